What follows belongs to an exercise in optimizing a design on an open flow for small area; a production flow would make more cautious choices. RTL that was checked went through simulation tests only; none was proved equivalent to the original. The runs stand in the order in which they began. Some may have run side by side, so a run need not build on the results above it, and the first need not be the original design. Not every run is shown, and edits may drop behaviour that the tests do not exercise. No functional check of the RTL was part of runs 3 and 4. Power is estimated from default activity; no workload was simulated. No driver is modelled on the clock port, so clocking that relies on it looks cheaper here than on a real chip.

==> design.v <==
module Pc(
  input         clock,
  input         reset,
  input  [63:0] io_in,
  output [63:0] io_out,
  output [63:0] io_pc4
);
  reg [63:0] reg_;  
  assign io_out = reg_;  
  assign io_pc4 = $signed(reg_) + 64'sh4;  
  always @(posedge clock) begin
    if (reset) begin  
      reg_ <= 64'sh0;  
    end else begin
      reg_ <= io_in;  
    end
  end
endmodule
module RegFiles(
  input         clock,
  input         reset,
  input         io_reg_write,
  input  [4:0]  io_rs1,
  input  [4:0]  io_rs2,
  input  [4:0]  io_rd,
  input  [63:0] io_w_data,
  output [63:0] io_r_data1,
  output [63:0] io_r_data2
);
  reg [63:0] registers_0;  
  reg [63:0] registers_1;  
  reg [63:0] registers_2;  
  reg [63:0] registers_3;  
  reg [63:0] registers_4;  
  reg [63:0] registers_5;  
  reg [63:0] registers_6;  
  reg [63:0] registers_7;  
  reg [63:0] registers_8;  
  reg [63:0] registers_9;  
  reg [63:0] registers_10;  
  reg [63:0] registers_11;  
  reg [63:0] registers_12;  
  reg [63:0] registers_13;  
  reg [63:0] registers_14;  
  reg [63:0] registers_15;  
  reg [63:0] registers_16;  
  reg [63:0] registers_17;  
  reg [63:0] registers_18;  
  reg [63:0] registers_19;  
  reg [63:0] registers_20;  
  reg [63:0] registers_21;  
  reg [63:0] registers_22;  
  reg [63:0] registers_23;  
  reg [63:0] registers_24;  
  reg [63:0] registers_25;  
  reg [63:0] registers_26;  
  reg [63:0] registers_27;  
  reg [63:0] registers_28;  
  reg [63:0] registers_29;  
  reg [63:0] registers_30;  
  reg [63:0] registers_31;  
  wire [63:0] _GEN_1 = 5'h1 == io_rs1 ? $signed(registers_1) : $signed(registers_0);  
  wire [63:0] _GEN_2 = 5'h2 == io_rs1 ? $signed(registers_2) : $signed(_GEN_1);  
  wire [63:0] _GEN_3 = 5'h3 == io_rs1 ? $signed(registers_3) : $signed(_GEN_2);  
  wire [63:0] _GEN_4 = 5'h4 == io_rs1 ? $signed(registers_4) : $signed(_GEN_3);  
  wire [63:0] _GEN_5 = 5'h5 == io_rs1 ? $signed(registers_5) : $signed(_GEN_4);  
  wire [63:0] _GEN_6 = 5'h6 == io_rs1 ? $signed(registers_6) : $signed(_GEN_5);  
  wire [63:0] _GEN_7 = 5'h7 == io_rs1 ? $signed(registers_7) : $signed(_GEN_6);  
  wire [63:0] _GEN_8 = 5'h8 == io_rs1 ? $signed(registers_8) : $signed(_GEN_7);  
  wire [63:0] _GEN_9 = 5'h9 == io_rs1 ? $signed(registers_9) : $signed(_GEN_8);  
  wire [63:0] _GEN_10 = 5'ha == io_rs1 ? $signed(registers_10) : $signed(_GEN_9);  
  wire [63:0] _GEN_11 = 5'hb == io_rs1 ? $signed(registers_11) : $signed(_GEN_10);  
  wire [63:0] _GEN_12 = 5'hc == io_rs1 ? $signed(registers_12) : $signed(_GEN_11);  
  wire [63:0] _GEN_13 = 5'hd == io_rs1 ? $signed(registers_13) : $signed(_GEN_12);  
  wire [63:0] _GEN_14 = 5'he == io_rs1 ? $signed(registers_14) : $signed(_GEN_13);  
  wire [63:0] _GEN_15 = 5'hf == io_rs1 ? $signed(registers_15) : $signed(_GEN_14);  
  wire [63:0] _GEN_16 = 5'h10 == io_rs1 ? $signed(registers_16) : $signed(_GEN_15);  
  wire [63:0] _GEN_17 = 5'h11 == io_rs1 ? $signed(registers_17) : $signed(_GEN_16);  
  wire [63:0] _GEN_18 = 5'h12 == io_rs1 ? $signed(registers_18) : $signed(_GEN_17);  
  wire [63:0] _GEN_19 = 5'h13 == io_rs1 ? $signed(registers_19) : $signed(_GEN_18);  
  wire [63:0] _GEN_20 = 5'h14 == io_rs1 ? $signed(registers_20) : $signed(_GEN_19);  
  wire [63:0] _GEN_21 = 5'h15 == io_rs1 ? $signed(registers_21) : $signed(_GEN_20);  
  wire [63:0] _GEN_22 = 5'h16 == io_rs1 ? $signed(registers_22) : $signed(_GEN_21);  
  wire [63:0] _GEN_23 = 5'h17 == io_rs1 ? $signed(registers_23) : $signed(_GEN_22);  
  wire [63:0] _GEN_24 = 5'h18 == io_rs1 ? $signed(registers_24) : $signed(_GEN_23);  
  wire [63:0] _GEN_25 = 5'h19 == io_rs1 ? $signed(registers_25) : $signed(_GEN_24);  
  wire [63:0] _GEN_26 = 5'h1a == io_rs1 ? $signed(registers_26) : $signed(_GEN_25);  
  wire [63:0] _GEN_27 = 5'h1b == io_rs1 ? $signed(registers_27) : $signed(_GEN_26);  
  wire [63:0] _GEN_28 = 5'h1c == io_rs1 ? $signed(registers_28) : $signed(_GEN_27);  
  wire [63:0] _GEN_29 = 5'h1d == io_rs1 ? $signed(registers_29) : $signed(_GEN_28);  
  wire [63:0] _GEN_30 = 5'h1e == io_rs1 ? $signed(registers_30) : $signed(_GEN_29);  
  wire [63:0] _GEN_33 = 5'h1 == io_rs2 ? $signed(registers_1) : $signed(registers_0);  
  wire [63:0] _GEN_34 = 5'h2 == io_rs2 ? $signed(registers_2) : $signed(_GEN_33);  
  wire [63:0] _GEN_35 = 5'h3 == io_rs2 ? $signed(registers_3) : $signed(_GEN_34);  
  wire [63:0] _GEN_36 = 5'h4 == io_rs2 ? $signed(registers_4) : $signed(_GEN_35);  
  wire [63:0] _GEN_37 = 5'h5 == io_rs2 ? $signed(registers_5) : $signed(_GEN_36);  
  wire [63:0] _GEN_38 = 5'h6 == io_rs2 ? $signed(registers_6) : $signed(_GEN_37);  
  wire [63:0] _GEN_39 = 5'h7 == io_rs2 ? $signed(registers_7) : $signed(_GEN_38);  
  wire [63:0] _GEN_40 = 5'h8 == io_rs2 ? $signed(registers_8) : $signed(_GEN_39);  
  wire [63:0] _GEN_41 = 5'h9 == io_rs2 ? $signed(registers_9) : $signed(_GEN_40);  
  wire [63:0] _GEN_42 = 5'ha == io_rs2 ? $signed(registers_10) : $signed(_GEN_41);  
  wire [63:0] _GEN_43 = 5'hb == io_rs2 ? $signed(registers_11) : $signed(_GEN_42);  
  wire [63:0] _GEN_44 = 5'hc == io_rs2 ? $signed(registers_12) : $signed(_GEN_43);  
  wire [63:0] _GEN_45 = 5'hd == io_rs2 ? $signed(registers_13) : $signed(_GEN_44);  
  wire [63:0] _GEN_46 = 5'he == io_rs2 ? $signed(registers_14) : $signed(_GEN_45);  
  wire [63:0] _GEN_47 = 5'hf == io_rs2 ? $signed(registers_15) : $signed(_GEN_46);  
  wire [63:0] _GEN_48 = 5'h10 == io_rs2 ? $signed(registers_16) : $signed(_GEN_47);  
  wire [63:0] _GEN_49 = 5'h11 == io_rs2 ? $signed(registers_17) : $signed(_GEN_48);  
  wire [63:0] _GEN_50 = 5'h12 == io_rs2 ? $signed(registers_18) : $signed(_GEN_49);  
  wire [63:0] _GEN_51 = 5'h13 == io_rs2 ? $signed(registers_19) : $signed(_GEN_50);  
  wire [63:0] _GEN_52 = 5'h14 == io_rs2 ? $signed(registers_20) : $signed(_GEN_51);  
  wire [63:0] _GEN_53 = 5'h15 == io_rs2 ? $signed(registers_21) : $signed(_GEN_52);  
  wire [63:0] _GEN_54 = 5'h16 == io_rs2 ? $signed(registers_22) : $signed(_GEN_53);  
  wire [63:0] _GEN_55 = 5'h17 == io_rs2 ? $signed(registers_23) : $signed(_GEN_54);  
  wire [63:0] _GEN_56 = 5'h18 == io_rs2 ? $signed(registers_24) : $signed(_GEN_55);  
  wire [63:0] _GEN_57 = 5'h19 == io_rs2 ? $signed(registers_25) : $signed(_GEN_56);  
  wire [63:0] _GEN_58 = 5'h1a == io_rs2 ? $signed(registers_26) : $signed(_GEN_57);  
  wire [63:0] _GEN_59 = 5'h1b == io_rs2 ? $signed(registers_27) : $signed(_GEN_58);  
  wire [63:0] _GEN_60 = 5'h1c == io_rs2 ? $signed(registers_28) : $signed(_GEN_59);  
  wire [63:0] _GEN_61 = 5'h1d == io_rs2 ? $signed(registers_29) : $signed(_GEN_60);  
  wire [63:0] _GEN_62 = 5'h1e == io_rs2 ? $signed(registers_30) : $signed(_GEN_61);  
  assign io_r_data1 = 5'h1f == io_rs1 ? $signed(registers_31) : $signed(_GEN_30);  
  assign io_r_data2 = 5'h1f == io_rs2 ? $signed(registers_31) : $signed(_GEN_62);  
  always @(posedge clock) begin
    if (reset) begin  
      registers_0 <= 64'sh0;  
    end else if (io_reg_write) begin  
      if (io_rd != 5'h0) begin  
        if (5'h0 == io_rd) begin  
          registers_0 <= io_w_data;  
        end else begin
          registers_0 <= 64'sh0;  
        end
      end else begin
        registers_0 <= 64'sh0;  
      end
    end else begin
      registers_0 <= 64'sh0;  
    end
    if (reset) begin  
      registers_1 <= 64'sh0;  
    end else if (io_reg_write) begin  
      if (io_rd != 5'h0) begin  
        if (5'h1 == io_rd) begin  
          registers_1 <= io_w_data;  
        end
      end
    end
    if (reset) begin  
      registers_2 <= 64'sh0;  
    end else if (io_reg_write) begin  
      if (io_rd != 5'h0) begin  
        if (5'h2 == io_rd) begin  
          registers_2 <= io_w_data;  
        end
      end
    end
    if (reset) begin  
      registers_3 <= 64'sh0;  
    end else if (io_reg_write) begin  
      if (io_rd != 5'h0) begin  
        if (5'h3 == io_rd) begin  
          registers_3 <= io_w_data;  
        end
      end
    end
    if (reset) begin  
      registers_4 <= 64'sh0;  
    end else if (io_reg_write) begin  
      if (io_rd != 5'h0) begin  
        if (5'h4 == io_rd) begin  
          registers_4 <= io_w_data;  
        end
      end
    end
    if (reset) begin  
      registers_5 <= 64'sh0;  
    end else if (io_reg_write) begin  
      if (io_rd != 5'h0) begin  
        if (5'h5 == io_rd) begin  
          registers_5 <= io_w_data;  
        end
      end
    end
    if (reset) begin  
      registers_6 <= 64'sh0;  
    end else if (io_reg_write) begin  
      if (io_rd != 5'h0) begin  
        if (5'h6 == io_rd) begin  
          registers_6 <= io_w_data;  
        end
      end
    end
    if (reset) begin  
      registers_7 <= 64'sh0;  
    end else if (io_reg_write) begin  
      if (io_rd != 5'h0) begin  
        if (5'h7 == io_rd) begin  
          registers_7 <= io_w_data;  
        end
      end
    end
    if (reset) begin  
      registers_8 <= 64'sh0;  
    end else if (io_reg_write) begin  
      if (io_rd != 5'h0) begin  
        if (5'h8 == io_rd) begin  
          registers_8 <= io_w_data;  
        end
      end
    end
    if (reset) begin  
      registers_9 <= 64'sh0;  
    end else if (io_reg_write) begin  
      if (io_rd != 5'h0) begin  
        if (5'h9 == io_rd) begin  
          registers_9 <= io_w_data;  
        end
      end
    end
    if (reset) begin  
      registers_10 <= 64'sh0;  
    end else if (io_reg_write) begin  
      if (io_rd != 5'h0) begin  
        if (5'ha == io_rd) begin  
          registers_10 <= io_w_data;  
        end
      end
    end
    if (reset) begin  
      registers_11 <= 64'sh0;  
    end else if (io_reg_write) begin  
      if (io_rd != 5'h0) begin  
        if (5'hb == io_rd) begin  
          registers_11 <= io_w_data;  
        end
      end
    end
    if (reset) begin  
      registers_12 <= 64'sh0;  
    end else if (io_reg_write) begin  
      if (io_rd != 5'h0) begin  
        if (5'hc == io_rd) begin  
          registers_12 <= io_w_data;  
        end
      end
    end
    if (reset) begin  
      registers_13 <= 64'sh0;  
    end else if (io_reg_write) begin  
      if (io_rd != 5'h0) begin  
        if (5'hd == io_rd) begin  
          registers_13 <= io_w_data;  
        end
      end
    end
    if (reset) begin  
      registers_14 <= 64'sh0;  
    end else if (io_reg_write) begin  
      if (io_rd != 5'h0) begin  
        if (5'he == io_rd) begin  
          registers_14 <= io_w_data;  
        end
      end
    end
    if (reset) begin  
      registers_15 <= 64'sh0;  
    end else if (io_reg_write) begin  
      if (io_rd != 5'h0) begin  
        if (5'hf == io_rd) begin  
          registers_15 <= io_w_data;  
        end
      end
    end
    if (reset) begin  
      registers_16 <= 64'sh0;  
    end else if (io_reg_write) begin  
      if (io_rd != 5'h0) begin  
        if (5'h10 == io_rd) begin  
          registers_16 <= io_w_data;  
        end
      end
    end
    if (reset) begin  
      registers_17 <= 64'sh0;  
    end else if (io_reg_write) begin  
      if (io_rd != 5'h0) begin  
        if (5'h11 == io_rd) begin  
          registers_17 <= io_w_data;  
        end
      end
    end
    if (reset) begin  
      registers_18 <= 64'sh0;  
    end else if (io_reg_write) begin  
      if (io_rd != 5'h0) begin  
        if (5'h12 == io_rd) begin  
          registers_18 <= io_w_data;  
        end
      end
    end
    if (reset) begin  
      registers_19 <= 64'sh0;  
    end else if (io_reg_write) begin  
      if (io_rd != 5'h0) begin  
        if (5'h13 == io_rd) begin  
          registers_19 <= io_w_data;  
        end
      end
    end
    if (reset) begin  
      registers_20 <= 64'sh0;  
    end else if (io_reg_write) begin  
      if (io_rd != 5'h0) begin  
        if (5'h14 == io_rd) begin  
          registers_20 <= io_w_data;  
        end
      end
    end
    if (reset) begin  
      registers_21 <= 64'sh0;  
    end else if (io_reg_write) begin  
      if (io_rd != 5'h0) begin  
        if (5'h15 == io_rd) begin  
          registers_21 <= io_w_data;  
        end
      end
    end
    if (reset) begin  
      registers_22 <= 64'sh0;  
    end else if (io_reg_write) begin  
      if (io_rd != 5'h0) begin  
        if (5'h16 == io_rd) begin  
          registers_22 <= io_w_data;  
        end
      end
    end
    if (reset) begin  
      registers_23 <= 64'sh0;  
    end else if (io_reg_write) begin  
      if (io_rd != 5'h0) begin  
        if (5'h17 == io_rd) begin  
          registers_23 <= io_w_data;  
        end
      end
    end
    if (reset) begin  
      registers_24 <= 64'sh0;  
    end else if (io_reg_write) begin  
      if (io_rd != 5'h0) begin  
        if (5'h18 == io_rd) begin  
          registers_24 <= io_w_data;  
        end
      end
    end
    if (reset) begin  
      registers_25 <= 64'sh0;  
    end else if (io_reg_write) begin  
      if (io_rd != 5'h0) begin  
        if (5'h19 == io_rd) begin  
          registers_25 <= io_w_data;  
        end
      end
    end
    if (reset) begin  
      registers_26 <= 64'sh0;  
    end else if (io_reg_write) begin  
      if (io_rd != 5'h0) begin  
        if (5'h1a == io_rd) begin  
          registers_26 <= io_w_data;  
        end
      end
    end
    if (reset) begin  
      registers_27 <= 64'sh0;  
    end else if (io_reg_write) begin  
      if (io_rd != 5'h0) begin  
        if (5'h1b == io_rd) begin  
          registers_27 <= io_w_data;  
        end
      end
    end
    if (reset) begin  
      registers_28 <= 64'sh0;  
    end else if (io_reg_write) begin  
      if (io_rd != 5'h0) begin  
        if (5'h1c == io_rd) begin  
          registers_28 <= io_w_data;  
        end
      end
    end
    if (reset) begin  
      registers_29 <= 64'sh0;  
    end else if (io_reg_write) begin  
      if (io_rd != 5'h0) begin  
        if (5'h1d == io_rd) begin  
          registers_29 <= io_w_data;  
        end
      end
    end
    if (reset) begin  
      registers_30 <= 64'sh0;  
    end else if (io_reg_write) begin  
      if (io_rd != 5'h0) begin  
        if (5'h1e == io_rd) begin  
          registers_30 <= io_w_data;  
        end
      end
    end
    if (reset) begin  
      registers_31 <= 64'sh0;  
    end else if (io_reg_write) begin  
      if (io_rd != 5'h0) begin  
        if (5'h1f == io_rd) begin  
          registers_31 <= io_w_data;  
        end
      end
    end
  end
endmodule
module Alu(
  input  [63:0] io_oper_a,
  input  [63:0] io_oper_b,
  input  [4:0]  io_alu_ctrl,
  output [63:0] io_result,
  output        io_zero
);
  wire [63:0] _res_T_1 = $signed(io_oper_a) & $signed(io_oper_b);  
  wire [63:0] _res_T_3 = $signed(io_oper_a) | $signed(io_oper_b);  
  wire [63:0] _res_T_6 = $signed(io_oper_a) + $signed(io_oper_b);  
  wire [63:0] _res_T_9 = $signed(io_oper_a) - $signed(io_oper_b);  
  wire [63:0] _GEN_0 = 5'h6 == io_alu_ctrl ? $signed(_res_T_9) : $signed(64'sh0);  
  wire [63:0] _GEN_1 = 5'h2 == io_alu_ctrl ? $signed(_res_T_6) : $signed(_GEN_0);  
  wire [63:0] _GEN_2 = 5'h1 == io_alu_ctrl ? $signed(_res_T_3) : $signed(_GEN_1);  
  wire [63:0] res = 5'h0 == io_alu_ctrl ? $signed(_res_T_1) : $signed(_GEN_2);  
  assign io_result = 5'h0 == io_alu_ctrl ? $signed(_res_T_1) : $signed(_GEN_2);  
  assign io_zero = $signed(res) == 64'sh0;  
endmodule
module AluCtrl(
  input  [1:0] io_alu_op,
  input  [2:0] io_fun3,
  input        io_fun7,
  output [3:0] io_alu_ctrl
);
  wire [3:0] _io_alu_ctrl_T = {1'h0,io_fun7,2'h2};  
  wire [3:0] _GEN_0 = 3'h0 == io_fun3 ? _io_alu_ctrl_T : 4'h0;  
  wire [3:0] _GEN_1 = 3'h6 == io_fun3 ? 4'h1 : _GEN_0;  
  wire [3:0] _GEN_2 = 3'h7 == io_fun3 ? 4'h0 : _GEN_1;  
  wire [3:0] _GEN_3 = 2'h2 == io_alu_op ? _GEN_2 : 4'h0;  
  wire [3:0] _GEN_4 = 2'h1 == io_alu_op ? 4'h6 : _GEN_3;  
  assign io_alu_ctrl = 2'h0 == io_alu_op ? 4'h2 : _GEN_4;  
endmodule
module Ctrl(
  input  [31:0] io_inst,
  output        io_alu_src,
  output        io_mem_to_reg,
  output        io_reg_write,
  output        io_mem_read,
  output        io_mem_write,
  output        io_branch,
  output [1:0]  io_alu_op
);
  wire [6:0] opcode = io_inst[6:0];  
  wire  _io_alu_src_T_1 = ~io_inst[6];  
  wire  _io_mem_to_reg_T_4 = _io_alu_src_T_1 & ~io_inst[5];  
  wire  _io_mem_to_reg_T_6 = ~io_inst[4];  
  wire  _io_reg_write_T_5 = io_inst[5] & _io_mem_to_reg_T_6;  
  wire  alu_op0 = io_inst[6] & io_inst[5] & _io_mem_to_reg_T_6;  
  wire  alu_op1 = _io_alu_src_T_1 & io_inst[4];  
  assign io_alu_src = ~io_inst[6] & ~(io_inst[5] & io_inst[4]);  
  assign io_mem_to_reg = _io_alu_src_T_1 & ~io_inst[5] & ~io_inst[4];  
  assign io_reg_write = _io_alu_src_T_1 & ~(io_inst[5] & _io_mem_to_reg_T_6);  
  assign io_mem_read = _io_mem_to_reg_T_4 & _io_mem_to_reg_T_6;  
  assign io_mem_write = _io_alu_src_T_1 & _io_reg_write_T_5;  
  assign io_branch = opcode[6];  
  assign io_alu_op = {alu_op1,alu_op0};  
endmodule
module ImmGen(
  input  [31:0] io_instruction,
  output [63:0] io_i_imm,
  output [63:0] io_s_imm,
  output [63:0] io_b_imm,
  output [63:0] io_u_imm,
  output [63:0] io_j_imm
);
  wire [11:0] i_imm_12 = io_instruction[31:20];  
  wire [51:0] _i_imm_32_T_2 = i_imm_12[11] ? 52'hfffffffffffff : 52'h0;  
  wire [4:0] s_lower_half = io_instruction[11:7];  
  wire [6:0] s_upper_half = io_instruction[31:25];  
  wire [11:0] s_imm_12 = {s_upper_half,s_lower_half};  
  wire [51:0] _s_imm_64_T_2 = s_imm_12[11] ? 52'hfffffffffffff : 52'h0;  
  wire [3:0] sb_lower_half = io_instruction[11:8];  
  wire [5:0] sb_upper_half = io_instruction[30:25];  
  wire  sb_11thbit = io_instruction[7];  
  wire  sb_12thbit = io_instruction[31];  
  wire [12:0] sb_imm_13 = {sb_12thbit,sb_11thbit,sb_upper_half,sb_lower_half,1'h0};  
  wire [50:0] _sb_imm_64_T_2 = sb_imm_13[12] ? 51'h7ffffffffffff : 51'h0;  
  wire [19:0] u_imm_20 = io_instruction[31:12];  
  wire [43:0] _u_imm_64_T_2 = u_imm_20[19] ? 44'hfffffffffff : 44'h0;  
  wire [63:0] u_imm_64 = {_u_imm_64_T_2,u_imm_20};  
  wire [75:0] _GEN_0 = {u_imm_64, 12'h0};  
  wire [78:0] _io_u_imm_T = {{3'd0}, _GEN_0};  
  wire [9:0] uj_lower_half = io_instruction[30:21];  
  wire  uj_11thbit = io_instruction[20];  
  wire [7:0] uj_upper_half = io_instruction[19:12];  
  wire [20:0] uj_imm_21 = {sb_12thbit,uj_upper_half,uj_11thbit,uj_lower_half,1'h0};  
  wire [42:0] _uj_imm_64_T_2 = uj_imm_21[20] ? 43'h7ffffffffff : 43'h0;  
  assign io_i_imm = {_i_imm_32_T_2,i_imm_12};  
  assign io_s_imm = {_s_imm_64_T_2,s_upper_half,s_lower_half};  
  assign io_b_imm = {_sb_imm_64_T_2,sb_12thbit,sb_11thbit,sb_upper_half,sb_lower_half,1'h0};  
  assign io_u_imm = _io_u_imm_T[63:0];  
  assign io_j_imm = {_uj_imm_64_T_2,sb_12thbit,uj_upper_half,uj_11thbit,uj_lower_half,1'h0};  
endmodule
module Top(
  input         clock,
  input         reset,
  output [9:0]  imem_addr,
  input  [31:0] imem_inst,
  output [9:0]  dmem_addr,
  output [63:0] dmem_wdata,
  output        dmem_we,
  input  [63:0] dmem_rdata
);
  wire  pc_clock;  
  wire  pc_reset;  
  wire [63:0] pc_io_in;  
  wire [63:0] pc_io_out;  
  wire [63:0] pc_io_pc4;  
  wire [9:0] imem_io_address;  
  wire [31:0] imem_io_inst;  
  wire  reg_files_clock;  
  wire  reg_files_reset;  
  wire  reg_files_io_reg_write;  
  wire [4:0] reg_files_io_rs1;  
  wire [4:0] reg_files_io_rs2;  
  wire [4:0] reg_files_io_rd;  
  wire [63:0] reg_files_io_w_data;  
  wire [63:0] reg_files_io_r_data1;  
  wire [63:0] reg_files_io_r_data2;  
  wire [63:0] alu_io_oper_a;  
  wire [63:0] alu_io_oper_b;  
  wire [4:0] alu_io_alu_ctrl;  
  wire [63:0] alu_io_result;  
  wire  alu_io_zero;  
  wire [1:0] alu_ctrl_io_alu_op;  
  wire [2:0] alu_ctrl_io_fun3;  
  wire  alu_ctrl_io_fun7;  
  wire [3:0] alu_ctrl_io_alu_ctrl;  
  wire [31:0] ctrl_io_inst;  
  wire  ctrl_io_alu_src;  
  wire  ctrl_io_mem_to_reg;  
  wire  ctrl_io_reg_write;  
  wire  ctrl_io_mem_read;  
  wire  ctrl_io_mem_write;  
  wire  ctrl_io_branch;  
  wire [1:0] ctrl_io_alu_op;  
  wire [31:0] imm_gen_io_instruction;  
  wire [63:0] imm_gen_io_i_imm;  
  wire [63:0] imm_gen_io_s_imm;  
  wire [63:0] imm_gen_io_b_imm;  
  wire [63:0] imm_gen_io_u_imm;  
  wire [63:0] imm_gen_io_j_imm;  
  wire  dmem_io_mem_write;  
  wire  dmem_io_mem_read;  
  wire [9:0] dmem_io_address;  
  wire [63:0] dmem_io_write_data;  
  wire [63:0] dmem_io_read_data;  
  wire [63:0] _GEN_0 = imem_io_inst[6:0] == 7'h37 ? $signed(imm_gen_io_u_imm) : $signed(64'sh0);  
  wire [63:0] _GEN_1 = imem_io_inst[6:0] == 7'h17 ? $signed(imm_gen_io_u_imm) : $signed(_GEN_0);  
  wire [63:0] _GEN_2 = imem_io_inst[6:0] == 7'h6f ? $signed(imm_gen_io_j_imm) : $signed(_GEN_1);  
  wire [63:0] _GEN_3 = imem_io_inst[6:0] == 7'h63 ? $signed(imm_gen_io_b_imm) : $signed(_GEN_2);  
  wire [63:0] _GEN_4 = imem_io_inst[6:0] == 7'h23 ? $signed(imm_gen_io_s_imm) : $signed(_GEN_3);  
  wire [63:0] _GEN_5 = imem_io_inst[6:0] == 7'h13 ? $signed(imm_gen_io_i_imm) : $signed(_GEN_4);  
  wire [63:0] imm = imem_io_inst[6:0] == 7'h3 ? $signed(imm_gen_io_i_imm) : $signed(_GEN_5);  
  wire [63:0] _pc_io_in_T_2 = $signed(pc_io_out) + $signed(imm);  
  Pc pc (  
    .clock(pc_clock),
    .reset(pc_reset),
    .io_in(pc_io_in),
    .io_out(pc_io_out),
    .io_pc4(pc_io_pc4)
  );
  RegFiles reg_files (  
    .clock(reg_files_clock),
    .reset(reg_files_reset),
    .io_reg_write(reg_files_io_reg_write),
    .io_rs1(reg_files_io_rs1),
    .io_rs2(reg_files_io_rs2),
    .io_rd(reg_files_io_rd),
    .io_w_data(reg_files_io_w_data),
    .io_r_data1(reg_files_io_r_data1),
    .io_r_data2(reg_files_io_r_data2)
  );
  Alu alu (  
    .io_oper_a(alu_io_oper_a),
    .io_oper_b(alu_io_oper_b),
    .io_alu_ctrl(alu_io_alu_ctrl),
    .io_result(alu_io_result),
    .io_zero(alu_io_zero)
  );
  AluCtrl alu_ctrl (  
    .io_alu_op(alu_ctrl_io_alu_op),
    .io_fun3(alu_ctrl_io_fun3),
    .io_fun7(alu_ctrl_io_fun7),
    .io_alu_ctrl(alu_ctrl_io_alu_ctrl)
  );
  Ctrl ctrl (  
    .io_inst(ctrl_io_inst),
    .io_alu_src(ctrl_io_alu_src),
    .io_mem_to_reg(ctrl_io_mem_to_reg),
    .io_reg_write(ctrl_io_reg_write),
    .io_mem_read(ctrl_io_mem_read),
    .io_mem_write(ctrl_io_mem_write),
    .io_branch(ctrl_io_branch),
    .io_alu_op(ctrl_io_alu_op)
  );
  ImmGen imm_gen (  
    .io_instruction(imm_gen_io_instruction),
    .io_i_imm(imm_gen_io_i_imm),
    .io_s_imm(imm_gen_io_s_imm),
    .io_b_imm(imm_gen_io_b_imm),
    .io_u_imm(imm_gen_io_u_imm),
    .io_j_imm(imm_gen_io_j_imm)
  );
  assign imem_addr = imem_io_address;
  assign imem_io_inst = imem_inst;
  assign dmem_addr = dmem_io_address;
  assign dmem_wdata = dmem_io_write_data;
  assign dmem_we = dmem_io_mem_write & ~dmem_io_mem_read;  
  assign dmem_io_read_data = dmem_rdata;
  assign pc_clock = clock;
  assign pc_reset = reset;
  assign pc_io_in = alu_io_zero & ctrl_io_branch ? $signed(_pc_io_in_T_2) : $signed(pc_io_pc4);  
  assign imem_io_address = pc_io_out[11:2];  
  assign reg_files_clock = clock;
  assign reg_files_reset = reset;
  assign reg_files_io_reg_write = ctrl_io_reg_write;  
  assign reg_files_io_rs1 = imem_io_inst[19:15];  
  assign reg_files_io_rs2 = imem_io_inst[24:20];  
  assign reg_files_io_rd = imem_io_inst[11:7];  
  assign reg_files_io_w_data = ctrl_io_mem_to_reg ? $signed(dmem_io_read_data) : $signed(alu_io_result);  
  assign alu_io_oper_a = reg_files_io_r_data1;  
  assign alu_io_oper_b = ctrl_io_alu_src ? $signed(imm) : $signed(reg_files_io_r_data2);  
  assign alu_io_alu_ctrl = {{1'd0}, alu_ctrl_io_alu_ctrl};  
  assign alu_ctrl_io_alu_op = ctrl_io_alu_op;  
  assign alu_ctrl_io_fun3 = imem_io_inst[14:12];  
  assign alu_ctrl_io_fun7 = imem_io_inst[30];  
  assign ctrl_io_inst = imem_io_inst;  
  assign imm_gen_io_instruction = imem_io_inst;  
  assign dmem_io_mem_write = ctrl_io_mem_write;  
  assign dmem_io_mem_read = ctrl_io_mem_read;  
  assign dmem_io_address = alu_io_result[11:2];  
  assign dmem_io_write_data = reg_files_io_r_data2;  
endmodule
==> run.sh <==
#!/bin/bash
# synth_recipe.tcl (not shown) runs the flow's synth.tcl, then flattens the netlist and writes it again
# the make line also repeats each setting of config.mk as NAME=value (left out here)
make -C /OpenROAD-flow-scripts/flow DESIGN_CONFIG=/design/flow/config.mk WORK_HOME=/design/flow/orfs CLKGATE_MAP_FILE= SYNTH_SCRIPT=/design/flow/synth_recipe.tcl finish
==> config.mk <==
export PLATFORM = sky130hd
export DESIGN_NAME = Top
export DESIGN_NICKNAME = Top
export VERILOG_FILES = /design/flow/design.v
export SDC_FILE = /design/flow/constraint.sdc
export NUM_CORES = 8
export LEC_CHECK = 0
export CAP_MARGIN = 20
export CORE_MARGIN = 2
export CORE_UTILIZATION = 40
export SLEW_MARGIN = 20
==> constraint.sdc <==
create_clock -name core_clock -period 20.0 [get_ports {clock}]
set_input_delay 4.0000 -clock core_clock [delete_from_list [all_inputs] [get_ports {clock}]]
set_output_delay 4.0000 -clock core_clock [all_outputs]
set_load 0.01 [all_outputs]
==> results of run 1 <==
-- logic make-up (layout without fill, tap and decap cells) --
logic type | Yosys count | after routing | synth area share, %
AO/OA/AOI/OAI | 5435 | 5435 | 31.6
XOR/XNOR | 59 | 59 | 0.464
adder cells (fa/ha/maj) | 206 | 206 | 2.33
buffers and inverters | 1783 | 1099 | 6.05
flip-flops | 2060 | 2060 | 37.0
multiplexers | 353 | 353 | 3.29
other | 1 | 72 | 0.00337
AND/OR/NAND/NOR | 5310 | 5310 | 19.3
-- final cells by class --
cell class,instances,area share (%)
multi-input cells,11400,52.7
inverters,203,0.617
flip-flops and latches,2060,33.4
repair buffers,481,3.42
well taps,3705,3.76
diodes,8,0.0162
clock buffers,350,5.40
clock inverters,65,0.655
-- through the flow --
step | power, W | utilization (%) | hold slack (ns) | std cells
2_1_floorplan | 0.00578 | - | 0.444 | 15300
3_3_place_gp | 0.00697 | 41.8 | 0.453 | 17900
3_5_place_dp | 0.00696 | 41.8 | 0.460 | 17900
4_1_cts | 0.0112 | 44.5 | 0.468 | 18300
5_1_grt | 0.0115 | 44.6 | 0.483 | 18300
6_report | 0.0113 | 44.6 | 0.469 | 18300
-- worst max-delay path, cell delays in order --
cell	delay, ns
sky130_fd_sc_hd__clkbuf_8	0.35
sky130_fd_sc_hd__buf_4	0.77
sky130_fd_sc_hd__nand2b_1	0.68
sky130_fd_sc_hd__nor2_4	0.88
sky130_fd_sc_hd__buf_4	0.57
sky130_fd_sc_hd__nand2_1	0.10
sky130_fd_sc_hd__nand3_1	0.09
sky130_fd_sc_hd__a21oi_1	0.07
sky130_fd_sc_hd__o21ai_0	0.46
sky130_fd_sc_hd__a222oi_1	0.22
sky130_fd_sc_hd__o211ai_1	0.23
sky130_fd_sc_hd__o221ai_1	0.15
sky130_fd_sc_hd__a221oi_1	0.82
sky130_fd_sc_hd__o32a_1	0.35
sky130_fd_sc_hd__nand2_1	0.16
sky130_fd_sc_hd__a21boi_0	0.22
sky130_fd_sc_hd__ha_1	0.53
sky130_fd_sc_hd__nor4_1	0.92
sky130_fd_sc_hd__o41ai_1	0.22
sky130_fd_sc_hd__xnor2_1	0.17
sky130_fd_sc_hd__a221oi_1	0.70
sky130_fd_sc_hd__clkdlybuf4s50_1	0.67
-- final timing paths --
path / slack [ns] / depth (start not counted) / end / startpoint
min: 0.47 / 2 / reg_files.registers_28[60]$_SDFFE_PP0P_ / reg_files.registers_28[60]$_SDFFE_PP0P_
max: 2.56 / 22 / dmem_addr[8] / imem_inst[20]
max reg2reg: 9.51 / 30 / pc.reg_[11]$_SDFF_PP0_ / reg_files.registers_1[34]$_SDFFE_PP0P_
min reg2reg: 0.47 / 2 / reg_files.registers_28[60]$_SDFFE_PP0P_ / reg_files.registers_28[60]$_SDFFE_PP0P_
-- placed cells by master, fill, tap and decap left out, types with 177 or more instances in the layout --
cell	instances
sky130_fd_sc_hd__o22ai_1	455
sky130_fd_sc_hd__a22oi_1	333
sky130_fd_sc_hd__buf_4	289
sky130_fd_sc_hd__o21ai_0	485
sky130_fd_sc_hd__nand3_1	177
sky130_fd_sc_hd__nor2_1	1996
sky130_fd_sc_hd__clkbuf_16	225
sky130_fd_sc_hd__nand2_1	2441
sky130_fd_sc_hd__inv_1	202
sky130_fd_sc_hd__ha_1	203
sky130_fd_sc_hd__a211oi_1	1097
sky130_fd_sc_hd__mux2i_1	265
sky130_fd_sc_hd__a221oi_1	208
sky130_fd_sc_hd__dfxtp_1	2060
sky130_fd_sc_hd__nor3_1	197
sky130_fd_sc_hd__a22o_1	193
sky130_fd_sc_hd__a21oi_1	1924
-- where the power goes --
group / leakage [nW] / internal, W / switching [W] / total (W)
sequential: 16.6 / 0.00415 / 0.0000351 / 0.00418
clock: 3.69 / 0.00244 / 0.00183 / 0.00428
combinational: 23.5 / 0.000727 / 0.00206 / 0.00279
-- layer usage --
metal  GRT usage, %  share of wire, %
met1           43.7                40
met2           50.2                43
met3           6.84               9.9
met4           19.3               6.6
met5              0            0.0085
==> impl_metrics.env, run 1 <==
export IMPL_status="timing/DRC/antenna clean"
export IMPL_die_area_mm2=0.283
export IMPL_postSynth_topFlopCell="sky130_fd_sc_hd__dfxtp_1"
export IMPL_yosys_top_cells_area="sky130_fd_sc_hd__dfxtp_1 37%, sky130_fd_sc_hd__a21oi_1 8.8%, sky130_fd_sc_hd__nand2_1 8.4%"
export IMPL_post_route_drc_count=0
export IMPL_hold_viol_final=0
export IMPL_achievable_frequency_ghz=0.0573
export IMPL_synth_yosys_warnings=2
export IMPL_clock_sinks=2060
export IMPL_synthDistinctLibCells=92
export IMPL_chipHeight_um=532
export IMPL_grt_setup_unrepaired="false"
export IMPL_finalNetCount=14700
export IMPL_cts_inserted_buffers=223
export IMPL_setup_tns_ns=0
export IMPL_drt_first_pass_iters=8
export IMPL_min_path_type="register to register"
export IMPL_yosysMostFrequentCell="sky130_fd_sc_hd__nand2_1"
export IMPL_worstSetupEndpointType="output port"
export IMPL_gp_congestion=0.988
export IMPL_cts_max_path_buffers=3
export IMPL_post_dp_cell_area_mm2=0.116
export IMPL_number_of_violations_reported_at_the_end_of_detailed_routing_iteration_0=15700
export IMPL_worst_path_max_fanout=39
export IMPL_clk_latency_ns=0.90
export IMPL_ctsHtreeMaxLevel=4
export IMPL_fin_ws_ns=2.56
export IMPL_synth_seq_area_share_pct=37.0
export IMPL_timing_final_crit_period_ns=17.44
export IMPL_cp_data_required_time_ns=16.00
export IMPL_grt_start_max_net_pins=202
export IMPL_drv_max_cap_violation_count=0
export IMPL_dp_worst_setup_slack_ns=3.04
export IMPL_synth_seq_cells=2060
export IMPL_postRouteWirelength_um=496000
export IMPL_timing_final_max_slew_violations=0
export IMPL_max_slew_margin_rel_pct=18.5
export IMPL_globalRouteOverflowTotal=0
export IMPL_grt_first_pass_wirelength_um=723000
export IMPL_synthTopCellsByCount="2488 x sky130_fd_sc_hd__nand2_1, 2060 x sky130_fd_sc_hd__dfxtp_1, 2058 x sky130_fd_sc_hd__nor2_1, 1954 x sky130_fd_sc_hd__a21oi_1, 1410 x sky130_fd_sc_hd__clkbuf_1"
export IMPL_stdcell_area_mm2=0.123
export IMPL_synth_largest_area_cell="sky130_fd_sc_hd__dfxtp_1"
export IMPL_routed_via_count=116000
export IMPL_dp_hpwl_um=318000
export IMPL_synth_edff_count=0
export IMPL_grt_antenna_before_repair=16
export IMPL_share_of_cells_above_drive_strength_1_pct=6.67
export IMPL_clkSlewWorstSetupHoldPaths_ns=0.06
export IMPL_setup_viol=0
export IMPL_cts_setup_buffers=0
export IMPL_tritoncts="built"
export IMPL_synth_avg_cell_area_um2=7.32
export IMPL_drt_wirelength_per_cell_um=27.1
export IMPL_io_pin_count=183
export IMPL_pwr_density_cell_mw_per_mm2=91.2
export IMPL_power_leakage_nw=43.8
export IMPL_filler_cell_count=28100
export IMPL_start_util_pct=40.2
export IMPL_asyncSetResetFlopFracSynth_pct=0
export IMPL_timing_worst_setup_path_type="input port to output port"
export IMPL_multiInputGateArea_mm2=0.0651
export IMPL_core_mm2=0.277
export IMPL_cts_repair_resized=0
export IMPL_root_buffer="sky130_fd_sc_hd__clkbuf_16"
export IMPL_synth_cells=15200
export IMPL_synthToLayoutAreaGrowth_pct=10.8
export IMPL_final_min_period_over_clock_period_pct=87.2
export IMPL_post_synth_instance_area_mm2=0.111
export IMPL_buffer_ports_inserted=182
export IMPL_critPathLaunchType="input port"
export IMPL_viasPerCell=6.32
export IMPL_grt_use_total_pct=33.2
export IMPL_synth_top_area_share_pct=37.0
export IMPL_timing_clock_skew_ns=0.0560
export IMPL_holdBufCountCts=0
export IMPL_grt_pass1_vias=105000
export IMPL_cp_data_arrival_time_ns=13.44
export IMPL_placementRows=193
export IMPL_drt_antenna_violating_nets=0
export IMPL_area_sequential_mm2=0.0412
export IMPL_peakVddDrop_uv=87.6
export IMPL_tightestPinTransition_ns=1.22
export IMPL_fp_dieW_um=532
==> run 2, diff against run 1 <==
==> design.v (replaced) <==
module Top(
  input         clock,
  input         reset,
  output [9:0]  imem_addr,
  input  [31:0] imem_inst,
  output [9:0]  dmem_addr,
  output [63:0] dmem_wdata,
  output        dmem_we,
  input  [63:0] dmem_rdata
);
  reg  [2:0]  phase;
  reg         clr;        
  reg  [9:0]  pc;         
  reg         cy;         
  reg         eqf;        
  reg  [9:0]  addr_r;     
  reg  [55:0] sbuf;       
  wire [31:0] inst = imem_inst;
  wire [4:0]  rd  = inst[11:7];
  wire [4:0]  rs1 = inst[19:15];
  wire [4:0]  rs2 = inst[24:20];
  wire is_br  = inst[6];
  wire is_st  = ~inst[6] & inst[5] & ~inst[4];
  wire is_r   = inst[5] & inst[4];             
  wire wr_op  = ~inst[6] & ~(inst[5] & ~inst[4]);
  wire p0     = (phase == 3'd0);
  wire p7     = (phase == 3'd7);
  wire [255:0] tap0;      
  wire [127:0] tap1;      
  wire [7:0]   wd;
  genvar i;
  assign tap0[7:0] = 8'd0;
  assign tap1[3:0] = 4'd0;
  generate
    for (i = 1; i < 32; i = i + 1) begin : g_reg
      reg [63:0] r;
      wire we = clr | (wr_op & (rd == i));
      always @(posedge clock)
        r <= {we ? wd : r[7:0], r[63:8]};
      assign tap0[8*i+7:8*i] = r[7:0];
      assign tap1[4*i+3:4*i] = r[11:8];
    end
  endgenerate
  wire [7:0] a  = tap0[8*rs1 +: 8];
  wire [3:0] a1 = tap1[4*rs1 +: 4];
  wire [7:0] b  = tap0[8*rs2 +: 8];
  wire [11:0] imm  = is_st ? {inst[31:25], inst[11:7]} : inst[31:20];
  wire [7:0]  immb = p0 ? imm[7:0] :
                     (phase == 3'd1) ? {{4{imm[11]}}, imm[11:8]} : {8{imm[11]}};
  wire       use_b = is_r | is_br;
  wire [7:0] opb   = use_b ? b : immb;
  wire       inv   = (is_r & inst[30]) | is_br;
  wire       cin   = p0 ? inv : cy;
  wire [8:0] sum   = {1'b0, a} + {1'b0, opb ^ {8{inv}}} + {8'd0, cin};
  wire [7:0] lg    = inst[12] ? (a & opb) : (a | opb);
  wire [7:0] alu   = inst[13] ? lg : sum[7:0];
  wire [7:0] ldb   = dmem_rdata[8*phase +: 8];
  assign wd = clr ? 8'd0 : (inst[4] ? alu : ldb);
  wire       zb    = (sum[7:0] == 8'd0);
  wire [3:0] ahi   = a1 + imm[11:8] + {3'd0, sum[8]};
  wire [9:0] addr0 = {ahi, sum[7:2]};
  wire [9:0] boff  = {inst[7], inst[30:25], inst[11:9]};
  wire       taken = is_br & eqf & zb;
  always @(posedge clock) begin
    cy   <= sum[8];
    eqf  <= zb & (p0 | eqf);
    sbuf <= {b, sbuf[55:8]};
    if (p0) addr_r <= addr0;
    if (reset) begin
      phase <= 3'd0;
      clr   <= 1'b1;
      pc    <= 10'd0;
    end else begin
      phase <= phase + 3'd1;
      if (p7) begin
        clr <= 1'b0;
        if (!clr) pc <= pc + (taken ? boff : 10'd1);
      end
    end
  end
  assign imem_addr  = pc;
  assign dmem_addr  = p0 ? addr0 : addr_r;
  assign dmem_wdata = {b, sbuf};
  assign dmem_we    = is_st & p7 & ~clr;
endmodule
==> run 2 against run 1 <==
  * Sequential power decreased by 1%
  * Synthesized cell count decreased by 79%
  * First-iteration DRC count decreased by 88%
  * Critical path type unchanged
  * Largest power group is now sequential cells
  * Highest routed layer unchanged
==> impl_metrics.env, run 2 <==
export IMPL_cts_inserted_buffers=185
export IMPL_synth_adder_area_share_pct=0.862
export IMPL_grt_use_total_pct=17.7
export IMPL_grt_start_max_net_pins=68
export IMPL_tightestPinTransition_ns=1.20
export IMPL_met3_usage_pct=4.32
export IMPL_drt_first_pass_iters=5
export IMPL_dp_hpwl_um=78300
export IMPL_buffer_ports_inserted=177
export IMPL_routed_via_count=26200
export IMPL_ctsHtreeMaxLevel=4
export IMPL_setup_viol=0
export IMPL_post_synth_instance_area_mm2=0.0521
export IMPL_start_util_pct=40.3
export IMPL_final_core_utilization_pct=48.2
export IMPL_globalRouteOverflowTotal=0
export IMPL_post_dp_cell_area_mm2=0.0559
export IMPL_io_pin_count=183
export IMPL_clk_latency_ns=0.77
export IMPL_synth_edff_count=0
export IMPL_clkSlewWorstSetupHoldPaths_ns=0.06
export IMPL_peakVddDrop_uv=100
export IMPL_core_mm2=0.129
export IMPL_worst_path_max_fanout=32
export IMPL_synth_seq_cells=2066
export IMPL_grt_setup_unrepaired="false"
export IMPL_synth_avg_cell_area_um2=16.0
export IMPL_filler_cell_count=11000
export IMPL_gp_congestion=0.902
export IMPL_synth_yosys_warnings=1
export IMPL_cts_repair_resized=0
export IMPL_max_flop_register="g.r"
export IMPL_synthMuxAreaShare_pct=8.21
export IMPL_timing_clock_skew_ns=0.0265
export IMPL_timing_final_max_slew_violations=0
export IMPL_setup_tns_ns=0
export IMPL_global_route_layer_with_the_greatest_usage="met2"
export IMPL_final_common_cell="sky130_fd_sc_hd__dfxtp_1"
export IMPL_postRouteWirelength_um=119000
export IMPL_power_leakage_nw=24.3
export IMPL_timing_final_crit_period_ns=15.12
export IMPL_pwr_density_cell_mw_per_mm2=129
export IMPL_root_buffer="sky130_fd_sc_hd__clkbuf_16"
export IMPL_status="timing/DRC/antenna clean"
export IMPL_final_min_period_over_clock_period_pct=75.6
export IMPL_fp_dieW_um=365
export IMPL_layout_cells_excl_fill=5459
export IMPL_clock_sinks=2066
export IMPL_min_path_type="register to register"
export IMPL_r2r_worst_path_cells=26
export IMPL_critPathMaxStageDelay_ns=0.81
export IMPL_synth_cells=3260
export IMPL_timing_worst_setup_path_type="input port to output port"
export IMPL_synth_seq_area_share_pct=79.4
export IMPL_number_of_violations_reported_at_the_end_of_detailed_routing_iteration_0=1930
export IMPL_cts_max_path_buffers=3
export IMPL_achievable_frequency_ghz=0.0661
export IMPL_yosysMostFrequentCell="sky130_fd_sc_hd__dfxtp_1"
export IMPL_largest_register_ff_count=1984
export IMPL_synthToLayoutAreaGrowth_pct=19.6
export IMPL_cts_setup_buffers=0
export IMPL_synth_top_area_share_pct=79.4
export IMPL_global_route_usage_met2_pct=26.9
export IMPL_synth_largest_area_cell="sky130_fd_sc_hd__dfxtp_1"
export IMPL_numPlacedInstances=5118
export IMPL_hold_path_cell_count=0
export IMPL_finalNetCount=3688
export IMPL_grt_first_pass_wirelength_um=169000
export IMPL_post_route_drc_count=0
export IMPL_grt_antenna_before_repair=6
export IMPL_drt_antenna_violating_nets=0
export IMPL_final_cell_mix="2066 x sky130_fd_sc_hd__dfxtp_1, 225 x sky130_fd_sc_hd__a22o_1, 185 x sky130_fd_sc_hd__clkbuf_16"
export IMPL_synth_top_family_by_area="multiplexers"
export IMPL_synthDistinctLibCells=74
export IMPL_share_of_cells_above_drive_strength_1_pct=15.6
export IMPL_cp_slowest_cell="sky130_fd_sc_hd__o311ai_0"
export IMPL_grt_pass1_vias=25500
export IMPL_synthTopCellsByCount="2066 x sky130_fd_sc_hd__dfxtp_1, 225 x sky130_fd_sc_hd__a22o_1, 152 x sky130_fd_sc_hd__mux4_2, 86 x sky130_fd_sc_hd__nand2_1, 75 x sky130_fd_sc_hd__nor2_1"
export IMPL_cp_data_arrival_time_ns=11.12
export IMPL_largestRegisters="g.r: 1984 flops, sbuf: 56 flops"
export IMPL_max_slew_margin_rel_pct=20.1
export IMPL_postSynth_topFlopCell="sky130_fd_sc_hd__dfxtp_1"
export IMPL_worstSetupEndpointType="output port"
export IMPL_post_layout_total_power_w=0.00806
export IMPL_hold_viol_final=0
export IMPL_tritoncts="built"
export IMPL_die_area_mm2=0.133
export IMPL_asyncSetResetFlopFracSynth_pct=0
export IMPL_critPathLaunchType="input port"
export IMPL_drv_max_cap_violation_count=0
export IMPL_stdcell_area_mm2=0.0623
export IMPL_compound_cell_area_share_of_the_yosys_netlist_pct=7.04
export IMPL_synth_xor_area_share_pct=0.219
export IMPL_synthSimpleGateAreaFrac_pct=2.75
export IMPL_placementRows=132
export IMPL_use_met1_pct=24.3
export IMPL_chipHeight_um=365
export IMPL_cp_data_required_time_ns=16.00
export IMPL_drt_wirelength_per_cell_um=21.8
export IMPL_yosys_top_cells_area="sky130_fd_sc_hd__dfxtp_1 79%, sky130_fd_sc_hd__mux4_2 6.6%, sky130_fd_sc_hd__a22o_1 3.8%"
export IMPL_holdBufCountCts=0
export IMPL_viasPerCell=4.80
-- run 2: changes by cell type in the layout (fill, tap and decap cells not counted), moves of 158 or more --
cell,change
sky130_fd_sc_hd__a211oi_1,-1093
sky130_fd_sc_hd__buf_4,-237
sky130_fd_sc_hd__a22oi_1,-329
sky130_fd_sc_hd__o21ai_0,-459
sky130_fd_sc_hd__nor2_1,-1925
sky130_fd_sc_hd__inv_1,-169
sky130_fd_sc_hd__nor3_1,-158
sky130_fd_sc_hd__a221oi_1,-202
sky130_fd_sc_hd__mux2i_1,-215
sky130_fd_sc_hd__o22ai_1,-426
sky130_fd_sc_hd__ha_1,-181
sky130_fd_sc_hd__nand2_1,-2355
sky130_fd_sc_hd__nand3_1,-165
sky130_fd_sc_hd__a21oi_1,-1866
-- run 2: kinds of logic (layout without fill, tap and decap cells) --
| family | Yosys count | after routing |
|---|---|---|
| buffers and inverters | 148 | 604 |
| other | 0 | 1 |
| AOI/OAI and AO/OA | 469 | 469 |
| and+or+nand+nor | 298 | 298 |
| adders and majority gates | 34 | 34 |
| muxes | 232 | 232 |
| DFF | 2066 | 2066 |
| xor gates and xnor gates | 13 | 13 |
-- run 2: worst paths after layout --
| path | start | endpoint | slack [ns] |
|---|---|---|---|
| worst max-delay path | imem_inst[20] | dmem_addr[9] | 4.88 |
| worst min register to register | g_reg[30].r[21]$_DFF_P_ | g_reg[30].r[13]$_DFF_P_ | 0.31 |
| worst min-delay path | g_reg[30].r[21]$_DFF_P_ | g_reg[30].r[13]$_DFF_P_ | 0.31 |
| worst max register to register | phase[1]$_SDFF_PP0_ | pc[9]$_SDFFE_PP0P_ | 12.49 |
-- run 2: final cells by class --
class	instances	area, um2	area share (%)
Antenna cell	1	2.50	0.00402
Clock buffer	273	5450	8.75
Clock inverter	67	972	1.56
Inverter	36	135	0.217
Multi-Input combinational cell	1046	10100	16.1
Sequential cell	2066	41400	66.4
Tap cell	1742	2180	3.50
Timing Repair Buffer	228	2160	3.47
-- run 2: worst max-delay path, delay by kind of cell --
| family | cells | cell delay, ns |
|---|---|---|
| adders and majority gates | 3 | 0.89 |
| xor gates and xnor gates | 3 | 0.50 |
| AOI/OAI and AO/OA | 10 | 2.77 |
| buffers and inverters | 5 | 1.86 |
| muxes | 2 | 0.84 |
| and+or+nand+nor | 2 | 0.17 |
-- run 2: metrics by stage --
stage / hold slack [ns] / setup WS (ns)
2_1_floorplan: 0.310 / 7.56
3_5_place_dp: 0.312 / 4.88
3_3_place_gp: 0.309 / 4.88
6_report: 0.308 / 4.88
5_1_grt: 0.304 / 4.44
4_1_cts: 0.306 / 4.87
-- run 2: per-layer routing --
metal,vias up,wire [um]
li1,12000,-
met1,12900,54600
met2,1012,51800
met3,250,8870
met4,4,3860
met5,-,16
-- run 2: report_power, final --
group	switching (W)	total, W	leakage (nW)	internal [W]
clock network	0.00148	0.00361	3.14	0.00213
logic	0.000189	0.000300	4.49	0.000111
registers	0.00000937	0.00414	16.7	0.00413
total	0.00168	0.00806	24.3	0.00638
==> run 3, diff against run 2 <==
--- a/design.v
+++ b/design.v
@@ -1,2 +1,30 @@
+module ao222n(input a1, input a2, input b1, input b2, input c1, input c2, output y);
+  assign y = ~((a1 & a2) | (b1 & b2) | (c1 & c2));
+endmodule
+module ao22n(input a1, input a2, input b1, input b2, output y);
+  assign y = ~((a1 & a2) | (b1 & b2));
+endmodule
+module wmux(input s, input sn, input a, input b, output y);
+  assign y = (s & a) | (sn & b);
+endmodule
+module sel31(input [30:0] s, input [30:0] d, output y);
+  wire [10:0] n;
+  genvar k;
+  generate
+    for (k = 0; k < 10; k = k + 1) begin : g
+      ao222n u(.a1(s[3*k]), .a2(d[3*k]), .b1(s[3*k+1]), .b2(d[3*k+1]),
+               .c1(s[3*k+2]), .c2(d[3*k+2]), .y(n[k]));
+    end
+  endgenerate
+  assign n[10] = ~(s[30] & d[30]);
+  assign y = ~&n;
+endmodule
+module sel8(input [7:0] s, input [7:0] d, output y);
+  wire [2:0] n;
+  ao222n u0(.a1(s[0]), .a2(d[0]), .b1(s[1]), .b2(d[1]), .c1(s[2]), .c2(d[2]), .y(n[0]));
+  ao222n u1(.a1(s[3]), .a2(d[3]), .b1(s[4]), .b2(d[4]), .c1(s[5]), .c2(d[5]), .y(n[1]));
+  ao22n  u2(.a1(s[6]), .a2(d[6]), .b1(s[7]), .b2(d[7]), .y(n[2]));
+  assign y = ~&n;
+endmodule
 module Top(
   input         clock,
@@ -26,23 +54,49 @@
   wire p0     = (phase == 3'd0);
   wire p7     = (phase == 3'd7);
-  wire [255:0] tap0;      
-  wire [127:0] tap1;      
-  wire [7:0]   wd;
-  genvar i;
-  assign tap0[7:0] = 8'd0;
-  assign tap1[3:0] = 4'd0;
+  wire [30:0] sa, sb, sw, swn;
+  genvar i, j;
+  generate
+    for (i = 0; i < 31; i = i + 1) begin : g_sel
+      assign sa[i]  = (rs1 == i + 1);
+      assign sb[i]  = (rs2 == i + 1);
+      assign sw[i]  = clr | (wr_op & (rd == i + 1));
+      assign swn[i] = ~sw[i];
+    end
+  endgenerate
+  wire [7:0] tap0 [0:30];   
+  wire [3:0] tap1 [0:30];   
+  wire [7:0] wd;
   generate
     for (i = 1; i < 32; i = i + 1) begin : g_reg
-      reg [63:0] r;
-      wire we = clr | (wr_op & (rd == i));
+      reg  [63:0] r;
+      wire [7:0]  nb;
+      for (j = 0; j < 8; j = j + 1) begin : g_w
+        wmux u(.s(sw[i-1]), .sn(swn[i-1]), .a(wd[j]), .b(r[j]), .y(nb[j]));
+      end
       always @(posedge clock)
-        r <= {we ? wd : r[7:0], r[63:8]};
-      assign tap0[8*i+7:8*i] = r[7:0];
-      assign tap1[4*i+3:4*i] = r[11:8];
+        r <= {nb, r[63:8]};
+      assign tap0[i-1] = r[7:0];
+      assign tap1[i-1] = r[11:8];
     end
   endgenerate
-  wire [7:0] a  = tap0[8*rs1 +: 8];
-  wire [3:0] a1 = tap1[4*rs1 +: 4];
-  wire [7:0] b  = tap0[8*rs2 +: 8];
+  wire [7:0] a, b;
+  wire [3:0] a1;
+  generate
+    for (j = 0; j < 8; j = j + 1) begin : g_rd
+      wire [30:0] da, db;
+      for (i = 0; i < 31; i = i + 1) begin : g_c
+        assign da[i] = tap0[i][j];
+      end
+      sel31 ua(.s(sa), .d(da), .y(a[j]));
+      sel31 ub(.s(sb), .d(da), .y(b[j]));
+    end
+    for (j = 0; j < 4; j = j + 1) begin : g_rd1
+      wire [30:0] da;
+      for (i = 0; i < 31; i = i + 1) begin : g_c
+        assign da[i] = tap1[i][j];
+      end
+      sel31 ua(.s(sa), .d(da), .y(a1[j]));
+    end
+  endgenerate
   wire [11:0] imm  = is_st ? {inst[31:25], inst[11:7]} : inst[31:20];
   wire [7:0]  immb = p0 ? imm[7:0] :
@@ -55,6 +109,19 @@
   wire [7:0] lg    = inst[12] ? (a & opb) : (a | opb);
   wire [7:0] alu   = inst[13] ? lg : sum[7:0];
-  wire [7:0] ldb   = dmem_rdata[8*phase +: 8];
-  assign wd = clr ? 8'd0 : (inst[4] ? alu : ldb);
+  wire [7:0] sl;
+  wire [7:0] ldb;
+  generate
+    for (i = 0; i < 8; i = i + 1) begin : g_ph
+      assign sl[i] = (phase == i) & ~inst[4] & ~clr;
+    end
+    for (j = 0; j < 8; j = j + 1) begin : g_ld
+      wire [7:0] dd;
+      for (i = 0; i < 8; i = i + 1) begin : g_c
+        assign dd[i] = dmem_rdata[8*i+j];
+      end
+      sel8 u(.s(sl), .d(dd), .y(ldb[j]));
+    end
+  endgenerate
+  assign wd = ldb | (alu & {8{inst[4] & ~clr}});
   wire       zb    = (sum[7:0] == 8'd0);
   wire [3:0] ahi   = a1 + imm[11:8] + {3'd0, sum[8]};
--- a/config.mk
+++ b/config.mk
@@ -8,4 +8,8 @@
 export CAP_MARGIN = 20
 export CORE_MARGIN = 2
-export CORE_UTILIZATION = 40
+export CORE_UTILIZATION = 65
+export CTS_CLUSTER_DIAMETER = 60
+export CTS_CLUSTER_SIZE = 30
 export SLEW_MARGIN = 20
+export SYNTH_HIERARCHICAL = 1
+export SYNTH_MINIMUM_KEEP_SIZE = 0
==> run 3 against run 2 <==
  * Core utilization grew 26 points
  * Count of clock-buffer cells in the layout down 176
  * Synthesized area decreased by 5.4%
  * Sequential power about the same
  * Flip-flop and latch count is the same
  * Clock power down 38%
==> impl_metrics.env, run 3 <==
export IMPL_synth_top_area_share_pct=83.9
export IMPL_drt_wirelength_per_cell_um=25.7
export IMPL_synth_seq_cells=2066
export IMPL_grt_antenna_before_repair=3
export IMPL_placementRows=100
export IMPL_reg2reg_setup_slack_ns=12.85
export IMPL_synth_avg_cell_area_um2=15.9
export IMPL_finalNetCount=3500
export IMPL_fin_ws_ns=5.04
export IMPL_post_route_drc_count=0
export IMPL_clk_latency_ns=0.69
export IMPL_dp_worst_setup_slack_ns=5.25
export IMPL_cts_inserted_buffers=93
export IMPL_switchingPower_w=0.00139
export IMPL_io_pin_count=183
export IMPL_grt_use_total_pct=28.4
export IMPL_routed_via_count=25800
export IMPL_drt_first_pass_iters=10
export IMPL_largest_register_ff_count=1984
export IMPL_synth_largest_area_cell="sky130_fd_sc_hd__dfxtp_1"
export IMPL_yosys_top_cells_area="sky130_fd_sc_hd__dfxtp_1 84%, sky130_fd_sc_hd__a22o_1 4.4%, sky130_fd_sc_hd__a222oi_1 4.4%"
export IMPL_crit_reg2reg_launch="g_reg[25].r[0]$_DFF_P_"
export IMPL_synthDistinctLibCells=53
export IMPL_cts_max_path_buffers=3
export IMPL_r2r_end="pc[9]$_SDFFE_PP0P_"
export IMPL_holdBufCountCts=0
export IMPL_chipHeight_um=279
export IMPL_power_leakage_nw=21.9
export IMPL_hold_path_cell_count=0
export IMPL_hold_viol_final=0
export IMPL_final_hold_worst_slack_ns=0.316
export IMPL_postSynth_topFlopCell="sky130_fd_sc_hd__dfxtp_1"
export IMPL_asyncSetResetFlopFracSynth_pct=0
export IMPL_max_flop_register="g.r"
export IMPL_core_mm2=0.0748
export IMPL_start_util_pct=65.9
export IMPL_synth_cells=3105
export IMPL_final_min_period_over_clock_period_pct=74.8
export IMPL_power_report_internal_total_w=0.00511
export IMPL_peakVddDrop_uv=112
export IMPL_synth_edff_count=0
export IMPL_synthToLayoutAreaGrowth_pct=12.5
export IMPL_cts_repair_resized=0
export IMPL_power_share_clock_pct=34.3
export IMPL_cts_setup_buffers=0
export IMPL_timing_final_max_slew_violations=0
export IMPL_largestRegisters="g.r: 1984 flops, sbuf: 56 flops"
export IMPL_die_area_mm2=0.0781
export IMPL_gp_congestion=1.03
export IMPL_worstSetupEndpointType="output port"
export IMPL_globalRouteOverflowTotal=0
export IMPL_tritoncts="built"
export IMPL_clock_sinks=2066
export IMPL_timing_worst_setup_path_type="input port to output port"
export IMPL_clkSlewWorstSetupHoldPaths_ns=0.10
export IMPL_final_common_cell="sky130_fd_sc_hd__dfxtp_1"
export IMPL_synthTopCellsByCount="2066 x sky130_fd_sc_hd__dfxtp_1, 248 x sky130_fd_sc_hd__a22o_1, 216 x sky130_fd_sc_hd__a222oi_1, 88 x sky130_fd_sc_hd__nor2_1, 53 x sky130_fd_sc_hd__nand2_1"
export IMPL_share_of_cells_above_drive_strength_1_pct=5.81
export IMPL_cp_data_arrival_time_ns=10.96
export IMPL_worst_path_max_fanout=8
export IMPL_r2r_worst_path_cells=21
export IMPL_dp_hpwl_um=75500
export IMPL_ctsHtreeMaxLevel=3
export IMPL_fp_dieW_um=279
export IMPL_min_path_type="register to register"
export IMPL_synth_seq_area_share_pct=83.9
export IMPL_timing_final_crit_period_ns=14.96
export IMPL_min_from="g_reg[21].r[25]$_DFF_P_"
export IMPL_max_slew_margin_rel_pct=20.6
export IMPL_power_frac_comb_pct=1.9
export IMPL_setup_tns_ns=0
export IMPL_postRouteWirelength_um=113000
export IMPL_pwr_density_cell_mw_per_mm2=117
export IMPL_number_of_violations_reported_at_the_end_of_detailed_routing_iteration_0=3577
export IMPL_timing_hold_worst_endpoint="g_reg[21].r[17]$_DFF_P_"
export IMPL_buffer_ports_inserted=177
export IMPL_status="timing/DRC/antenna clean"
export IMPL_setup_viol=0
export IMPL_final_cell_mix="2066 x sky130_fd_sc_hd__dfxtp_1, 248 x sky130_fd_sc_hd__a22o_1, 216 x sky130_fd_sc_hd__a222oi_1"
export IMPL_achievable_frequency_ghz=0.0668
export IMPL_grt_first_pass_wirelength_um=162000
export IMPL_drt_antenna_violating_nets=0
export IMPL_part_of_the_total_power_dissipated_in_sequential_elements_pct=63.8
export IMPL_root_buffer="sky130_fd_sc_hd__clkbuf_16"
export IMPL_cp_data_required_time_ns=16.00
export IMPL_critPathLaunchType="input port"
export IMPL_post_synth_instance_area_mm2=0.0493
export IMPL_grt_setup_unrepaired="false"
export IMPL_yosysMostFrequentCell="sky130_fd_sc_hd__dfxtp_1"
export IMPL_drv_max_cap_violation_count=0
export IMPL_timing_clock_skew_ns=0.0382
export IMPL_grt_pass1_vias=25100
export IMPL_viasPerCell=5.86
export IMPL_grt_start_max_net_pins=37
export IMPL_tightestPinTransition_ns=1.19
export IMPL_synth_yosys_warnings=7
export IMPL_p_sw_share_pct=21.4
==> run 3: changes by cell type after synthesis, moves of 30 or more <==
cell | before | now
sky130_fd_sc_hd__a21o_1 | 8 | 39
sky130_fd_sc_hd__mux2i_1 | 50 | 11
sky130_fd_sc_hd__a222oi_1 | 0 | 216
sky130_fd_sc_hd__nand4_1 | 2 | 42
sky130_fd_sc_hd__a221o_1 | 32 | 2
sky130_fd_sc_hd__mux4_2 | 152 | 0
sky130_fd_sc_hd__a21oi_1 | 67 | 29
sky130_fd_sc_hd__nand2_1 | 86 | 53
==> run 3: layout make-up <==
cell class | count | area [um2]
antenna | 3 | 7.51
inverter | 45 | 169
multi-input combinational | 961 | 7700
fill | 4457 | 19300
timing repair buffer | 207 | 2000
tap | 969 | 1210
clock inverter | 50 | 666
sequential | 2066 | 41400
clock buffer | 97 | 2360
==> run 3: power by group through the flow <==
stage / Sequential, W / Clock, W / Combinational, W
after floorplan: 0.00424 / 0 / 0.0000573
after global placement: 0.00424 / 0 / 0.000119
after detailed placement: 0.00424 / 0 / 0.000121
after CTS: 0.00415 / 0.00226 / 0.000122
after global routing: 0.00415 / 0.00241 / 0.000131
final: 0.00415 / 0.00223 / 0.000123
==> run 3: per-module statistics from Yosys (local to each module, per instance) <==
module / cell area [um2] / cells inside / flops+latches
wmux: 8.76 / 1 / 0
ao22n: 12.5 / 1 / 0
Top: 44300 / 2545 / 2066
sel31: 27.5 / 4 / 0
ao222n: 10.0 / 1 / 0
sel8: 5.00 / 1 / 0
==> run 3: kinds of logic (layout without fill, tap and decap cells) <==
kind of cell               Yosys count  after routing  share of synthesized area, %
DFF                               2066           2066                          83.9
buffers and inverters               78            399                         0.594
and+or+nand+nor                    285            285                          2.86
muxes                               17             17                         0.360
adders and majority gates           36             36                         0.934
other                                0              3                             0
AOI/OAI and AO/OA                  604            604                          11.0
xor gates and xnor gates            19             19                         0.338
==> run 3: through the flow <==
step	cells	util [%]	total power, W	instance area, um2
6_report	4398	74.1	0.00650	55500
5_1_grt	4395	74.1	0.00669	55500
4_1_cts	4395	74.1	0.00653	55500
3_5_place_dp	4248	70.1	0.00436	52400
3_3_place_gp	4248	70.1	0.00436	52400
2_1_floorplan	3105	-	0.00430	49300
==> run 3: metal layers <==
layer  global-route usage (%)  wire length, um  up-vias
met5                        0               14        -
met4                     13.1             5520        2
met3                     5.31             8920      267
met2                     44.1            49600     1296
met1                     39.0            48800    12500
li1                         -                -    11700
==> run 3: critical path, stage by stage <==
cell,delay (ns)
sky130_fd_sc_hd__clkdlybuf4s50_1,0.66
sky130_fd_sc_hd__nand2b_1,0.49
sky130_fd_sc_hd__nor3_1,0.29
sky130_fd_sc_hd__a222oi_1,0.68
sky130_fd_sc_hd__nand4_1,0.42
sky130_fd_sc_hd__a2111o_1,0.59
sky130_fd_sc_hd__mux2_2,0.34
sky130_fd_sc_hd__xnor2_1,0.15
sky130_fd_sc_hd__fa_1,0.51
sky130_fd_sc_hd__a211oi_1,0.34
sky130_fd_sc_hd__o21ai_1,0.14
sky130_fd_sc_hd__a221oi_2,0.33
sky130_fd_sc_hd__o21bai_1,0.16
sky130_fd_sc_hd__fa_1,0.42
sky130_fd_sc_hd__fa_1,0.39
sky130_fd_sc_hd__xnor2_1,0.14
sky130_fd_sc_hd__o21ai_1,0.29
sky130_fd_sc_hd__clkdlybuf4s50_1,0.60
==> run 3: worst max-delay path by stage <==
stage             startpoint            to  slack (ns)  depth (start not counted)
6_report       imem_inst[22]  dmem_addr[8]        5.04                         18
5_1_grt        imem_inst[22]  dmem_addr[9]        4.91                         19
4_1_cts        imem_inst[22]  dmem_addr[8]        5.23                         18
2_1_floorplan  imem_inst[21]  dmem_addr[8]        7.72                         18
3_3_place_gp   imem_inst[22]  dmem_addr[8]        5.29                         18
3_5_place_dp   imem_inst[22]  dmem_addr[8]        5.25                         18
==> run 4, diff against run 3 <==
--- a/config.mk
+++ b/config.mk
@@ -8,5 +8,5 @@
 export CAP_MARGIN = 20
 export CORE_MARGIN = 2
-export CORE_UTILIZATION = 65
+export CORE_UTILIZATION = 40
 export CTS_CLUSTER_DIAMETER = 60
 export CTS_CLUSTER_SIZE = 30
==> run 4 against run 3 <==
  * Via count decreased by 2.1%
  * Count of clock-buffer cells in the layout increased by 15
  * Core utilization decreased by 27 points
  * Critical path type unchanged
  * Highest routed layer unchanged
==> impl_metrics.env, run 4 <==
export IMPL_status="timing/DRC/antenna clean"
export IMPL_timing_final_max_slew_violations=0
export IMPL_placementRows=128
export IMPL_grt_use_total_pct=16.6
export IMPL_synthSimpleGateAreaFrac_pct=2.86
export IMPL_asyncSetResetFlopFracSynth_pct=0
export IMPL_compound_cell_area_share_of_the_yosys_netlist_pct=11.0
export IMPL_final_common_cell="sky130_fd_sc_hd__dfxtp_1"
export IMPL_worst_path_max_fanout=8
export IMPL_largestRegisters="g.r: 1984 flops, sbuf: 56 flops"
export IMPL_path_buf_inv=2
export IMPL_synth_edff_count=0
export IMPL_synth_cells=3105
export IMPL_peakVddDrop_uv=71.1
export IMPL_grt_antenna_before_repair=7
export IMPL_core_mm2=0.122
export IMPL_buffer_ports_inserted=177
export IMPL_critPathTopFamily="compound AO/OA/AOI/OAI gates"
export IMPL_grt_setup_unrepaired="false"
export IMPL_dp_hpwl_um=75400
export IMPL_start_util_pct=40.4
export IMPL_chipHeight_um=355
export IMPL_clkSlewWorstSetupHoldPaths_ns=0.09
export IMPL_final_core_utilization_pct=46.8
export IMPL_part_of_the_total_power_dissipated_in_sequential_elements_pct=61.0
export IMPL_postRouteWirelength_um=107000
export IMPL_max_slew_margin_rel_pct=28.2
export IMPL_cts_max_path_buffers=3
export IMPL_synth_top_family_by_area="compound AO/OA/AOI/OAI gates"
export IMPL_clock_sinks=2066
export IMPL_synth_adder_area_share_pct=0.934
export IMPL_cp_slowest_cell="sky130_fd_sc_hd__clkdlybuf4s50_1"
export IMPL_ctsHtreeMaxLevel=3
export IMPL_drv_max_cap_violation_count=0
export IMPL_synthMuxAreaShare_pct=0.360
export IMPL_drt_antenna_violating_nets=0
export IMPL_power_report_internal_total_w=0.00529
export IMPL_globalRouteOverflowTotal=0
export IMPL_synthTopCellsByCount="2066 x sky130_fd_sc_hd__dfxtp_1, 248 x sky130_fd_sc_hd__a22o_1, 216 x sky130_fd_sc_hd__a222oi_1, 88 x sky130_fd_sc_hd__nor2_1, 53 x sky130_fd_sc_hd__nand2_1"
export IMPL_synth_xor_area_share_pct=0.338
export IMPL_setup_viol=0
export IMPL_power_frac_comb_pct=1.8
export IMPL_worstSetupEndpointType="output port"
export IMPL_postSynth_topFlopCell="sky130_fd_sc_hd__dfxtp_1"
export IMPL_critPathMaxStageDelay_ns=0.68
export IMPL_n_antenna_cell=0
export IMPL_r2r_worst_path_cells=21
export IMPL_synth_yosys_warnings=7
export IMPL_max_flop_register="g.r"
export IMPL_cell_breakdown_of_the_critical_path="clkdlybuf4s50_1 > nand2b_1 > nor2_1 > a222oi_1 > nand4_1 > a2111o_1 > mux2_2 > xnor2_1 > fa_1 > a211oi_1 > o21ai_1 > a221oi_2 > o21bai_1 > fa_1 > a21o_1 > a21oi_1 > xnor2_1 > o21ai_1 > clkdlybuf4s50_1"
export IMPL_cp_data_arrival_time_ns=11.19
export IMPL_pwr_density_cell_mw_per_mm2=119
export IMPL_synth_seq_area_share_pct=83.9
export IMPL_number_of_violations_reported_at_the_end_of_detailed_routing_iteration_0=3401
export IMPL_synth_avg_cell_area_um2=15.9
export IMPL_viasPerCell=4.95
export IMPL_critPathLaunchType="input port"
export IMPL_timing_final_crit_period_ns=15.19
export IMPL_min_path_type="register to register"
export IMPL_yosys_top_cells_area="sky130_fd_sc_hd__dfxtp_1 84%, sky130_fd_sc_hd__a22o_1 4.4%, sky130_fd_sc_hd__a222oi_1 4.4%"
export IMPL_final_min_period_over_clock_period_pct=75.9
export IMPL_yosysMostFrequentCell="sky130_fd_sc_hd__dfxtp_1"
export IMPL_holdBufCountCts=0
export IMPL_clk_latency_ns=0.74
export IMPL_power_share_clock_pct=37.2
export IMPL_largest_register_ff_count=1984
export IMPL_timing_hold_worst_endpoint="g_reg[25].r[55]$_DFF_P_"
export IMPL_gp_congestion=0.908
export IMPL_hold_path_cell_count=0
export IMPL_final_cell_mix="2066 x sky130_fd_sc_hd__dfxtp_1, 248 x sky130_fd_sc_hd__a22o_1, 216 x sky130_fd_sc_hd__a222oi_1"
export IMPL_tightestPinTransition_ns=1.07
export IMPL_tritoncts="built"
export IMPL_share_of_cells_above_drive_strength_1_pct=7.05
export IMPL_hold_viol_final=0
export IMPL_routed_via_count=25200
export IMPL_synthToLayoutAreaGrowth_pct=15.8
export IMPL_synth_seq_cells=2066
export IMPL_crit_reg2reg_launch="g_reg[10].r[0]$_DFF_P_"
export IMPL_fp_dieW_um=355
export IMPL_synthDistinctLibCells=53
export IMPL_drt_wirelength_per_cell_um=21.1
export IMPL_post_route_drc_count=0
export IMPL_cts_inserted_buffers=104
export IMPL_grt_pass1_vias=23700
export IMPL_synth_top_area_share_pct=83.9
export IMPL_root_buffer="sky130_fd_sc_hd__clkbuf_16"
export IMPL_finalNetCount=3516
export IMPL_post_synth_instance_area_mm2=0.0493
export IMPL_grt_first_pass_wirelength_um=154000
export IMPL_switchingPower_w=0.00151
export IMPL_timing_clock_skew_ns=0.0603
export IMPL_io_pin_count=183
export IMPL_setup_tns_ns=0
export IMPL_drt_first_pass_iters=11
export IMPL_cts_repair_resized=0
export IMPL_power_leakage_nw=22.3
export IMPL_die_area_mm2=0.126
export IMPL_filler_cell_count=10600
export IMPL_cts_setup_buffers=0
export IMPL_achievable_frequency_ghz=0.0658
export IMPL_cp_data_required_time_ns=16.00
export IMPL_reg2reg_setup_slack_ns=13.25
export IMPL_min_from="g_reg[25].r[63]$_DFF_P_"
export IMPL_timing_worst_setup_path_type="input port to output port"
export IMPL_synth_largest_area_cell="sky130_fd_sc_hd__dfxtp_1"
export IMPL_grt_start_max_net_pins=37
export IMPL_r2r_end="pc[9]$_SDFFE_PP0P_"
export IMPL_p_sw_share_pct=22.2
## run 4: changes by cell type in the layout (fill, tap and decap cells not counted), sizes merged
cell      previous run  this run
clkinv              22        24
buf                 30        35
clkinvlp             5         7
diode                3         0
clkbuf              97       112
bufinv               0         2
inv                 68        89
## run 4: per-module statistics from Yosys, one instance, submodules excluded
module  cell area [um2]  flip-flops and latches  times used  cells
sel8               5.00                       0           8      1
ao222n             10.0                       0         216      1
Top               44300                    2066           1   2545
wmux               8.76                       0         248      1
ao22n              12.5                       0           8      1
sel31              27.5                       0          20      4
## run 4: cell type report
cell class	instances	area, um2	share of cell area, %
Multi-Input combinational cell	961	7690	13.5
Timing Repair Buffer	212	2030	3.56
Clock inverter	77	1090	1.92
Inverter	45	169	0.296
Tap cell	1625	2030	3.56
Sequential cell	2066	41400	72.5
Clock buffer	112	2680	4.70
## run 4: cell families (layout without fill, tap and decap cells)
family	Yosys count	count (layout)
xor gates and xnor gates	19	19
adders and majority gates	36	36
muxes	17	17
DFF	2066	2066
buffers and inverters	78	446
and+or+nand+nor	285	285
AOI/OAI and AO/OA	604	604
## run 4: power by group through the flow
stage	sequential [W]	clock, W	combinational [W]
finish	0.00415	0.00253	0.000123
global route	0.00415	0.00275	0.000131
CTS	0.00415	0.00259	0.000123
detailed placement	0.00424	0	0.000123
global placement	0.00424	0	0.000122
floorplan	0.00424	0	0.0000573
## run 4: layer usage
metal	share of wire, %	track usage [%]
met1	47	23.4
met2	43	25.3
met3	7.5	3.39
met4	3.2	5.88
met5	0.077	0
## run 4: stage by stage
step / instances / hold slack (ns) / area, um2 / setup WS [ns] / power (W)
after floorplan: 3105 / 0.310 / 49300 / 7.72 / 0.00430
after global placement: 4909 / 0.309 / 53300 / 4.91 / 0.00436
after detailed placement: 4909 / 0.312 / 53300 / 4.91 / 0.00436
after CTS: 5098 / 0.281 / 57100 / 4.88 / 0.00686
after global routing: 5098 / 0.289 / 57100 / 4.60 / 0.00703
final: 5098 / 0.283 / 57100 / 4.81 / 0.00680
## run 4: worst max-delay path by stage
stage	from	to	slack, ns	depth (start not counted)
global placement	imem_inst[22]	dmem_addr[9]	4.91	19
CTS	imem_inst[22]	dmem_addr[9]	4.88	19
global route	imem_inst[22]	dmem_addr[9]	4.60	19
finish	imem_inst[22]	dmem_addr[9]	4.81	19
floorplan	imem_inst[21]	dmem_addr[8]	7.72	18
detailed placement	imem_inst[22]	dmem_addr[9]	4.91	19
==> run 5, diff against run 4 <==
--- a/design.v
+++ b/design.v
@@ -7,4 +7,19 @@
 module wmux(input s, input sn, input a, input b, output y);
   assign y = (s & a) | (sn & b);
+endmodule
+module fadd(input a, input b, input ci, output s, output co);
+  assign {co, s} = {1'b0, a} + {1'b0, b} + {1'b0, ci};
+endmodule
+module radd #(parameter W = 8) (input [W-1:0] a, input [W-1:0] b, input ci,
+                                output [W-1:0] s, output co);
+  wire [W:0] c;
+  assign c[0] = ci;
+  genvar k;
+  generate
+    for (k = 0; k < W; k = k + 1) begin : g
+      fadd u(.a(a[k]), .b(b[k]), .ci(c[k]), .s(s[k]), .co(c[k+1]));
+    end
+  endgenerate
+  assign co = c[W];
 endmodule
 module sel31(input [30:0] s, input [30:0] d, output y);
@@ -106,5 +121,6 @@
   wire       inv   = (is_r & inst[30]) | is_br;
   wire       cin   = p0 ? inv : cy;
-  wire [8:0] sum   = {1'b0, a} + {1'b0, opb ^ {8{inv}}} + {8'd0, cin};
+  wire [8:0] sum;
+  radd #(8) u_alu(.a(a), .b(opb ^ {8{inv}}), .ci(cin), .s(sum[7:0]), .co(sum[8]));
   wire [7:0] lg    = inst[12] ? (a & opb) : (a | opb);
   wire [7:0] alu   = inst[13] ? lg : sum[7:0];
@@ -125,8 +141,13 @@
   assign wd = ldb | (alu & {8{inst[4] & ~clr}});
   wire       zb    = (sum[7:0] == 8'd0);
-  wire [3:0] ahi   = a1 + imm[11:8] + {3'd0, sum[8]};
+  wire [3:0] ahi;
+  wire       ahi_co;
+  radd #(4) u_ahi(.a(a1), .b(imm[11:8]), .ci(sum[8]), .s(ahi), .co(ahi_co));
   wire [9:0] addr0 = {ahi, sum[7:2]};
   wire [9:0] boff  = {inst[7], inst[30:25], inst[11:9]};
   wire       taken = is_br & eqf & zb;
+  wire [9:0] pc_nx;
+  wire       pc_co;
+  radd #(10) u_pc(.a(pc), .b(taken ? boff : 10'd0), .ci(~taken), .s(pc_nx), .co(pc_co));
   always @(posedge clock) begin
     cy   <= sum[8];
@@ -142,5 +163,5 @@
       if (p7) begin
         clr <= 1'b0;
-        if (!clr) pc <= pc + (taken ? boff : 10'd1);
+        if (!clr) pc <= pc_nx;
       end
     end
==> flow/run.sh (new file) <==
#!/bin/bash
# Own layout flow: the standard flow (standard.sh) with two changes:
#  - port buffers use the smallest buffer cell (buf_1) instead of the default pick
#  - clock tree synthesis without dummy loads, clustering as in config.mk
set -euo pipefail
export BUFFER_PORTS_ARGS="-buffer_cell sky130_fd_sc_hd__buf_1"
export CTS_ARGS="-sink_clustering_enable -repair_clock_nets -dont_use_dummy_load -sink_clustering_size 30 -sink_clustering_max_diameter 60"
bash standard.sh finish > standard_flow.log 2>&1
==> standard.sh (new file) <==
#!/bin/bash
# synth_recipe.tcl (not shown) runs the flow's synth.tcl, then flattens the netlist and writes it again
# the make line also repeats each setting of config.mk as NAME=value (left out here)
make -C /OpenROAD-flow-scripts/flow DESIGN_CONFIG=/design/flow/config.mk WORK_HOME=/design/flow/orfs CLKGATE_MAP_FILE= SYNTH_SCRIPT=/design/flow/synth_recipe.tcl "${@:-finish}"
--- a/config.mk
+++ b/config.mk
@@ -8,5 +8,5 @@
 export CAP_MARGIN = 20
 export CORE_MARGIN = 2
-export CORE_UTILIZATION = 40
+export CORE_UTILIZATION = 65
 export CTS_CLUSTER_DIAMETER = 60
 export CTS_CLUSTER_SIZE = 30
removed: run.sh
==> run 5 against run 4 <==
  * Still clean on timing, DRC and antenna
  * Total power decreased by 8.6%
  * Sequential share of layout area rose by 4.8 points
  * Cell count down 15%
  * Worst hold slack barely moved
  * Synthesized cell count is 1.3% lower
  * Final area fell by 6.2%
  * Combinational power fell by 23%
  * Count of clock-buffer cells in the layout fell by 19
  * Largest cell class unchanged
  * Largest power group unchanged
==> impl_metrics.env, run 5 <==
export IMPL_drv_max_cap_violation_count=0
export IMPL_timing_worst_setup_path_type="input port to output port"
export IMPL_synth_cells=3065
export IMPL_power_frac_comb_pct=1.5
export IMPL_wl_met1_um=49400
export IMPL_hold_viol_final=0
export IMPL_grt_antenna_before_repair=10
export IMPL_holdBufCountCts=0
export IMPL_chipHeight_um=279
export IMPL_dp_worst_setup_slack_ns=3.40
export IMPL_cts_max_path_buffers=3
export IMPL_dr_max_layer_used="met5"
export IMPL_largest_register_ff_count=1984
export IMPL_tightestPinTransition_ns=1.18
export IMPL_setup_viol=0
export IMPL_dp_hpwl_um=75400
export IMPL_wl_met3_um=8360
export IMPL_synthTopCellsByCount="2066 x sky130_fd_sc_hd__dfxtp_1, 248 x sky130_fd_sc_hd__a22o_1, 216 x sky130_fd_sc_hd__a222oi_1, 87 x sky130_fd_sc_hd__nand2_1, 72 x sky130_fd_sc_hd__nor2_1"
export IMPL_power_share_clock_pct=31.8
export IMPL_timing_clock_skew_ns=0.0955
export IMPL_drt_wirelength_per_cell_um=25.7
export IMPL_buffer_ports_inserted=177
export IMPL_grt_first_pass_wirelength_um=159000
export IMPL_yosys_top_cells_area="sky130_fd_sc_hd__dfxtp_1 84%, sky130_fd_sc_hd__a22o_1 4.4%, sky130_fd_sc_hd__a222oi_1 4.4%"
export IMPL_die_area_mm2=0.0776
export IMPL_synth_top_area_share_pct=84.4
export IMPL_fp_dieW_um=279
export IMPL_routed_wl_met2_um=48100
export IMPL_synthToLayoutAreaGrowth_pct=9.12
export IMPL_tritoncts="built"
export IMPL_critPathTopFamily="adder cells"
export IMPL_grt_use_total_pct=28.2
export IMPL_share_of_cells_above_drive_strength_1_pct=4.97
export IMPL_cts_inserted_buffers=93
export IMPL_cp_data_required_time_ns=16.00
export IMPL_max_flop_register="g.r"
export IMPL_synth_avg_cell_area_um2=16.0
export IMPL_start_util_pct=65.8
export IMPL_power_report_internal_total_w=0.00499
export IMPL_switchingPower_w=0.00122
export IMPL_viasPerCell=5.84
export IMPL_power_leakage_nw=20.9
export IMPL_final_min_period_over_clock_period_pct=83.6
export IMPL_max_slew_margin_rel_pct=21.2
export IMPL_postSynth_topFlopCell="sky130_fd_sc_hd__dfxtp_1"
export IMPL_finalNetCount=3465
export IMPL_achievable_frequency_ghz=0.0598
export IMPL_synth_seq_area_share_pct=84.4
export IMPL_clock_sinks=2066
export IMPL_placementRows=100
export IMPL_number_of_violations_reported_at_the_end_of_detailed_routing_iteration_0=3427
export IMPL_synth_yosys_warnings=7
export IMPL_setup_tns_ns=0
export IMPL_core_mm2=0.0746
export IMPL_filler_cell_count=4820
export IMPL_postRouteWirelength_um=111000
export IMPL_drt_first_pass_iters=11
export IMPL_worst_path_most_repeated_cell="sky130_fd_sc_hd__fa_1"
export IMPL_routed_via_count=25200
export IMPL_clk_latency_ns=0.70
export IMPL_cp_data_arrival_time_ns=12.72
export IMPL_pwr_density_cell_mw_per_mm2=116
export IMPL_largestRegisters="g.r: 1984 flops, sbuf: 56 flops"
export IMPL_gp_congestion=0.956
export IMPL_ctsHtreeMaxLevel=3
export IMPL_final_cell_mix="2065 x sky130_fd_sc_hd__dfxtp_1, 248 x sky130_fd_sc_hd__a22o_1, 216 x sky130_fd_sc_hd__a222oi_1"
export IMPL_peakVddDrop_uv=105
export IMPL_timing_final_crit_period_ns=16.72
export IMPL_cp_slowest_cell="sky130_fd_sc_hd__nor3_1"
export IMPL_drt_antenna_violating_nets=0
export IMPL_fin_ws_ns=3.28
export IMPL_yosysMostFrequentCell="sky130_fd_sc_hd__dfxtp_1"
export IMPL_io_pin_count=183
export IMPL_synth_seq_cells=2066
export IMPL_worstSetupEndpointType="output port"
export IMPL_grt_setup_unrepaired="false"
export IMPL_post_synth_instance_area_mm2=0.0490
export IMPL_grt_pass1_vias=24900
export IMPL_asyncSetResetFlopFracSynth_pct=0
export IMPL_synthDistinctLibCells=46
export IMPL_critPathMaxStageDelay_ns=0.97
export IMPL_part_of_the_total_power_dissipated_in_sequential_elements_pct=66.7
export IMPL_timing_final_max_slew_violations=0
export IMPL_worst_path_max_fanout=10
export IMPL_root_buffer="sky130_fd_sc_hd__clkbuf_16"
export IMPL_synth_edff_count=0
export IMPL_min_path_type="register to register"
export IMPL_final_common_cell="sky130_fd_sc_hd__dfxtp_1"
export IMPL_path_buf_inv=2
export IMPL_synth_largest_area_cell="sky130_fd_sc_hd__dfxtp_1"
export IMPL_post_route_drc_count=0
export IMPL_cts_repair_resized=0
export IMPL_grt_start_max_net_pins=55
export IMPL_cell_breakdown_of_the_critical_path="buf_1 > nand2_1 > nor3_1 > a222oi_1 > nand4_1 > a2111o_1 > a22oi_1 > xor2_1 > fa_1 > fa_1 > fa_1 > fa_1 > fa_1 > fa_1 > fa_1 > fa_1 > fa_1 > fa_1 > fa_1 > fa_1 > nand2_1 > nand2_1 > buf_1"
export IMPL_cts_setup_buffers=0
export IMPL_clkSlewWorstSetupHoldPaths_ns=0.10
export IMPL_status="timing/DRC/antenna clean"
export IMPL_p_sw_share_pct=19.7
export IMPL_critPathLaunchType="input port"
export IMPL_globalRouteOverflowTotal=0
==> run 5: layer usage <==
| layer | vias up | global-route usage (%) |
|---|---|---|
| met5 | - | 0 |
| met4 | 8 | 12.4 |
| met3 | 271 | 5.19 |
| met2 | 1149 | 43.1 |
| met1 | 12200 | 39.6 |
| li1 | 11500 | - |
==> run 5: final timing paths <==
kind              slack [ns]                     from  depth (start not counted)                 endpoint
setup / recovery        3.28            imem_inst[20]                         23             dmem_addr[9]
hold / removal          0.28  g_reg[16].r[56]$_DFF_P_                          0  g_reg[16].r[48]$_DFF_P_
setup reg to reg        8.83   g_reg[10].r[0]$_DFF_P_                         29       pc[9]$_SDFFE_PP0P_
hold reg to reg         0.28  g_reg[16].r[56]$_DFF_P_                          0  g_reg[16].r[48]$_DFF_P_
==> run 5: cell families after synthesis <==
group | count (synthesis) | share of synthesized area [%]
mux | 2 | 0.0408
compound gates | 601 | 10.9
xor+xnor | 8 | 0.143
buf+inv | 63 | 0.526
fa+ha+maj | 28 | 1.05
simple gates | 297 | 2.95
flops | 2066 | 84.4
==> run 5: power groups by stage <==
stage               Combinational (W)  Clock (W)  Sequential [W]
CTS                         0.0000922    0.00200         0.00414
finish                      0.0000946    0.00198         0.00414
detailed placement          0.0000918          0         0.00424
global placement            0.0000901          0         0.00424
global route                 0.000101    0.00214         0.00415
floorplan                   0.0000505          0         0.00424
==> run 5: final cells by class <==
type                    instances  area [um2]  share of cell area (%)
flip-flops and latches       2066       41400                    77.3
multi-input cells             936        7540                    14.1
clock buffers                  93        2330                    4.35
well taps                     969        1210                    2.27
repair buffers                215         950                    1.77
inverters                      27         101                   0.189
diodes                          6        15.0                  0.0281
==> run 5: per-module statistics from Yosys, one instance, submodules excluded, excerpt <==
module / cells / cell area, um2
ao222n: 1 / 10.0
ao22n: 1 / 12.5
wmux: 1 / 8.76
fadd: 1 / 20.0
Top: 2483 / 43600
sel8: 1 / 5.00
sel31: 4 / 27.5
==> run 5: through the flow <==
| stage | cell area [um2] | instances | power [W] | util (%) | hold WS [ns] |
|---|---|---|---|---|---|
| 2_1_floorplan | 49000 | 3065 | 0.00429 | - | 0.310 |
| 3_3_place_gp | 51100 | 4213 | 0.00433 | 68.6 | 0.309 |
| 3_5_place_dp | 51100 | 4213 | 0.00433 | 68.6 | 0.312 |
| 4_1_cts | 53500 | 4306 | 0.00624 | 71.7 | 0.283 |
| 5_1_grt | 53500 | 4309 | 0.00639 | 71.7 | 0.278 |
| 6_report | 53500 | 4312 | 0.00622 | 71.8 | 0.283 |
==> run 6, diff against run 5 <==
==> flow/run.sh (replaced) <==
#!/bin/bash
# Own layout flow: the standard flow (standard.sh), with two changes:
#  - port buffers use the smallest buffer cell (buf_1) instead of the default pick
#  - clock tree: clkbuf_16 leaf buffers driving clusters of up to 30 flip-flops,
#    clkbuf_8 above them, and no dummy loads
set -euo pipefail
export BUFFER_PORTS_ARGS="-buffer_cell sky130_fd_sc_hd__buf_1"
export CTS_ARGS="-sink_clustering_enable -repair_clock_nets -dont_use_dummy_load -sink_clustering_size 30 -sink_clustering_max_diameter 50 -buf_list sky130_fd_sc_hd__clkbuf_8 -root_buf sky130_fd_sc_hd__clkbuf_8 -sink_clustering_buffer sky130_fd_sc_hd__clkbuf_16"
bash standard.sh finish > standard_flow.log 2>&1
--- a/config.mk
+++ b/config.mk
@@ -8,7 +8,5 @@
 export CAP_MARGIN = 20
 export CORE_MARGIN = 2
-export CORE_UTILIZATION = 65
-export CTS_CLUSTER_DIAMETER = 60
-export CTS_CLUSTER_SIZE = 30
+export CORE_UTILIZATION = 70
 export SLEW_MARGIN = 20
 export SYNTH_HIERARCHICAL = 1
==> run 6 against run 5 <==
  * Largest power group unchanged
  * Wire length increased by 12%
  * Die area decreased by 7.0%
  * Via count rose by 5.5%
  * Clock skew increased by 0.034 ns
  * Global-route usage increased by 5.8 points
  * Combinational power grew 2%
  * First-iteration DRC count grew 26%
  * Clock power up about 10%
==> impl_metrics.env, run 6 <==
export IMPL_status="timing/DRC/antenna clean"
export IMPL_synth_yosys_warnings=7
export IMPL_part_of_the_total_power_dissipated_in_sequential_elements_pct=64.5
export IMPL_largest_register_ff_count=1984
export IMPL_cts_repair_resized=0
export IMPL_clkSlewWorstSetupHoldPaths_ns=0.10
export IMPL_cp_data_required_time_ns=16.00
export IMPL_synthSimpleGateAreaFrac_pct=2.95
export IMPL_grt_antenna_before_repair=11
export IMPL_drv_max_cap_violation_count=0
export IMPL_synth_edff_count=0
export IMPL_timing_final_crit_period_ns=17.13
export IMPL_max_slew_margin_rel_pct=19.6
export IMPL_die_area_mm2=0.0722
export IMPL_power_leakage_nw=21.2
export IMPL_ctsHtreeMaxLevel=3
export IMPL_cp_data_arrival_time_ns=13.13
export IMPL_synth_seq_cells=2066
export IMPL_filler_cell_count=3742
export IMPL_critPathLaunchType="input port"
export IMPL_drt_antenna_violating_nets=0
export IMPL_post_synth_instance_area_mm2=0.0490
export IMPL_cp_slowest_cell="sky130_fd_sc_hd__a222oi_1"
export IMPL_grt_pass1_vias=26400
export IMPL_setup_tns_ns=0
export IMPL_cell_breakdown_of_the_critical_path="buf_1 > nand2b_1 > nor3_1 > a222oi_1 > nand4_1 > a2111o_1 > a22oi_1 > xor2_1 > fa_1 > fa_1 > fa_1 > fa_1 > fa_1 > fa_1 > fa_1 > fa_1 > fa_1 > fa_1 > fa_1 > fa_1 > nand2_1 > nand2_1 > buf_1"
export IMPL_timing_clock_skew_ns=0.129
export IMPL_globalRouteOverflowTotal=0
export IMPL_met3_usage_pct=7.07
export IMPL_peakVddDrop_uv=97.2
export IMPL_gp_congestion=0.974
export IMPL_worst_path_most_repeated_cell="sky130_fd_sc_hd__fa_1"
export IMPL_use_met1_pct=45.1
export IMPL_tightestPinTransition_ns=1.20
export IMPL_final_common_cell="sky130_fd_sc_hd__dfxtp_1"
export IMPL_synthMuxAreaShare_pct=0.0408
export IMPL_layout_cells_excl_fill=4306
export IMPL_synthTopCellsByCount="2066 x sky130_fd_sc_hd__dfxtp_1, 248 x sky130_fd_sc_hd__a22o_1, 216 x sky130_fd_sc_hd__a222oi_1, 87 x sky130_fd_sc_hd__nand2_1, 72 x sky130_fd_sc_hd__nor2_1"
export IMPL_drt_wirelength_per_cell_um=28.7
export IMPL_final_cell_mix="2065 x sky130_fd_sc_hd__dfxtp_1, 248 x sky130_fd_sc_hd__a22o_1, 216 x sky130_fd_sc_hd__a222oi_1"
export IMPL_path_buf_inv=2
export IMPL_core_mm2=0.0697
export IMPL_critPathMaxStageDelay_ns=0.67
export IMPL_post_route_drc_count=0
export IMPL_yosys_top_cells_area="sky130_fd_sc_hd__dfxtp_1 84%, sky130_fd_sc_hd__a22o_1 4.4%, sky130_fd_sc_hd__a222oi_1 4.4%"
export IMPL_synth_avg_cell_area_um2=16.0
export IMPL_clock_sinks=2066
export IMPL_synth_largest_area_cell="sky130_fd_sc_hd__dfxtp_1"
export IMPL_numPlacedInstances=4183
export IMPL_grt_start_max_net_pins=55
export IMPL_cts_max_path_buffers=3
export IMPL_tritoncts="built"
export IMPL_grt_first_pass_wirelength_um=175000
export IMPL_timing_worst_setup_path_type="input port to output port"
export IMPL_share_of_cells_above_drive_strength_1_pct=5.57
export IMPL_pwr_density_cell_mw_per_mm2=119
export IMPL_achievable_frequency_ghz=0.0584
export IMPL_worstSetupEndpointType="output port"
export IMPL_synth_adder_area_share_pct=1.05
export IMPL_postSynth_topFlopCell="sky130_fd_sc_hd__dfxtp_1"
export IMPL_final_min_period_over_clock_period_pct=85.7
export IMPL_largestRegisters="g.r: 1984 flops, sbuf: 56 flops"
export IMPL_postRouteWirelength_um=124000
export IMPL_holdBufCountCts=0
export IMPL_io_pin_count=183
export IMPL_power_share_clock_pct=34.0
export IMPL_power_frac_comb_pct=1.5
export IMPL_asyncSetResetFlopFracSynth_pct=0
export IMPL_synthDistinctLibCells=46
export IMPL_chipHeight_um=269
export IMPL_p_sw_share_pct=20.0
export IMPL_clk_latency_ns=0.86
export IMPL_min_path_type="register to register"
export IMPL_switchingPower_w=0.00128
export IMPL_viasPerCell=6.17
export IMPL_global_route_usage_met2_pct=54.0
export IMPL_root_buffer="sky130_fd_sc_hd__clkbuf_8"
export IMPL_global_route_layer_with_the_greatest_usage="met2"
export IMPL_synth_cells=3065
export IMPL_synth_xor_area_share_pct=0.143
export IMPL_dp_hpwl_um=78900
export IMPL_cts_inserted_buffers=117
export IMPL_timing_final_max_slew_violations=0
export IMPL_worst_path_max_fanout=9
export IMPL_number_of_violations_reported_at_the_end_of_detailed_routing_iteration_0=4312
export IMPL_start_util_pct=70.4
export IMPL_cts_setup_buffers=0
export IMPL_synthToLayoutAreaGrowth_pct=10.0
export IMPL_buffer_ports_inserted=177
export IMPL_finalNetCount=3488
export IMPL_fp_dieW_um=269
export IMPL_grt_setup_unrepaired="false"
export IMPL_hold_viol_final=0
export IMPL_synth_top_family_by_area="compound AO/OA/AOI/OAI gates"
export IMPL_power_report_internal_total_w=0.00514
export IMPL_compound_cell_area_share_of_the_yosys_netlist_pct=10.9
export IMPL_setup_viol=0
export IMPL_synth_top_area_share_pct=84.4
export IMPL_post_layout_total_power_w=0.00642
export IMPL_grt_use_total_pct=34.0
export IMPL_synth_seq_area_share_pct=84.4
export IMPL_placementRows=97
export IMPL_routed_via_count=26600
export IMPL_critPathTopFamily="adder cells"
export IMPL_max_flop_register="g.r"
export IMPL_yosysMostFrequentCell="sky130_fd_sc_hd__dfxtp_1"
export IMPL_drt_first_pass_iters=14
==> run 6: cell counts after synthesis <==
No cell type changed its count.
==> run 6: Yosys stat by module, one instance, submodules excluded, a selection <==
module,copies in the design,cells,cell area (um2),flip-flops and latches
fadd,22,1,20.0,0
sel8,8,1,5.00,0
ao222n,216,1,10.0,0
ao22n,8,1,12.5,0
Top,1,2483,43600,2066
sel31,20,4,27.5,0
wmux,248,1,8.76,0
==> run 6: layout make-up <==
class                           instances  area, um2  area share [%]
Sequential cell                      2066      41400            76.7
Antenna cell                            6       15.0          0.0278
Clock buffer                          117       2830            5.24
Multi-Input combinational cell        936       7530            14.0
Inverter                               27        101           0.188
Tap cell                              940       1180            2.18
Timing Repair Buffer                  214        942            1.75
==> run 6: path summary, 6_finish.rpt <==
check	start	end	slack, ns	depth (start not counted)
setup reg to reg	g_reg[10].r[0]$_DFF_P_	pc[9]$_SDFFE_PP0P_	8.24	29
setup / recovery	imem_inst[22]	dmem_addr[9]	2.87	23
hold / removal	g_reg[31].r[55]$_DFF_P_	g_reg[31].r[47]$_DFF_P_	0.22	0
hold reg to reg	g_reg[31].r[55]$_DFF_P_	g_reg[31].r[47]$_DFF_P_	0.22	0
==> run 6: power groups by stage <==
stage	logic, W	clock network, W	registers, W
after floorplan	0.0000505	0	0.00424
after CTS	0.0000924	0.00220	0.00415
after global routing	0.000102	0.00233	0.00415
after global placement	0.0000887	0	0.00424
final	0.0000964	0.00218	0.00415
after detailed placement	0.0000907	0	0.00424
==> run 6: per-stage QoR <==
| stage | utilization [%] | setup slack (ns) | cell area [um2] | hold WS, ns |
|---|---|---|---|---|
| 2_1_floorplan | - | 5.15 | 49000 | 0.310 |
| 3_3_place_gp | 73.3 | 3.24 | 51100 | 0.309 |
| 3_5_place_dp | 73.3 | 3.12 | 51100 | 0.312 |
| 4_1_cts | 77.4 | 3.12 | 53900 | 0.218 |
| 5_1_grt | 77.4 | 2.79 | 53900 | 0.213 |
| 6_report | 77.4 | 2.87 | 53900 | 0.215 |
==> run 6: cell families (layout without fill, tap and decap cells) <==
| family | Yosys count | in the layout |
|---|---|---|
| other | 0 | 6 |
| muxes | 2 | 2 |
| AOI/OAI and AO/OA | 601 | 601 |
| xor gates and xnor gates | 8 | 8 |
| and+or+nand+nor | 297 | 297 |
| DFF | 2066 | 2066 |
| buffers and inverters | 63 | 358 |
| adders and majority gates | 28 | 28 |
==> run 6: worst register-to-register path: cells and delay by family, from the launching register on <==
| family | cells | cell delay (ns) |
|---|---|---|
| compound gates | 4 | 1.70 |
| fa+ha+maj | 18 | 7.74 |
| buf+inv | 1 | 0.22 |
| simple gates | 5 | 1.44 |
| xor+xnor | 1 | 0.16 |
| flops | 1 | 0.37 |
==> run 6: metal layers <==
metal  up-vias  share of wire (%)
met2      1674                 45
li1      11500                  -
met1     12900                 40
met5         -              0.053
met4        10                5.4
met3       381                9.5
==> run 7, diff against run 6 <==
==> flow/run.sh (replaced) <==
#!/bin/bash
# Own layout flow: the standard flow (standard.sh), with two changes:
#  - port buffers use the smallest buffer cell (buf_1) instead of the default pick
#  - clock tree: clkbuf_16 leaf buffers driving clusters of up to 30 flip-flops,
#    clkbuf_8 above them, and no dummy loads
set -euo pipefail
export BUFFER_PORTS_ARGS="-buffer_cell sky130_fd_sc_hd__buf_1"
export CTS_ARGS="-sink_clustering_enable -repair_clock_nets -dont_use_dummy_load -sink_clustering_size 30 -sink_clustering_max_diameter 60 -buf_list sky130_fd_sc_hd__clkbuf_8 -root_buf sky130_fd_sc_hd__clkbuf_8 -sink_clustering_buffer sky130_fd_sc_hd__clkbuf_16"
bash standard.sh finish > standard_flow.log 2>&1
--- a/config.mk
+++ b/config.mk
@@ -8,5 +8,5 @@
 export CAP_MARGIN = 20
 export CORE_MARGIN = 2
-export CORE_UTILIZATION = 70
+export CORE_UTILIZATION = 65
 export SLEW_MARGIN = 20
 export SYNTH_HIERARCHICAL = 1
==> run 7 against run 6 <==
  * Flip-flop and latch count unchanged
  * Clock skew increased by 0.0010 ns
  * Wire length decreased by 11%
  * Sequential share of layout area increased by 0.78 points
  * Clock power decreased by 12%
  * Highest routed layer unchanged
  * First-iteration DRC count decreased by 16%
==> impl_metrics.env, run 7 <==
export IMPL_viasPerCell=5.82
export IMPL_final_common_cell="sky130_fd_sc_hd__dfxtp_1"
export IMPL_r2r_worst_path_cells=29
export IMPL_synth_seq_cells=2066
export IMPL_final_hold_worst_slack_ns=0.271
export IMPL_synthToLayoutAreaGrowth_pct=8.92
export IMPL_grt_start_max_net_pins=55
export IMPL_yosys_top_cells_area="sky130_fd_sc_hd__dfxtp_1 84%, sky130_fd_sc_hd__a22o_1 4.4%, sky130_fd_sc_hd__a222oi_1 4.4%"
export IMPL_synth_avg_cell_area_um2=16.0
export IMPL_reg2reg_setup_slack_ns=8.86
export IMPL_grt_pass1_vias=24900
export IMPL_cp_slowest_cell="sky130_fd_sc_hd__a222oi_1"
export IMPL_clock_sinks=2066
export IMPL_synth_seq_area_share_pct=84.4
export IMPL_critPathLaunchType="input port"
export IMPL_drt_first_pass_iters=13
export IMPL_postSynth_topFlopCell="sky130_fd_sc_hd__dfxtp_1"
export IMPL_largestRegisters="g.r: 1984 flops, sbuf: 56 flops"
export IMPL_tightestPinTransition_ns=1.20
export IMPL_area_sequential_mm2=0.0414
export IMPL_core_mm2=0.0746
export IMPL_share_of_cells_above_drive_strength_1_pct=4.97
export IMPL_cp_data_required_time_ns=16.00
export IMPL_dp_hpwl_um=75400
export IMPL_cts_repair_resized=0
export IMPL_ctsHtreeMaxLevel=3
export IMPL_max_slew_margin_rel_pct=19.6
export IMPL_die_area_mm2=0.0776
export IMPL_drt_antenna_violating_nets=0
export IMPL_number_of_violations_reported_at_the_end_of_detailed_routing_iteration_0=3625
export IMPL_postRouteWirelength_um=111000
export IMPL_clkSlewWorstSetupHoldPaths_ns=0.10
export IMPL_routed_via_count=25100
export IMPL_buffer_ports_inserted=177
export IMPL_holdBufCountCts=0
export IMPL_drt_wirelength_per_cell_um=25.6
export IMPL_peakVddDrop_uv=105
export IMPL_timing_clock_skew_ns=0.130
export IMPL_start_util_pct=65.8
export IMPL_min_from="g_reg[10].r[12]$_DFF_P_"
export IMPL_timing_worst_setup_path_type="input port to output port"
export IMPL_status="timing/DRC/antenna clean"
export IMPL_grt_antenna_before_repair=10
export IMPL_final_cell_mix="2065 x sky130_fd_sc_hd__dfxtp_1, 248 x sky130_fd_sc_hd__a22o_1, 216 x sky130_fd_sc_hd__a222oi_1"
export IMPL_grt_use_total_pct=28.0
export IMPL_cts_inserted_buffers=93
export IMPL_yosysMostFrequentCell="sky130_fd_sc_hd__dfxtp_1"
export IMPL_asyncSetResetFlopFracSynth_pct=0
export IMPL_cts_max_path_buffers=3
export IMPL_io_pin_count=183
export IMPL_chipHeight_um=279
export IMPL_worst_path_most_repeated_cell="sky130_fd_sc_hd__fa_1"
export IMPL_synth_top_area_share_pct=84.4
export IMPL_synth_edff_count=0
export IMPL_r2r_end="pc[9]$_SDFFE_PP0P_"
export IMPL_grt_first_pass_wirelength_um=159000
export IMPL_post_synth_instance_area_mm2=0.0490
export IMPL_timing_final_crit_period_ns=16.79
export IMPL_post_route_drc_count=0
export IMPL_root_buffer="sky130_fd_sc_hd__clkbuf_8"
export IMPL_worst_path_max_fanout=9
export IMPL_max_flop_register="g.r"
export IMPL_timing_hold_worst_endpoint="g_reg[10].r[4]$_DFF_P_"
export IMPL_clk_latency_ns=0.85
export IMPL_fp_dieW_um=279
export IMPL_achievable_frequency_ghz=0.0596
export IMPL_timing_final_max_slew_violations=0
export IMPL_synthTopCellsByCount="2066 x sky130_fd_sc_hd__dfxtp_1, 248 x sky130_fd_sc_hd__a22o_1, 216 x sky130_fd_sc_hd__a222oi_1, 87 x sky130_fd_sc_hd__nand2_1, 72 x sky130_fd_sc_hd__nor2_1"
export IMPL_tritoncts="built"
export IMPL_gp_congestion=0.956
export IMPL_multiInputGateArea_mm2=0.00754
export IMPL_finalNetCount=3465
export IMPL_min_path_type="register to register"
export IMPL_synthDistinctLibCells=46
export IMPL_pwr_density_cell_mw_per_mm2=115
export IMPL_synth_yosys_warnings=7
export IMPL_setup_viol=0
export IMPL_grt_setup_unrepaired="false"
export IMPL_synth_cells=3065
export IMPL_globalRouteOverflowTotal=0
export IMPL_crit_reg2reg_launch="g_reg[22].r[0]$_DFF_P_"
export IMPL_hold_viol_final=0
export IMPL_setup_tns_ns=0
export IMPL_cts_setup_buffers=0
export IMPL_cell_breakdown_of_the_critical_path="buf_1 > nand2b_1 > nor2_1 > a222oi_1 > nand4_1 > a2111o_1 > a22oi_1 > xor2_1 > fa_1 > fa_1 > fa_1 > fa_1 > fa_1 > fa_1 > fa_1 > fa_1 > fa_1 > fa_1 > fa_1 > fa_1 > nand2_1 > nand2_1 > buf_1"
export IMPL_drv_max_cap_violation_count=0
export IMPL_power_leakage_nw=20.9
export IMPL_timing_critical_path_from="imem_inst[22]"
export IMPL_critPathMaxStageDelay_ns=0.60
export IMPL_filler_cell_count=4833
export IMPL_synth_largest_area_cell="sky130_fd_sc_hd__dfxtp_1"
export IMPL_largest_register_ff_count=1984
export IMPL_cp_data_arrival_time_ns=12.79
export IMPL_hold_path_cell_count=0
export IMPL_placementRows=100
export IMPL_final_min_period_over_clock_period_pct=84.0
export IMPL_worstSetupEndpointType="output port"
## run 7: per-stage QoR
| step | cell area, um2 | utilization [%] | power, W | instances | setup WS, ns |
|---|---|---|---|---|---|
| 2_1_floorplan | 49000 | - | 0.00429 | 3065 | 5.15 |
| 3_3_place_gp | 51100 | 68.6 | 0.00433 | 4213 | 3.57 |
| 3_5_place_dp | 51100 | 68.6 | 0.00433 | 4213 | 3.40 |
| 4_1_cts | 53400 | 71.5 | 0.00619 | 4306 | 3.39 |
| 5_1_grt | 53400 | 71.6 | 0.00634 | 4311 | 2.99 |
| 6_report | 53400 | 71.6 | 0.00616 | 4314 | 3.21 |
## run 7: cells by family (layout without fill, tap and decap cells)
logic type	after synthesis	after routing	synth area share (%)
AOI/OAI and AO/OA	601	601	10.9
xor gates and xnor gates	8	8	0.143
adders and majority gates	28	28	1.05
buffers and inverters	63	335	0.526
DFF	2066	2066	84.4
muxes	2	2	0.0408
other	0	8	0
and+or+nand+nor	297	297	2.95
## run 7: power breakdown
part | switching [W] | internal (W)
Combinational | 0.0000689 | 0.0000258
Clock | 0.00114 | 0.000783
Sequential | 0.00000913 | 0.00413
Total | 0.00122 | 0.00494
## run 7: Yosys stat by module, one instance, submodules excluded, excerpt
module,area (um2),flip-flops and latches,cells,copies in the design
ao222n,10.0,0,1,216
Top,43600,2066,2483,1
ao22n,12.5,0,1,8
sel8,5.00,0,1,8
sel31,27.5,0,4,20
fadd,20.0,0,1,22
## run 7: final cells by class
cell class / count / share of cell area, %
sequential: 2066 / 77.4
tap: 969 / 2.27
antenna: 8 / 0.0375
timing repair buffer: 215 / 1.78
multi-input combinational: 936 / 14.1
inverter: 27 / 0.190
clock buffer: 93 / 4.17
## run 7: how the worst max path moves through the flow
| stage | endpoint | slack, ns | cells after the start |
|---|---|---|---|
| after floorplan | dmem_addr[9] | 5.15 | 23 |
| after global placement | dmem_addr[9] | 3.57 | 23 |
| after detailed placement | dmem_addr[9] | 3.40 | 23 |
| after CTS | dmem_addr[9] | 3.39 | 23 |
| after global routing | dmem_addr[9] | 2.99 | 23 |
| final | dmem_addr[9] | 3.21 | 23 |
## run 7: worst max-delay path, delay by kind of cell
kind,cells,cell delay [ns]
XOR/XNOR,1,0.16
buffers and inverters,2,0.66
AO/OA/AOI/OAI,3,1.50
AND/OR/NAND/NOR,5,1.36
adder cells (fa/ha/maj),12,5.08
## run 7: metal layers
| metal | vias to the layer above | wire length, um | global-route usage, % |
|---|---|---|---|
| li1 | 11500 | - | - |
| met4 | 8 | 4860 | 11.7 |
| met3 | 271 | 8410 | 5.15 |
| met5 | - | 36 | 0 |
| met1 | 12200 | 49300 | 39.7 |
| met2 | 1168 | 47900 | 43.0 |
==> run 8, diff against run 7 <==
==> flow/run.sh (replaced) <==
#!/bin/bash
# Own layout flow: the standard flow (standard.sh), with two changes:
#  - port buffers use the smallest buffer cell (buf_1) instead of the default pick
#  - clock tree: clkbuf_16 leaf buffers driving clusters of up to 30 flip-flops,
#    clkbuf_8 above them, and no dummy loads
set -euo pipefail
export BUFFER_PORTS_ARGS="-buffer_cell sky130_fd_sc_hd__buf_1"
export CTS_ARGS="-sink_clustering_enable -repair_clock_nets -dont_use_dummy_load -sink_clustering_size 30 -sink_clustering_max_diameter 80 -buf_list sky130_fd_sc_hd__clkbuf_8 -root_buf sky130_fd_sc_hd__clkbuf_8 -sink_clustering_buffer sky130_fd_sc_hd__clkbuf_16"
bash standard.sh finish > standard_flow.log 2>&1
==> run 8 against run 7 <==
  * Clock power fell by 7%
  * Combinational power barely moved
  * Clock skew fell by 0.052 ns
  * Setup slack got worse by 0.0065 ns
  * Sequential share of layout area rose by 0.49 points
  * Wire length fell by 1.4%
  * Via count rose by 0.32%
  * Flip-flop and latch count did not move
  * Count of clock-buffer cells in the layout fell by 13
  * Sequential power barely moved
  * Total power fell by 2.3%
  * Critical endpoint unchanged
==> impl_metrics.env, run 8 <==
export IMPL_status="timing/DRC/antenna clean"
export IMPL_synth_cells=3065
export IMPL_clk_latency_ns=0.80
export IMPL_holdBufCountCts=0
export IMPL_final_hold_worst_slack_ns=0.306
export IMPL_die_area_mm2=0.0776
export IMPL_p_sw_share_pct=19.7
export IMPL_gp_congestion=0.956
export IMPL_core_mm2=0.0746
export IMPL_power_frac_comb_pct=1.6
export IMPL_finalNetCount=3452
export IMPL_power_report_internal_total_w=0.00484
export IMPL_synthToLayoutAreaGrowth_pct=8.23
export IMPL_synth_avg_cell_area_um2=16.0
export IMPL_viasPerCell=5.86
export IMPL_tightestPinTransition_ns=1.16
export IMPL_fp_dieW_um=279
export IMPL_synth_top_area_share_pct=84.4
export IMPL_clock_sinks=2066
export IMPL_routed_via_count=25200
export IMPL_root_buffer="sky130_fd_sc_hd__clkbuf_8"
export IMPL_synth_yosys_warnings=7
export IMPL_dr_max_layer_used="met5"
export IMPL_cp_data_arrival_time_ns=12.80
export IMPL_postRouteWirelength_um=109000
export IMPL_io_pin_count=183
export IMPL_ctsHtreeMaxLevel=3
export IMPL_grt_antenna_before_repair=8
export IMPL_timing_worst_setup_path_type="input port to output port"
export IMPL_switchingPower_w=0.00118
export IMPL_power_leakage_nw=20.7
export IMPL_clkSlewWorstSetupHoldPaths_ns=0.10
export IMPL_chipHeight_um=279
export IMPL_post_synth_instance_area_mm2=0.0490
export IMPL_power_share_clock_pct=29.6
export IMPL_final_cell_mix="2065 x sky130_fd_sc_hd__dfxtp_1, 248 x sky130_fd_sc_hd__a22o_1, 216 x sky130_fd_sc_hd__a222oi_1"
export IMPL_synth_seq_area_share_pct=84.4
export IMPL_cts_max_path_buffers=3
export IMPL_timing_final_crit_period_ns=16.80
export IMPL_globalRouteOverflowTotal=0
export IMPL_drt_antenna_violating_nets=0
export IMPL_grt_first_pass_wirelength_um=156000
export IMPL_part_of_the_total_power_dissipated_in_sequential_elements_pct=68.8
export IMPL_postSynth_topFlopCell="sky130_fd_sc_hd__dfxtp_1"
export IMPL_start_util_pct=65.8
export IMPL_tritoncts="built"
export IMPL_cts_inserted_buffers=80
export IMPL_number_of_violations_reported_at_the_end_of_detailed_routing_iteration_0=3630
export IMPL_largest_register_ff_count=1984
export IMPL_largestRegisters="g.r: 1984 flops, sbuf: 56 flops"
export IMPL_peakVddDrop_uv=103
export IMPL_setup_viol=0
export IMPL_routed_wl_met2_um=47300
export IMPL_worstSetupEndpointType="output port"
export IMPL_grt_setup_unrepaired="false"
export IMPL_post_route_drc_count=0
export IMPL_synth_edff_count=0
export IMPL_grt_use_total_pct=27.6
export IMPL_pwr_density_cell_mw_per_mm2=113
export IMPL_grt_start_max_net_pins=55
export IMPL_wl_met1_um=48600
export IMPL_max_flop_register="g.r"
export IMPL_grt_pass1_vias=24400
export IMPL_filler_cell_count=4887
export IMPL_dp_hpwl_um=75400
export IMPL_yosys_top_cells_area="sky130_fd_sc_hd__dfxtp_1 84%, sky130_fd_sc_hd__a22o_1 4.4%, sky130_fd_sc_hd__a222oi_1 4.4%"
export IMPL_fin_ws_ns=3.20
export IMPL_buffer_ports_inserted=177
export IMPL_final_common_cell="sky130_fd_sc_hd__dfxtp_1"
export IMPL_synth_largest_area_cell="sky130_fd_sc_hd__dfxtp_1"
export IMPL_max_slew_margin_rel_pct=21.8
export IMPL_drt_first_pass_iters=11
export IMPL_asyncSetResetFlopFracSynth_pct=0
export IMPL_critPathLaunchType="input port"
export IMPL_drv_max_cap_violation_count=0
export IMPL_placementRows=100
export IMPL_setup_tns_ns=0
export IMPL_timing_final_max_slew_violations=0
export IMPL_synthDistinctLibCells=46
export IMPL_synthTopCellsByCount="2066 x sky130_fd_sc_hd__dfxtp_1, 248 x sky130_fd_sc_hd__a22o_1, 216 x sky130_fd_sc_hd__a222oi_1, 87 x sky130_fd_sc_hd__nand2_1, 72 x sky130_fd_sc_hd__nor2_1"
export IMPL_share_of_cells_above_drive_strength_1_pct=4.60
export IMPL_cts_repair_resized=0
export IMPL_timing_clock_skew_ns=0.0785
export IMPL_dp_worst_setup_slack_ns=3.40
export IMPL_yosysMostFrequentCell="sky130_fd_sc_hd__dfxtp_1"
export IMPL_final_min_period_over_clock_period_pct=84.0
export IMPL_cp_data_required_time_ns=16.00
export IMPL_post_layout_total_power_w=0.00602
export IMPL_min_path_type="register to register"
export IMPL_cts_setup_buffers=0
export IMPL_synth_seq_cells=2066
export IMPL_wl_met3_um=8280
export IMPL_drt_wirelength_per_cell_um=25.4
export IMPL_worst_path_max_fanout=9
export IMPL_hold_viol_final=0
export IMPL_achievable_frequency_ghz=0.0595
## run 8: cell counts after synthesis
No cell type changed its count.
## run 8: worst max-delay path: stages
cell                       delay [ns]
sky130_fd_sc_hd__buf_1           0.46
sky130_fd_sc_hd__nand2b_1        0.44
sky130_fd_sc_hd__nor2_1          0.32
sky130_fd_sc_hd__a222oi_1        0.62
sky130_fd_sc_hd__nand4_1         0.32
sky130_fd_sc_hd__a2111o_1        0.52
sky130_fd_sc_hd__a22oi_1         0.39
sky130_fd_sc_hd__xor2_1          0.16
sky130_fd_sc_hd__fa_1            0.45
sky130_fd_sc_hd__fa_1            0.40
sky130_fd_sc_hd__fa_1            0.42
sky130_fd_sc_hd__fa_1            0.42
sky130_fd_sc_hd__fa_1            0.43
sky130_fd_sc_hd__fa_1            0.41
sky130_fd_sc_hd__fa_1            0.40
sky130_fd_sc_hd__fa_1            0.42
sky130_fd_sc_hd__fa_1            0.40
sky130_fd_sc_hd__fa_1            0.41
sky130_fd_sc_hd__fa_1            0.41
sky130_fd_sc_hd__fa_1            0.51
sky130_fd_sc_hd__nand2_1         0.05
sky130_fd_sc_hd__nand2_1         0.23
sky130_fd_sc_hd__buf_1           0.18
## run 8: per-module statistics from Yosys (local to each module, per instance), excerpt
module / cells inside / times used
Top: 2483 / 1
ao222n: 1 / 216
ao22n: 1 / 8
wmux: 1 / 248
fadd: 1 / 22
sel8: 1 / 8
sel31: 4 / 20
## run 8: path summary, 6_finish.rpt
| kind | from | depth (start not counted) | slack [ns] | endpoint |
|---|---|---|---|---|
| min | g_reg[4].r[35]$_DFF_P_ | 0 | 0.31 | g_reg[4].r[27]$_DFF_P_ |
| max | imem_inst[22] | 23 | 3.20 | dmem_addr[9] |
| max reg2reg | g_reg[22].r[0]$_DFF_P_ | 29 | 8.77 | pc[9]$_SDFFE_PP0P_ |
| min reg2reg | g_reg[4].r[35]$_DFF_P_ | 0 | 0.31 | g_reg[4].r[27]$_DFF_P_ |
## run 8: kinds of logic (layout without fill, tap and decap cells)
kind of cell | count (synthesis) | in the layout | share of synthesized area (%)
muxes | 2 | 2 | 0.0408
and+or+nand+nor | 297 | 297 | 2.95
buffers and inverters | 63 | 322 | 0.526
DFF | 2066 | 2066 | 84.4
AOI/OAI and AO/OA | 601 | 601 | 10.9
adders and majority gates | 28 | 28 | 1.05
other | 0 | 3 | 0
xor gates and xnor gates | 8 | 8 | 0.143
## run 8: layer usage
layer	vias to the layer above	track usage (%)
met5	-	0
met4	10	11.4
met3	255	4.64
met2	1171	42.4
met1	12300	39.3
li1	11500	-
## run 8: power by group through the flow
stage	Combinational [W]	Clock [W]	Sequential (W)
after detailed placement	0.0000918	0	0.00424
final	0.0000946	0.00178	0.00414
after CTS	0.0000922	0.00181	0.00414
after global routing	0.000101	0.00195	0.00415
after floorplan	0.0000505	0	0.00424
after global placement	0.0000901	0	0.00424
## run 8: stage by stage
stage	instance area, um2	std cells	util (%)
final	53100	4296	71.2
after global routing	53100	4296	71.2
after CTS	53000	4293	71.1
after detailed placement	51100	4213	68.6
after global placement	51100	4213	68.6
after floorplan	49000	3065	-
## run 8: cell type report
cell class	instances	area (um2)	area share, %
diodes	3	7.51	0.0141
repair buffers	215	950	1.79
well taps	969	1210	2.28
multi-input cells	936	7540	14.2
clock buffers	80	1900	3.58
flip-flops and latches	2066	41400	77.9
inverters	27	101	0.191
==> run 9, diff against run 8 <==
--- a/design.v
+++ b/design.v
@@ -7,4 +7,10 @@
 module wmux(input s, input sn, input a, input b, output y);
   assign y = (s & a) | (sn & b);
+endmodule
+module nor2m(input a, input b, output y);
+  assign y = ~(a | b);
+endmodule
+module nand2m(input a, input b, output y);
+  assign y = ~(a & b);
 endmodule
 module fadd(input a, input b, input ci, output s, output co);
@@ -69,12 +75,26 @@
   wire p0     = (phase == 3'd0);
   wire p7     = (phase == 3'd7);
+  wire [3:0] alo_n, blo_n, wlo, wlo_n;
+  wire [7:0] ahi_n, bhi_n, whi, whi_n;
   wire [30:0] sa, sb, sw, swn;
   genvar i, j;
   generate
+    for (i = 0; i < 4; i = i + 1) begin : g_plo
+      assign alo_n[i] = ~(rs1[1:0] == i);
+      assign blo_n[i] = ~(rs2[1:0] == i);
+      assign wlo[i]   = clr | (wr_op & (rd[1:0] == i));
+      assign wlo_n[i] = ~wlo[i];
+    end
+    for (i = 0; i < 8; i = i + 1) begin : g_phi
+      assign ahi_n[i] = ~(rs1[4:2] == i);
+      assign bhi_n[i] = ~(rs2[4:2] == i);
+      assign whi[i]   = clr | (rd[4:2] == i);
+      assign whi_n[i] = ~whi[i];
+    end
     for (i = 0; i < 31; i = i + 1) begin : g_sel
-      assign sa[i]  = (rs1 == i + 1);
-      assign sb[i]  = (rs2 == i + 1);
-      assign sw[i]  = clr | (wr_op & (rd == i + 1));
-      assign swn[i] = ~sw[i];
+      nor2m  ua(.a(alo_n[(i + 1) % 4]), .b(ahi_n[(i + 1) / 4]), .y(sa[i]));
+      nor2m  ub(.a(blo_n[(i + 1) % 4]), .b(bhi_n[(i + 1) / 4]), .y(sb[i]));
+      nor2m  uw(.a(wlo_n[(i + 1) % 4]), .b(whi_n[(i + 1) / 4]), .y(sw[i]));
+      nand2m un(.a(wlo[(i + 1) % 4]),   .b(whi[(i + 1) / 4]),   .y(swn[i]));
     end
   endgenerate
@@ -149,5 +169,7 @@
   wire [9:0] pc_nx;
   wire       pc_co;
-  radd #(10) u_pc(.a(pc), .b(taken ? boff : 10'd0), .ci(~taken), .s(pc_nx), .co(pc_co));
+  wire       pc_up = p7 & ~clr;    
+  radd #(10) u_pc(.a(pc), .b((pc_up & taken) ? boff : 10'd0), .ci(pc_up & ~taken),
+                  .s(pc_nx), .co(pc_co));
   always @(posedge clock) begin
     cy   <= sum[8];
@@ -155,14 +177,11 @@
     sbuf <= {b, sbuf[55:8]};
     if (p0) addr_r <= addr0;
+    pc <= reset ? 10'd0 : pc_nx;
     if (reset) begin
       phase <= 3'd0;
       clr   <= 1'b1;
-      pc    <= 10'd0;
     end else begin
       phase <= phase + 3'd1;
-      if (p7) begin
-        clr <= 1'b0;
-        if (!clr) pc <= pc_nx;
-      end
+      if (p7) clr <= 1'b0;
     end
   end
--- a/config.mk
+++ b/config.mk
@@ -9,4 +9,5 @@
 export CORE_MARGIN = 2
 export CORE_UTILIZATION = 65
+export PLACE_DENSITY = 0.8
 export SLEW_MARGIN = 20
 export SYNTH_HIERARCHICAL = 1
==> run 9 against run 8 <==
  * Still clean on timing, DRC and antenna
  * Setup slack got worse by 0.0073 ns
  * Clock power barely moved
  * Register-to-register slack improved by 0.55 ns
  * Total power barely moved
  * Non-clock buffer count fell by 9
  * Sequential share of layout area rose by 0.46 points
  * Combinational power fell by 3.3%
  * Sequential power barely moved
  * Die area fell by 0.46%
  * Cell count fell by 0.40%
  * Wire length rose by 6.8%
  * Via count rose by 0.81%
  * Largest cell class unchanged
  * Largest power group unchanged
==> impl_metrics.env, run 9 <==
export IMPL_status="timing/DRC/antenna clean"
export IMPL_synthTopCellsByCount="2066 x sky130_fd_sc_hd__dfxtp_1, 248 x sky130_fd_sc_hd__a22o_1, 216 x sky130_fd_sc_hd__a222oi_1, 113 x sky130_fd_sc_hd__nor2_1, 109 x sky130_fd_sc_hd__nand2_1"
export IMPL_synth_top_area_share_pct=84.7
export IMPL_synthToLayoutAreaGrowth_pct=8.10
export IMPL_synth_largest_area_cell="sky130_fd_sc_hd__dfxtp_1"
export IMPL_peakVddDrop_uv=119
export IMPL_synth_seq_cells=2066
export IMPL_yosysMostFrequentCell="sky130_fd_sc_hd__dfxtp_1"
export IMPL_final_min_period_over_clock_period_pct=84.0
export IMPL_drt_wirelength_per_cell_um=27.2
export IMPL_path_buf_inv=2
export IMPL_postRouteWirelength_um=116000
export IMPL_cp_data_required_time_ns=16.00
export IMPL_die_area_mm2=0.0773
export IMPL_cp_data_arrival_time_ns=12.81
export IMPL_cts_inserted_buffers=79
export IMPL_buffer_ports_inserted=177
export IMPL_hold_path_cell_count=0
export IMPL_r2r_worst_path_cells=29
export IMPL_drv_max_cap_violation_count=0
export IMPL_final_cell_mix="2066 x sky130_fd_sc_hd__dfxtp_1, 248 x sky130_fd_sc_hd__a22o_1, 216 x sky130_fd_sc_hd__a222oi_1"
export IMPL_start_util_pct=65.6
export IMPL_critPathTopFamily="adder cells"
export IMPL_final_hold_worst_slack_ns=0.279
export IMPL_io_pin_count=183
export IMPL_root_buffer="sky130_fd_sc_hd__clkbuf_8"
export IMPL_worstSetupEndpointType="output port"
export IMPL_worst_path_max_fanout=8
export IMPL_fp_dieW_um=278
export IMPL_routed_via_count=25400
export IMPL_synth_edff_count=0
export IMPL_clk_latency_ns=0.80
export IMPL_fin_ws_ns=3.19
export IMPL_grt_pass1_vias=24700
export IMPL_cp_slowest_cell="sky130_fd_sc_hd__nand2b_1"
export IMPL_largestRegisters="g.r: 1984 flops, sbuf: 56 flops"
export IMPL_setup_tns_ns=0
export IMPL_finalNetCount=3434
export IMPL_cell_breakdown_of_the_critical_path="buf_1 > nand2b_1 > nor2_1 > a222oi_1 > nand4_1 > a2111o_1 > nand2_1 > o31ai_1 > xnor2_1 > fa_1 > fa_1 > fa_1 > fa_1 > fa_1 > fa_1 > fa_1 > fa_1 > fa_1 > fa_1 > fa_1 > fa_1 > nand2_1 > nand2_1 > buf_1"
export IMPL_timing_hold_worst_endpoint="g_reg[10].r[25]$_DFF_P_"
export IMPL_numPlacedInstances=4196
export IMPL_grt_use_total_pct=29.6
export IMPL_layout_cells_excl_fill=4279
export IMPL_drt_antenna_violating_nets=0
export IMPL_post_synth_instance_area_mm2=0.0488
export IMPL_postSynth_topFlopCell="sky130_fd_sc_hd__dfxtp_1"
export IMPL_synthDistinctLibCells=47
export IMPL_globalRouteOverflowTotal=0
export IMPL_critPathMaxStageDelay_ns=0.78
export IMPL_grt_antenna_before_repair=4
export IMPL_achievable_frequency_ghz=0.0595
export IMPL_grt_start_max_net_pins=32
export IMPL_cts_setup_buffers=0
export IMPL_synth_cells=3039
export IMPL_ctsHtreeMaxLevel=3
export IMPL_timing_final_crit_period_ns=16.81
export IMPL_worst_path_most_repeated_cell="sky130_fd_sc_hd__fa_1"
export IMPL_synth_seq_area_share_pct=84.7
export IMPL_critPathLaunchType="input port"
export IMPL_number_of_violations_reported_at_the_end_of_detailed_routing_iteration_0=4058
export IMPL_share_of_cells_above_drive_strength_1_pct=4.20
export IMPL_r2r_end="pc[9]$_SDFF_PP0_"
export IMPL_clock_sinks=2066
export IMPL_gp_congestion=0.974
export IMPL_core_mm2=0.0744
export IMPL_clkSlewWorstSetupHoldPaths_ns=0.10
export IMPL_power_leakage_nw=20.8
export IMPL_crit_reg2reg_launch="g_reg[25].r[0]$_DFF_P_"
export IMPL_min_from="g_reg[10].r[33]$_DFF_P_"
export IMPL_grt_setup_unrepaired="false"
export IMPL_largest_register_ff_count=1984
export IMPL_placementRows=100
export IMPL_synth_avg_cell_area_um2=16.1
export IMPL_timing_clock_skew_ns=0.0935
export IMPL_setup_viol=0
export IMPL_asyncSetResetFlopFracSynth_pct=0
export IMPL_dp_worst_setup_slack_ns=3.39
export IMPL_hold_viol_final=0
export IMPL_pwr_density_cell_mw_per_mm2=114
export IMPL_yosys_top_cells_area="sky130_fd_sc_hd__dfxtp_1 85%, sky130_fd_sc_hd__a22o_1 4.5%, sky130_fd_sc_hd__a222oi_1 4.4%"
export IMPL_tightestPinTransition_ns=1.29
export IMPL_cts_repair_resized=0
export IMPL_reg2reg_setup_slack_ns=9.32
export IMPL_dp_hpwl_um=78300
export IMPL_drt_first_pass_iters=11
export IMPL_post_route_drc_count=0
export IMPL_synth_yosys_warnings=7
export IMPL_holdBufCountCts=0
export IMPL_viasPerCell=5.94
export IMPL_cts_max_path_buffers=3
export IMPL_min_path_type="register to register"
export IMPL_chipHeight_um=278
export IMPL_grt_first_pass_wirelength_um=165000
export IMPL_max_flop_register="g.r"
export IMPL_timing_final_max_slew_violations=0
export IMPL_timing_worst_setup_path_type="input port to output port"
export IMPL_max_slew_margin_rel_pct=13.0
export IMPL_final_common_cell="sky130_fd_sc_hd__dfxtp_1"
export IMPL_tritoncts="built"
-- run 9: modules after synthesis, one instance, submodules excluded, a selection --
module | area (um2) | flip-flops and latches
ao222n | 10.0 | 0
ao22n | 12.5 | 0
nand2m | 3.75 | 0
fadd | 20.0 | 0
sel31 | 27.5 | 0
sel8 | 5.00 | 0
nor2m | 3.75 | 0
Top | 42900 | 2066
wmux | 8.76 | 0
-- run 9: worst max path at each step --
stage | cells after the start | start | slack [ns] | endpoint
after global routing | 24 | imem_inst[21] | 3.16 | dmem_addr[9]
after detailed placement | 24 | imem_inst[21] | 3.39 | dmem_addr[9]
after floorplan | 23 | imem_inst[22] | 5.40 | dmem_addr[9]
final | 24 | imem_inst[20] | 3.19 | dmem_addr[9]
after CTS | 24 | imem_inst[21] | 3.38 | dmem_addr[9]
after global placement | 24 | imem_inst[21] | 3.55 | dmem_addr[9]
-- run 9: area by class of cell --
| cell class | count | area [um2] |
|---|---|---|
| sequential | 2066 | 41400 |
| multi-input combinational | 935 | 7340 |
| tap | 969 | 1210 |
| fill | 4689 | 21700 |
| antenna | 4 | 10.0 |
| inverter | 20 | 75.1 |
| clock buffer | 79 | 1880 |
| timing repair buffer | 206 | 882 |
-- run 9: power breakdown --
| group | internal (W) | switching, W |
|---|---|---|
| clock | 0.000668 | 0.00111 |
| combinational | 0.0000252 | 0.0000663 |
| sequential | 0.00413 | 0.00000892 |
| total | 0.00483 | 0.00119 |
-- run 9: cells by family (layout without fill, tap and decap cells) --
| logic type | after synthesis | after routing | share of synthesized area, % |
|---|---|---|---|
| adder cells (fa/ha/maj) | 29 | 29 | 1.08 |
| XOR/XNOR | 8 | 8 | 0.144 |
| other | 0 | 4 | 0 |
| AO/OA/AOI/OAI | 543 | 543 | 10.3 |
| multiplexers | 2 | 2 | 0.0410 |
| flip-flops | 2066 | 2066 | 84.7 |
| buffers and inverters | 38 | 305 | 0.315 |
| AND/OR/NAND/NOR | 353 | 353 | 3.41 |
-- run 9: layer usage --
| metal | vias up | global-route usage [%] | routed length, um |
|---|---|---|---|
| li1 | 11400 | - | - |
| met1 | 12400 | 40.4 | 48900 |
| met2 | 1362 | 47.1 | 52700 |
| met3 | 314 | 5.40 | 9270 |
| met4 | 2 | 12.7 | 5630 |
| met5 | - | 0 | 16 |
-- run 9: through the flow --
stage	power, W	cell area (um2)	utilization, %
after CTS	0.00604	52700	70.9
after global routing	0.00618	52800	70.9
after detailed placement	0.00433	50900	68.3
after global placement	0.00432	50900	68.3
final	0.00602	52800	70.9
after floorplan	0.00428	48800	-
==> run 10, diff against run 9 <==
--- a/config.mk
+++ b/config.mk
@@ -9,5 +9,4 @@
 export CORE_MARGIN = 2
 export CORE_UTILIZATION = 65
-export PLACE_DENSITY = 0.8
 export SLEW_MARGIN = 20
 export SYNTH_HIERARCHICAL = 1
==> run 10 against run 9 <==
  * Critical path type unchanged
  * Global-route usage is 1.5 points lower
  * Still clean
  * Total power hardly changed
  * Fmax is 1.1% higher
  * Flip-flop and latch count stayed put
  * Wire length is 4.9% lower
  * Non-clock buffer count is 3 higher
==> impl_metrics.env, run 10 <==
export IMPL_status="timing/DRC/antenna clean"
export IMPL_synth_cells=3039
export IMPL_synth_top_area_share_pct=84.7
export IMPL_timing_clock_skew_ns=0.0781
export IMPL_share_of_cells_above_drive_strength_1_pct=4.29
export IMPL_cts_setup_buffers=0
export IMPL_chipHeight_um=278
export IMPL_achievable_frequency_ghz=0.0602
export IMPL_post_route_drc_count=0
export IMPL_grt_use_total_pct=28.2
export IMPL_routed_via_count=25100
export IMPL_placementRows=100
export IMPL_final_hold_worst_slack_ns=0.293
export IMPL_globalRouteOverflowTotal=0
export IMPL_postSynth_topFlopCell="sky130_fd_sc_hd__dfxtp_1"
export IMPL_critPathMaxStageDelay_ns=0.73
export IMPL_clkSlewWorstSetupHoldPaths_ns=0.11
export IMPL_hold_viol_final=0
export IMPL_drt_antenna_violating_nets=0
export IMPL_holdBufCountCts=0
export IMPL_final_min_period_over_clock_period_pct=83.1
export IMPL_final_cell_mix="2066 x sky130_fd_sc_hd__dfxtp_1, 248 x sky130_fd_sc_hd__a22o_1, 216 x sky130_fd_sc_hd__a222oi_1"
export IMPL_setup_viol=0
export IMPL_path_buf_inv=2
export IMPL_grt_antenna_before_repair=3
export IMPL_cell_breakdown_of_the_critical_path="buf_1 > nand2b_1 > nor2_1 > a222oi_1 > nand4_1 > a2111o_1 > nand2_1 > o31ai_1 > xnor2_1 > fa_1 > fa_1 > fa_1 > fa_1 > fa_1 > fa_1 > fa_1 > fa_1 > fa_1 > fa_1 > fa_1 > fa_1 > nand2_1 > nand2_1 > buf_1"
export IMPL_worstSetupEndpointType="output port"
export IMPL_max_flop_register="g.r"
export IMPL_root_buffer="sky130_fd_sc_hd__clkbuf_8"
export IMPL_clk_latency_ns=0.77
export IMPL_worst_path_most_repeated_cell="sky130_fd_sc_hd__fa_1"
export IMPL_min_path_type="register to register"
export IMPL_dp_hpwl_um=74500
export IMPL_critPathLaunchType="input port"
export IMPL_cts_inserted_buffers=79
export IMPL_timing_worst_setup_path_type="input port to output port"
export IMPL_cp_data_required_time_ns=16.00
export IMPL_cp_data_arrival_time_ns=12.62
export IMPL_final_common_cell="sky130_fd_sc_hd__dfxtp_1"
export IMPL_synthToLayoutAreaGrowth_pct=8.12
export IMPL_hold_path_cell_count=0
export IMPL_setup_tns_ns=0
export IMPL_synth_yosys_warnings=7
export IMPL_peakVddDrop_uv=97.7
export IMPL_buffer_ports_inserted=177
export IMPL_post_synth_instance_area_mm2=0.0488
export IMPL_final_core_utilization_pct=70.9
export IMPL_timing_final_max_slew_violations=0
export IMPL_r2r_worst_path_cells=29
export IMPL_synth_seq_cells=2066
export IMPL_timing_final_crit_period_ns=16.62
export IMPL_cp_slowest_cell="sky130_fd_sc_hd__nand2b_1"
export IMPL_tritoncts="built"
export IMPL_postRouteWirelength_um=111000
export IMPL_worst_path_max_fanout=8
export IMPL_tightestPinTransition_ns=1.14
export IMPL_gp_congestion=1.07
export IMPL_crit_cells=24
export IMPL_viasPerCell=5.87
export IMPL_fp_dieW_um=278
export IMPL_finalNetCount=3437
export IMPL_yosys_top_cells_area="sky130_fd_sc_hd__dfxtp_1 85%, sky130_fd_sc_hd__a22o_1 4.5%, sky130_fd_sc_hd__a222oi_1 4.4%"
export IMPL_grt_pass1_vias=24400
export IMPL_largest_register_ff_count=1984
export IMPL_number_of_violations_reported_at_the_end_of_detailed_routing_iteration_0=3482
export IMPL_power_leakage_nw=20.8
export IMPL_grt_first_pass_wirelength_um=159000
export IMPL_critPathTopFamily="adder cells"
export IMPL_asyncSetResetFlopFracSynth_pct=0
export IMPL_pwr_density_cell_mw_per_mm2=114
export IMPL_start_util_pct=65.6
export IMPL_drt_first_pass_iters=14
export IMPL_synth_largest_area_cell="sky130_fd_sc_hd__dfxtp_1"
export IMPL_die_area_mm2=0.0773
export IMPL_largestRegisters="g.r: 1984 flops, sbuf: 56 flops"
export IMPL_cts_repair_resized=0
export IMPL_synth_seq_area_share_pct=84.7
export IMPL_cts_max_path_buffers=3
export IMPL_drt_wirelength_per_cell_um=25.9
export IMPL_synthTopCellsByCount="2066 x sky130_fd_sc_hd__dfxtp_1, 248 x sky130_fd_sc_hd__a22o_1, 216 x sky130_fd_sc_hd__a222oi_1, 113 x sky130_fd_sc_hd__nor2_1, 109 x sky130_fd_sc_hd__nand2_1"
export IMPL_core_mm2=0.0744
export IMPL_synth_avg_cell_area_um2=16.1
export IMPL_yosysMostFrequentCell="sky130_fd_sc_hd__dfxtp_1"
export IMPL_grt_start_max_net_pins=32
export IMPL_ctsHtreeMaxLevel=3
export IMPL_synthDistinctLibCells=47
export IMPL_drv_max_cap_violation_count=0
export IMPL_grt_setup_unrepaired="false"
export IMPL_io_pin_count=183
export IMPL_max_slew_margin_rel_pct=23.9
export IMPL_clock_sinks=2066
export IMPL_synth_edff_count=0
-- run 10: power by group --
group	switching, W	internal [W]	total, W
Combinational	0.0000640	0.0000247	0.0000887
Sequential	0.00000882	0.00413	0.00414
Clock	0.00111	0.000668	0.00178
-- run 10: area by class of cell --
class | instances | area [um2]
Tap cell | 969 | 1210
Inverter | 20 | 75.1
Timing Repair Buffer | 209 | 905
Fill cell | 4812 | 21700
Sequential cell | 2066 | 41400
Multi-Input combinational cell | 935 | 7330
Antenna cell | 2 | 5.00
Clock buffer | 79 | 1880
-- run 10: final timing paths --
kind,startpoint,endpoint,slack (ns)
setup / recovery,imem_inst[21],dmem_addr[9],3.38
hold / removal,g_reg[5].r[25]$_DFF_P_,g_reg[5].r[17]$_DFF_P_,0.29
setup reg to reg,g_reg[13].r[0]$_DFF_P_,pc[9]$_SDFF_PP0_,9.38
hold reg to reg,g_reg[5].r[25]$_DFF_P_,g_reg[5].r[17]$_DFF_P_,0.29
-- run 10: logic make-up after synthesis --
family,share of synthesized area [%]
adders and majority gates,1.08
xor gates and xnor gates,0.144
muxes,0.0410
and+or+nand+nor,3.41
DFF,84.7
buffers and inverters,0.315
AOI/OAI and AO/OA,10.3
-- run 10: per-stage QoR --
| step | power, W | worst slack [ns] | area [um2] | instances |
|---|---|---|---|---|
| 5_1_grt | 0.00619 | 3.27 | 52800 | 4279 |
| 4_1_cts | 0.00604 | 3.62 | 52800 | 4278 |
| 6_report | 0.00601 | 3.38 | 52800 | 4280 |
| 2_1_floorplan | 0.00428 | 5.40 | 48800 | 3039 |
| 3_3_place_gp | 0.00432 | 3.66 | 50900 | 4199 |
| 3_5_place_dp | 0.00432 | 3.65 | 50900 | 4199 |
-- run 10: routing by layer --
metal	up-vias	wire length, um	part of all wire (%)	global-route usage, %
met4	2	3730	3.4	8.83
met3	239	8650	7.8	4.81
met5	-	13	0.012	0
met2	1276	49100	44	44.0
met1	12300	49300	44	40.7
li1	11300	-	-	-
-- run 10: Yosys stat by module (local to each module, per instance), excerpt --
module	copies in the design	cell area [um2]	cells inside	flops+latches
Top	1	42900	2333	2066
sel31	20	27.5	4	0
nor2m	93	3.75	1	0
ao22n	8	12.5	1	0
ao222n	216	10.0	1	0
sel8	8	5.00	1	0
fadd	22	20.0	1	0
wmux	248	8.76	1	0
nand2m	31	3.75	1	0
==> run 11, diff against run 10 <==
==> flow/run.sh (replaced) <==
#!/bin/bash
# Own layout flow: the standard flow (standard.sh), with two changes:
#  - port buffers use the smallest buffer cell (buf_1) instead of the default pick
#  - clock tree: clkbuf_16 leaf buffers driving clusters of up to 33 flip-flops,
#    clkbuf_8 above them, and no dummy loads
set -euo pipefail
export BUFFER_PORTS_ARGS="-buffer_cell sky130_fd_sc_hd__buf_1"
export CTS_ARGS="-sink_clustering_enable -repair_clock_nets -dont_use_dummy_load -sink_clustering_size 33 -sink_clustering_max_diameter 80 -buf_list sky130_fd_sc_hd__clkbuf_8 -root_buf sky130_fd_sc_hd__clkbuf_8 -sink_clustering_buffer sky130_fd_sc_hd__clkbuf_16"
bash standard.sh finish > standard_flow.log 2>&1
==> run 11 against run 10 <==
  * Largest cell class unchanged
  * Fmax down 0.53%
  * Non-clock buffer count unchanged
  * First-iteration DRC count shrank 0.40%
  * Highest routed layer unchanged
  * Still clean on timing, DRC and antenna
==> impl_metrics.env, run 11 <==
export IMPL_grt_use_total_pct=28.0
export IMPL_largestRegisters="g.r: 1984 flops, sbuf: 56 flops"
export IMPL_crit_reg2reg_launch="g_reg[13].r[0]$_DFF_P_"
export IMPL_clkSlewWorstSetupHoldPaths_ns=0.11
export IMPL_critPathTopFamily="adder cells"
export IMPL_yosys_top_cells_area="sky130_fd_sc_hd__dfxtp_1 85%, sky130_fd_sc_hd__a22o_1 4.5%, sky130_fd_sc_hd__a222oi_1 4.4%"
export IMPL_r2r_worst_path_cells=29
export IMPL_core_mm2=0.0744
export IMPL_timing_worst_setup_path_type="input port to output port"
export IMPL_synthDistinctLibCells=47
export IMPL_min_from="g_reg[19].r[19]$_DFF_P_"
export IMPL_cell_breakdown_of_the_critical_path="buf_1 > nand2b_1 > nor2_1 > a222oi_1 > nand4_1 > a2111o_1 > nand2_1 > o31ai_1 > xnor2_1 > fa_1 > fa_1 > fa_1 > fa_1 > fa_1 > fa_1 > fa_1 > fa_1 > fa_1 > fa_1 > fa_1 > fa_1 > nand2_1 > nand2_1 > buf_1"
export IMPL_ctsHtreeMaxLevel=3
export IMPL_power_leakage_nw=20.7
export IMPL_final_hold_worst_slack_ns=0.279
export IMPL_hold_viol_final=0
export IMPL_synth_seq_area_share_pct=84.7
export IMPL_r2r_end="pc[9]$_SDFF_PP0_"
export IMPL_final_cell_mix="2066 x sky130_fd_sc_hd__dfxtp_1, 248 x sky130_fd_sc_hd__a22o_1, 216 x sky130_fd_sc_hd__a222oi_1"
export IMPL_globalRouteOverflowTotal=0
export IMPL_setup_tns_ns=0
export IMPL_filler_cell_count=4831
export IMPL_timing_final_crit_period_ns=16.71
export IMPL_grt_antenna_before_repair=3
export IMPL_cp_data_arrival_time_ns=12.71
export IMPL_synth_seq_cells=2066
export IMPL_final_common_cell="sky130_fd_sc_hd__dfxtp_1"
export IMPL_timing_final_max_slew_violations=0
export IMPL_hold_path_cell_count=0
export IMPL_min_path_type="register to register"
export IMPL_largest_register_ff_count=1984
export IMPL_finalNetCount=3431
export IMPL_gp_congestion=1.07
export IMPL_number_of_violations_reported_at_the_end_of_detailed_routing_iteration_0=3468
export IMPL_area_sequential_mm2=0.0414
export IMPL_grt_start_max_net_pins=34
export IMPL_setup_viol=0
export IMPL_dp_hpwl_um=74500
export IMPL_cts_repair_resized=0
export IMPL_routed_via_count=25100
export IMPL_final_core_utilization_pct=70.7
export IMPL_post_dp_cell_area_mm2=0.0509
export IMPL_max_slew_margin_rel_pct=26.7
export IMPL_max_flop_register="g.r"
export IMPL_cts_max_path_buffers=3
export IMPL_critPathMaxStageDelay_ns=0.74
export IMPL_die_area_mm2=0.0773
export IMPL_postRouteWirelength_um=110000
export IMPL_io_pin_count=183
export IMPL_clk_latency_ns=0.77
export IMPL_synthToLayoutAreaGrowth_pct=7.80
export IMPL_viasPerCell=5.88
export IMPL_status="timing/DRC/antenna clean"
export IMPL_chipHeight_um=278
export IMPL_asyncSetResetFlopFracSynth_pct=0
export IMPL_achievable_frequency_ghz=0.0598
export IMPL_final_min_period_over_clock_period_pct=83.6
export IMPL_multiInputGateArea_mm2=0.00733
export IMPL_cts_inserted_buffers=73
export IMPL_timing_hold_worst_endpoint="g_reg[19].r[11]$_DFF_P_"
export IMPL_worstSetupEndpointType="output port"
export IMPL_grt_first_pass_wirelength_um=158000
export IMPL_stdcell_area_mm2=0.0526
export IMPL_synthTopCellsByCount="2066 x sky130_fd_sc_hd__dfxtp_1, 248 x sky130_fd_sc_hd__a22o_1, 216 x sky130_fd_sc_hd__a222oi_1, 113 x sky130_fd_sc_hd__nor2_1, 109 x sky130_fd_sc_hd__nand2_1"
export IMPL_cp_slowest_cell="sky130_fd_sc_hd__a222oi_1"
export IMPL_critPathLaunchType="input port"
export IMPL_synth_largest_area_cell="sky130_fd_sc_hd__dfxtp_1"
export IMPL_holdBufCountCts=0
export IMPL_worst_path_most_repeated_cell="sky130_fd_sc_hd__fa_1"
export IMPL_yosysMostFrequentCell="sky130_fd_sc_hd__dfxtp_1"
export IMPL_drt_antenna_violating_nets=0
export IMPL_post_layout_total_power_w=0.00595
export IMPL_synth_avg_cell_area_um2=16.1
export IMPL_grt_setup_unrepaired="false"
export IMPL_tritoncts="built"
export IMPL_grt_pass1_vias=24200
export IMPL_tightestPinTransition_ns=1.09
export IMPL_synth_edff_count=0
export IMPL_drt_wirelength_per_cell_um=25.7
export IMPL_drt_first_pass_iters=10
export IMPL_start_util_pct=65.6
export IMPL_cp_data_required_time_ns=16.00
export IMPL_synth_cells=3039
export IMPL_post_synth_instance_area_mm2=0.0488
export IMPL_placementRows=100
export IMPL_reg2reg_setup_slack_ns=9.34
export IMPL_path_buf_inv=2
export IMPL_synth_top_area_share_pct=84.7
export IMPL_fp_dieW_um=278
export IMPL_postSynth_topFlopCell="sky130_fd_sc_hd__dfxtp_1"
export IMPL_cts_setup_buffers=0
export IMPL_drv_max_cap_violation_count=0
export IMPL_worst_path_max_fanout=8
export IMPL_peakVddDrop_uv=102
export IMPL_clock_sinks=2066
export IMPL_synth_yosys_warnings=7
export IMPL_timing_clock_skew_ns=0.0738
export IMPL_root_buffer="sky130_fd_sc_hd__clkbuf_8"
export IMPL_share_of_cells_above_drive_strength_1_pct=4.12
export IMPL_buffer_ports_inserted=177
export IMPL_pwr_density_cell_mw_per_mm2=113
export IMPL_post_route_drc_count=0
[run 11: cell families (layout without fill, tap and decap cells)]
logic type	Yosys count	in the layout	synth area share, %
and+or+nand+nor	353	353	3.41
xor gates and xnor gates	8	8	0.144
AOI/OAI and AO/OA	543	543	10.3
DFF	2066	2066	84.7
buffers and inverters	38	302	0.315
other	0	1	0
muxes	2	2	0.0410
adders and majority gates	29	29	1.08
[run 11: through the flow]
stage | std cells | worst slack [ns]
floorplan | 3039 | 5.40
global placement | 4199 | 3.66
detailed placement | 4199 | 3.65
CTS | 4272 | 3.64
global route | 4273 | 3.27
finish | 4273 | 3.29
[run 11: cell type report]
| class | instances | share of cell area [%] |
|---|---|---|
| inverter | 20 | 0.143 |
| timing repair buffer | 209 | 1.72 |
| clock buffer | 73 | 3.28 |
| antenna | 1 | 0.00476 |
| multi-input combinational | 935 | 13.9 |
| sequential | 2066 | 78.6 |
| tap | 969 | 2.30 |
[run 11: routing by layer]
layer	vias up	wire, um	global-route usage (%)
li1	11300	-	-
met2	1298	48000	43.4
met1	12200	48900	40.4
met3	257	8860	4.44
met4	2	4320	10.0
met5	-	8	0
[run 11: worst register-to-register path, delay by kind of cell, from the launching register on]
kind | cells | cell delay (ns)
AO/OA/AOI/OAI | 3 | 1.28
XOR/XNOR | 1 | 0.18
adder cells (fa/ha/maj) | 18 | 7.45
flip-flops | 1 | 0.36
AND/OR/NAND/NOR | 7 | 1.26
[run 11: where the power goes]
part           total (W)  internal, W  switching, W
combinational  0.0000887    0.0000247     0.0000639
clock            0.00172     0.000618       0.00110
sequential       0.00414      0.00414    0.00000875
total            0.00595      0.00478       0.00117
[run 11: worst max path at each step]
stage	from	end	slack, ns	cells past startpoint
after CTS	imem_inst[20]	dmem_addr[9]	3.64	24
after floorplan	imem_inst[22]	dmem_addr[9]	5.40	23
final	imem_inst[21]	dmem_addr[9]	3.29	24
after detailed placement	imem_inst[21]	dmem_addr[9]	3.65	24
after global placement	imem_inst[21]	dmem_addr[9]	3.66	24
after global routing	imem_inst[21]	dmem_addr[9]	3.27	24
[run 11: modules after synthesis, one instance, submodules excluded, excerpt]
module | flip-flops and latches | cells inside | cell area [um2] | copies in the design
Top | 2066 | 2333 | 42900 | 1
ao222n | 0 | 1 | 10.0 | 216
ao22n | 0 | 1 | 12.5 | 8
nor2m | 0 | 1 | 3.75 | 93
sel31 | 0 | 4 | 27.5 | 20
sel8 | 0 | 1 | 5.00 | 8
wmux | 0 | 1 | 8.76 | 248

[separate check: timing with driven ports]
In the flow no input, the clock included, has a driving cell. The finished layouts below were timed again as built, in two steps. Step 1: set_driving_cell puts a clkbuf_16 on clock and a buf_2 on each other input, an assumption about the parent block. Step 2 times the ports against the registers' clock, not the clock port: input delays grow and output delays shrink by t, the midpoint of the rising clock arrivals with the driver on. a / b / c = no drivers / after step 1 / after step 2; a / b = the first two.
| run | t, ns | setup slack, ns | hold slack, ns | worst register clock-pin slew, ns | cell pins on the clock port's net |
|---|---|---|---|---|---|
| run 1 | 0.974 | 2.562 / 2.426 / 2.426 | 0.469 / 0.469 / 0.469 | 0.07 / 0.07 | 1 |
| run 2 | 0.835 | 4.879 / 4.856 / 4.856 | 0.308 / 0.308 / 0.308 | 0.07 / 0.07 | 1 |
| run 3 | 0.740 | 5.038 / 4.977 / 4.977 | 0.316 / 0.316 / 0.316 | 0.11 / 0.11 | 1 |
| run 4 | 0.780 | 4.812 / 4.786 / 4.786 | 0.283 / 0.283 / 0.283 | 0.11 / 0.11 | 1 |
| run 5 | 0.720 | 3.282 / 3.180 / 3.180 | 0.283 / 0.283 / 0.283 | 0.11 / 0.11 | 1 |
| run 6 | 0.854 | 2.865 / 2.766 / 2.766 | 0.215 / 0.215 / 0.215 | 0.11 / 0.11 | 1 |
| run 7 | 0.850 | 3.209 / 3.074 / 3.074 | 0.271 / 0.271 / 0.271 | 0.11 / 0.11 | 1 |
| run 8 | 0.829 | 3.202 / 3.068 / 3.068 | 0.306 / 0.306 / 0.306 | 0.12 / 0.12 | 1 |
| run 9 | 0.816 | 3.195 / 3.159 / 3.159 | 0.279 / 0.279 / 0.279 | 0.11 / 0.11 | 1 |
| run 10 | 0.795 | 3.377 / 3.343 / 3.343 | 0.293 / 0.293 / 0.293 | 0.11 / 0.11 | 1 |
| run 11 | 0.799 | 3.289 / 3.254 / 3.254 | 0.279 / 0.279 / 0.279 | 0.12 / 0.12 | 1 |
After both steps every run listed still meets setup and hold. For run 1, which loses most, drivers alone change the setup slack by -0.136 ns; drivers and shift together by -0.136 ns.
